Context: an optimization exercise on an open-source flow, tuned for a short achievable clock period and few clock cycles. The choices shown serve that exercise and are no tape-out recipe. In this exercise RTL edits were held to simulation tests only and were not proved equivalent to the original. Order is by start time. A run may have started before the one above it ended, and the first run may already hold edits. The series may have gaps, and a smaller design here may also do less where the tests do not look.

==> design/flow/config.mk <==
export PLATFORM = sky130hd
export DESIGN_NAME = lc_3b_processor
export DESIGN_NICKNAME = lc_3b_processor
export VERILOG_FILES = /design/flow/design.v
export SDC_FILE = /design/flow/constraint.sdc
export NUM_CORES = 4
export LEC_CHECK = 0
export CAP_MARGIN = 20
export CORE_MARGIN = 2
export CORE_UTILIZATION = 40
export SLEW_MARGIN = 20
==> design/flow/design.v <==
module lc_3b_processor(clk,reset,mem_addr,mem_rdata,mem_wdata,mem_we,halt);
input clk,reset;
output [15:0] mem_addr;
input [15:0] mem_rdata;
output [15:0] mem_wdata;
output [1:0] mem_we;
output halt;
reg [15:0] areg;       
reg [15:0] fpc;        
reg        mcyc;       
reg        mld;        
reg [2:0]  mdr;        
reg        mbyte;      
reg [15:0] ir;         
reg [15:0] irpc;       
reg        irv;        
reg [15:0] rf [0:7];
reg        n, z, p;
reg [1:0]  we_r;
reg [15:0] wd_r;
reg        halt_r;
assign mem_addr  = areg;
assign mem_we    = we_r;
assign mem_wdata = wd_r;
assign halt      = halt_r;
wire [3:0] op = ir[15:12];
wire [2:0] dr = ir[11:9];
wire [2:0] sr1 = ir[8:6];
wire [15:0] a  = rf[sr1];
wire [15:0] b  = ir[5] ? {{11{ir[4]}}, ir[4:0]} : rf[ir[2:0]];
wire [15:0] sd = rf[dr];
wire xv = irv & ~mcyc & ~halt_r;
wire is_br   = (op == 4'b0000);
wire is_jsr  = (op == 4'b0100);
wire is_jmp  = (op == 4'b1100);
wire is_lea  = (op == 4'b1110);
wire is_ld   = (op == 4'b0010) | (op == 4'b0110);
wire is_st   = (op == 4'b0011) | (op == 4'b0111);
wire is_zero = (ir == 16'd0);
wire is_alu  = ~(is_br | is_jsr | is_jmp | is_lea | is_ld | is_st);
wire [15:0] off9  = {{6{ir[8]}}, ir[8:0], 1'b0};
wire [15:0] off11 = {{4{ir[10]}}, ir[10:0], 1'b0};
wire [15:0] off6  = ir[14] ? {{9{ir[5]}}, ir[5:0], 1'b0} : {{10{ir[5]}}, ir[5:0]};
wire [31:0] sra32 = {{16{a[15]}}, a} >> ir[3:0];
wire [15:0] sra = sra32[15:0];
reg [15:0] alu;
always @(*) begin
  case (op[3:2])
    2'b00: alu = a + b;
    2'b01: alu = a & b;
    2'b10: alu = a ^ b;
    default: case (ir[5:4])
      2'b00: alu = a << ir[3:0];
      2'b01: alu = a >> ir[3:0];
      default: alu = sra;
    endcase
  endcase
end
wire [15:0] brt  = irpc + (is_jsr ? off11 : off9);
wire [15:0] ea   = a + off6;
wire br_take = is_br & ~is_zero & ((ir[11] & n) | (ir[10] & z) | (ir[9] & p)) & (ir[8:0] != 9'd0);
wire jsr_rel = is_jsr & ir[11];
wire jsr_reg = is_jsr & ~ir[11] & (sr1 != 3'd7);    
wire redirect = xv & (br_take | is_jmp | jsr_rel | jsr_reg);
wire [15:0] rtarget = (br_take | jsr_rel) ? brt : a;
wire ldst = xv & (is_ld | is_st);
wire [15:0] xres = is_lea ? brt : alu;
wire xwr = xv & (is_alu | is_lea) & ~is_zero;
wire [15:0] ldata = ~mbyte ? mem_rdata :
                    areg[0] ? {{8{mem_rdata[15]}}, mem_rdata[15:8]} : {{8{mem_rdata[7]}}, mem_rdata[7:0]};
wire mwr = mcyc & mld & ~halt_r;
wire [15:0] wval = mwr ? ldata : xres;
wire [2:0]  wadr = mwr ? mdr : dr;
wire fetch_ok = ~mcyc & ~halt_r & ~redirect;
wire halt_f = fetch_ok & (mem_rdata == 16'd0) & ~(xv & is_st);
wire halt_x = irv & is_zero & ~halt_r;
integer i;
always @(posedge clk) begin
  if (!reset) begin
    areg <= 16'd0;
    mcyc <= 1'b0;
    mld <= 1'b0;
    irv <= 1'b0;
    n <= 1'b0; z <= 1'b0; p <= 1'b0;
    we_r <= 2'b00;
    halt_r <= 1'b0;
    for (i = 0; i < 8; i = i + 1) rf[i] <= 16'd0;
  end else begin
    if (mwr | xwr) begin
      rf[wadr] <= wval;
      n <= wval[15];
      z <= (wval == 16'd0);
      p <= ~wval[15] & (wval != 16'd0);
    end
    if (xv & is_jsr) rf[7] <= irpc;
    if (halt_f | halt_x) halt_r <= 1'b1;
    we_r <= 2'b00;
    if (mcyc) begin
      mcyc <= 1'b0;
      areg <= fpc;
    end else if (!halt_r) begin
      if (redirect) begin
        areg <= rtarget;
        irv <= 1'b0;
      end else begin
        ir <= mem_rdata;
        irpc <= areg + 16'd2;
        irv <= 1'b1;
        if (ldst) begin
          areg <= ea;
          fpc <= areg + 16'd2;
          mcyc <= 1'b1;
          mld <= is_ld;
          mdr <= dr;
          mbyte <= ~ir[14];
          if (is_st) begin
            we_r <= ir[14] ? 2'b11 : (ea[0] ? 2'b10 : 2'b01);
            wd_r <= ir[14] ? sd : {sd[7:0], sd[7:0]};
          end
        end else
          areg <= areg + 16'd2;
      end
    end
  end
end
endmodule
==> design/flow/constraint.sdc <==
create_clock -name core_clock -period 8.0 [get_ports {clk}]
set_input_delay 1.6000 -clock core_clock [delete_from_list [all_inputs] [get_ports {clk}]]
set_output_delay 1.6000 -clock core_clock [all_outputs]
set_load 0.01 [all_outputs]
==> design/flow/run.sh <==
#!/bin/bash
# synth_recipe.tcl (not shown) runs the flow's synth.tcl, then flattens the netlist and writes it again
# the make line also repeats each setting of config.mk as NAME=value (left out here)
make -C /OpenROAD-flow-scripts/flow DESIGN_CONFIG=/design/flow/config.mk WORK_HOME=/design/flow/orfs CLKGATE_MAP_FILE= SYNTH_SCRIPT=/design/flow/synth_recipe.tcl finish
==> run_summary.xml, run 1 <==
<?xml version="1.0" encoding="UTF-8"?>
<metrics>
  <group name="sta">
    <metric name="hold_slack" unit="ns">0.4852</metric>
    <metric name="final.setup_skew" unit="ns">0.01764</metric>
    <metric name="count_of_pins_over_their_slew_limit" unit="">0</metric>
    <metric name="report.final.hold_viol_count" unit="">0</metric>
    <metric name="max-slew-margin-rel" unit="%">22.49</metric>
    <metric name="finalCritPeriodShare" unit="%">69.75</metric>
    <metric name="fin_tns_setup" unit="ns">0</metric>
    <metric name="max_slew.worst_pin.slew" unit="ns">1.160</metric>
    <metric name="rsz0062_at_grt" unit="">no</metric>
    <metric name="fmaxAchievable" unit="MHz">179.2</metric>
    <metric name="finalSetupViolCount" unit="">0</metric>
    <metric name="final_critical_period" unit="ns">5.580</metric>
  </group>
  <group name="worst_setup_path">
    <metric name="path_class" unit="">reg2reg</metric>
    <metric name="worst_ep_arrival_time" unit="ns">5.98</metric>
    <metric name="cell_family_with_most_cp_delay" unit="">compound AO/OA/AOI/OAI gates</metric>
    <metric name="critical_path.slowest_cell" unit="">mux4_2</metric>
    <metric name="critPathRequiredTime" unit="ns">8.40</metric>
    <metric name="critical_path.max_fanout" unit="">39</metric>
    <metric name="r2r_setup_slack" unit="ns">2.42</metric>
    <metric name="critical_path.startpoint_type" unit="">register</metric>
    <metric name="critical_path.n_buffers_inverters" unit="">2</metric>
    <metric name="timing.critical_path.slowest_cell_delay" unit="ns">0.58</metric>
    <metric name="critPathCaptureType" unit="">register</metric>
    <metric name="chain_of_cells_forming_the_critical_path" unit="">buf_4 &gt; mux4_2 &gt; or2_2 &gt; nand2_1 &gt; inv_1 &gt; ha_1 &gt; fa_1 &gt; a211oi_1 &gt; o21ai_0 &gt; a21oi_1 &gt; nor2_1 &gt; o41ai_1 &gt; o21ai_0 &gt; o2111a_1 &gt; a21oi_1 &gt; nand3b_1 &gt; o221ai_1</metric>
  </group>
  <group name="die">
    <metric name="floorplan.core_area" unit="um2">46460</metric>
    <metric name="fp.dieH" unit="um">220.8</metric>
    <metric name="initial_utilization" unit="%">40.46</metric>
    <metric name="die-area" unit="um2">48740</metric>
    <metric name="die_w" unit="um">220.8</metric>
    <metric name="design.portCount" unit="">53</metric>
    <metric name="rows" unit="">79</metric>
  </group>
  <group name="synthesis">
    <metric name="postSynthAreaPerCell" unit="um2">10.12</metric>
    <metric name="synth-seq-area-share" unit="%">34.94</metric>
    <metric name="post_synth_arst_share" unit="%">0</metric>
    <metric name="syn_inst" unit="">1858</metric>
    <metric name="yosysTopAreaCell" unit="">edfxtp_1</metric>
    <metric name="syn_area" unit="um2">18800</metric>
    <metric name="yosys-top-cells-count" unit="">251 x nor2_1, 196 x edfxtp_1, 159 x nand2_1, 135 x mux4_2, 106 x o21ai_0</metric>
    <metric name="post_synth_main_area_contributors" unit="">edfxtp_1 31%, mux4_2 16%, nor2_1 5.0%</metric>
    <metric name="synth-seq-cells" unit="">230</metric>
    <metric name="synth_top_area_share" unit="%">31.31</metric>
    <metric name="yosys.cell_count.top_type" unit="">nor2_1</metric>
    <metric name="count_of_distinct_cell_types_in_the_synthesized_netlist" unit="">88</metric>
    <metric name="synth_flop_cell" unit="">edfxtp_1</metric>
    <metric name="synth_fp_nets" unit="">1925</metric>
    <metric name="synth.yosys.warnings" unit="">1</metric>
    <metric name="synth-edff-count" unit="">196</metric>
  </group>
  <group name="detailed_routing">
    <metric name="drc_errors" unit="">0</metric>
    <metric name="viasPerCell" unit="">6.839</metric>
    <metric name="ant_nets" unit="">0</metric>
    <metric name="dr.first_iter.drc_count" unit="">2533</metric>
    <metric name="wire_per_inst" unit="um">31.56</metric>
    <metric name="detail_route.wirelength" unit="mm">77.87</metric>
    <metric name="route.vias.total" unit="">16870</metric>
    <metric name="drtPass1Iterations" unit="">5</metric>
  </group>
  <group name="placed_design">
    <metric name="gp_routability_congestion" unit="">1.024</metric>
    <metric name="port_buffers" unit="">52</metric>
    <metric name="detailed_place_hpwl" unit="mm">57.69</metric>
  </group>
  <group name="clocking">
    <metric name="cts_resized" unit="">0</metric>
    <metric name="post_cts_buffers" unit="">0</metric>
    <metric name="tritoncts" unit="">yes</metric>
    <metric name="htreeDepth" unit="">1</metric>
    <metric name="clk_transition_reported_paths" unit="ns">0.06</metric>
    <metric name="clock_path_buffers" unit="">3</metric>
    <metric name="clock_sink_total" unit="">230</metric>
    <metric name="post_cts_hold_buffer_count" unit="">0</metric>
    <metric name="cts-buffers-inserted" unit="">27</metric>
    <metric name="clkLatencyLatePin" unit="ns">0.57</metric>
    <metric name="clk_root_buffer_cell" unit="">clkbuf_16</metric>
  </group>
  <group name="flow_run">
    <metric name="max_cap_violations" unit="">0</metric>
  </group>
  <group name="final_layout">
    <metric name="synthToLayoutAreaGrowth" unit="%">10.30</metric>
    <metric name="insertedDiodeCount" unit="">0</metric>
    <metric name="layout-drive-gt1-share" unit="%">16.61</metric>
    <metric name="nNetsFinal" unit="">1907</metric>
    <metric name="finalCoreUtilization" unit="%">44.63</metric>
  </group>
  <group name="hold_path">
    <metric name="hold_path.class" unit="">reg2reg</metric>
  </group>
  <group name="outcome">
    <metric name="status" unit="">no timing/DRC/antenna violations</metric>
  </group>
  <group name="global_route">
    <metric name="grt_overflow" unit="">0</metric>
    <metric name="grt_pass1_wl" unit="mm">112.9</metric>
    <metric name="antenna_found_initial" unit="">0</metric>
    <metric name="total_global_route_track_usage" unit="%">31.98</metric>
    <metric name="grt_max_degree" unit="">115</metric>
    <metric name="grt_pass1_vias" unit="">16110</metric>
  </group>
</metrics>
[metal layers]
metal	vias up	wire length [um]	GRT usage (%)
li1	7195	-	-
met1	8485	32270	44.80
met2	1047	33900	47.44
met3	145	9086	9.663
met4	0	2616	9.911
met5	-	0	0
[tightest hold or removal path, delay by kind of cell, from the launching register on]
family / cells / cell delay, ns
flip-flops: 1 / 0.31
AND/OR/NAND/NOR: 1 / 0.07
AO/OA/AOI/OAI: 1 / 0.06
[worst paths after layout]
check / startpoint / to / cells after the start
hold / removal: fpc[8]$_DFFE_PP_ / areg[8]$_SDFFE_PN0P_ / 2
setup reg to reg: register / p$_SDFFE_PN0N_ / 17
hold reg to reg: fpc[8]$_DFFE_PP_ / areg[8]$_SDFFE_PN0P_ / 2
setup / recovery: register / p$_SDFFE_PN0N_ / 17
[final cells by class]
class | instances | area [um2]
inverters | 39 | 146.4
repair buffers | 88 | 803.3
fillers | 4389 | 25720
clock buffers | 36 | 769.5
well taps | 607 | 759.5
clock inverters | 13 | 155.1
flip-flops and latches | 230 | 6574
multi-input cells | 1454 | 11520
[logic make-up after synthesis]
group           Yosys count  share of synthesized area, %
xor+xnor                 39                         1.817
fa+ha+maj                49                         3.382
buf+inv                 174                         3.921
flops                   230                         34.94
compound gates          464                         16.58
simple gates            624                         15.08
mux                     278                         24.29
[layout by cell type (no fill, tap or decap), types with 21 or more instances in the layout]
master / instances
a21oi_1: 94
nor2_1: 250
buf_4: 35
ha_1: 46
mux2_2: 52
edfxtp_1: 196
inv_1: 36
clkdlybuf4s50_1: 52
clkbuf_16: 27
nor3_1: 40
o22ai_1: 21
xnor2_1: 24
mux4_2: 135
nand2_1: 155
nor2b_1: 31
nand3_1: 33
a211oi_1: 43
mux2i_1: 89
dfxtp_1: 30
o21ai_0: 106
[through the flow]
step	instances	instance area [um2]	setup WS, ns
floorplan	1858	18800	3.357
detailed placement	2418	19800	2.584
CTS	2467	20720	2.540
finish	2467	20730	2.420
global placement	2417	19790	2.670
global route	2467	20730	2.151
[flip-flops by register name (all words and copies together), names as in the netlist, 2 cells and up, named ones only]
name  flops
areg     16
fpc      16
ir       16
irpc     16
mdr       3
rf      128
wd_r     16
we_r      2
Testbench counts, summed over its fixed seeds: cycles 89,512.
Power of run 1 is not shown: the default activity estimate is doubtful for this run.
==> inputs of run 2 (changes only) <==
==> design/flow/design.v (replaced) <==
module lc_3b_processor(clk,reset,mem_addr,mem_rdata,mem_wdata,mem_we,halt);
input clk,reset;
output [15:0] mem_addr;
input [15:0] mem_rdata;
output [15:0] mem_wdata;
output [1:0] mem_we;
output halt;
reg [15:0] areg;       
reg [15:0] fpc;        
reg        mcyc;       
reg        mld;        
reg [2:0]  mdr;        
reg        mbyte;      
reg [1:0]  we_r;
reg [15:0] wd_r;
reg        halt_r;
reg [15:0] rfd [0:7];   
reg [7:0]  rfv;         
wire [15:0] rf [0:7];
genvar g;
generate
  for (g = 0; g < 8; g = g + 1) begin : rfr
    assign rf[g] = rfv[g] ? rfd[g] : 16'd0;
  end
endgenerate
reg [15:0] ccv;        
reg        ccs;        
reg        d_v,  sk_v;
reg [15:0] d_ir, sk_ir;
reg [15:0] d_pc, sk_pc;      
reg [15:0] d_pc2, sk_pc2;    
reg        d_pt, sk_pt;      
reg [3:0]  d_hi, sk_hi;      
reg [15:0] d_np, sk_np;      
reg [15:0] d_off, sk_off;    
reg        d_sp, sk_sp;      
function [15:0] f_off;
  input [15:0] w;
  f_off = (w[15:12] == 4'b0100) ? {{4{w[10]}}, w[10:0], 1'b0} : {{6{w[8]}}, w[8:0], 1'b0};
endfunction
function f_sp;
  input [15:0] w;
  f_sp = ((w[15:12] == 4'b0100) & w[11]) |
         ((w[15:12] == 4'b0000) & (w[8:0] != 9'd0) & ((w[11:9] == 3'b111) | (w[8] & (w[11:9] != 3'b000))));
endfunction
reg        x_v;
reg [15:0] x_pc, x_pc2, x_brt, x_off, x_np;
reg        x_pt;             
reg        x_bh;             
reg [3:0]  x_hi;
reg [15:0] x_a, x_b, x_s;
reg [2:0]  x_dr, x_sr1;
reg [3:0]  x_sh;             
reg [1:0]  x_sht;            
reg [2:0]  x_nzp;
reg        x_add, x_and, x_xor, x_shf, x_lea, x_jsr, x_jsrl, x_br, x_jmp, x_ld, x_st, x_word, x_br0;
localparam NB = 16;
reg        bv  [0:NB-1];
localparam TW = 9;          
reg [TW-1:0] btag[0:NB-1];
reg [15:0] btgt[0:NB-1];
reg        br7 [0:NB-1];    
reg [3:0]  bptr;
assign mem_addr  = areg;
assign mem_we    = we_r;
assign mem_wdata = wd_r;
assign halt      = halt_r;
wire xv = x_v & ~mcyc & ~halt_r;
wire [31:0] sra32 = {{16{x_a[15]}}, x_a} >> x_sh;
wire [15:0] shl = x_a << x_sh;
wire [15:0] shr = (x_sht == 2'b01) ? (x_a >> x_sh) : sra32[15:0];
wire [15:0] sum;
add16 u_sum(.a(x_a), .b(x_b), .s(sum));
wire [15:0] xoth = ({16{x_and}} & (x_a & x_b)) | ({16{x_xor}} & (x_a ^ x_b)) |
                   ({16{x_shf & ~x_sht[1] & ~x_sht[0]}} & shl) | ({16{x_shf & (x_sht != 2'b00)}} & shr) |
                   ({16{x_lea}} & x_brt) | ({16{x_jsr}} & x_pc2);
wire [15:0] xres = x_add ? sum : xoth;
wire xw  = xv & (x_add | x_and | x_xor | x_shf | x_lea | x_jsr);    
wire xcc = xv & (x_add | x_and | x_xor | x_shf | x_lea);
wire [2:0] xwa = x_jsr ? 3'd7 : x_dr;
wire cn = ccs & ccv[15];
wire cz = ccs & (ccv == 16'd0);
wire cp = ccs & ~ccv[15] & (ccv != 16'd0);
wire br_take = x_br & ~x_br0 & ((x_nzp[2] & cn) | (x_nzp[1] & cz) | (x_nzp[0] & cp));
wire jsr_reg = x_jsr & ~x_jsrl & (x_sr1 != 3'd7);    
wire rel     = br_take | x_jsrl;
wire indir   = x_jmp | jsr_reg;
wire taken   = rel | indir;
wire [15:0] tgt = (x_br | x_jsrl) ? x_brt : x_a;    
wire tgt_bad = taken & x_bh & (x_np != tgt);
wire mispred = xv & ~x_ld & ~x_st & ((x_pt != taken) | tgt_bad);
wire [15:0] rtarget = taken ? tgt : x_pc2;
wire [15:0] ea;
add16 u_ea(.a(x_a), .b(x_off), .s(ea));
wire xls = xv & (x_ld | x_st);
wire bupd = xv & taken & (~x_bh | tgt_bad);
reg        u_upd, u_inv, u_new, u_r7;
reg [3:0]  u_idx;
reg [15:0] u_tag, u_tgt;
wire binv = xv & x_bh & ~taken;
wire [15:0] ldata = ~mbyte ? mem_rdata :
                    areg[0] ? {{8{mem_rdata[15]}}, mem_rdata[15:8]} : {{8{mem_rdata[7]}}, mem_rdata[7:0]};
wire mwr = mcyc & mld & ~halt_r;
wire [2:0] ra = d_ir[8:6], rb = d_ir[2:0], rs = d_ir[11:9];
wire sxa = ~mcyc & xw & (xwa == ra);
wire sxb = ~mcyc & xw & (xwa == rb) & ~d_ir[5];
wire sxs = ~mcyc & xw & (xwa == rs);
wire sma = mwr & (mdr == ra);
wire smb = mwr & (mdr == rb) & ~d_ir[5];
wire sms = mwr & (mdr == rs);
wire [15:0] oa0 = sxa ? xoth : sma ? ldata : rf[ra];
wire [15:0] ob0 = d_ir[5] ? {{11{d_ir[4]}}, d_ir[4:0]} : sxb ? xoth : smb ? ldata : rf[rb];
wire [15:0] os0 = sxs ? xoth : sms ? ldata : rf[rs];
wire [15:0] opa = (sxa & x_add) ? sum : oa0;
wire [15:0] opb = (sxb & x_add) ? sum : ob0;
wire [15:0] ops = (sxs & x_add) ? sum : os0;
wire [3:0]  dop = d_ir[15:12];
wire        d_jsr = (dop == 4'b0100);
wire [15:0] dbrt;
add16 u_brt(.a(d_pc2), .b(d_off), .s(dbrt));
wire        d_z = (d_ir == 16'd0);
reg        bhit;
reg [3:0]  bidx;
reg [15:0] bt;
integer k;
always @(*) begin
  bhit = 1'b0; bidx = 4'd0; bt = 16'd0;
  for (k = 0; k < NB; k = k + 1)
    if (bv[k] && btag[k] == areg[TW:1]) begin
      bhit = 1'b1; bidx = bidx | k; bt = bt | (br7[k] ? rf[7] : btgt[k]);
    end
end
wire [15:0] apc2 = areg + 16'd2;
wire [15:0] npred = bhit ? bt : apc2;
wire xls_bad = xls & x_pt;
wire squash = mispred | xls_bad;
wire d_stt = d_v & ~d_pt & d_sp;
wire dredir = d_stt & ~squash & (mcyc | ~xls);
wire [15:0] anext = mcyc ? (d_stt ? dbrt : fpc) : xls ? ea : d_stt ? dbrt : npred;
wire halt_set = d_v & d_z & ~squash & ~(xv & x_st) & ~halt_r;
integer i;
always @(posedge clk) begin
  if (!reset) begin
    areg <= 16'd0;
    mcyc <= 1'b0;
    mld <= 1'b0;
    we_r <= 2'b00;
    halt_r <= 1'b0;
    ccs <= 1'b0;
    d_v <= 1'b0;
    sk_v <= 1'b0;
    x_v <= 1'b0;
    bptr <= 4'd0;
    u_upd <= 1'b0;
    u_inv <= 1'b0;
    for (i = 0; i < NB; i = i + 1) bv[i] <= 1'b0;
    rfv <= 8'd0;
  end else begin
    if (mwr) begin
      rfv[mdr] <= 1'b1;
      ccs <= 1'b1;
    end
    if (xw) rfv[xwa] <= 1'b1;
    if (xcc) ccs <= 1'b1;
    if (halt_set) halt_r <= 1'b1;
    u_upd <= bupd;
    u_inv <= binv;
    if (u_upd) begin
      bv[u_idx] <= 1'b1;
      if (u_new) bptr <= bptr + 4'd1;
    end
    if (u_inv) bv[u_idx] <= 1'b0;
    we_r <= 2'b00;
    areg <= mispred ? rtarget : anext;
    if (mcyc) begin
      mcyc <= 1'b0;
    end else if (mispred) begin
    end else if (xls) begin
      mcyc <= 1'b1;
      mld <= x_ld;
      if (x_st) we_r <= x_word ? 2'b11 : (ea[0] ? 2'b10 : 2'b01);
    end
    if (squash) begin
      d_v <= 1'b0;
      sk_v <= 1'b0;
    end
    if (!mcyc && xls) begin
      x_v <= 1'b0;
      sk_v <= ~xls_bad;
    end else if (squash) begin
      x_v <= 1'b0;
    end else begin
      x_v <= d_v & ~d_z;
      d_v <= ~dredir & (mcyc ? sk_v : 1'b1);
    end
  end
end
always @(posedge clk) begin
  if (mwr) rfd[mdr] <= ldata;
  if (xw) rfd[xwa] <= xres;
  if (mwr) ccv <= ldata;
  if (xcc) ccv <= xres;
  u_idx <= x_bh ? x_hi : bptr;
  u_new <= ~x_bh;
  u_tag <= x_pc;
  u_tgt <= tgt;
  u_r7 <= x_jmp & (x_sr1 == 3'd7);
  if (u_upd) begin
    btag[u_idx] <= u_tag[TW:1];
    btgt[u_idx] <= u_tgt;
    br7[u_idx] <= u_r7;
  end
  if (!mcyc && xls) begin
    fpc <= xls_bad ? x_pc2 : npred;
    mdr <= x_dr;
    mbyte <= ~x_word;
    wd_r <= x_word ? x_s : {x_s[7:0], x_s[7:0]};
    sk_ir <= mem_rdata; sk_off <= f_off(mem_rdata); sk_sp <= f_sp(mem_rdata); sk_pc <= areg; sk_pc2 <= apc2; sk_pt <= bhit; sk_hi <= bidx; sk_np <= bt;
  end
  x_pc <= d_pc; x_pc2 <= d_pc2; x_brt <= dbrt; x_np <= d_np;
  x_pt <= d_pt | d_stt; x_bh <= d_pt; x_hi <= d_hi;
  x_a <= opa; x_b <= opb; x_s <= ops;
  x_dr <= d_ir[11:9]; x_sr1 <= d_ir[8:6];
  x_sh <= d_ir[3:0]; x_sht <= d_ir[5:4]; x_nzp <= d_ir[11:9];
  x_off <= d_ir[14] ? {{9{d_ir[5]}}, d_ir[5:0], 1'b0} : {{10{d_ir[5]}}, d_ir[5:0]};
  x_word <= d_ir[14];
  x_br0 <= (d_ir[8:0] == 9'd0);
  x_add <= (dop[3:2] == 2'b00) & ~(dop == 4'b0000) & ~(dop == 4'b0010) & ~(dop == 4'b0011);
  x_and <= (dop[3:2] == 2'b01) & ~(dop == 4'b0100) & ~(dop == 4'b0110) & ~(dop == 4'b0111);
  x_xor <= (dop[3:2] == 2'b10);
  x_shf <= (dop == 4'b1101) | (dop == 4'b1111);
  x_lea <= (dop == 4'b1110);
  x_jsr <= d_jsr;
  x_jsrl <= d_jsr & d_ir[11];
  x_br <= (dop == 4'b0000);
  x_jmp <= (dop == 4'b1100);
  x_ld <= (dop == 4'b0010) | (dop == 4'b0110);
  x_st <= (dop == 4'b0011) | (dop == 4'b0111);
  if (mcyc) begin
    d_ir <= sk_ir; d_off <= sk_off; d_sp <= sk_sp; d_pc <= sk_pc; d_pc2 <= sk_pc2; d_pt <= sk_pt; d_hi <= sk_hi; d_np <= sk_np;
  end else if (!xls) begin
    d_ir <= mem_rdata; d_off <= f_off(mem_rdata); d_sp <= f_sp(mem_rdata); d_pc <= areg; d_pc2 <= apc2; d_pt <= bhit; d_hi <= bidx; d_np <= bt;
  end
end
endmodule
module add16(a, b, s);
input [15:0] a, b;
output [15:0] s;
wire [15:0] g0 = a & b, p0 = a ^ b;
wire [15:0] g1, p1, g2, p2, g3, p3, g4, p4;
genvar i;
generate
  for (i = 0; i < 16; i = i + 1) begin : l1
    if (i >= 1) begin : c
      assign g1[i] = g0[i] | (p0[i] & g0[i-1]);
      assign p1[i] = p0[i] & p0[i-1];
    end else begin : n
      assign g1[i] = g0[i];
      assign p1[i] = p0[i];
    end
  end
  for (i = 0; i < 16; i = i + 1) begin : l2
    if (i >= 2) begin : c
      assign g2[i] = g1[i] | (p1[i] & g1[i-2]);
      assign p2[i] = p1[i] & p1[i-2];
    end else begin : n
      assign g2[i] = g1[i];
      assign p2[i] = p1[i];
    end
  end
  for (i = 0; i < 16; i = i + 1) begin : l3
    if (i >= 4) begin : c
      assign g3[i] = g2[i] | (p2[i] & g2[i-4]);
      assign p3[i] = p2[i] & p2[i-4];
    end else begin : n
      assign g3[i] = g2[i];
      assign p3[i] = p2[i];
    end
  end
  for (i = 0; i < 16; i = i + 1) begin : l4
    if (i >= 8) begin : c
      assign g4[i] = g3[i] | (p3[i] & g3[i-8]);
      assign p4[i] = p3[i] & p3[i-8];
    end else begin : n
      assign g4[i] = g3[i];
      assign p4[i] = p3[i];
    end
  end
endgenerate
assign s = p0 ^ {g4[14:0], 1'b0};
endmodule
--- a/design/flow/config.mk
+++ b/design/flow/config.mk
@@ -8,4 +8,6 @@
 export CAP_MARGIN = 20
 export CORE_MARGIN = 2
 export CORE_UTILIZATION = 40
+export SETUP_SLACK_MARGIN = 5
 export SLEW_MARGIN = 20
+export TNS_END_PERCENT = 10
==> run_summary.xml, run 2 <==
<?xml version="1.0" encoding="UTF-8"?>
<metrics>
  <group name="worst_setup_path">
    <metric name="chain_of_cells_forming_the_critical_path" unit="">buf_4 &gt; buf_4 &gt; nand2b_1 &gt; or2_2 &gt; o2111ai_1 &gt; o211ai_1 &gt; o21ai_0 &gt; mux2_2</metric>
    <metric name="critical_path.startpoint_type" unit="">register</metric>
    <metric name="critPathRequiredTime" unit="ns">8.60</metric>
    <metric name="worst_path_most_repeated_cell" unit="">buf_4</metric>
    <metric name="cell_family_with_most_cp_delay" unit="">compound AO/OA/AOI/OAI gates</metric>
    <metric name="worst_ep_arrival_time" unit="ns">3.94</metric>
    <metric name="critical_path.n_buffers_inverters" unit="">2</metric>
    <metric name="critical_path.max_fanout" unit="">33</metric>
    <metric name="timing.critical_path.slowest_cell_delay" unit="ns">0.46</metric>
    <metric name="r2r_setup_slack" unit="ns">4.65</metric>
    <metric name="path_class" unit="">reg2reg</metric>
    <metric name="critical_path.slowest_cell" unit="">edfxtp_1</metric>
    <metric name="critPathCaptureType" unit="">register</metric>
  </group>
  <group name="final_layout">
    <metric name="top_library_cells_by_usage_in_the_layout_fill_and_taps_aside" unit="">726 x edfxtp_1, 352 x nand2_1, 294 x mux2i_1, 246 x nor2_1, 195 x buf_4</metric>
    <metric name="top_register" unit="">btgt</metric>
    <metric name="top_regs" unit="">btgt (256), btag (144), rfd (128)</metric>
    <metric name="final_common_cell" unit="">edfxtp_1</metric>
    <metric name="largest_register_ff_count" unit="">256</metric>
    <metric name="layout-drive-gt1-share" unit="%">18.14</metric>
    <metric name="synthToLayoutAreaGrowth" unit="%">18.57</metric>
    <metric name="nNetsFinal" unit="">4238</metric>
  </group>
  <group name="detailed_routing">
    <metric name="route.vias.total" unit="">36660</metric>
    <metric name="dr.first_iter.drc_count" unit="">5223</metric>
    <metric name="wire_per_inst" unit="um">30.85</metric>
    <metric name="met2_wirelength" unit="mm">76.51</metric>
    <metric name="drtPass1Iterations" unit="">6</metric>
    <metric name="ant_nets" unit="">0</metric>
    <metric name="met3_length" unit="mm">21.06</metric>
    <metric name="drc_errors" unit="">0</metric>
    <metric name="viasPerCell" unit="">6.353</metric>
    <metric name="route.layer.met1.wl" unit="mm">71.84</metric>
    <metric name="top_signal_layer_used" unit="">met5</metric>
    <metric name="detail_route.wirelength" unit="mm">178.0</metric>
  </group>
  <group name="sta">
    <metric name="fmaxAchievable" unit="MHz">298.6</metric>
    <metric name="rsz0062_at_grt" unit="">yes</metric>
    <metric name="max_slew.worst_pin.slew" unit="ns">1.280</metric>
    <metric name="fin_tns_setup" unit="ns">0</metric>
    <metric name="finalSetupViolCount" unit="">0</metric>
    <metric name="count_of_pins_over_their_slew_limit" unit="">0</metric>
    <metric name="report.final.hold_viol_count" unit="">0</metric>
    <metric name="final_critical_period" unit="ns">3.349</metric>
    <metric name="finalCritPeriodShare" unit="%">41.87</metric>
    <metric name="max-slew-margin-rel" unit="%">13.91</metric>
    <metric name="final.setup_skew" unit="ns">0.05914</metric>
  </group>
  <group name="global_route">
    <metric name="grt_pass1_vias" unit="">34000</metric>
    <metric name="antenna_found_initial" unit="">12</metric>
    <metric name="grt_max_degree" unit="">72</metric>
    <metric name="grt_overflow" unit="">0</metric>
    <metric name="total_global_route_track_usage" unit="%">29.38</metric>
    <metric name="grt_pass1_wl" unit="mm">250.4</metric>
  </group>
  <group name="synthesis">
    <metric name="count_of_distinct_cell_types_in_the_synthesized_netlist" unit="">88</metric>
    <metric name="largest_family_of_logic_cells_by_synthesized_area" unit="">compound AO/OA/AOI/OAI gates</metric>
    <metric name="synth-seq-cells" unit="">953</metric>
    <metric name="synth_compound_area_share" unit="%">12.90</metric>
    <metric name="synth-adder-area-share" unit="%">1.561</metric>
    <metric name="yosysTopAreaCell" unit="">edfxtp_1</metric>
    <metric name="post_synth_and_or_nand_nor_area_fraction" unit="%">11.49</metric>
    <metric name="synth-edff-count" unit="">726</metric>
    <metric name="synth_fp_nets" unit="">4117</metric>
    <metric name="yosys.cell_count.top_type" unit="">edfxtp_1</metric>
    <metric name="syn_inst" unit="">4043</metric>
    <metric name="post_synth_mux_area_share" unit="%">9.734</metric>
    <metric name="yosys-top-cells-count" unit="">726 x edfxtp_1, 361 x nand2_1, 310 x mux2i_1, 261 x nor2_1, 236 x clkbuf_1</metric>
    <metric name="post_synth_arst_share" unit="%">0</metric>
    <metric name="postSynthAreaPerCell" unit="um2">11.46</metric>
    <metric name="syn_area" unit="um2">46340</metric>
    <metric name="post_synth_main_area_contributors" unit="">edfxtp_1 47%, dfxtp_1 9.8%, mux2i_1 6.7%</metric>
    <metric name="synth-seq-area-share" unit="%">56.85</metric>
    <metric name="synth_flop_cell" unit="">edfxtp_1</metric>
    <metric name="synth_top_area_share" unit="%">47.05</metric>
    <metric name="synth-xor-area-share" unit="%">4.366</metric>
    <metric name="synth.yosys.warnings" unit="">1</metric>
  </group>
  <group name="hold_path">
    <metric name="hold_path.class" unit="">reg2reg</metric>
  </group>
  <group name="clocking">
    <metric name="clock_sink_total" unit="">953</metric>
    <metric name="cts-buffers-inserted" unit="">104</metric>
    <metric name="clk_root_buffer_cell" unit="">clkbuf_16</metric>
    <metric name="tritoncts" unit="">yes</metric>
    <metric name="clock_path_buffers" unit="">3</metric>
    <metric name="clk_transition_reported_paths" unit="ns">0.06</metric>
    <metric name="clkLatencyLatePin" unit="ns">0.74</metric>
    <metric name="htreeDepth" unit="">3</metric>
  </group>
  <group name="placed_design">
    <metric name="gp_routability_congestion" unit="">0.9795</metric>
    <metric name="detailed_place_hpwl" unit="mm">112.4</metric>
    <metric name="port_buffers" unit="">52</metric>
  </group>
  <group name="flow_run">
    <metric name="max_cap_violations" unit="">0</metric>
  </group>
  <group name="die">
    <metric name="design.portCount" unit="">53</metric>
    <metric name="floorplan.core_area" unit="um2">114700</metric>
    <metric name="fp.dieH" unit="um">344.4</metric>
    <metric name="rows" unit="">124</metric>
    <metric name="die-area" unit="um2">118600</metric>
    <metric name="die_w" unit="um">344.4</metric>
    <metric name="initial_utilization" unit="%">40.42</metric>
  </group>
  <group name="outcome">
    <metric name="status" unit="">no timing/DRC/antenna violations</metric>
  </group>
</metrics>
## run 2: path summary, 6_finish.rpt
path / startpoint / to / cells after the start
setup / recovery: d_ir[6]$_DFFE_PN_ / x_a[1]$_DFF_P_ / 8
hold / removal: x_pc[5]$_DFF_P_ / u_tag[5]$_DFF_P_ / 0
setup reg to reg: d_ir[6]$_DFFE_PN_ / x_a[1]$_DFF_P_ / 8
hold reg to reg: x_pc[5]$_DFF_P_ / u_tag[5]$_DFF_P_ / 0
## run 2: cell families (layout without fill, tap and decap cells)
group	count (synthesis)	in the layout
other	0	3
and+or+nand+nor	1109	1110
adders and majority gates	56	56
DFF	953	953
muxes	420	420
AOI/OAI and AO/OA	915	915
xor gates and xnor gates	231	231
buffers and inverters	359	570
## run 2: worst register-to-register path: stages (launching register included)
cell and delay (ns):
edfxtp_1 0.46, buf_4 0.45, buf_4 0.41, nand2b_1 0.24
or2_2 0.40, o2111ai_1 0.20, o211ai_1 0.38, o21ai_0 0.33
mux2_2 0.36
## run 2: cell type report
type	count	area, um2
Inverter	63	266.5
Fill cell	10250	59710
Clock inverter	72	762.0
Antenna cell	3	7.507
Multi-Input combinational cell	2732	19540
Sequential cell	953	26430
Tap cell	1512	1892
Timing Repair Buffer	310	3229
Clock buffer	125	2816
## run 2: routing by layer
layer  vias to the layer above  global-route usage [%]
met3                       448                   6.933
met1                     18120                   40.99
met5                         -                       0
li1                      15640                       -
met2                      2439                   43.27
met4                        10                   13.38
## run 2: repair_timing
action	in CTS	in global routing
gates cloned	12	0
hold buffers	0	0
endpoints found under the setup margin	435	418
setup buffers	87	40
resized for setup	242	100
pin swaps	48	43
## run 2: per-stage QoR
step	cells	util, %	hold WS (ns)	worst slack [ns]	instance area (um2)
6_report	5770	47.92	0.3239	4.651	54940
5_1_grt	5769	47.92	0.3281	4.740	54940
3_3_place_gp	5426	42.38	0.3115	3.914	48590
2_1_floorplan	4043	-	0.3096	4.925	46360
3_5_place_dp	5428	42.42	0.3175	3.936	48630
4_1_cts	5724	47.19	0.3249	4.727	54100
Testbench counts for the RTL of run 2, summed over its fixed seeds: cycles 82,386.
Power of run 2 is not shown: the default activity estimate is doubtful for this run.
==> inputs of run 3 (changes only) <==
--- a/design/flow/config.mk
+++ b/design/flow/config.mk
@@ -7,7 +7,8 @@
 export LEC_CHECK = 0
 export CAP_MARGIN = 20
 export CORE_MARGIN = 2
-export CORE_UTILIZATION = 40
-export SETUP_SLACK_MARGIN = 5
+export CORE_UTILIZATION = 55
+export PLACE_DENSITY = 0.7
+export SETUP_SLACK_MARGIN = 4.7
 export SLEW_MARGIN = 20
 export TNS_END_PERCENT = 10
==> run_summary.xml, run 3 <==
<?xml version="1.0" encoding="UTF-8"?>
<metrics>
  <group name="outcome">
    <metric name="status" unit="">no timing/DRC/antenna violations</metric>
  </group>
  <group name="sta">
    <metric name="max_slew.worst_pin.slew" unit="ns">1.205</metric>
    <metric name="final_critical_period" unit="ns">3.586</metric>
    <metric name="count_of_pins_over_their_slew_limit" unit="">0</metric>
    <metric name="report.final.hold_viol_count" unit="">0</metric>
    <metric name="final.setup_skew" unit="ns">0.05604</metric>
    <metric name="finalCritPeriodShare" unit="%">44.83</metric>
    <metric name="rsz0062_at_grt" unit="">yes</metric>
    <metric name="fmaxAchievable" unit="MHz">278.8</metric>
    <metric name="finalSetupViolCount" unit="">0</metric>
    <metric name="max-slew-margin-rel" unit="%">19.58</metric>
    <metric name="fin_tns_setup" unit="ns">0</metric>
  </group>
  <group name="global_route">
    <metric name="grt_overflow" unit="">0</metric>
    <metric name="grt_pass1_wl" unit="mm">235.2</metric>
    <metric name="grt_pass1_vias" unit="">33700</metric>
    <metric name="antenna_found_initial" unit="">11</metric>
    <metric name="total_global_route_track_usage" unit="%">37.50</metric>
    <metric name="grt_max_degree" unit="">76</metric>
  </group>
  <group name="synthesis">
    <metric name="postSynthAreaPerCell" unit="um2">11.46</metric>
    <metric name="syn_inst" unit="">4043</metric>
    <metric name="yosys.cell_count.top_type" unit="">edfxtp_1</metric>
    <metric name="syn_area" unit="um2">46340</metric>
    <metric name="post_synth_arst_share" unit="%">0</metric>
    <metric name="post_synth_main_area_contributors" unit="">edfxtp_1 47%, dfxtp_1 9.8%, mux2i_1 6.7%</metric>
    <metric name="yosysTopAreaCell" unit="">edfxtp_1</metric>
    <metric name="synth-edff-count" unit="">726</metric>
    <metric name="yosys-top-cells-count" unit="">726 x edfxtp_1, 361 x nand2_1, 310 x mux2i_1, 261 x nor2_1, 236 x clkbuf_1</metric>
    <metric name="synth-seq-cells" unit="">953</metric>
    <metric name="synth_flop_cell" unit="">edfxtp_1</metric>
    <metric name="synth_fp_nets" unit="">4117</metric>
    <metric name="synth-seq-area-share" unit="%">56.85</metric>
    <metric name="synth.yosys.warnings" unit="">1</metric>
    <metric name="count_of_distinct_cell_types_in_the_synthesized_netlist" unit="">88</metric>
    <metric name="synth_top_area_share" unit="%">47.05</metric>
  </group>
  <group name="detailed_routing">
    <metric name="viasPerCell" unit="">7.004</metric>
    <metric name="detail_route.wirelength" unit="mm">164.6</metric>
    <metric name="ant_nets" unit="">0</metric>
    <metric name="wire_per_inst" unit="um">31.68</metric>
    <metric name="route.vias.total" unit="">36390</metric>
    <metric name="drtPass1Iterations" unit="">12</metric>
    <metric name="drc_errors" unit="">0</metric>
    <metric name="dr.first_iter.drc_count" unit="">5354</metric>
  </group>
  <group name="clocking">
    <metric name="clk_root_buffer_cell" unit="">clkbuf_16</metric>
    <metric name="clock_path_buffers" unit="">3</metric>
    <metric name="htreeDepth" unit="">3</metric>
    <metric name="clk_transition_reported_paths" unit="ns">0.07</metric>
    <metric name="cts-buffers-inserted" unit="">100</metric>
    <metric name="clkLatencyLatePin" unit="ns">0.72</metric>
    <metric name="clock_sink_total" unit="">953</metric>
    <metric name="tritoncts" unit="">yes</metric>
  </group>
  <group name="worst_setup_path">
    <metric name="critPathCaptureType" unit="">register</metric>
    <metric name="timing.critical_path.slowest_cell_delay" unit="ns">0.55</metric>
    <metric name="critical_path.slowest_cell" unit="">a211oi_1</metric>
    <metric name="critPathRequiredTime" unit="ns">8.62</metric>
    <metric name="worst_ep_arrival_time" unit="ns">4.20</metric>
    <metric name="critical_path.startpoint_type" unit="">register</metric>
    <metric name="crit_path_launch" unit="">d_ir[0]$_DFFE_PN_</metric>
    <metric name="critical_path.n_buffers_inverters" unit="">2</metric>
    <metric name="critical_path.max_fanout" unit="">38</metric>
    <metric name="path_class" unit="">reg2reg</metric>
    <metric name="chain_of_cells_forming_the_critical_path" unit="">buf_4 &gt; buf_6 &gt; and2_1 &gt; nand2_1 &gt; o221ai_1 &gt; a211oi_1 &gt; a211oi_1 &gt; a211oi_1 &gt; o311ai_0 &gt; o21a_1</metric>
    <metric name="r2r_setup_slack" unit="ns">4.41</metric>
    <metric name="rr_startpoint" unit="">d_ir[0]$_DFFE_PN_</metric>
    <metric name="cell_family_with_most_cp_delay" unit="">compound AO/OA/AOI/OAI gates</metric>
    <metric name="worst_path_most_repeated_cell" unit="">a211oi_1</metric>
  </group>
  <group name="final_layout">
    <metric name="final-seq-area" unit="um2">26380</metric>
    <metric name="top_register" unit="">btgt</metric>
    <metric name="synthToLayoutAreaGrowth" unit="%">12.55</metric>
    <metric name="cell_area_after_layout" unit="um2">52160</metric>
    <metric name="layout-drive-gt1-share" unit="%">12.60</metric>
    <metric name="top_library_cells_by_usage_in_the_layout_fill_and_taps_aside" unit="">726 x edfxtp_1, 359 x nand2_1, 303 x mux2i_1, 248 x nor2_1, 211 x dfxtp_1</metric>
    <metric name="multi_input_area" unit="um2">18930</metric>
    <metric name="nNetsFinal" unit="">4097</metric>
    <metric name="fillCellCount" unit="">6488</metric>
    <metric name="top_regs" unit="">btgt (256), btag (144), rfd (128)</metric>
    <metric name="largest_register_ff_count" unit="">256</metric>
    <metric name="final_common_cell" unit="">edfxtp_1</metric>
  </group>
  <group name="placed_design">
    <metric name="placed_area" unit="um2">47940</metric>
    <metric name="detailed_place_hpwl" unit="mm">107.3</metric>
    <metric name="port_buffers" unit="">52</metric>
    <metric name="gp_routability_congestion" unit="">1.007</metric>
  </group>
  <group name="hold_path">
    <metric name="hold_path.class" unit="">reg2reg</metric>
    <metric name="holdCritStartpoint" unit="">d_np[9]$_DFFE_PN_</metric>
  </group>
  <group name="die">
    <metric name="initial_utilization" unit="%">55.46</metric>
    <metric name="die-area" unit="um2">86590</metric>
    <metric name="design.portCount" unit="">53</metric>
    <metric name="floorplan.core_area" unit="um2">83560</metric>
    <metric name="fp.dieH" unit="um">294.3</metric>
    <metric name="die_w" unit="um">294.3</metric>
    <metric name="rows" unit="">106</metric>
  </group>
  <group name="flow_run">
    <metric name="max_cap_violations" unit="">0</metric>
  </group>
</metrics>
==> run 3: path summary, 6_finish.rpt <==
path / end / depth (start not counted)
setup / recovery: x_b[8]$_DFF_P_ / 10
hold / removal: x_np[9]$_DFF_P_ / 0
setup reg to reg: x_b[8]$_DFF_P_ / 10
hold reg to reg: x_np[9]$_DFF_P_ / 0
==> run 3: what timing repair did <==
action	in CTS	in global routing
hold buffers	0	0
gates cloned	2	0
endpoints found under the setup margin	209	203
resized for setup	80	37
pin swaps	9	3
setup buffers	14	1
==> run 3: layout make-up <==
| class | instances | share of cell area [%] |
|---|---|---|
| Antenna cell | 4 | 0.01919 |
| Multi-Input combinational cell | 2731 | 36.29 |
| Clock buffer | 122 | 5.112 |
| Timing Repair Buffer | 174 | 3.061 |
| Tap cell | 1080 | 2.591 |
| Inverter | 63 | 0.4822 |
| Sequential cell | 953 | 50.58 |
| Clock inverter | 68 | 1.862 |
==> run 3: cells by family after synthesis <==
| logic type | synth area share [%] |
|---|---|
| AOI/OAI and AO/OA | 12.90 |
| muxes | 9.734 |
| xor gates and xnor gates | 4.366 |
| DFF | 56.85 |
| buffers and inverters | 3.100 |
| adders and majority gates | 1.561 |
| and+or+nand+nor | 11.49 |
==> run 3: through the flow <==
step / worst slack [ns] / hold slack, ns / util [%] / std cells
global route: 4.406 / 0.3281 / 62.41 / 5191
global placement: 3.774 / 0.3099 / 57.37 / 4984
CTS: 4.366 / 0.3012 / 62.25 / 5190
detailed placement: 3.752 / 0.3121 / 57.37 / 4984
finish: 4.414 / 0.2959 / 62.42 / 5195
floorplan: 4.452 / 0.3096 / - / 4043
==> run 3: worst register-to-register path: cells and delay by family, from the launching register on <==
kind	cells	cell delay, ns
and+or+nand+nor	2	0.84
DFF	1	0.32
buffers and inverters	2	0.72
AOI/OAI and AO/OA	6	1.66
==> run 3: routing by layer <==
metal	vias up	routed length (um)	GRT usage, %
li1	15360	-	-
met1	17450	60090	49.59
met2	2890	71590	56.13
met3	668	21160	9.162
met4	18	11640	22.42
met5	-	121	0
Power of run 3 is not shown: the default activity estimate is doubtful for this run.
==> inputs of run 4 (changes only) <==
==> design/flow/flow/run.sh (new file) <==
#!/bin/bash
# The standard layout (standard.sh: ORFS synthesis through finish), with
# one change: the buffers that ORFS puts on every input and output port are
# sky130_fd_sc_hd__buf_8 instead of the slow delay buffer buffer_ports picks by
# default, which footprint-matched resizing can then not replace.
set -euo pipefail
bash standard.sh BUFFER_PORTS_ARGS="-buffer_cell sky130_fd_sc_hd__buf_8" finish > flow_make.log 2>&1
==> design/flow/standard.sh (new file) <==
#!/bin/bash
# synth_recipe.tcl (not shown) runs the flow's synth.tcl, then flattens the netlist and writes it again
# the make line also repeats each setting of config.mk as NAME=value (left out here)
make -C /OpenROAD-flow-scripts/flow DESIGN_CONFIG=/design/flow/config.mk WORK_HOME=/design/flow/orfs CLKGATE_MAP_FILE= SYNTH_SCRIPT=/design/flow/synth_recipe.tcl "${@:-finish}"
--- a/design/flow/config.mk
+++ b/design/flow/config.mk
@@ -7,8 +7,7 @@
 export LEC_CHECK = 0
 export CAP_MARGIN = 20
 export CORE_MARGIN = 2
-export CORE_UTILIZATION = 55
-export PLACE_DENSITY = 0.7
-export SETUP_SLACK_MARGIN = 4.7
+export CORE_UTILIZATION = 40
+export SETUP_SLACK_MARGIN = 5
 export SLEW_MARGIN = 20
 export TNS_END_PERCENT = 10
removed: design/flow/run.sh
==> run_summary.xml, run 4 <==
<?xml version="1.0" encoding="UTF-8"?>
<metrics>
  <group name="worst_setup_path">
    <metric name="worst_path_most_repeated_cell" unit="">a211oi_1</metric>
    <metric name="critPathRequiredTime" unit="ns">8.68</metric>
    <metric name="timing.reg2reg.worst_path_depth" unit="">8</metric>
    <metric name="rr_startpoint" unit="">d_ir[2]$_DFFE_PN_</metric>
    <metric name="cell_family_with_most_cp_delay" unit="">compound AO/OA/AOI/OAI gates</metric>
    <metric name="critPathCaptureType" unit="">register</metric>
    <metric name="worst_ep_arrival_time" unit="ns">3.91</metric>
    <metric name="r2r_setup_slack" unit="ns">4.76</metric>
    <metric name="path_class" unit="">reg2reg</metric>
    <metric name="critical_path.max_fanout" unit="">32</metric>
    <metric name="worst_r2r_endpoint" unit="">x_b[8]$_DFF_P_</metric>
    <metric name="timing.critical_path.slowest_cell_delay" unit="ns">0.71</metric>
    <metric name="worst_setup_path_endpoint" unit="">x_b[8]$_DFF_P_</metric>
    <metric name="worstSetupPathDepth" unit="">8</metric>
    <metric name="critical_path.n_buffers_inverters" unit="">1</metric>
    <metric name="critical_path.startpoint_type" unit="">register</metric>
    <metric name="critical_path.slowest_cell" unit="">nand3b_1</metric>
    <metric name="chain_of_cells_forming_the_critical_path" unit="">buf_6 &gt; nand3b_1 &gt; o22ai_1 &gt; a211oi_1 &gt; a211oi_1 &gt; a211oi_1 &gt; o311ai_0 &gt; o21a_1</metric>
    <metric name="crit_path_launch" unit="">d_ir[2]$_DFFE_PN_</metric>
  </group>
  <group name="synthesis">
    <metric name="synth-edff-count" unit="">726</metric>
    <metric name="yosys.cell_count.top_type" unit="">edfxtp_1</metric>
    <metric name="syn_inst" unit="">4043</metric>
    <metric name="yosysTopAreaCell" unit="">edfxtp_1</metric>
    <metric name="synth_fp_nets" unit="">4117</metric>
    <metric name="synth-seq-cells" unit="">953</metric>
    <metric name="synth.yosys.warnings" unit="">1</metric>
    <metric name="syn_area" unit="um2">46340</metric>
    <metric name="post_synth_main_area_contributors" unit="">edfxtp_1 47%, dfxtp_1 9.8%, mux2i_1 6.7%</metric>
    <metric name="synth-seq-area-share" unit="%">56.85</metric>
    <metric name="yosys-top-cells-count" unit="">726 x edfxtp_1, 361 x nand2_1, 310 x mux2i_1, 261 x nor2_1, 236 x clkbuf_1</metric>
    <metric name="count_of_distinct_cell_types_in_the_synthesized_netlist" unit="">88</metric>
    <metric name="synth_top_area_share" unit="%">47.05</metric>
    <metric name="synth_flop_cell" unit="">edfxtp_1</metric>
    <metric name="post_synth_arst_share" unit="%">0</metric>
    <metric name="postSynthAreaPerCell" unit="um2">11.46</metric>
  </group>
  <group name="sta">
    <metric name="final_critical_period" unit="ns">3.239</metric>
    <metric name="rsz0062_at_grt" unit="">yes</metric>
    <metric name="finalCritPeriodShare" unit="%">40.48</metric>
    <metric name="count_of_pins_over_their_slew_limit" unit="">0</metric>
    <metric name="fin_tns_setup" unit="ns">0</metric>
    <metric name="finalSetupViolCount" unit="">0</metric>
    <metric name="max_slew.worst_pin.slew" unit="ns">1.136</metric>
    <metric name="fmaxAchievable" unit="MHz">308.8</metric>
    <metric name="final.setup_skew" unit="ns">0.07656</metric>
    <metric name="report.final.hold_viol_count" unit="">0</metric>
    <metric name="max-slew-margin-rel" unit="%">24.06</metric>
  </group>
  <group name="global_route">
    <metric name="grt_overflow" unit="">0</metric>
    <metric name="antenna_found_initial" unit="">7</metric>
    <metric name="grt_pass1_vias" unit="">33570</metric>
    <metric name="grt_max_degree" unit="">80</metric>
    <metric name="grt_pass1_wl" unit="mm">245.9</metric>
    <metric name="total_global_route_track_usage" unit="%">28.60</metric>
  </group>
  <group name="clocking">
    <metric name="clk_root_buffer_cell" unit="">clkbuf_16</metric>
    <metric name="htreeDepth" unit="">3</metric>
    <metric name="post_cts_hold_buffer_count" unit="">0</metric>
    <metric name="clkLatencyLatePin" unit="ns">0.74</metric>
    <metric name="clock_path_buffers" unit="">3</metric>
    <metric name="tritoncts" unit="">yes</metric>
    <metric name="clk_transition_reported_paths" unit="ns">0.06</metric>
    <metric name="cts-buffers-inserted" unit="">103</metric>
    <metric name="clock_sink_total" unit="">953</metric>
  </group>
  <group name="die">
    <metric name="die-area" unit="um2">118600</metric>
    <metric name="fp.dieH" unit="um">344.4</metric>
    <metric name="floorplan.core_area" unit="um2">114700</metric>
    <metric name="rows" unit="">124</metric>
    <metric name="design.portCount" unit="">53</metric>
    <metric name="die_w" unit="um">344.4</metric>
    <metric name="initial_utilization" unit="%">40.42</metric>
  </group>
  <group name="detailed_routing">
    <metric name="drtPass1Iterations" unit="">6</metric>
    <metric name="route.vias.total" unit="">35900</metric>
    <metric name="ant_nets" unit="">0</metric>
    <metric name="top_signal_layer_used" unit="">met5</metric>
    <metric name="dr.first_iter.drc_count" unit="">5129</metric>
    <metric name="met2_wirelength" unit="mm">76.01</metric>
    <metric name="met3_length" unit="mm">17.97</metric>
    <metric name="route.layer.met1.wl" unit="mm">71.41</metric>
    <metric name="wire_per_inst" unit="um">30.46</metric>
    <metric name="drc_errors" unit="">0</metric>
    <metric name="detail_route.wirelength" unit="mm">173.1</metric>
    <metric name="viasPerCell" unit="">6.320</metric>
  </group>
  <group name="final_layout">
    <metric name="top_register" unit="">btgt</metric>
    <metric name="nNetsFinal" unit="">4152</metric>
    <metric name="final_common_cell" unit="">edfxtp_1</metric>
    <metric name="synthToLayoutAreaGrowth" unit="%">16.51</metric>
    <metric name="largest_register_ff_count" unit="">256</metric>
    <metric name="top_library_cells_by_usage_in_the_layout_fill_and_taps_aside" unit="">726 x edfxtp_1, 350 x nand2_1, 291 x mux2i_1, 244 x nor2_1, 199 x dfxtp_1</metric>
    <metric name="layout-drive-gt1-share" unit="%">16.87</metric>
    <metric name="top_regs" unit="">btgt (256), btag (144), rfd (128)</metric>
  </group>
  <group name="flow_run">
    <metric name="max_cap_violations" unit="">0</metric>
  </group>
  <group name="outcome">
    <metric name="status" unit="">no timing/DRC/antenna violations</metric>
  </group>
  <group name="hold_path">
    <metric name="hold_path.class" unit="">reg2reg</metric>
    <metric name="whs_path_depth" unit="">0</metric>
  </group>
  <group name="placed_design">
    <metric name="detailed_place_hpwl" unit="mm">113.6</metric>
    <metric name="gp_routability_congestion" unit="">0.9823</metric>
    <metric name="port_buffers" unit="">52</metric>
  </group>
</metrics>
## run 4: cell counts after synthesis
No cell type changed its count.
## run 4: logic make-up (layout without fill, tap and decap cells)
family | after synthesis | count (layout) | share of synthesized area, %
mux | 420 | 420 | 9.734
simple gates | 1109 | 1112 | 11.49
xor+xnor | 231 | 231 | 4.366
fa+ha+maj | 56 | 56 | 1.561
compound gates | 915 | 915 | 12.90
buf+inv | 359 | 481 | 3.100
flops | 953 | 953 | 56.85
other cells | 0 | 1 | 0
## run 4: cell type report
type | count | area (um2)
Fill cell | 10340 | 60660
Clock buffer | 138 | 2763
Multi-Input combinational cell | 2734 | 19480
Sequential cell | 953 | 26400
Tap cell | 1512 | 1892
Clock inverter | 57 | 763.2
Inverter | 63 | 259.0
Timing Repair Buffer | 223 | 2432
Antenna cell | 1 | 2.502
## run 4: worst register-to-register path, stage by stage (launching register included)
cell	delay, ns
edfxtp_1	0.38
buf_6	0.23
nand3b_1	0.77
o22ai_1	0.43
a211oi_1	0.12
a211oi_1	0.57
a211oi_1	0.18
o311ai_0	0.36
o21a_1	0.17
## run 4: worst min path at each step
stage	from	to	slack [ns]
final	x_pc[8]$_DFF_P_	u_tag[8]$_DFF_P_	0.32
after global routing	x_pc[8]$_DFF_P_	u_tag[8]$_DFF_P_	0.33
after global placement	x_pc[8]$_DFF_P_	u_tag[8]$_DFF_P_	0.31
after detailed placement	x_pc[3]$_DFF_P_	u_tag[3]$_DFF_P_	0.31
after floorplan	x_pc[1]$_DFF_P_	u_tag[1]$_DFF_P_	0.31
after CTS	x_pc[7]$_DFF_P_	u_tag[7]$_DFF_P_	0.33
## run 4: metal layers
| metal | vias up | global-route usage, % |
|---|---|---|
| met5 | - | 0 |
| met4 | 12 | 12.06 |
| met3 | 406 | 5.963 |
| met2 | 2268 | 42.98 |
| met1 | 17750 | 40.10 |
| li1 | 15470 | - |
## run 4: repair_timing
item,in CTS,in global routing
gates cloned,7,0
buffers inserted,57,17
setup endpoints to repair,310,251
pin swaps,38,5
gates resized for setup,236,31
## run 4: stage by stage
| stage | hold WS [ns] | std cells | worst slack [ns] | utilization, % | instance area (um2) |
|---|---|---|---|---|---|
| 3_5_place_dp | 0.3128 | 5403 | 3.833 | 42.46 | 48680 |
| 4_1_cts | 0.3276 | 5662 | 4.883 | 46.82 | 53690 |
| 2_1_floorplan | 0.3096 | 4043 | 4.925 | - | 46360 |
| 5_1_grt | 0.3325 | 5681 | 4.738 | 47.09 | 53990 |
| 6_report | 0.3241 | 5681 | 4.761 | 47.09 | 53990 |
| 3_3_place_gp | 0.3110 | 5403 | 3.784 | 42.46 | 48680 |
Power of run 4 is not shown: the default activity estimate is doubtful for this run.
==> inputs of run 5 (changes only) <==
--- a/design/flow/design.v
+++ b/design/flow/design.v
@@ -9,7 +9,6 @@
 reg [15:0] fpc;        
 reg        mcyc;       
 reg        mld;        
-reg [2:0]  mdr;        
 reg        mbyte;      
 reg [1:0]  we_r;
 reg [15:0] wd_r;
@@ -34,10 +33,17 @@
 reg [15:0] d_np, sk_np;      
 reg [15:0] d_off, sk_off;    
 reg        d_sp, sk_sp;      
+reg [7:0]  d_ra, sk_ra;      
+reg [7:0]  d_rb, sk_rb;      
+reg [7:0]  d_rs, sk_rs;      
 function [15:0] f_off;
   input [15:0] w;
   f_off = (w[15:12] == 4'b0100) ? {{4{w[10]}}, w[10:0], 1'b0} : {{6{w[8]}}, w[8:0], 1'b0};
 endfunction
+function [7:0] f_1h;
+  input [2:0] r;
+  f_1h = 8'd1 << r;
+endfunction
 function f_sp;
   input [15:0] w;
   f_sp = ((w[15:12] == 4'b0100) & w[11]) |
@@ -50,8 +56,9 @@
 reg [3:0]  x_hi;
 reg [15:0] x_a, x_b, x_s;
 reg [2:0]  x_dr, x_sr1;
-reg [3:0]  x_sh;             
-reg [1:0]  x_sht;            
+reg [7:0]  x_wa;             
+reg [7:0]  m_dr;             
+reg [3:0]  x_l_lo, x_l_hi, x_r_lo, x_r_hi, x_s_lo, x_s_hi;   
 reg [2:0]  x_nzp;
 reg        x_add, x_and, x_xor, x_shf, x_lea, x_jsr, x_jsrl, x_br, x_jmp, x_ld, x_st, x_word, x_br0;
 localparam NB = 16;
@@ -66,18 +73,30 @@
 assign mem_wdata = wd_r;
 assign halt      = halt_r;
 wire xv = x_v & ~mcyc & ~halt_r;
-wire [31:0] sra32 = {{16{x_a[15]}}, x_a} >> x_sh;
-wire [15:0] shl = x_a << x_sh;
-wire [15:0] shr = (x_sht == 2'b01) ? (x_a >> x_sh) : sra32[15:0];
+reg [15:0] shl1, shr1, sra1, shl, shr, sra;
+integer j;
+always @(*) begin
+  shl1 = 16'd0; shr1 = 16'd0; sra1 = 16'd0;
+  for (j = 0; j < 4; j = j + 1) begin
+    shl1 = shl1 | ({16{x_l_lo[j]}} & (x_a << j));
+    shr1 = shr1 | ({16{x_r_lo[j]}} & (x_a >> j));
+    sra1 = sra1 | ({16{x_s_lo[j]}} & ((x_a >> j) | ~(16'hffff >> j) & {16{x_a[15]}}));
+  end
+  shl = 16'd0; shr = 16'd0; sra = 16'd0;
+  for (j = 0; j < 4; j = j + 1) begin
+    shl = shl | ({16{x_l_hi[j]}} & (shl1 << (4*j)));
+    shr = shr | ({16{x_r_hi[j]}} & (shr1 >> (4*j)));
+    sra = sra | ({16{x_s_hi[j]}} & ((sra1 >> (4*j)) | ~(16'hffff >> (4*j)) & {16{sra1[15]}}));
+  end
+end
 wire [15:0] sum;
 add16 u_sum(.a(x_a), .b(x_b), .s(sum));
 wire [15:0] xoth = ({16{x_and}} & (x_a & x_b)) | ({16{x_xor}} & (x_a ^ x_b)) |
-                   ({16{x_shf & ~x_sht[1] & ~x_sht[0]}} & shl) | ({16{x_shf & (x_sht != 2'b00)}} & shr) |
+                   shl | shr | sra |
                    ({16{x_lea}} & x_brt) | ({16{x_jsr}} & x_pc2);
 wire [15:0] xres = x_add ? sum : xoth;
 wire xw  = xv & (x_add | x_and | x_xor | x_shf | x_lea | x_jsr);    
 wire xcc = xv & (x_add | x_and | x_xor | x_shf | x_lea);
-wire [2:0] xwa = x_jsr ? 3'd7 : x_dr;
 wire cn = ccs & ccv[15];
 wire cz = ccs & (ccv == 16'd0);
 wire cp = ccs & ~ccv[15] & (ccv != 16'd0);
@@ -101,21 +120,31 @@
 wire [15:0] ldata = ~mbyte ? mem_rdata :
                     areg[0] ? {{8{mem_rdata[15]}}, mem_rdata[15:8]} : {{8{mem_rdata[7]}}, mem_rdata[7:0]};
 wire mwr = mcyc & mld & ~halt_r;
-wire [2:0] ra = d_ir[8:6], rb = d_ir[2:0], rs = d_ir[11:9];
-wire sxa = ~mcyc & xw & (xwa == ra);
-wire sxb = ~mcyc & xw & (xwa == rb) & ~d_ir[5];
-wire sxs = ~mcyc & xw & (xwa == rs);
-wire sma = mwr & (mdr == ra);
-wire smb = mwr & (mdr == rb) & ~d_ir[5];
-wire sms = mwr & (mdr == rs);
-wire [15:0] oa0 = sxa ? xoth : sma ? ldata : rf[ra];
-wire [15:0] ob0 = d_ir[5] ? {{11{d_ir[4]}}, d_ir[4:0]} : sxb ? xoth : smb ? ldata : rf[rb];
-wire [15:0] os0 = sxs ? xoth : sms ? ldata : rf[rs];
+wire sxa = ~mcyc & xw & |(x_wa & d_ra);
+wire sxb = ~mcyc & xw & |(x_wa & d_rb) & ~d_ir[5];
+wire sxs = ~mcyc & xw & |(x_wa & d_rs);
+wire sma = mwr & |(m_dr & d_ra);
+wire smb = mwr & |(m_dr & d_rb) & ~d_ir[5];
+wire sms = mwr & |(m_dr & d_rs);
+reg [15:0] rfa, rfb, rfs;
+integer r;
+always @(*) begin
+  rfa = 16'd0; rfb = 16'd0; rfs = 16'd0;
+  for (r = 0; r < 8; r = r + 1) begin
+    rfa = rfa | ({16{d_ra[r] & rfv[r]}} & rfd[r]);
+    rfb = rfb | ({16{d_rb[r] & rfv[r]}} & rfd[r]);
+    rfs = rfs | ({16{d_rs[r] & rfv[r]}} & rfd[r]);
+  end
+end
+wire [15:0] oa0 = sxa ? xoth : sma ? ldata : rfa;
+wire [15:0] ob0 = d_ir[5] ? {{11{d_ir[4]}}, d_ir[4:0]} : sxb ? xoth : smb ? ldata : rfb;
+wire [15:0] os0 = sxs ? xoth : sms ? ldata : rfs;
 wire [15:0] opa = (sxa & x_add) ? sum : oa0;
 wire [15:0] opb = (sxb & x_add) ? sum : ob0;
 wire [15:0] ops = (sxs & x_add) ? sum : os0;
 wire [3:0]  dop = d_ir[15:12];
 wire        d_jsr = (dop == 4'b0100);
+wire        d_shf = (dop == 4'b1101) | (dop == 4'b1111);
 wire [15:0] dbrt;
 add16 u_brt(.a(d_pc2), .b(d_off), .s(dbrt));
 wire        d_z = (d_ir == 16'd0);
@@ -156,11 +185,8 @@
     for (i = 0; i < NB; i = i + 1) bv[i] <= 1'b0;
     rfv <= 8'd0;
   end else begin
-    if (mwr) begin
-      rfv[mdr] <= 1'b1;
-      ccs <= 1'b1;
-    end
-    if (xw) rfv[xwa] <= 1'b1;
+    if (mwr) ccs <= 1'b1;
+    rfv <= rfv | ({8{mwr}} & m_dr) | ({8{xw}} & x_wa);
     if (xcc) ccs <= 1'b1;
     if (halt_set) halt_r <= 1'b1;
     u_upd <= bupd;
@@ -196,8 +222,10 @@
   end
 end
 always @(posedge clk) begin
-  if (mwr) rfd[mdr] <= ldata;
-  if (xw) rfd[xwa] <= xres;
+  for (i = 0; i < 8; i = i + 1) begin
+    if (mwr & m_dr[i]) rfd[i] <= ldata;
+    if (xw & x_wa[i]) rfd[i] <= xres;
+  end
   if (mwr) ccv <= ldata;
   if (xcc) ccv <= xres;
   u_idx <= x_bh ? x_hi : bptr;
@@ -212,23 +240,29 @@
   end
   if (!mcyc && xls) begin
     fpc <= xls_bad ? x_pc2 : npred;
-    mdr <= x_dr;
+    m_dr <= x_wa;
     mbyte <= ~x_word;
     wd_r <= x_word ? x_s : {x_s[7:0], x_s[7:0]};
-    sk_ir <= mem_rdata; sk_off <= f_off(mem_rdata); sk_sp <= f_sp(mem_rdata); sk_pc <= areg; sk_pc2 <= apc2; sk_pt <= bhit; sk_hi <= bidx; sk_np <= bt;
+    sk_ir <= mem_rdata; sk_off <= f_off(mem_rdata); sk_sp <= f_sp(mem_rdata); sk_ra <= f_1h(mem_rdata[8:6]); sk_rb <= f_1h(mem_rdata[2:0]); sk_rs <= f_1h(mem_rdata[11:9]); sk_pc <= areg; sk_pc2 <= apc2; sk_pt <= bhit; sk_hi <= bidx; sk_np <= bt;
   end
   x_pc <= d_pc; x_pc2 <= d_pc2; x_brt <= dbrt; x_np <= d_np;
   x_pt <= d_pt | d_stt; x_bh <= d_pt; x_hi <= d_hi;
   x_a <= opa; x_b <= opb; x_s <= ops;
-  x_dr <= d_ir[11:9]; x_sr1 <= d_ir[8:6];
-  x_sh <= d_ir[3:0]; x_sht <= d_ir[5:4]; x_nzp <= d_ir[11:9];
+  x_dr <= d_ir[11:9]; x_sr1 <= d_ir[8:6]; x_wa <= d_jsr ? 8'h80 : d_rs;
+  x_nzp <= d_ir[11:9];
+  x_l_lo <= {4{d_shf & (d_ir[5:4] == 2'b00)}} & (4'd1 << d_ir[1:0]);
+  x_l_hi <= {4{d_shf & (d_ir[5:4] == 2'b00)}} & (4'd1 << d_ir[3:2]);
+  x_r_lo <= {4{d_shf & (d_ir[5:4] == 2'b01)}} & (4'd1 << d_ir[1:0]);
+  x_r_hi <= {4{d_shf & (d_ir[5:4] == 2'b01)}} & (4'd1 << d_ir[3:2]);
+  x_s_lo <= {4{d_shf & d_ir[5]}} & (4'd1 << d_ir[1:0]);
+  x_s_hi <= {4{d_shf & d_ir[5]}} & (4'd1 << d_ir[3:2]);
   x_off <= d_ir[14] ? {{9{d_ir[5]}}, d_ir[5:0], 1'b0} : {{10{d_ir[5]}}, d_ir[5:0]};
   x_word <= d_ir[14];
   x_br0 <= (d_ir[8:0] == 9'd0);
   x_add <= (dop[3:2] == 2'b00) & ~(dop == 4'b0000) & ~(dop == 4'b0010) & ~(dop == 4'b0011);
   x_and <= (dop[3:2] == 2'b01) & ~(dop == 4'b0100) & ~(dop == 4'b0110) & ~(dop == 4'b0111);
   x_xor <= (dop[3:2] == 2'b10);
-  x_shf <= (dop == 4'b1101) | (dop == 4'b1111);
+  x_shf <= d_shf;
   x_lea <= (dop == 4'b1110);
   x_jsr <= d_jsr;
   x_jsrl <= d_jsr & d_ir[11];
@@ -237,9 +271,9 @@
   x_ld <= (dop == 4'b0010) | (dop == 4'b0110);
   x_st <= (dop == 4'b0011) | (dop == 4'b0111);
   if (mcyc) begin
-    d_ir <= sk_ir; d_off <= sk_off; d_sp <= sk_sp; d_pc <= sk_pc; d_pc2 <= sk_pc2; d_pt <= sk_pt; d_hi <= sk_hi; d_np <= sk_np;
+    d_ir <= sk_ir; d_off <= sk_off; d_sp <= sk_sp; d_ra <= sk_ra; d_rb <= sk_rb; d_rs <= sk_rs; d_pc <= sk_pc; d_pc2 <= sk_pc2; d_pt <= sk_pt; d_hi <= sk_hi; d_np <= sk_np;
   end else if (!xls) begin
-    d_ir <= mem_rdata; d_off <= f_off(mem_rdata); d_sp <= f_sp(mem_rdata); d_pc <= areg; d_pc2 <= apc2; d_pt <= bhit; d_hi <= bidx; d_np <= bt;
+    d_ir <= mem_rdata; d_off <= f_off(mem_rdata); d_sp <= f_sp(mem_rdata); d_ra <= f_1h(mem_rdata[8:6]); d_rb <= f_1h(mem_rdata[2:0]); d_rs <= f_1h(mem_rdata[11:9]); d_pc <= areg; d_pc2 <= apc2; d_pt <= bhit; d_hi <= bidx; d_np <= bt;
   end
 end
 endmodule
==> run_summary.xml, run 5 <==
<?xml version="1.0" encoding="UTF-8"?>
<metrics>
  <group name="synthesis">
    <metric name="synth_flop_cell" unit="">edfxtp_1</metric>
    <metric name="post_synth_main_area_contributors" unit="">edfxtp_1 47%, dfxtp_1 10%, mux2i_1 6.8%</metric>
    <metric name="synth-seq-area-share" unit="%">57.35</metric>
    <metric name="postSynthAreaPerCell" unit="um2">11.92</metric>
    <metric name="synth_fp_nets" unit="">4233</metric>
    <metric name="count_of_distinct_cell_types_in_the_synthesized_netlist" unit="">87</metric>
    <metric name="synth.yosys.warnings" unit="">2</metric>
    <metric name="yosys-top-cells-count" unit="">779 x edfxtp_1, 337 x mux2i_1, 261 x nor2_1, 254 x dfxtp_1, 253 x clkbuf_1</metric>
    <metric name="synth-seq-cells" unit="">1033</metric>
    <metric name="yosysTopAreaCell" unit="">edfxtp_1</metric>
    <metric name="post_synth_arst_share" unit="%">0</metric>
    <metric name="synth_top_area_share" unit="%">47.11</metric>
    <metric name="synth-edff-count" unit="">779</metric>
    <metric name="syn_inst" unit="">4165</metric>
    <metric name="yosys.cell_count.top_type" unit="">edfxtp_1</metric>
    <metric name="syn_area" unit="um2">49650</metric>
  </group>
  <group name="clocking">
    <metric name="post_cts_hold_buffer_count" unit="">0</metric>
    <metric name="cts-buffers-inserted" unit="">112</metric>
    <metric name="clkLatencyLatePin" unit="ns">0.75</metric>
    <metric name="clock_path_buffers" unit="">3</metric>
    <metric name="tritoncts" unit="">yes</metric>
    <metric name="clk_root_buffer_cell" unit="">clkbuf_16</metric>
    <metric name="clk_transition_reported_paths" unit="ns">0.07</metric>
    <metric name="clock_sink_total" unit="">1033</metric>
    <metric name="htreeDepth" unit="">3</metric>
  </group>
  <group name="global_route">
    <metric name="total_global_route_track_usage" unit="%">29.34</metric>
    <metric name="grt_pass1_wl" unit="mm">269.5</metric>
    <metric name="antenna_found_initial" unit="">5</metric>
    <metric name="grt_pass1_vias" unit="">36320</metric>
    <metric name="grt_overflow" unit="">0</metric>
    <metric name="grt_max_degree" unit="">67</metric>
  </group>
  <group name="placed_design">
    <metric name="detailed_place_hpwl" unit="mm">126.5</metric>
    <metric name="gp_routability_congestion" unit="">0.9774</metric>
    <metric name="port_buffers" unit="">52</metric>
  </group>
  <group name="final_layout">
    <metric name="nNetsFinal" unit="">4245</metric>
    <metric name="layout-drive-gt1-share" unit="%">16.12</metric>
    <metric name="synthToLayoutAreaGrowth" unit="%">14.98</metric>
    <metric name="final_common_cell" unit="">edfxtp_1</metric>
    <metric name="top_library_cells_by_usage_in_the_layout_fill_and_taps_aside" unit="">779 x edfxtp_1, 327 x mux2i_1, 243 x nor2_1, 243 x a22oi_1, 231 x dfxtp_1</metric>
    <metric name="top_register" unit="">btgt</metric>
    <metric name="largest_register_ff_count" unit="">256</metric>
    <metric name="top_regs" unit="">btgt (256), btag (144), rfd (128)</metric>
  </group>
  <group name="detailed_routing">
    <metric name="route.vias.total" unit="">38340</metric>
    <metric name="detail_route.wirelength" unit="mm">190.8</metric>
    <metric name="dr.first_iter.drc_count" unit="">5934</metric>
    <metric name="wire_per_inst" unit="um">32.27</metric>
    <metric name="viasPerCell" unit="">6.482</metric>
    <metric name="drc_errors" unit="">0</metric>
    <metric name="drtPass1Iterations" unit="">7</metric>
    <metric name="ant_nets" unit="">0</metric>
  </group>
  <group name="sta">
    <metric name="max-slew-margin-rel" unit="%">7.952</metric>
    <metric name="fmaxAchievable" unit="MHz">314.2</metric>
    <metric name="count_of_pins_over_their_slew_limit" unit="">0</metric>
    <metric name="report.final.hold_viol_count" unit="">0</metric>
    <metric name="fin_tns_setup" unit="ns">0</metric>
    <metric name="final.setup_skew" unit="ns">0.03362</metric>
    <metric name="finalSetupViolCount" unit="">0</metric>
    <metric name="max_slew.worst_pin.slew" unit="ns">1.381</metric>
    <metric name="finalCritPeriodShare" unit="%">39.78</metric>
    <metric name="final_critical_period" unit="ns">3.182</metric>
    <metric name="rsz0062_at_grt" unit="">yes</metric>
  </group>
  <group name="die">
    <metric name="rows" unit="">129</metric>
    <metric name="fp.dieH" unit="um">356.3</metric>
    <metric name="floorplan.core_area" unit="um2">123500</metric>
    <metric name="die_w" unit="um">356.3</metric>
    <metric name="initial_utilization" unit="%">40.21</metric>
    <metric name="design.portCount" unit="">53</metric>
    <metric name="die-area" unit="um2">127000</metric>
  </group>
  <group name="worst_setup_path">
    <metric name="critical_path.max_fanout" unit="">16</metric>
    <metric name="worst_ep_arrival_time" unit="ns">3.81</metric>
    <metric name="critPathCaptureType" unit="">register</metric>
    <metric name="critical_path.startpoint_type" unit="">register</metric>
    <metric name="critPathRequiredTime" unit="ns">8.63</metric>
    <metric name="path_class" unit="">reg2reg</metric>
  </group>
  <group name="flow_run">
    <metric name="max_cap_violations" unit="">0</metric>
  </group>
  <group name="outcome">
    <metric name="status" unit="">no timing/DRC/antenna violations</metric>
  </group>
  <group name="hold_path">
    <metric name="hold_path.class" unit="">reg2reg</metric>
  </group>
</metrics>
-- run 5: changes by cell type after synthesis, sizes merged, moves of 31 or more --
cell    before  now
a22oi       30  244
nand2      361  234
o22ai      156   95
nand4       70  128
a22o         8   65
edfxtp     726  779
a221oi      18   68
a21oi      200  159
nand3       82   45
a211oi      44    9
o21ai      164  133
-- run 5: critical path, stage by stage, from the launching register on --
cell	delay (ns)
edfxtp_1	0.52
and2_1	0.25
buf_4	0.25
mux2i_1	0.33
nor4_1	0.11
a2111oi_0	0.72
nand4_1	0.18
buf_4	0.24
a21oi_1	0.16
and3_1	0.18
o32ai_1	0.08
-- run 5: worst paths after layout --
check                                          start             endpoint  slack (ns)  cells past startpoint
worst min-delay path                 x_pc[2]$_DFF_P_     u_tag[2]$_DFF_P_        0.33                      0
worst max-delay path            rfd[7][15]$_DFFE_PP_  areg[15]$_SDFF_PN0_        4.82                     10
worst min register to register       x_pc[2]$_DFF_P_     u_tag[2]$_DFF_P_        0.33                      0
worst max register to register  rfd[7][15]$_DFFE_PP_  areg[15]$_SDFF_PN0_        4.82                     10
-- run 5: cell families after synthesis --
family	share of synthesized area, %
adder cells (fa/ha/maj)	1.305
AND/OR/NAND/NOR	10.71
XOR/XNOR	3.800
flip-flops	57.35
AO/OA/AOI/OAI	14.08
multiplexers	9.409
buffers and inverters	3.336
-- run 5: area by class of cell --
type	instances	area, um2
clock buffers	150	3163
flip-flops and latches	1033	28530
diodes	2	5.005
multi-input cells	2738	20070
clock inverters	62	598.1
repair buffers	230	2435
well taps	1637	2048
inverters	62	242.7
fillers	11180	66380
-- run 5: per-layer routing --
layer  global-route usage (%)  up-vias  part of all wire [%]
li1                         -    16190                     -
met1                    41.82    18970                    41
met2                    43.11     2718                    43
met3                    6.772      457                    12
met4                    11.64        0                   4.1
met5                        0        -                     0
-- run 5: per-stage QoR --
stage	std cells	cell area, um2	util (%)	setup slack (ns)	hold WS [ns]
floorplan	4165	49670	-	4.966	0.3096
global placement	5639	52100	42.19	3.959	0.3112
detailed placement	5640	52120	42.21	3.799	0.3121
CTS	5903	56800	46.00	4.769	0.3265
global route	5912	57090	46.23	4.846	0.3317
finish	5914	57090	46.24	4.818	0.3251
-- run 5: timing repair --
| action | 4_1_cts | 5_1_grt |
|---|---|---|
| pin swaps | 18 | 2 |
| setup endpoints to repair | 416 | 287 |
| cloned | 2 | 1 |
| setup buffers | 49 | 3 |
| resized for setup | 107 | 37 |
Testbench counts for the RTL of run 5, summed over its fixed seeds: cycles 82,386.
Power of run 5 is not shown: the default activity estimate is doubtful for this run.
==> inputs of run 6 (changes only) <==
--- a/design/flow/design.v
+++ b/design/flow/design.v
@@ -63,7 +63,7 @@
 reg        x_add, x_and, x_xor, x_shf, x_lea, x_jsr, x_jsrl, x_br, x_jmp, x_ld, x_st, x_word, x_br0;
 localparam NB = 16;
 reg        bv  [0:NB-1];
-localparam TW = 9;          
+localparam TW = 8;          
 reg [TW-1:0] btag[0:NB-1];
 reg [15:0] btgt[0:NB-1];
 reg        br7 [0:NB-1];    
@@ -152,12 +152,15 @@
 reg [3:0]  bidx;
 reg [15:0] bt;
 integer k;
+reg [NB-1:0] bh;
 always @(*) begin
   bhit = 1'b0; bidx = 4'd0; bt = 16'd0;
-  for (k = 0; k < NB; k = k + 1)
-    if (bv[k] && btag[k] == areg[TW:1]) begin
+  for (k = 0; k < NB; k = k + 1) begin
+    bh[k] = bv[k] && btag[k] == areg[TW:1];
+    if (bh[k]) begin
       bhit = 1'b1; bidx = bidx | k; bt = bt | (br7[k] ? rf[7] : btgt[k]);
     end
+  end
 end
 wire [15:0] apc2 = areg + 16'd2;
 wire [15:0] npred = bhit ? bt : apc2;
@@ -165,7 +168,9 @@
 wire squash = mispred | xls_bad;
 wire d_stt = d_v & ~d_pt & d_sp;
 wire dredir = d_stt & ~squash & (mcyc | ~xls);
-wire [15:0] anext = mcyc ? (d_stt ? dbrt : fpc) : xls ? ea : d_stt ? dbrt : npred;
+wire use_bt = ~mcyc & ~xls & ~d_stt;
+wire [15:0] alt = mcyc ? (d_stt ? dbrt : fpc) : xls ? ea : d_stt ? dbrt : apc2;
+wire [15:0] anext = ({16{use_bt}} & bt) | ({16{~(use_bt & bhit)}} & alt);
 wire halt_set = d_v & d_z & ~squash & ~(xv & x_st) & ~halt_r;
 integer i;
 always @(posedge clk) begin
==> run_summary.xml, run 6 <==
<?xml version="1.0" encoding="UTF-8"?>
<metrics>
  <group name="clocking">
    <metric name="cts-buffers-inserted" unit="">110</metric>
    <metric name="clkLatencyLatePin" unit="ns">0.73</metric>
    <metric name="htreeDepth" unit="">3</metric>
    <metric name="clk_root_buffer_cell" unit="">clkbuf_16</metric>
    <metric name="clk_transition_reported_paths" unit="ns">0.06</metric>
    <metric name="clock_sink_total" unit="">1013</metric>
    <metric name="post_cts_hold_buffer_count" unit="">0</metric>
    <metric name="clock_path_buffers" unit="">3</metric>
    <metric name="tritoncts" unit="">yes</metric>
  </group>
  <group name="detailed_routing">
    <metric name="drc_errors" unit="">0</metric>
    <metric name="ant_nets" unit="">0</metric>
    <metric name="wire_per_inst" unit="um">31.15</metric>
    <metric name="viasPerCell" unit="">6.384</metric>
    <metric name="detail_route.wirelength" unit="mm">179.2</metric>
    <metric name="drtPass1Iterations" unit="">7</metric>
    <metric name="dr.first_iter.drc_count" unit="">5499</metric>
    <metric name="route.vias.total" unit="">36730</metric>
  </group>
  <group name="final_layout">
    <metric name="largest_register_ff_count" unit="">256</metric>
    <metric name="final-seq-area" unit="um2">27920</metric>
    <metric name="finalCoreUtilization" unit="%">45.89</metric>
    <metric name="synthToLayoutAreaGrowth" unit="%">13.90</metric>
    <metric name="top_library_cells_by_usage_in_the_layout_fill_and_taps_aside" unit="">761 x edfxtp_1, 265 x mux2i_1, 246 x nand2_1, 242 x dfxtp_1, 235 x a22oi_1</metric>
    <metric name="multi_input_area" unit="um2">19240</metric>
    <metric name="top_regs" unit="">btgt (256), btag (128), rfd (128)</metric>
    <metric name="fillCellCount" unit="">10860</metric>
    <metric name="layout-drive-gt1-share" unit="%">15.66</metric>
    <metric name="final_common_cell" unit="">edfxtp_1</metric>
    <metric name="top_register" unit="">btgt</metric>
    <metric name="nNetsFinal" unit="">4109</metric>
  </group>
  <group name="placed_design">
    <metric name="placement.setup.worst_slack" unit="ns">3.926</metric>
    <metric name="detailed_place_hpwl" unit="mm">117.9</metric>
    <metric name="port_buffers" unit="">52</metric>
    <metric name="gp_routability_congestion" unit="">0.9912</metric>
  </group>
  <group name="synthesis">
    <metric name="syn_area" unit="um2">48270</metric>
    <metric name="synth-edff-count" unit="">761</metric>
    <metric name="synth_fp_nets" unit="">4150</metric>
    <metric name="synth.yosys.warnings" unit="">2</metric>
    <metric name="yosys-top-cells-count" unit="">761 x edfxtp_1, 302 x clkbuf_1, 269 x mux2i_1, 265 x nand2_1, 252 x dfxtp_1</metric>
    <metric name="yosys.cell_count.top_type" unit="">edfxtp_1</metric>
    <metric name="synth-seq-cells" unit="">1013</metric>
    <metric name="postSynthAreaPerCell" unit="um2">11.82</metric>
    <metric name="syn_inst" unit="">4082</metric>
    <metric name="post_synth_main_area_contributors" unit="">edfxtp_1 47%, dfxtp_1 10%, mux2i_1 5.6%</metric>
    <metric name="synth_flop_cell" unit="">edfxtp_1</metric>
    <metric name="post_synth_arst_share" unit="%">0</metric>
    <metric name="yosysTopAreaCell" unit="">edfxtp_1</metric>
    <metric name="synth_top_area_share" unit="%">47.34</metric>
    <metric name="synth-seq-area-share" unit="%">57.79</metric>
    <metric name="count_of_distinct_cell_types_in_the_synthesized_netlist" unit="">86</metric>
  </group>
  <group name="sta">
    <metric name="final_critical_period" unit="ns">3.153</metric>
    <metric name="count_of_pins_over_their_slew_limit" unit="">0</metric>
    <metric name="rsz0062_at_grt" unit="">yes</metric>
    <metric name="fin_tns_setup" unit="ns">0</metric>
    <metric name="max_slew.worst_pin.slew" unit="ns">1.177</metric>
    <metric name="finalCritPeriodShare" unit="%">39.41</metric>
    <metric name="hold_slack" unit="ns">0.3093</metric>
    <metric name="final.setup_skew" unit="ns">0.05466</metric>
    <metric name="report.final.hold_viol_count" unit="">0</metric>
    <metric name="max-slew-margin-rel" unit="%">20.68</metric>
    <metric name="finalSetupViolCount" unit="">0</metric>
    <metric name="fmaxAchievable" unit="MHz">317.2</metric>
    <metric name="post-route-worst-setup-slack" unit="ns">4.847</metric>
  </group>
  <group name="worst_setup_path">
    <metric name="timing.critical_path.slowest_cell_delay" unit="ns">0.47</metric>
    <metric name="critical_path.startpoint_type" unit="">register</metric>
    <metric name="worst_ep_arrival_time" unit="ns">3.62</metric>
    <metric name="chain_of_cells_forming_the_critical_path" unit="">buf_8 &gt; xnor2_1 &gt; nand4_1 &gt; or3_1 &gt; buf_4 &gt; nor2_1 &gt; a2111oi_0 &gt; nand4_1 &gt; mux2_2</metric>
    <metric name="critPathRequiredTime" unit="ns">8.47</metric>
    <metric name="critical_path.n_buffers_inverters" unit="">2</metric>
    <metric name="crit_path_launch" unit="">areg[4]$_SDFF_PN0_</metric>
    <metric name="cell_family_with_most_cp_delay" unit="">simple AND/OR/NAND/NOR gates</metric>
    <metric name="critPathCaptureType" unit="">register</metric>
    <metric name="critical_path.slowest_cell" unit="">nand4_1</metric>
    <metric name="rr_startpoint" unit="">areg[4]$_SDFF_PN0_</metric>
    <metric name="critical_path.max_fanout" unit="">24</metric>
    <metric name="path_class" unit="">reg2reg</metric>
    <metric name="worst_path_most_repeated_cell" unit="">nand4_1</metric>
  </group>
  <group name="die">
    <metric name="die_w" unit="um">351.4</metric>
    <metric name="die-area" unit="um2">123500</metric>
    <metric name="fp.dieH" unit="um">351.4</metric>
    <metric name="initial_utilization" unit="%">40.29</metric>
    <metric name="design.portCount" unit="">53</metric>
    <metric name="floorplan.core_area" unit="um2">119800</metric>
    <metric name="rows" unit="">127</metric>
  </group>
  <group name="hold_path">
    <metric name="hold_path.class" unit="">reg2reg</metric>
    <metric name="holdCritStartpoint" unit="">d_np[3]$_DFFE_PN_</metric>
  </group>
  <group name="global_route">
    <metric name="grt_max_degree" unit="">83</metric>
    <metric name="grt_pass1_vias" unit="">34110</metric>
    <metric name="grt_pass1_wl" unit="mm">253.6</metric>
    <metric name="grt_overflow" unit="">0</metric>
    <metric name="antenna_found_initial" unit="">3</metric>
    <metric name="total_global_route_track_usage" unit="%">28.27</metric>
  </group>
  <group name="outcome">
    <metric name="status" unit="">no timing/DRC/antenna violations</metric>
  </group>
  <group name="flow_run">
    <metric name="max_cap_violations" unit="">0</metric>
  </group>
</metrics>
## run 6: changes by cell type after synthesis, sizes merged, moves of 25 or more
cell | before | now
o21ai | 133 | 166
nor4 | 101 | 37
mux2i | 337 | 269
buf | 81 | 44
clkbuf | 253 | 302
nand2 | 234 | 265
nand4 | 128 | 85
a21oi | 159 | 184
mux2 | 115 | 172
## run 6: worst paths after layout
check | to | slack (ns) | cells past startpoint
hold reg to reg | x_np[3]$_DFF_P_ | 0.31 | 0
setup reg to reg | d_np[1]$_DFFE_PN_ | 4.85 | 9
hold / removal | x_np[3]$_DFF_P_ | 0.31 | 0
setup / recovery | d_np[1]$_DFFE_PN_ | 4.85 | 9
## run 6: cell families (layout without fill, tap and decap cells)
group / Yosys count / count (layout) / share of synthesized area [%]
AOI/OAI and AO/OA: 1072 / 1073 / 15.35
DFF: 1013 / 1013 / 57.79
and+or+nand+nor: 909 / 911 / 9.073
muxes: 441 / 441 / 9.591
buffers and inverters: 407 / 461 / 3.403
xor gates and xnor gates: 190 / 190 / 3.448
adders and majority gates: 50 / 50 / 1.343
other: 0 / 2 / 0
## run 6: what timing repair did
action	CTS	global route
buffers inserted	4	17
gates cloned	1	3
endpoints found under the setup margin	465	400
pin swaps	2	11
resized for setup	77	49
## run 6: worst register-to-register path, cell delays in order (launching register included)
cell       delay [ns]
dfxtp_1          0.34
buf_8            0.27
xnor2_1          0.14
nand4_1          0.19
or3_1            0.18
buf_4            0.32
nor2_1           0.09
a2111oi_0        0.46
nand4_1          0.47
mux2_2           0.43
## run 6: metrics by stage
step | cells | cell area [um2]
after detailed placement | 5515 | 50720
after global placement | 5513 | 50680
after CTS | 5730 | 54580
final | 5753 | 54980
after global routing | 5751 | 54970
after floorplan | 4082 | 48270
## run 6: per-layer routing
metal	track usage [%]	up-vias	share of wire (%)
met4	10.00	4	4.0
met5	0	-	0.014
met1	40.92	18250	42
li1	-	15640	-
met2	41.75	2437	43
met3	5.970	399	11
## run 6: cell type report
| class | count | area share [%] |
|---|---|---|
| sequential | 1013 | 50.79 |
| multi-input combinational | 2665 | 35.00 |
| clock buffer | 145 | 5.467 |
| tap | 1612 | 3.669 |
| timing repair buffer | 190 | 3.591 |
| clock inverter | 65 | 1.026 |
| inverter | 61 | 0.4415 |
| antenna | 2 | 0.009103 |
Testbench counts for the RTL of run 6, summed over its fixed seeds: cycles 82,386.
Power of run 6 is not shown: the default activity estimate is doubtful for this run.
==> inputs of run 7 (changes only) <==
--- a/design/flow/design.v
+++ b/design/flow/design.v
@@ -55,6 +55,8 @@
 reg        x_bh;             
 reg [3:0]  x_hi;
 reg [15:0] x_a, x_b, x_s;
+reg [15:0] x_sa;             
+reg [15:0] x_ia;             
 reg [2:0]  x_dr, x_sr1;
 reg [7:0]  x_wa;             
 reg [7:0]  m_dr;             
@@ -78,9 +80,9 @@
 always @(*) begin
   shl1 = 16'd0; shr1 = 16'd0; sra1 = 16'd0;
   for (j = 0; j < 4; j = j + 1) begin
-    shl1 = shl1 | ({16{x_l_lo[j]}} & (x_a << j));
-    shr1 = shr1 | ({16{x_r_lo[j]}} & (x_a >> j));
-    sra1 = sra1 | ({16{x_s_lo[j]}} & ((x_a >> j) | ~(16'hffff >> j) & {16{x_a[15]}}));
+    shl1 = shl1 | ({16{x_l_lo[j]}} & (x_sa << j));
+    shr1 = shr1 | ({16{x_r_lo[j]}} & (x_sa >> j));
+    sra1 = sra1 | ({16{x_s_lo[j]}} & ((x_sa >> j) | ~(16'hffff >> j) & {16{x_sa[15]}}));
   end
   shl = 16'd0; shr = 16'd0; sra = 16'd0;
   for (j = 0; j < 4; j = j + 1) begin
@@ -105,12 +107,12 @@
 wire rel     = br_take | x_jsrl;
 wire indir   = x_jmp | jsr_reg;
 wire taken   = rel | indir;
-wire [15:0] tgt = (x_br | x_jsrl) ? x_brt : x_a;    
+wire [15:0] tgt = (x_br | x_jsrl) ? x_brt : x_ia;    
 wire tgt_bad = taken & x_bh & (x_np != tgt);
 wire mispred = xv & ~x_ld & ~x_st & ((x_pt != taken) | tgt_bad);
 wire [15:0] rtarget = taken ? tgt : x_pc2;
 wire [15:0] ea;
-add16 u_ea(.a(x_a), .b(x_off), .s(ea));
+add16 u_ea(.a(x_ia), .b(x_off), .s(ea));
 wire xls = xv & (x_ld | x_st);
 wire bupd = xv & taken & (~x_bh | tgt_bad);
 reg        u_upd, u_inv, u_new, u_r7;
@@ -153,14 +155,18 @@
 reg [15:0] bt;
 integer k;
 reg [NB-1:0] bh;
+reg        bhr;             
+reg [15:0] btt;             
 always @(*) begin
-  bhit = 1'b0; bidx = 4'd0; bt = 16'd0;
+  bhit = 1'b0; bidx = 4'd0; btt = 16'd0; bhr = 1'b0;
   for (k = 0; k < NB; k = k + 1) begin
     bh[k] = bv[k] && btag[k] == areg[TW:1];
     if (bh[k]) begin
-      bhit = 1'b1; bidx = bidx | k; bt = bt | (br7[k] ? rf[7] : btgt[k]);
+      bhit = 1'b1; bidx = bidx | k;
+      if (br7[k]) bhr = 1'b1; else btt = btt | btgt[k];
     end
   end
+  bt = btt | ({16{bhr}} & rf[7]);
 end
 wire [15:0] apc2 = areg + 16'd2;
 wire [15:0] npred = bhit ? bt : apc2;
@@ -253,6 +259,8 @@
   x_pc <= d_pc; x_pc2 <= d_pc2; x_brt <= dbrt; x_np <= d_np;
   x_pt <= d_pt | d_stt; x_bh <= d_pt; x_hi <= d_hi;
   x_a <= opa; x_b <= opb; x_s <= ops;
+  x_sa <= d_shf ? opa : 16'd0;
+  x_ia <= ((dop == 4'b0010) | (dop == 4'b0110) | (dop == 4'b0011) | (dop == 4'b0111) | d_jsr | (dop == 4'b1100)) ? opa : 16'd0;
   x_dr <= d_ir[11:9]; x_sr1 <= d_ir[8:6]; x_wa <= d_jsr ? 8'h80 : d_rs;
   x_nzp <= d_ir[11:9];
   x_l_lo <= {4{d_shf & (d_ir[5:4] == 2'b00)}} & (4'd1 << d_ir[1:0]);
==> run_summary.xml, run 7 <==
<?xml version="1.0" encoding="UTF-8"?>
<metrics>
  <group name="flow_run">
    <metric name="max_cap_violations" unit="">0</metric>
  </group>
  <group name="sta">
    <metric name="final.setup_skew" unit="ns">0.04771</metric>
    <metric name="count_of_pins_over_their_slew_limit" unit="">0</metric>
    <metric name="report.final.hold_viol_count" unit="">0</metric>
    <metric name="finalSetupViolCount" unit="">0</metric>
    <metric name="max_slew.worst_pin.slew" unit="ns">1.264</metric>
    <metric name="final_critical_period" unit="ns">3.449</metric>
    <metric name="hold_slack" unit="ns">0.3269</metric>
    <metric name="max-slew-margin-rel" unit="%">15.72</metric>
    <metric name="finalCritPeriodShare" unit="%">43.12</metric>
    <metric name="fin_tns_setup" unit="ns">0</metric>
    <metric name="rsz0062_at_grt" unit="">yes</metric>
    <metric name="fmaxAchievable" unit="MHz">289.9</metric>
    <metric name="post-route-worst-setup-slack" unit="ns">4.551</metric>
  </group>
  <group name="die">
    <metric name="floorplan.core_area" unit="um2">115900</metric>
    <metric name="rows" unit="">125</metric>
    <metric name="design.portCount" unit="">53</metric>
    <metric name="die-area" unit="um2">119400</metric>
    <metric name="initial_utilization" unit="%">40.28</metric>
    <metric name="fp.dieH" unit="um">345.6</metric>
    <metric name="die_w" unit="um">345.6</metric>
  </group>
  <group name="final_layout">
    <metric name="synthToLayoutAreaGrowth" unit="%">17.73</metric>
    <metric name="cell_area_after_layout" unit="um2">54950</metric>
    <metric name="top_register" unit="">btgt</metric>
    <metric name="layout-drive-gt1-share" unit="%">17.57</metric>
    <metric name="top_regs" unit="">btgt (256), btag (128), rfd (128)</metric>
    <metric name="largest_register_ff_count" unit="">256</metric>
    <metric name="top_library_cells_by_usage_in_the_layout_fill_and_taps_aside" unit="">761 x edfxtp_1, 297 x a22oi_1, 273 x dfxtp_1, 246 x nor2_1, 184 x nand2_1</metric>
    <metric name="final_common_cell" unit="">edfxtp_1</metric>
    <metric name="nNetsFinal" unit="">3916</metric>
  </group>
  <group name="placed_design">
    <metric name="port_buffers" unit="">52</metric>
    <metric name="placed_area" unit="um2">49150</metric>
    <metric name="gp_routability_congestion" unit="">0.9671</metric>
    <metric name="detailed_place_hpwl" unit="mm">111.7</metric>
    <metric name="placement.setup.worst_slack" unit="ns">3.338</metric>
  </group>
  <group name="worst_setup_path">
    <metric name="critical_path.startpoint_type" unit="">register</metric>
    <metric name="worst_path_most_repeated_cell" unit="">a221o_1</metric>
    <metric name="worst_ep_arrival_time" unit="ns">4.05</metric>
    <metric name="critical_path.max_fanout" unit="">3</metric>
    <metric name="chain_of_cells_forming_the_critical_path" unit="">ha_4 &gt; fa_2 &gt; a211oi_4 &gt; nor2_2 &gt; or4_4 &gt; a221o_1 &gt; o41a_1 &gt; xor2_2 &gt; o211ai_2 &gt; o21ai_2 &gt; a221o_1</metric>
    <metric name="cell_family_with_most_cp_delay" unit="">compound AO/OA/AOI/OAI gates</metric>
    <metric name="r2r_setup_slack" unit="ns">4.55</metric>
    <metric name="rr_startpoint" unit="">d_pc2[1]$_DFFE_PN_</metric>
    <metric name="critPathCaptureType" unit="">register</metric>
    <metric name="timing.reg2reg.worst_path_depth" unit="">11</metric>
    <metric name="critPathRequiredTime" unit="ns">8.60</metric>
    <metric name="path_class" unit="">reg2reg</metric>
    <metric name="critical_path.n_buffers_inverters" unit="">0</metric>
    <metric name="critical_path.slowest_cell" unit="">edfxtp_1</metric>
    <metric name="worst_r2r_endpoint" unit="">areg[13]$_SDFF_PN0_</metric>
    <metric name="timing.critical_path.slowest_cell_delay" unit="ns">0.47</metric>
  </group>
  <group name="detailed_routing">
    <metric name="dr.first_iter.drc_count" unit="">5698</metric>
    <metric name="route.vias.total" unit="">35100</metric>
    <metric name="drtPass1Iterations" unit="">9</metric>
    <metric name="wire_per_inst" unit="um">31.98</metric>
    <metric name="ant_nets" unit="">0</metric>
    <metric name="drc_errors" unit="">0</metric>
    <metric name="detail_route.wirelength" unit="mm">175.1</metric>
    <metric name="viasPerCell" unit="">6.413</metric>
  </group>
  <group name="outcome">
    <metric name="status" unit="">no timing/DRC/antenna violations</metric>
  </group>
  <group name="synthesis">
    <metric name="post_synth_arst_share" unit="%">0</metric>
    <metric name="syn_inst" unit="">3818</metric>
    <metric name="synth_flop_cell" unit="">edfxtp_1</metric>
    <metric name="yosys.cell_count.top_type" unit="">edfxtp_1</metric>
    <metric name="synth-seq-area-share" unit="%">61.14</metric>
    <metric name="synth_fp_nets" unit="">3886</metric>
    <metric name="synth-seq-cells" unit="">1045</metric>
    <metric name="yosys-top-cells-count" unit="">761 x edfxtp_1, 297 x a22oi_1, 284 x dfxtp_1, 264 x nor2_1, 224 x clkbuf_1</metric>
    <metric name="synth_top_area_share" unit="%">48.96</metric>
    <metric name="synth.yosys.warnings" unit="">2</metric>
    <metric name="syn_area" unit="um2">46680</metric>
    <metric name="synth-edff-count" unit="">761</metric>
    <metric name="post_synth_main_area_contributors" unit="">edfxtp_1 49%, dfxtp_1 12%, a22oi_1 4.8%</metric>
    <metric name="count_of_distinct_cell_types_in_the_synthesized_netlist" unit="">93</metric>
    <metric name="postSynthAreaPerCell" unit="um2">12.23</metric>
    <metric name="yosysTopAreaCell" unit="">edfxtp_1</metric>
  </group>
  <group name="global_route">
    <metric name="grt_overflow" unit="">0</metric>
    <metric name="grt_pass1_vias" unit="">32250</metric>
    <metric name="grt_pass1_wl" unit="mm">241.6</metric>
    <metric name="antenna_found_initial" unit="">7</metric>
    <metric name="total_global_route_track_usage" unit="%">27.74</metric>
    <metric name="grt_max_degree" unit="">105</metric>
  </group>
  <group name="hold_path">
    <metric name="hold_path.class" unit="">reg2reg</metric>
    <metric name="min_to" unit="">u_tag[2]$_DFF_P_</metric>
    <metric name="holdCritStartpoint" unit="">x_pc[2]$_DFF_P_</metric>
    <metric name="whs_path_depth" unit="">0</metric>
  </group>
  <group name="clocking">
    <metric name="clk_root_buffer_cell" unit="">clkbuf_16</metric>
    <metric name="clkLatencyLatePin" unit="ns">0.73</metric>
    <metric name="cts-buffers-inserted" unit="">109</metric>
    <metric name="tritoncts" unit="">yes</metric>
    <metric name="clock_path_buffers" unit="">3</metric>
    <metric name="clk_transition_reported_paths" unit="ns">0.06</metric>
    <metric name="htreeDepth" unit="">3</metric>
    <metric name="post_cts_hold_buffer_count" unit="">0</metric>
    <metric name="clock_sink_total" unit="">1045</metric>
  </group>
</metrics>
==> run 7: cell count changes after synthesis, sizes merged, moves of 16 or more <==
cell	before	now
mux2i	269	115
clkbuf	302	224
o22ai	83	6
mux2	172	106
a22oi	235	297
nand2	265	208
o21ai	166	113
nand3	61	95
dfxtp	252	284
a221oi	81	104
nor2	242	265
a22o	72	92
inv	60	80
o211ai	50	34
==> run 7: worst register-to-register path, cell delays in order (launching register included) <==
cell,delay [ns]
edfxtp_1,0.47
ha_4,0.21
fa_2,0.41
a211oi_4,0.26
nor2_2,0.07
or4_4,0.43
a221o_1,0.34
o41a_1,0.38
xor2_2,0.18
o211ai_2,0.16
o21ai_2,0.09
a221o_1,0.33
==> run 7: cells by family after synthesis <==
| family | after synthesis | synth area share, % |
|---|---|---|
| flops | 1045 | 61.14 |
| buf+inv | 361 | 3.174 |
| simple gates | 933 | 9.996 |
| compound gates | 1017 | 15.67 |
| fa+ha+maj | 50 | 1.389 |
| mux | 221 | 5.050 |
| xor+xnor | 191 | 3.584 |
==> run 7: worst max-delay path by stage <==
stage | from | to | slack (ns) | depth (start not counted)
global placement | x_add$_DFF_P_ | rfv[2]$_SDFF_PN0_ | 3.40 | 8
floorplan | d_ir[0]$_DFFE_PN_ | areg[13]$_SDFF_PN0_ | 4.88 | 11
finish | d_pc2[1]$_DFFE_PN_ | areg[13]$_SDFF_PN0_ | 4.55 | 11
global route | d_pc2[1]$_DFFE_PN_ | areg[13]$_SDFF_PN0_ | 4.48 | 11
CTS | d_pc2[1]$_DFFE_PN_ | areg[13]$_SDFF_PN0_ | 4.54 | 11
detailed placement | x_add$_DFF_P_ | rfd[2][3]$_DFFE_PP_ | 3.34 | 6
==> run 7: cell type report <==
class,count,area (um2)
Fill cell,10120,60940
Sequential cell,1045,28570
Multi-Input combinational cell,2413,17740
Clock buffer,155,3192
Timing Repair Buffer,197,2490
Tap cell,1524,1907
Clock inverter,53,726.9
Inverter,82,315.3
Antenna cell,5,12.51
==> run 7: what timing repair did <==
action / 4_1_cts / 5_1_grt
buffers inserted: 10 / 32
resized for setup: 39 / 201
endpoints found under the setup margin: 499 / 441
pin swaps: 12 / 39
cloned: 1 / 16
==> run 7: per-layer routing <==
layer | vias to the layer above | routed length [um] | global-route usage [%]
li1 | 14830 | - | -
met1 | 17510 | 73450 | 40.72
met2 | 2400 | 73510 | 39.48
met3 | 354 | 21400 | 6.664
met4 | 6 | 6641 | 10.35
met5 | - | 89 | 0.4002
==> run 7: through the flow <==
| stage | util (%) | instances |
|---|---|---|
| after floorplan | - | 3818 |
| after global placement | 42.40 | 5195 |
| after detailed placement | 42.41 | 5196 |
| after CTS | 46.01 | 5415 |
| after global routing | 47.40 | 5469 |
| final | 47.41 | 5474 |
Testbench counts for the RTL of run 7, summed over its fixed seeds: cycles 82,386.
Power of run 7 is not shown: the default activity estimate is doubtful for this run.
==> inputs of run 8 (changes only) <==
--- a/design/flow/config.mk
+++ b/design/flow/config.mk
@@ -7,7 +7,8 @@
 export LEC_CHECK = 0
 export CAP_MARGIN = 20
 export CORE_MARGIN = 2
-export CORE_UTILIZATION = 40
+export CORE_UTILIZATION = 35
+export PLACE_DENSITY = 0.65
 export SETUP_SLACK_MARGIN = 5
 export SLEW_MARGIN = 20
-export TNS_END_PERCENT = 10
+export TNS_END_PERCENT = 30
==> run_summary.xml, run 8 <==
<?xml version="1.0" encoding="UTF-8"?>
<metrics>
  <group name="global_route">
    <metric name="grt_overflow" unit="">0</metric>
    <metric name="grt_pass1_wl" unit="mm">237.6</metric>
    <metric name="antenna_found_initial" unit="">8</metric>
    <metric name="grt_pass1_vias" unit="">32400</metric>
    <metric name="total_global_route_track_usage" unit="%">23.82</metric>
    <metric name="grt_max_degree" unit="">72</metric>
  </group>
  <group name="synthesis">
    <metric name="count_of_distinct_cell_types_in_the_synthesized_netlist" unit="">93</metric>
    <metric name="syn_inst" unit="">3818</metric>
    <metric name="synth-seq-area-share" unit="%">61.14</metric>
    <metric name="synth_top_area_share" unit="%">48.96</metric>
    <metric name="synth-edff-count" unit="">761</metric>
    <metric name="yosysTopAreaCell" unit="">edfxtp_1</metric>
    <metric name="post_synth_main_area_contributors" unit="">edfxtp_1 49%, dfxtp_1 12%, a22oi_1 4.8%</metric>
    <metric name="synth.yosys.warnings" unit="">2</metric>
    <metric name="yosys-top-cells-count" unit="">761 x edfxtp_1, 297 x a22oi_1, 284 x dfxtp_1, 264 x nor2_1, 224 x clkbuf_1</metric>
    <metric name="postSynthAreaPerCell" unit="um2">12.23</metric>
    <metric name="synth_fp_nets" unit="">3886</metric>
    <metric name="synth-seq-cells" unit="">1045</metric>
    <metric name="syn_area" unit="um2">46680</metric>
    <metric name="synth_flop_cell" unit="">edfxtp_1</metric>
    <metric name="post_synth_arst_share" unit="%">0</metric>
    <metric name="yosys.cell_count.top_type" unit="">edfxtp_1</metric>
  </group>
  <group name="placed_design">
    <metric name="gp_routability_congestion" unit="">0.9937</metric>
    <metric name="placement.setup.worst_slack" unit="ns">3.297</metric>
    <metric name="detailed_place_hpwl" unit="mm">110.4</metric>
    <metric name="port_buffers" unit="">52</metric>
  </group>
  <group name="clocking">
    <metric name="clock_path_buffers" unit="">3</metric>
    <metric name="clk_transition_reported_paths" unit="ns">0.06</metric>
    <metric name="post_cts_hold_buffer_count" unit="">0</metric>
    <metric name="clkLatencyLatePin" unit="ns">0.73</metric>
    <metric name="tritoncts" unit="">yes</metric>
    <metric name="clk_root_buffer_cell" unit="">clkbuf_16</metric>
    <metric name="cts-buffers-inserted" unit="">103</metric>
    <metric name="clock_sink_total" unit="">1045</metric>
    <metric name="htreeDepth" unit="">3</metric>
  </group>
  <group name="worst_setup_path">
    <metric name="critical_path.max_fanout" unit="">3</metric>
    <metric name="timing.critical_path.slowest_cell_delay" unit="ns">0.51</metric>
    <metric name="worst_path_most_repeated_cell" unit="">a221o_1</metric>
    <metric name="chain_of_cells_forming_the_critical_path" unit="">ha_2 &gt; fa_2 &gt; a211oi_2 &gt; nor2_1 &gt; or4_4 &gt; a221o_1 &gt; o41a_1 &gt; xor2_2 &gt; o211ai_2 &gt; o21ai_2 &gt; a221o_1</metric>
    <metric name="critPathRequiredTime" unit="ns">8.60</metric>
    <metric name="worst_ep_arrival_time" unit="ns">4.20</metric>
    <metric name="critical_path.slowest_cell" unit="">edfxtp_1</metric>
    <metric name="critical_path.startpoint_type" unit="">register</metric>
    <metric name="critPathCaptureType" unit="">register</metric>
    <metric name="path_class" unit="">reg2reg</metric>
  </group>
  <group name="sta">
    <metric name="finalCritPeriodShare" unit="%">45.08</metric>
    <metric name="count_of_pins_over_their_slew_limit" unit="">0</metric>
    <metric name="report.final.hold_viol_count" unit="">0</metric>
    <metric name="finalSetupViolCount" unit="">0</metric>
    <metric name="max-slew-margin-rel" unit="%">14.52</metric>
    <metric name="fmaxAchievable" unit="MHz">277.3</metric>
    <metric name="max_slew.worst_pin.slew" unit="ns">1.282</metric>
    <metric name="fin_tns_setup" unit="ns">0</metric>
    <metric name="post-route-worst-setup-slack" unit="ns">4.393</metric>
    <metric name="final.setup_skew" unit="ns">0.03410</metric>
    <metric name="rsz0062_at_grt" unit="">yes</metric>
    <metric name="final_critical_period" unit="ns">3.607</metric>
  </group>
  <group name="final_layout">
    <metric name="fillCellCount" unit="">11980</metric>
    <metric name="final_common_cell" unit="">edfxtp_1</metric>
    <metric name="synthToLayoutAreaGrowth" unit="%">18.18</metric>
    <metric name="finalCoreUtilization" unit="%">41.80</metric>
    <metric name="top_regs" unit="">btgt (256), btag (128), rfd (128)</metric>
    <metric name="largest_register_ff_count" unit="">256</metric>
    <metric name="nNetsFinal" unit="">3924</metric>
    <metric name="layout-drive-gt1-share" unit="%">18.04</metric>
    <metric name="top_library_cells_by_usage_in_the_layout_fill_and_taps_aside" unit="">761 x edfxtp_1, 297 x a22oi_1, 275 x dfxtp_1, 247 x nor2_1, 178 x nand2_1</metric>
    <metric name="top_register" unit="">btgt</metric>
  </group>
  <group name="flow_run">
    <metric name="max_cap_violations" unit="">0</metric>
  </group>
  <group name="hold_path">
    <metric name="hold_path.class" unit="">reg2reg</metric>
  </group>
  <group name="die">
    <metric name="floorplan.core_area" unit="um2">132000</metric>
    <metric name="die-area" unit="um2">136300</metric>
    <metric name="rows" unit="">133</metric>
    <metric name="fp.dieH" unit="um">369.2</metric>
    <metric name="die_w" unit="um">369.2</metric>
    <metric name="initial_utilization" unit="%">35.37</metric>
    <metric name="design.portCount" unit="">53</metric>
  </group>
  <group name="detailed_routing">
    <metric name="drc_errors" unit="">0</metric>
    <metric name="ant_nets" unit="">0</metric>
    <metric name="route.vias.total" unit="">35360</metric>
    <metric name="wire_per_inst" unit="um">30.12</metric>
    <metric name="detail_route.wirelength" unit="mm">171.8</metric>
    <metric name="dr.first_iter.drc_count" unit="">5822</metric>
    <metric name="viasPerCell" unit="">6.200</metric>
    <metric name="drtPass1Iterations" unit="">19</metric>
  </group>
  <group name="outcome">
    <metric name="status" unit="">no timing/DRC/antenna violations</metric>
  </group>
</metrics>
==> run 8: cell counts after synthesis <==
Identical to the previous run, type by type.
==> run 8: per-stage QoR <==
stage / hold WS (ns) / instance area (um2) / instances
floorplan: 0.3096 / 46690 / 3818
global placement: 0.3100 / 49410 / 5427
detailed placement: 0.3132 / 49450 / 5429
CTS: 0.3125 / 53170 / 5635
global route: 0.3243 / 55160 / 5702
finish: 0.3124 / 55160 / 5704
==> run 8: routing by layer <==
layer  part of all wire (%)  vias to the layer above  GRT usage, %
met4                    4.6                       12         10.23
met3                     13                      483         6.160
met5                  0.048                        -             0
met1                     40                    17400         33.43
li1                       -                    14840             -
met2                     43                     2630         34.64
==> run 8: cell type report <==
class                      instances  area (um2)  share of cell area, %
tap                             1755        2196                  3.981
sequential                      1045       28560                  51.77
timing repair buffer             211        2562                  4.645
clock buffer                     139        2913                  5.280
inverter                          82       320.3                 0.5807
clock inverter                    57       599.3                  1.086
antenna                            2       5.005               0.009073
multi-input combinational       2413       18010                  32.64
==> run 8: worst max-delay path: cells and delay by family (launching register included) <==
| family | cells | cell delay (ns) |
|---|---|---|
| AO/OA/AOI/OAI | 6 | 1.60 |
| adder cells (fa/ha/maj) | 2 | 0.63 |
| AND/OR/NAND/NOR | 2 | 0.53 |
| flip-flops | 1 | 0.51 |
| XOR/XNOR | 1 | 0.19 |
==> run 8: worst paths after layout <==
path | end | startpoint | slack [ns] | depth (start not counted)
max | areg[13]$_SDFF_PN0_ | d_ir[0]$_DFFE_PN_ | 4.39 | 11
min | u_tag[8]$_DFF_P_ | x_pc[8]$_DFF_P_ | 0.31 | 0
max reg2reg | areg[13]$_SDFF_PN0_ | d_ir[0]$_DFFE_PN_ | 4.39 | 11
min reg2reg | u_tag[8]$_DFF_P_ | x_pc[8]$_DFF_P_ | 0.31 | 0
==> run 8: logic make-up after synthesis <==
| group | count (synthesis) | synth area share [%] |
|---|---|---|
| xor+xnor | 191 | 3.584 |
| flops | 1045 | 61.14 |
| compound gates | 1017 | 15.67 |
| buf+inv | 361 | 3.174 |
| mux | 221 | 5.050 |
| fa+ha+maj | 50 | 1.389 |
| simple gates | 933 | 9.996 |
==> run 8: repair_timing <==
action	CTS	global route
pin swaps	7	48
setup endpoints to repair	451	388
setup buffers	9	52
gates resized for setup	35	254
cloned	1	12
Power of run 8 is not shown: the default activity estimate is doubtful for this run.
==> inputs of run 9 (changes only) <==
--- a/design/flow/design.v
+++ b/design/flow/design.v
@@ -51,12 +51,11 @@
 endfunction
 reg        x_v;
 reg [15:0] x_pc, x_pc2, x_brt, x_off, x_np;
+reg        x_di;             
 reg        x_pt;             
 reg        x_bh;             
 reg [3:0]  x_hi;
 reg [15:0] x_a, x_b, x_s;
-reg [15:0] x_sa;             
-reg [15:0] x_ia;             
 reg [2:0]  x_dr, x_sr1;
 reg [7:0]  x_wa;             
 reg [7:0]  m_dr;             
@@ -80,9 +79,9 @@
 always @(*) begin
   shl1 = 16'd0; shr1 = 16'd0; sra1 = 16'd0;
   for (j = 0; j < 4; j = j + 1) begin
-    shl1 = shl1 | ({16{x_l_lo[j]}} & (x_sa << j));
-    shr1 = shr1 | ({16{x_r_lo[j]}} & (x_sa >> j));
-    sra1 = sra1 | ({16{x_s_lo[j]}} & ((x_sa >> j) | ~(16'hffff >> j) & {16{x_sa[15]}}));
+    shl1 = shl1 | ({16{x_l_lo[j]}} & (x_a << j));
+    shr1 = shr1 | ({16{x_r_lo[j]}} & (x_a >> j));
+    sra1 = sra1 | ({16{x_s_lo[j]}} & ((x_a >> j) | ~(16'hffff >> j) & {16{x_a[15]}}));
   end
   shl = 16'd0; shr = 16'd0; sra = 16'd0;
   for (j = 0; j < 4; j = j + 1) begin
@@ -107,12 +106,12 @@
 wire rel     = br_take | x_jsrl;
 wire indir   = x_jmp | jsr_reg;
 wire taken   = rel | indir;
-wire [15:0] tgt = (x_br | x_jsrl) ? x_brt : x_ia;    
-wire tgt_bad = taken & x_bh & (x_np != tgt);
+wire [15:0] tgt = (x_br | x_jsrl) ? x_brt : x_a;    
+wire tgt_bad = taken & (x_bh | x_di) & (x_np != tgt);
 wire mispred = xv & ~x_ld & ~x_st & ((x_pt != taken) | tgt_bad);
 wire [15:0] rtarget = taken ? tgt : x_pc2;
 wire [15:0] ea;
-add16 u_ea(.a(x_ia), .b(x_off), .s(ea));
+add16 u_ea(.a(x_a), .b(x_off), .s(ea));
 wire xls = xv & (x_ld | x_st);
 wire bupd = xv & taken & (~x_bh | tgt_bad);
 reg        u_upd, u_inv, u_new, u_r7;
@@ -155,27 +154,27 @@
 reg [15:0] bt;
 integer k;
 reg [NB-1:0] bh;
-reg        bhr;             
-reg [15:0] btt;             
 always @(*) begin
-  bhit = 1'b0; bidx = 4'd0; btt = 16'd0; bhr = 1'b0;
+  bhit = 1'b0; bidx = 4'd0; bt = 16'd0;
   for (k = 0; k < NB; k = k + 1) begin
     bh[k] = bv[k] && btag[k] == areg[TW:1];
     if (bh[k]) begin
-      bhit = 1'b1; bidx = bidx | k;
-      if (br7[k]) bhr = 1'b1; else btt = btt | btgt[k];
+      bhit = 1'b1; bidx = bidx | k; bt = bt | (br7[k] ? rf[7] : btgt[k]);
     end
   end
-  bt = btt | ({16{bhr}} & rf[7]);
 end
 wire [15:0] apc2 = areg + 16'd2;
 wire [15:0] npred = bhit ? bt : apc2;
 wire xls_bad = xls & x_pt;
 wire squash = mispred | xls_bad;
 wire d_stt = d_v & ~d_pt & d_sp;
-wire dredir = d_stt & ~squash & (mcyc | ~xls);
-wire use_bt = ~mcyc & ~xls & ~d_stt;
-wire [15:0] alt = mcyc ? (d_stt ? dbrt : fpc) : xls ? ea : d_stt ? dbrt : apc2;
+wire d_ind = d_v & ~d_pt & ((dop == 4'b1100) | (d_jsr & ~d_ir[11] & ~d_ra[7]));
+wire [15:0] d_itgt = (sxa & x_lea) ? x_brt : rfa;
+wire d_pr = d_stt | d_ind;
+wire [15:0] dtgt = d_stt ? dbrt : d_itgt;
+wire dredir = d_pr & ~squash & (mcyc | ~xls);
+wire use_bt = ~mcyc & ~xls & ~d_pr;
+wire [15:0] alt = mcyc ? (d_pr ? dtgt : fpc) : xls ? ea : d_pr ? dtgt : apc2;
 wire [15:0] anext = ({16{use_bt}} & bt) | ({16{~(use_bt & bhit)}} & alt);
 wire halt_set = d_v & d_z & ~squash & ~(xv & x_st) & ~halt_r;
 integer i;
@@ -256,11 +255,9 @@
     wd_r <= x_word ? x_s : {x_s[7:0], x_s[7:0]};
     sk_ir <= mem_rdata; sk_off <= f_off(mem_rdata); sk_sp <= f_sp(mem_rdata); sk_ra <= f_1h(mem_rdata[8:6]); sk_rb <= f_1h(mem_rdata[2:0]); sk_rs <= f_1h(mem_rdata[11:9]); sk_pc <= areg; sk_pc2 <= apc2; sk_pt <= bhit; sk_hi <= bidx; sk_np <= bt;
   end
-  x_pc <= d_pc; x_pc2 <= d_pc2; x_brt <= dbrt; x_np <= d_np;
-  x_pt <= d_pt | d_stt; x_bh <= d_pt; x_hi <= d_hi;
+  x_pc <= d_pc; x_pc2 <= d_pc2; x_brt <= dbrt; x_np <= d_ind ? d_itgt : d_np; x_di <= d_ind;
+  x_pt <= d_pt | d_pr; x_bh <= d_pt; x_hi <= d_hi;
   x_a <= opa; x_b <= opb; x_s <= ops;
-  x_sa <= d_shf ? opa : 16'd0;
-  x_ia <= ((dop == 4'b0010) | (dop == 4'b0110) | (dop == 4'b0011) | (dop == 4'b0111) | d_jsr | (dop == 4'b1100)) ? opa : 16'd0;
   x_dr <= d_ir[11:9]; x_sr1 <= d_ir[8:6]; x_wa <= d_jsr ? 8'h80 : d_rs;
   x_nzp <= d_ir[11:9];
   x_l_lo <= {4{d_shf & (d_ir[5:4] == 2'b00)}} & (4'd1 << d_ir[1:0]);
--- a/design/flow/config.mk
+++ b/design/flow/config.mk
@@ -7,8 +7,7 @@
 export LEC_CHECK = 0
 export CAP_MARGIN = 20
 export CORE_MARGIN = 2
-export CORE_UTILIZATION = 35
-export PLACE_DENSITY = 0.65
+export CORE_UTILIZATION = 40
 export SETUP_SLACK_MARGIN = 5
 export SLEW_MARGIN = 20
-export TNS_END_PERCENT = 30
+export TNS_END_PERCENT = 10
==> run_summary.xml, run 9 <==
<?xml version="1.0" encoding="UTF-8"?>
<metrics>
  <group name="outcome">
    <metric name="status" unit="">no timing/DRC/antenna violations</metric>
  </group>
  <group name="synthesis">
    <metric name="count_of_distinct_cell_types_in_the_synthesized_netlist" unit="">84</metric>
    <metric name="synth-edff-count" unit="">761</metric>
    <metric name="yosys-top-cells-count" unit="">761 x edfxtp_1, 339 x mux2i_1, 303 x clkbuf_1, 295 x nand2_1, 290 x a22oi_1</metric>
    <metric name="synth.yosys.warnings" unit="">2</metric>
    <metric name="synth-seq-cells" unit="">1014</metric>
    <metric name="synth_fp_nets" unit="">4258</metric>
    <metric name="yosys.cell_count.top_type" unit="">edfxtp_1</metric>
    <metric name="synth-seq-area-share" unit="%">56.85</metric>
    <metric name="yosysTopAreaCell" unit="">edfxtp_1</metric>
    <metric name="syn_area" unit="um2">49100</metric>
    <metric name="synth_top_area_share" unit="%">46.54</metric>
    <metric name="synth_flop_cell" unit="">edfxtp_1</metric>
    <metric name="syn_inst" unit="">4190</metric>
    <metric name="postSynthAreaPerCell" unit="um2">11.72</metric>
    <metric name="post_synth_main_area_contributors" unit="">edfxtp_1 47%, dfxtp_1 10%, mux2i_1 6.9%</metric>
    <metric name="post_synth_arst_share" unit="%">0</metric>
  </group>
  <group name="final_layout">
    <metric name="layout-drive-gt1-share" unit="%">15.77</metric>
    <metric name="top_library_cells_by_usage_in_the_layout_fill_and_taps_aside" unit="">761 x edfxtp_1, 338 x mux2i_1, 290 x a22oi_1, 282 x nand2_1, 240 x dfxtp_1</metric>
    <metric name="fillCellCount" unit="">10880</metric>
    <metric name="top_regs" unit="">btgt (256), btag (128), rfd (128)</metric>
    <metric name="synthToLayoutAreaGrowth" unit="%">14.27</metric>
    <metric name="top_register" unit="">btgt</metric>
    <metric name="final_common_cell" unit="">edfxtp_1</metric>
    <metric name="nNetsFinal" unit="">4231</metric>
    <metric name="largest_register_ff_count" unit="">256</metric>
  </group>
  <group name="sta">
    <metric name="max_slew.worst_pin.slew" unit="ns">1.251</metric>
    <metric name="max-slew-margin-rel" unit="%">16.61</metric>
    <metric name="finalSetupViolCount" unit="">0</metric>
    <metric name="fmaxAchievable" unit="MHz">307.1</metric>
    <metric name="report.final.hold_viol_count" unit="">0</metric>
    <metric name="fin_tns_setup" unit="ns">0</metric>
    <metric name="rsz0062_at_grt" unit="">yes</metric>
    <metric name="finalCritPeriodShare" unit="%">40.71</metric>
    <metric name="final.setup_skew" unit="ns">0.03731</metric>
    <metric name="count_of_pins_over_their_slew_limit" unit="">0</metric>
    <metric name="final_critical_period" unit="ns">3.257</metric>
  </group>
  <group name="clocking">
    <metric name="htreeDepth" unit="">3</metric>
    <metric name="clock_path_buffers" unit="">3</metric>
    <metric name="clock_sink_total" unit="">1014</metric>
    <metric name="post_cts_hold_buffer_count" unit="">0</metric>
    <metric name="clkLatencyLatePin" unit="ns">0.72</metric>
    <metric name="clk_root_buffer_cell" unit="">clkbuf_16</metric>
    <metric name="cts-buffers-inserted" unit="">104</metric>
    <metric name="tritoncts" unit="">yes</metric>
    <metric name="clk_transition_reported_paths" unit="ns">0.06</metric>
  </group>
  <group name="worst_setup_path">
    <metric name="worst_r2r_endpoint" unit="">areg[2]$_SDFF_PN0_</metric>
    <metric name="rr_startpoint" unit="">areg[8]$_SDFF_PN0_</metric>
    <metric name="worst_ep_arrival_time" unit="ns">1.66</metric>
    <metric name="critical_path.max_fanout" unit="">7</metric>
    <metric name="worstSetupPathDepth" unit="">1</metric>
    <metric name="timing.critical_path.slowest_cell_delay" unit="ns">0.76</metric>
    <metric name="critical_path.slowest_cell" unit="">dfxtp_1</metric>
    <metric name="cell_family_with_most_cp_delay" unit="">flip-flops</metric>
    <metric name="critical_path.n_buffers_inverters" unit="">1</metric>
    <metric name="r2r_setup_slack" unit="ns">4.79</metric>
    <metric name="timing.reg2reg.worst_path_depth" unit="">10</metric>
    <metric name="crit_path_launch" unit="">areg[0]$_SDFF_PN0_</metric>
    <metric name="critical_path.startpoint_type" unit="">register</metric>
    <metric name="worst_setup_path_endpoint" unit="">mem_addr[0]</metric>
    <metric name="critPathRequiredTime" unit="ns">6.40</metric>
    <metric name="critPathCaptureType" unit="">primary output</metric>
    <metric name="chain_of_cells_forming_the_critical_path" unit="">buf_8</metric>
    <metric name="path_class" unit="">reg2out</metric>
  </group>
  <group name="hold_path">
    <metric name="whs_path_depth" unit="">0</metric>
    <metric name="holdCritStartpoint" unit="">x_pc[6]$_DFF_P_</metric>
    <metric name="hold_path.class" unit="">reg2reg</metric>
  </group>
  <group name="die">
    <metric name="fp.dieH" unit="um">354.4</metric>
    <metric name="initial_utilization" unit="%">40.29</metric>
    <metric name="floorplan.core_area" unit="um2">121900</metric>
    <metric name="design.portCount" unit="">53</metric>
    <metric name="die_w" unit="um">354.4</metric>
    <metric name="die-area" unit="um2">125600</metric>
    <metric name="rows" unit="">128</metric>
  </group>
  <group name="detailed_routing">
    <metric name="wire_per_inst" unit="um">30.90</metric>
    <metric name="route.vias.total" unit="">37880</metric>
    <metric name="detail_route.wirelength" unit="mm">181.7</metric>
    <metric name="drc_errors" unit="">0</metric>
    <metric name="ant_nets" unit="">0</metric>
    <metric name="viasPerCell" unit="">6.441</metric>
    <metric name="dr.first_iter.drc_count" unit="">5759</metric>
    <metric name="drtPass1Iterations" unit="">9</metric>
  </group>
  <group name="global_route">
    <metric name="grt_pass1_wl" unit="mm">259.0</metric>
    <metric name="grt_overflow" unit="">0</metric>
    <metric name="grt_pass1_vias" unit="">35610</metric>
    <metric name="groute.layer.met2.usage" unit="%">40.23</metric>
    <metric name="grt_max_degree" unit="">92</metric>
    <metric name="total_global_route_track_usage" unit="%">28.08</metric>
    <metric name="grt-busiest-layer" unit="">met1</metric>
    <metric name="antenna_found_initial" unit="">6</metric>
    <metric name="gr-usage-met3" unit="%">6.473</metric>
    <metric name="use_met1" unit="%">40.26</metric>
  </group>
  <group name="placed_design">
    <metric name="port_buffers" unit="">52</metric>
    <metric name="detailed_place_hpwl" unit="mm">118.4</metric>
    <metric name="gp_routability_congestion" unit="">0.9834</metric>
  </group>
  <group name="flow_run">
    <metric name="max_cap_violations" unit="">0</metric>
  </group>
</metrics>
[run 9: changes by cell type after synthesis, moves of 29 or more]
cell / previous run / this run
o22ai_1: 6 / 87
clkbuf_1: 224 / 303
mux2i_1: 114 / 339
dfxtp_1: 284 / 253
nor4_1: 32 / 87
nand4_1: 81 / 52
a22o_1: 92 / 37
nand2_1: 207 / 295
mux2_2: 106 / 157
o21ai_0: 110 / 145
nor2_1: 264 / 199
a221oi_1: 104 / 40
[run 9: logic make-up (layout without fill, tap and decap cells)]
family          count (synthesis)  count (layout)  share of synthesized area [%]
mux                           497             497                          10.56
flops                        1014            1014                          56.85
other cells                     0               2                              0
fa+ha+maj                      50              50                          1.320
buf+inv                       417             480                          3.348
xor+xnor                      196             196                          3.496
simple gates                 1012            1013                          10.35
compound gates               1004            1004                          14.08
[run 9: area by class of cell]
| cell class | count | area, um2 | area share (%) |
|---|---|---|---|
| diodes | 2 | 5.005 | 0.008919 |
| clock buffers | 139 | 2938 | 5.236 |
| clock inverters | 58 | 599.3 | 1.068 |
| inverters | 64 | 256.5 | 0.4571 |
| multi-input cells | 2760 | 19970 | 35.59 |
| flip-flops and latches | 1014 | 27960 | 49.82 |
| well taps | 1625 | 2033 | 3.624 |
| repair buffers | 219 | 2354 | 4.194 |
[run 9: per-layer routing]
layer  up-vias  part of all wire [%]
li1      16070                     -
met4         4                   5.1
met5         -                 0.017
met2      2661                    42
met1     18640                    41
met3       513                    12
[run 9: worst min path at each step]
stage                                  end  slack [ns]
final                     u_tag[6]$_DFF_P_        0.33
after global routing      u_tag[8]$_DFF_P_        0.33
after CTS                 u_tag[6]$_DFF_P_        0.33
after detailed placement  u_tag[2]$_DFF_P_        0.31
after global placement    u_tag[4]$_DFF_P_        0.31
after floorplan           u_tag[1]$_DFF_P_        0.31
[run 9: repair_timing]
action	CTS	global route
pin swaps	16	0
hold endpoints to repair	0	0
setup buffers	34	0
gates resized for setup	116	19
gates cloned	2	0
endpoints found under the setup margin	306	268
[run 9: metrics by stage]
stage	std cells	setup WS (ns)	utilization, %	hold slack (ns)	area [um2]
after global routing	5879	4.730	46.04	0.3326	56110
after CTS	5872	4.717	45.82	0.3271	55840
final	5881	4.743	46.04	0.3267	56110
after global placement	5636	3.647	42.32	0.3100	51580
after floorplan	4190	4.759	-	0.3096	49120
after detailed placement	5639	3.544	42.38	0.3135	51650
Testbench counts for the RTL of run 9, summed over its fixed seeds: cycles 81,701.
Power of run 9 is not shown: the default activity estimate is doubtful for this run.
==> inputs of run 10 (changes only) <==
--- a/design/flow/config.mk
+++ b/design/flow/config.mk
@@ -8,6 +8,6 @@
 export CAP_MARGIN = 20
 export CORE_MARGIN = 2
 export CORE_UTILIZATION = 40
-export SETUP_SLACK_MARGIN = 5
+export SETUP_SLACK_MARGIN = 4.85
 export SLEW_MARGIN = 20
-export TNS_END_PERCENT = 10
+export TNS_END_PERCENT = 100
==> run_summary.xml, run 10 <==
<?xml version="1.0" encoding="UTF-8"?>
<metrics>
  <group name="clocking">
    <metric name="post_cts_hold_buffer_count" unit="">0</metric>
    <metric name="clock_sink_total" unit="">1014</metric>
    <metric name="clock_path_buffers" unit="">3</metric>
    <metric name="tritoncts" unit="">yes</metric>
    <metric name="cts-buffers-inserted" unit="">105</metric>
    <metric name="htreeDepth" unit="">3</metric>
    <metric name="clkLatencyLatePin" unit="ns">0.74</metric>
    <metric name="clk_root_buffer_cell" unit="">clkbuf_16</metric>
    <metric name="clk_transition_reported_paths" unit="ns">0.06</metric>
  </group>
  <group name="die">
    <metric name="design.portCount" unit="">53</metric>
    <metric name="floorplan.core_area" unit="um2">121900</metric>
    <metric name="die_w" unit="um">354.4</metric>
    <metric name="initial_utilization" unit="%">40.29</metric>
    <metric name="fp.dieH" unit="um">354.4</metric>
    <metric name="die-area" unit="um2">125600</metric>
    <metric name="rows" unit="">128</metric>
  </group>
  <group name="synthesis">
    <metric name="synth_flop_cell" unit="">edfxtp_1</metric>
    <metric name="largest_family_of_logic_cells_by_synthesized_area" unit="">compound AO/OA/AOI/OAI gates</metric>
    <metric name="synth_fp_nets" unit="">4258</metric>
    <metric name="synth_top_area_share" unit="%">46.54</metric>
    <metric name="synth.yosys.warnings" unit="">2</metric>
    <metric name="synth-seq-cells" unit="">1014</metric>
    <metric name="synth-edff-count" unit="">761</metric>
    <metric name="synth_compound_area_share" unit="%">14.08</metric>
    <metric name="postSynthAreaPerCell" unit="um2">11.72</metric>
    <metric name="post_synth_arst_share" unit="%">0</metric>
    <metric name="synth-adder-area-share" unit="%">1.320</metric>
    <metric name="syn_area" unit="um2">49100</metric>
    <metric name="post_synth_and_or_nand_nor_area_fraction" unit="%">10.35</metric>
    <metric name="post_synth_main_area_contributors" unit="">edfxtp_1 47%, dfxtp_1 10%, mux2i_1 6.9%</metric>
    <metric name="syn_inst" unit="">4190</metric>
    <metric name="synth-xor-area-share" unit="%">3.496</metric>
    <metric name="yosys.cell_count.top_type" unit="">edfxtp_1</metric>
    <metric name="yosys-top-cells-count" unit="">761 x edfxtp_1, 339 x mux2i_1, 303 x clkbuf_1, 295 x nand2_1, 290 x a22oi_1</metric>
    <metric name="yosysTopAreaCell" unit="">edfxtp_1</metric>
    <metric name="post_synth_mux_area_share" unit="%">10.56</metric>
    <metric name="synth-seq-area-share" unit="%">56.85</metric>
    <metric name="count_of_distinct_cell_types_in_the_synthesized_netlist" unit="">84</metric>
  </group>
  <group name="final_layout">
    <metric name="final_common_cell" unit="">edfxtp_1</metric>
    <metric name="fillCellCount" unit="">10960</metric>
    <metric name="layout-drive-gt1-share" unit="%">15.76</metric>
    <metric name="top_regs" unit="">btgt (256), btag (128), rfd (128)</metric>
    <metric name="top_library_cells_by_usage_in_the_layout_fill_and_taps_aside" unit="">761 x edfxtp_1, 335 x mux2i_1, 290 x a22oi_1, 281 x nand2_1, 240 x dfxtp_1</metric>
    <metric name="synthToLayoutAreaGrowth" unit="%">14.54</metric>
    <metric name="largest_register_ff_count" unit="">256</metric>
    <metric name="top_register" unit="">btgt</metric>
    <metric name="nNetsFinal" unit="">4237</metric>
  </group>
  <group name="worst_setup_path">
    <metric name="critical_path.max_fanout" unit="">8</metric>
    <metric name="worst_ep_arrival_time" unit="ns">3.93</metric>
    <metric name="path_class" unit="">reg2reg</metric>
    <metric name="cell_family_with_most_cp_delay" unit="">simple AND/OR/NAND/NOR gates</metric>
    <metric name="critPathCaptureType" unit="">register</metric>
    <metric name="critical_path.slowest_cell" unit="">and2_1</metric>
    <metric name="critPathRequiredTime" unit="ns">8.65</metric>
    <metric name="critical_path.startpoint_type" unit="">register</metric>
    <metric name="chain_of_cells_forming_the_critical_path" unit="">and2_1 &gt; buf_4 &gt; a22oi_1 &gt; and4_1 &gt; and2_1 &gt; o21ai_1 &gt; a22oi_1 &gt; or3_1 &gt; a31oi_1</metric>
    <metric name="critical_path.n_buffers_inverters" unit="">1</metric>
    <metric name="timing.critical_path.slowest_cell_delay" unit="ns">0.57</metric>
  </group>
  <group name="sta">
    <metric name="rsz0062_at_grt" unit="">yes</metric>
    <metric name="count_of_pins_over_their_slew_limit" unit="">0</metric>
    <metric name="fmaxAchievable" unit="MHz">304.4</metric>
    <metric name="max-slew-margin-rel" unit="%">20.51</metric>
    <metric name="fin_tns_setup" unit="ns">0</metric>
    <metric name="max_slew.worst_pin.slew" unit="ns">1.190</metric>
    <metric name="final.setup_skew" unit="ns">0.04219</metric>
    <metric name="report.final.hold_viol_count" unit="">0</metric>
    <metric name="finalSetupViolCount" unit="">0</metric>
    <metric name="final_critical_period" unit="ns">3.286</metric>
    <metric name="finalCritPeriodShare" unit="%">41.07</metric>
  </group>
  <group name="global_route">
    <metric name="grt_pass1_vias" unit="">35430</metric>
    <metric name="grt_overflow" unit="">0</metric>
    <metric name="grt_max_degree" unit="">120</metric>
    <metric name="total_global_route_track_usage" unit="%">28.27</metric>
    <metric name="antenna_found_initial" unit="">8</metric>
    <metric name="grt_pass1_wl" unit="mm">260.1</metric>
  </group>
  <group name="placed_design">
    <metric name="port_buffers" unit="">52</metric>
    <metric name="gp_routability_congestion" unit="">0.9852</metric>
    <metric name="detailed_place_hpwl" unit="mm">120.4</metric>
  </group>
  <group name="outcome">
    <metric name="status" unit="">no timing/DRC/antenna violations</metric>
  </group>
  <group name="detailed_routing">
    <metric name="drc_errors" unit="">0</metric>
    <metric name="detail_route.wirelength" unit="mm">182.9</metric>
    <metric name="wire_per_inst" unit="um">31.07</metric>
    <metric name="route.vias.total" unit="">38080</metric>
    <metric name="drtPass1Iterations" unit="">7</metric>
    <metric name="dr.first_iter.drc_count" unit="">5819</metric>
    <metric name="ant_nets" unit="">0</metric>
    <metric name="viasPerCell" unit="">6.465</metric>
  </group>
  <group name="flow_run">
    <metric name="max_cap_violations" unit="">0</metric>
  </group>
  <group name="hold_path">
    <metric name="hold_path.class" unit="">reg2reg</metric>
  </group>
</metrics>
## run 10: cell counts after synthesis
Identical to the previous run, type by type.
## run 10: final timing paths
check / slack [ns] / endpoint / start / cells past startpoint
max: 4.71 / areg[5]$_SDFF_PN0_ / d_ra[1]$_DFFE_PN_ / 9
min: 0.32 / x_hi[3]$_DFF_P_ / d_hi[3]$_DFFE_PN_ / 0
max reg2reg: 4.71 / areg[5]$_SDFF_PN0_ / d_ra[1]$_DFFE_PN_ / 9
min reg2reg: 0.32 / x_hi[3]$_DFF_P_ / d_hi[3]$_DFFE_PN_ / 0
## run 10: cell type report
| cell class | instances | area, um2 | area share (%) |
|---|---|---|---|
| clock buffer | 137 | 2890 | 5.139 |
| antenna | 6 | 15.01 | 0.02670 |
| timing repair buffer | 223 | 2399 | 4.265 |
| inverter | 64 | 251.5 | 0.4472 |
| sequential | 1014 | 27950 | 49.69 |
| clock inverter | 59 | 625.6 | 1.112 |
| multi-input combinational | 2761 | 20080 | 35.70 |
| tap | 1625 | 2033 | 3.615 |
## run 10: through the flow
step                hold WS [ns]  utilization, %  cells  area, um2  worst slack, ns
floorplan                 0.3096               -   4190      49110            5.002
finish                    0.3240           46.15   5889      56240            4.714
global placement          0.3109           42.34   5636      51600            3.781
CTS                       0.3278           45.73   5856      55730            4.830
detailed placement        0.3121           42.46   5643      51750            3.656
global route              0.3326           46.14   5884      56230            4.710
## run 10: metal layers
layer	track usage (%)	routed length, um
met1	40.36	75190
met4	11.53	7744
met3	6.231	21350
met5	0	43
met2	41.54	78620
## run 10: cells by family (layout without fill, tap and decap cells)
logic type,after synthesis,in the layout
DFF,1014,1014
and+or+nand+nor,1012,1013
AOI/OAI and AO/OA,1004,1005
muxes,497,497
buffers and inverters,417,483
xor gates and xnor gates,196,196
adders and majority gates,50,50
other,0,6
## run 10: timing repair
item / CTS / global route
cloned: 1 / 1
buffers inserted: 16 / 20
endpoints found under the setup margin: 299 / 160
gates resized for setup: 100 / 53
pin swaps: 11 / 12
Power of run 10 is not shown: the default activity estimate is doubtful for this run.
==> inputs of run 11 (changes only) <==
--- a/design/flow/design.v
+++ b/design/flow/design.v
@@ -15,6 +15,8 @@
 reg        halt_r;
 reg [15:0] rfd [0:7];   
 reg [7:0]  rfv;         
+reg [7:0]  wb_r;        
+reg [15:0] wb_val;
 wire [15:0] rf [0:7];
 genvar g;
 generate
@@ -132,10 +134,13 @@
 always @(*) begin
   rfa = 16'd0; rfb = 16'd0; rfs = 16'd0;
   for (r = 0; r < 8; r = r + 1) begin
-    rfa = rfa | ({16{d_ra[r] & rfv[r]}} & rfd[r]);
-    rfb = rfb | ({16{d_rb[r] & rfv[r]}} & rfd[r]);
-    rfs = rfs | ({16{d_rs[r] & rfv[r]}} & rfd[r]);
-  end
+    rfa = rfa | ({16{d_ra[r] & rfv[r] & ~wb_r[r]}} & rfd[r]);
+    rfb = rfb | ({16{d_rb[r] & rfv[r] & ~wb_r[r]}} & rfd[r]);
+    rfs = rfs | ({16{d_rs[r] & rfv[r] & ~wb_r[r]}} & rfd[r]);
+  end
+  rfa = rfa | ({16{|(d_ra & wb_r)}} & wb_val);
+  rfb = rfb | ({16{|(d_rb & wb_r)}} & wb_val);
+  rfs = rfs | ({16{|(d_rs & wb_r)}} & wb_val);
 end
 wire [15:0] oa0 = sxa ? xoth : sma ? ldata : rfa;
 wire [15:0] ob0 = d_ir[5] ? {{11{d_ir[4]}}, d_ir[4:0]} : sxb ? xoth : smb ? ldata : rfb;
@@ -153,13 +158,14 @@
 reg [3:0]  bidx;
 reg [15:0] bt;
 integer k;
+wire [15:0] r7 = wb_r[7] ? wb_val : rf[7];    
 reg [NB-1:0] bh;
 always @(*) begin
   bhit = 1'b0; bidx = 4'd0; bt = 16'd0;
   for (k = 0; k < NB; k = k + 1) begin
     bh[k] = bv[k] && btag[k] == areg[TW:1];
     if (bh[k]) begin
-      bhit = 1'b1; bidx = bidx | k; bt = bt | (br7[k] ? rf[7] : btgt[k]);
+      bhit = 1'b1; bidx = bidx | k; bt = bt | (br7[k] ? r7 : btgt[k]);
     end
   end
 end
@@ -194,9 +200,11 @@
     u_inv <= 1'b0;
     for (i = 0; i < NB; i = i + 1) bv[i] <= 1'b0;
     rfv <= 8'd0;
+    wb_r <= 8'd0;
   end else begin
     if (mwr) ccs <= 1'b1;
-    rfv <= rfv | ({8{mwr}} & m_dr) | ({8{xw}} & x_wa);
+    wb_r <= ({8{mwr}} & m_dr) | ({8{xw}} & x_wa);
+    rfv <= rfv | wb_r;
     if (xcc) ccs <= 1'b1;
     if (halt_set) halt_r <= 1'b1;
     u_upd <= bupd;
@@ -232,9 +240,9 @@
   end
 end
 always @(posedge clk) begin
+  wb_val <= mcyc ? ldata : xres;
   for (i = 0; i < 8; i = i + 1) begin
-    if (mwr & m_dr[i]) rfd[i] <= ldata;
-    if (xw & x_wa[i]) rfd[i] <= xres;
+    if (wb_r[i]) rfd[i] <= wb_val;
   end
   if (mwr) ccv <= ldata;
   if (xcc) ccv <= xres;
--- a/design/flow/config.mk
+++ b/design/flow/config.mk
@@ -8,6 +8,6 @@
 export CAP_MARGIN = 20
 export CORE_MARGIN = 2
 export CORE_UTILIZATION = 40
-export SETUP_SLACK_MARGIN = 4.85
+export SETUP_SLACK_MARGIN = 5
 export SLEW_MARGIN = 20
-export TNS_END_PERCENT = 100
+export TNS_END_PERCENT = 10
==> run_summary.xml, run 11 <==
<?xml version="1.0" encoding="UTF-8"?>
<metrics>
  <group name="outcome">
    <metric name="status" unit="">no timing/DRC/antenna violations</metric>
  </group>
  <group name="die">
    <metric name="floorplan.core_area" unit="um2">121600</metric>
    <metric name="die_w" unit="um">353.9</metric>
    <metric name="fp.dieH" unit="um">353.9</metric>
    <metric name="design.portCount" unit="">53</metric>
    <metric name="rows" unit="">128</metric>
    <metric name="die-area" unit="um2">125200</metric>
    <metric name="initial_utilization" unit="%">40.29</metric>
  </group>
  <group name="sta">
    <metric name="finalCritPeriodShare" unit="%">39.15</metric>
    <metric name="fmaxAchievable" unit="MHz">319.3</metric>
    <metric name="final.setup_skew" unit="ns">0.03635</metric>
    <metric name="rsz0062_at_grt" unit="">yes</metric>
    <metric name="max_slew.worst_pin.slew" unit="ns">1.261</metric>
    <metric name="final_critical_period" unit="ns">3.132</metric>
    <metric name="max-slew-margin-rel" unit="%">15.07</metric>
    <metric name="report.final.hold_viol_count" unit="">0</metric>
    <metric name="count_of_pins_over_their_slew_limit" unit="">0</metric>
    <metric name="fin_tns_setup" unit="ns">0</metric>
    <metric name="finalSetupViolCount" unit="">0</metric>
  </group>
  <group name="detailed_routing">
    <metric name="detail_route.wirelength" unit="mm">184.1</metric>
    <metric name="ant_nets" unit="">0</metric>
    <metric name="viasPerCell" unit="">6.479</metric>
    <metric name="route.vias.total" unit="">38650</metric>
    <metric name="drtPass1Iterations" unit="">10</metric>
    <metric name="dr.first_iter.drc_count" unit="">6723</metric>
    <metric name="wire_per_inst" unit="um">30.86</metric>
    <metric name="drc_errors" unit="">0</metric>
  </group>
  <group name="synthesis">
    <metric name="synth-edff-count" unit="">761</metric>
    <metric name="synth-seq-cells" unit="">1038</metric>
    <metric name="syn_inst" unit="">4210</metric>
    <metric name="synth_fp_nets" unit="">4278</metric>
    <metric name="syn_area" unit="um2">48970</metric>
    <metric name="post_synth_arst_share" unit="%">0</metric>
    <metric name="count_of_distinct_cell_types_in_the_synthesized_netlist" unit="">96</metric>
    <metric name="postSynthAreaPerCell" unit="um2">11.63</metric>
    <metric name="synth_top_area_share" unit="%">46.67</metric>
    <metric name="synth_flop_cell" unit="">edfxtp_1</metric>
    <metric name="post_synth_main_area_contributors" unit="">edfxtp_1 47%, dfxtp_1 11%, a22oi_1 3.8%</metric>
    <metric name="yosysTopAreaCell" unit="">edfxtp_1</metric>
    <metric name="yosys-top-cells-count" unit="">761 x edfxtp_1, 277 x dfxtp_1, 276 x nor2_1, 253 x clkbuf_1, 250 x a22oi_1</metric>
    <metric name="synth-seq-area-share" unit="%">57.99</metric>
    <metric name="yosys.cell_count.top_type" unit="">edfxtp_1</metric>
    <metric name="synth.yosys.warnings" unit="">2</metric>
  </group>
  <group name="worst_setup_path">
    <metric name="worst_path_most_repeated_cell" unit="">a22oi_1</metric>
    <metric name="worstSetupPathDepth" unit="">8</metric>
    <metric name="timing.reg2reg.worst_path_depth" unit="">8</metric>
    <metric name="critical_path.max_fanout" unit="">13</metric>
    <metric name="worst_setup_path_endpoint" unit="">areg[2]$_SDFF_PN0_</metric>
    <metric name="worst_r2r_endpoint" unit="">areg[2]$_SDFF_PN0_</metric>
    <metric name="critical_path.n_buffers_inverters" unit="">0</metric>
    <metric name="worst_ep_arrival_time" unit="ns">3.72</metric>
    <metric name="critPathRequiredTime" unit="ns">8.59</metric>
    <metric name="critPathCaptureType" unit="">register</metric>
    <metric name="cell_family_with_most_cp_delay" unit="">compound AO/OA/AOI/OAI gates</metric>
    <metric name="critical_path.slowest_cell" unit="">a2111oi_4</metric>
    <metric name="r2r_setup_slack" unit="ns">4.87</metric>
    <metric name="rr_startpoint" unit="">d_ra[6]$_DFFE_PN_</metric>
    <metric name="path_class" unit="">reg2reg</metric>
    <metric name="timing.critical_path.slowest_cell_delay" unit="ns">0.66</metric>
    <metric name="critical_path.startpoint_type" unit="">register</metric>
    <metric name="chain_of_cells_forming_the_critical_path" unit="">and3b_2 &gt; a22o_1 &gt; a2111oi_4 &gt; a211oi_2 &gt; o211ai_1 &gt; a22oi_1 &gt; a22oi_1 &gt; a211oi_1</metric>
    <metric name="crit_path_launch" unit="">d_ra[6]$_DFFE_PN_</metric>
  </group>
  <group name="clocking">
    <metric name="cts-buffers-inserted" unit="">105</metric>
    <metric name="clk_transition_reported_paths" unit="ns">0.07</metric>
    <metric name="clock_path_buffers" unit="">3</metric>
    <metric name="clk_root_buffer_cell" unit="">clkbuf_16</metric>
    <metric name="htreeDepth" unit="">3</metric>
    <metric name="clock_sink_total" unit="">1038</metric>
    <metric name="clkLatencyLatePin" unit="ns">0.75</metric>
    <metric name="tritoncts" unit="">yes</metric>
  </group>
  <group name="final_layout">
    <metric name="layout-drive-gt1-share" unit="%">17.23</metric>
    <metric name="fillCellCount" unit="">10870</metric>
    <metric name="top_regs" unit="">btgt (256), btag (128), rfd (128)</metric>
    <metric name="final_common_cell" unit="">edfxtp_1</metric>
    <metric name="largest_register_ff_count" unit="">256</metric>
    <metric name="multi_input_area" unit="um2">19950</metric>
    <metric name="top_register" unit="">btgt</metric>
    <metric name="synthToLayoutAreaGrowth" unit="%">16.33</metric>
    <metric name="cell_area_after_layout" unit="um2">56970</metric>
    <metric name="top_library_cells_by_usage_in_the_layout_fill_and_taps_aside" unit="">761 x edfxtp_1, 260 x nor2_1, 260 x dfxtp_1, 247 x a22oi_1, 223 x nand2_1</metric>
    <metric name="final-seq-area" unit="um2">28430</metric>
    <metric name="nNetsFinal" unit="">4310</metric>
  </group>
  <group name="placed_design">
    <metric name="port_buffers" unit="">52</metric>
    <metric name="gp_routability_congestion" unit="">0.9995</metric>
    <metric name="placed_area" unit="um2">51370</metric>
    <metric name="detailed_place_hpwl" unit="mm">119.1</metric>
  </group>
  <group name="global_route">
    <metric name="total_global_route_track_usage" unit="%">28.42</metric>
    <metric name="grt_max_degree" unit="">82</metric>
    <metric name="antenna_found_initial" unit="">14</metric>
    <metric name="grt_pass1_vias" unit="">35780</metric>
    <metric name="grt_overflow" unit="">0</metric>
    <metric name="grt_pass1_wl" unit="mm">263.1</metric>
  </group>
  <group name="hold_path">
    <metric name="hold_path.class" unit="">reg2reg</metric>
  </group>
  <group name="flow_run">
    <metric name="max_cap_violations" unit="">0</metric>
  </group>
</metrics>
==> run 11: metal layers <==
metal / track usage [%] / vias up / routed length, um
met5: 0 / - / 97
met4: 9.653 / 12 / 7842
met3: 6.567 / 494 / 20690
met2: 43.31 / 2634 / 80830
met1: 39.83 / 19030 / 74600
li1: - / 16480 / -
==> run 11: worst min path at each step <==
stage / end / startpoint / cells past startpoint
after global routing: u_tag[7]$_DFF_P_ / x_pc[7]$_DFF_P_ / 0
after global placement: u_tag[1]$_DFF_P_ / x_pc[1]$_DFF_P_ / 0
final: u_tag[5]$_DFF_P_ / x_pc[5]$_DFF_P_ / 0
after floorplan: u_tag[1]$_DFF_P_ / x_pc[1]$_DFF_P_ / 0
after CTS: u_tag[7]$_DFF_P_ / x_pc[7]$_DFF_P_ / 0
after detailed placement: u_tag[7]$_DFF_P_ / x_pc[7]$_DFF_P_ / 0
==> run 11: layout make-up <==
type / count / share of cell area (%)
repair buffers: 244 / 4.650
flip-flops and latches: 1038 / 49.91
well taps: 1625 / 3.569
multi-input cells: 2794 / 35.03
clock inverters: 65 / 1.186
inverters: 59 / 0.4217
diodes: 5 / 0.02196
clock buffers: 135 / 5.219
==> run 11: logic make-up (layout without fill, tap and decap cells) <==
| logic type | Yosys count | count (layout) | share of synthesized area, % |
|---|---|---|---|
| compound gates | 1182 | 1182 | 16.70 |
| xor+xnor | 189 | 189 | 3.380 |
| fa+ha+maj | 50 | 50 | 1.324 |
| buf+inv | 379 | 503 | 3.258 |
| flops | 1038 | 1038 | 57.99 |
| mux | 258 | 258 | 5.603 |
| other cells | 0 | 5 | 0 |
| simple gates | 1114 | 1115 | 11.75 |
==> run 11: timing repair <==
| action | in CTS | in global routing |
|---|---|---|
| cloned | 1 | 1 |
| setup buffers | 53 | 32 |
| endpoints found under the setup margin | 253 | 153 |
| pin swaps | 23 | 20 |
| gates resized for setup | 116 | 118 |
| hold buffers | 0 | 0 |
==> run 11: through the flow <==
step	hold slack, ns	instances	util, %	setup WS (ns)
2_1_floorplan	0.3096	4210	-	5.029
3_3_place_gp	0.3103	5670	42.24	3.970
3_5_place_dp	0.3138	5671	42.26	3.957
4_1_cts	0.3287	5925	46.19	4.708
5_1_grt	0.3341	5962	46.86	4.885
6_report	0.3273	5965	46.86	4.868
Testbench counts for the RTL of run 11, summed over its fixed seeds: cycles 81,701.
Power of run 11 is not shown: the default activity estimate is doubtful for this run.
==> inputs of run 12 (changes only) <==
--- a/design/flow/config.mk
+++ b/design/flow/config.mk
@@ -10,4 +10,4 @@
 export CORE_UTILIZATION = 40
 export SETUP_SLACK_MARGIN = 5
 export SLEW_MARGIN = 20
-export TNS_END_PERCENT = 10
+export TNS_END_PERCENT = 2
==> run_summary.xml, run 12 <==
<?xml version="1.0" encoding="UTF-8"?>
<metrics>
  <group name="global_route">
    <metric name="total_global_route_track_usage" unit="%">28.34</metric>
    <metric name="grt_pass1_vias" unit="">35660</metric>
    <metric name="antenna_found_initial" unit="">13</metric>
    <metric name="grt_max_degree" unit="">82</metric>
    <metric name="grt_pass1_wl" unit="mm">262.4</metric>
    <metric name="grt_overflow" unit="">0</metric>
  </group>
  <group name="synthesis">
    <metric name="synth-edff-count" unit="">761</metric>
    <metric name="postSynthAreaPerCell" unit="um2">11.63</metric>
    <metric name="post_synth_and_or_nand_nor_area_fraction" unit="%">11.75</metric>
    <metric name="synth-xor-area-share" unit="%">3.380</metric>
    <metric name="synth-seq-cells" unit="">1038</metric>
    <metric name="synth_top_area_share" unit="%">46.67</metric>
    <metric name="yosysTopAreaCell" unit="">edfxtp_1</metric>
    <metric name="synth_compound_area_share" unit="%">16.70</metric>
    <metric name="synth-seq-area-share" unit="%">57.99</metric>
    <metric name="post_synth_mux_area_share" unit="%">5.603</metric>
    <metric name="yosys.cell_count.top_type" unit="">edfxtp_1</metric>
    <metric name="syn_area" unit="um2">48970</metric>
    <metric name="synth_fp_nets" unit="">4278</metric>
    <metric name="synth_flop_cell" unit="">edfxtp_1</metric>
    <metric name="post_synth_arst_share" unit="%">0</metric>
    <metric name="syn_inst" unit="">4210</metric>
    <metric name="yosys-top-cells-count" unit="">761 x edfxtp_1, 277 x dfxtp_1, 276 x nor2_1, 253 x clkbuf_1, 250 x a22oi_1</metric>
    <metric name="synth.yosys.warnings" unit="">2</metric>
    <metric name="synth-adder-area-share" unit="%">1.324</metric>
    <metric name="largest_family_of_logic_cells_by_synthesized_area" unit="">compound AO/OA/AOI/OAI gates</metric>
    <metric name="count_of_distinct_cell_types_in_the_synthesized_netlist" unit="">96</metric>
    <metric name="post_synth_main_area_contributors" unit="">edfxtp_1 47%, dfxtp_1 11%, a22oi_1 3.8%</metric>
  </group>
  <group name="final_layout">
    <metric name="nNetsFinal" unit="">4293</metric>
    <metric name="layout-drive-gt1-share" unit="%">16.21</metric>
    <metric name="instances_no_fill" unit="">5951</metric>
    <metric name="synthToLayoutAreaGrowth" unit="%">15.54</metric>
    <metric name="top_regs" unit="">btgt (256), btag (128), rfd (128)</metric>
    <metric name="final_common_cell" unit="">edfxtp_1</metric>
    <metric name="top_register" unit="">btgt</metric>
    <metric name="largest_register_ff_count" unit="">256</metric>
    <metric name="top_library_cells_by_usage_in_the_layout_fill_and_taps_aside" unit="">761 x edfxtp_1, 263 x dfxtp_1, 260 x nor2_1, 247 x a22oi_1, 225 x nand2_1</metric>
    <metric name="finalCoreUtilization" unit="%">46.55</metric>
  </group>
  <group name="sta">
    <metric name="fin_tns_setup" unit="ns">0</metric>
    <metric name="max-slew-margin-rel" unit="%">21.56</metric>
    <metric name="final_critical_period" unit="ns">3.210</metric>
    <metric name="finalCritPeriodShare" unit="%">40.13</metric>
    <metric name="report.final.hold_viol_count" unit="">0</metric>
    <metric name="max_slew.worst_pin.slew" unit="ns">1.174</metric>
    <metric name="finalSetupViolCount" unit="">0</metric>
    <metric name="fmaxAchievable" unit="MHz">311.5</metric>
    <metric name="rsz0062_at_grt" unit="">yes</metric>
    <metric name="hold_slack" unit="ns">0.3269</metric>
    <metric name="count_of_pins_over_their_slew_limit" unit="">0</metric>
    <metric name="final.setup_skew" unit="ns">0.03429</metric>
  </group>
  <group name="detailed_routing">
    <metric name="viasPerCell" unit="">6.477</metric>
    <metric name="met2_wirelength" unit="mm">80.56</metric>
    <metric name="wire_per_inst" unit="um">30.77</metric>
    <metric name="top_signal_layer_used" unit="">met5</metric>
    <metric name="detail_route.wirelength" unit="mm">183.1</metric>
    <metric name="ant_nets" unit="">0</metric>
    <metric name="route.vias.total" unit="">38550</metric>
    <metric name="drtPass1Iterations" unit="">8</metric>
    <metric name="dr.first_iter.drc_count" unit="">6653</metric>
    <metric name="met3_length" unit="mm">21.39</metric>
    <metric name="drc_errors" unit="">0</metric>
    <metric name="route.layer.met1.wl" unit="mm">73.39</metric>
  </group>
  <group name="clocking">
    <metric name="clock_path_buffers" unit="">3</metric>
    <metric name="cts-buffers-inserted" unit="">105</metric>
    <metric name="post_cts_hold_buffer_count" unit="">0</metric>
    <metric name="clk_transition_reported_paths" unit="ns">0.07</metric>
    <metric name="clock_sink_total" unit="">1038</metric>
    <metric name="tritoncts" unit="">yes</metric>
    <metric name="clk_root_buffer_cell" unit="">clkbuf_16</metric>
    <metric name="htreeDepth" unit="">3</metric>
    <metric name="clkLatencyLatePin" unit="ns">0.75</metric>
  </group>
  <group name="worst_setup_path">
    <metric name="timing.critical_path.slowest_cell_delay" unit="ns">0.81</metric>
    <metric name="path_class" unit="">reg2reg</metric>
    <metric name="critical_path.startpoint_type" unit="">register</metric>
    <metric name="critical_path.max_fanout" unit="">17</metric>
    <metric name="critPathCaptureType" unit="">register</metric>
    <metric name="critical_path.slowest_cell" unit="">dfxtp_1</metric>
    <metric name="worst_ep_arrival_time" unit="ns">3.79</metric>
    <metric name="critPathRequiredTime" unit="ns">8.58</metric>
    <metric name="chain_of_cells_forming_the_critical_path" unit="">nor2_1 &gt; nand2_1 &gt; o21a_1 &gt; nand2_1 &gt; o211ai_1 &gt; o21ai_0 &gt; o22ai_1 &gt; nor2_1</metric>
  </group>
  <group name="die">
    <metric name="die_w" unit="um">353.9</metric>
    <metric name="design.portCount" unit="">53</metric>
    <metric name="die-area" unit="um2">125200</metric>
    <metric name="fp.dieH" unit="um">353.9</metric>
    <metric name="rows" unit="">128</metric>
    <metric name="floorplan.core_area" unit="um2">121600</metric>
    <metric name="initial_utilization" unit="%">40.29</metric>
  </group>
  <group name="hold_path">
    <metric name="hold_path.class" unit="">reg2reg</metric>
  </group>
  <group name="placed_design">
    <metric name="placed_cells" unit="">5671</metric>
    <metric name="port_buffers" unit="">52</metric>
    <metric name="detailed_place_hpwl" unit="mm">119.1</metric>
    <metric name="gp_routability_congestion" unit="">0.9995</metric>
  </group>
  <group name="outcome">
    <metric name="status" unit="">no timing/DRC/antenna violations</metric>
  </group>
  <group name="flow_run">
    <metric name="max_cap_violations" unit="">0</metric>
  </group>
</metrics>
## run 12: cell count changes in the layout (fill, tap and decap cells not counted), moves of 3 or more
cell and delta:
a211oi_2 -4, buf_6 +4, buf_4 -11, ha_1 +3, buf_12 -8, a211oi_1 +5, o21ai_0 +3, diode_2 +3
dfxtp_1 +3, ha_4 -4, dfxtp_2 -4
## run 12: stage by stage
stage	area, um2	worst slack [ns]
floorplan	48980	5.029
global placement	51350	3.970
detailed placement	51370	3.957
CTS	55880	4.707
global route	56560	4.733
finish	56580	4.790
## run 12: routing by layer
metal	GRT usage (%)	up-vias
li1	-	16440
met2	43.19	2598
met1	39.65	19010
met3	6.510	491
met5	0	-
met4	9.856	8
## run 12: path summary, 6_finish.rpt
check	endpoint	from	depth (start not counted)	slack [ns]
worst max-delay path	x_b[12]$_DFF_P_	x_xor$_DFF_P_	8	4.79
worst min-delay path	u_tag[5]$_DFF_P_	x_pc[5]$_DFF_P_	0	0.33
worst max register to register	x_b[12]$_DFF_P_	x_xor$_DFF_P_	8	4.79
worst min register to register	u_tag[5]$_DFF_P_	x_pc[5]$_DFF_P_	0	0.33
## run 12: worst max-delay path: cells and delay by family, from the launching register on
| family | cells | cell delay (ns) |
|---|---|---|
| AOI/OAI and AO/OA | 4 | 1.31 |
| DFF | 1 | 0.81 |
| and+or+nand+nor | 4 | 0.93 |
## run 12: repair_timing
item | 4_1_cts | 5_1_grt
buffers inserted | 35 | 33
gates resized for setup | 89 | 81
cloned | 1 | 1
endpoints found under the setup margin | 253 | 231
pin swaps | 18 | 12
## run 12: cells by family after synthesis
group,after synthesis
mux,258
buf+inv,379
xor+xnor,189
fa+ha+maj,50
simple gates,1114
compound gates,1182
flops,1038
## run 12: final cells by class
class	instances	area (um2)
Antenna cell	8	20.02
Sequential cell	1038	28430
Fill cell	10890	64980
Clock buffer	135	2973
Timing Repair Buffer	226	2396
Inverter	59	240.2
Tap cell	1625	2033
Clock inverter	65	675.6
Multi-Input combinational cell	2795	19810
Power of run 12 is not shown: the default activity estimate is doubtful for this run.
==> inputs of run 13 (changes only) <==
--- a/design/flow/design.v
+++ b/design/flow/design.v
@@ -58,6 +58,7 @@
 reg        x_bh;             
 reg [3:0]  x_hi;
 reg [15:0] x_a, x_b, x_s;
+reg        x_sw;             
 reg [2:0]  x_dr, x_sr1;
 reg [7:0]  x_wa;             
 reg [7:0]  m_dr;             
@@ -115,6 +116,7 @@
 wire [15:0] ea;
 add16 u_ea(.a(x_a), .b(x_off), .s(ea));
 wire xls = xv & (x_ld | x_st);
+wire [15:0] sdat = x_sw ? wb_val : x_s;    
 wire bupd = xv & taken & (~x_bh | tgt_bad);
 reg        u_upd, u_inv, u_new, u_r7;
 reg [3:0]  u_idx;
@@ -144,10 +146,9 @@
 end
 wire [15:0] oa0 = sxa ? xoth : sma ? ldata : rfa;
 wire [15:0] ob0 = d_ir[5] ? {{11{d_ir[4]}}, d_ir[4:0]} : sxb ? xoth : smb ? ldata : rfb;
-wire [15:0] os0 = sxs ? xoth : sms ? ldata : rfs;
+wire [15:0] os0 = sms ? ldata : rfs;    
 wire [15:0] opa = (sxa & x_add) ? sum : oa0;
 wire [15:0] opb = (sxb & x_add) ? sum : ob0;
-wire [15:0] ops = (sxs & x_add) ? sum : os0;
 wire [3:0]  dop = d_ir[15:12];
 wire        d_jsr = (dop == 4'b0100);
 wire        d_shf = (dop == 4'b1101) | (dop == 4'b1111);
@@ -160,14 +161,18 @@
 integer k;
 wire [15:0] r7 = wb_r[7] ? wb_val : rf[7];    
 reg [NB-1:0] bh;
+reg        bhr;             
+reg [15:0] btt;             
 always @(*) begin
-  bhit = 1'b0; bidx = 4'd0; bt = 16'd0;
+  bhit = 1'b0; bidx = 4'd0; btt = 16'd0; bhr = 1'b0;
   for (k = 0; k < NB; k = k + 1) begin
     bh[k] = bv[k] && btag[k] == areg[TW:1];
     if (bh[k]) begin
-      bhit = 1'b1; bidx = bidx | k; bt = bt | (br7[k] ? r7 : btgt[k]);
+      bhit = 1'b1; bidx = bidx | k;
+      if (br7[k]) bhr = 1'b1; else btt = btt | btgt[k];
     end
   end
+  bt = btt | ({16{bhr}} & r7);
 end
 wire [15:0] apc2 = areg + 16'd2;
 wire [15:0] npred = bhit ? bt : apc2;
@@ -260,12 +265,12 @@
     fpc <= xls_bad ? x_pc2 : npred;
     m_dr <= x_wa;
     mbyte <= ~x_word;
-    wd_r <= x_word ? x_s : {x_s[7:0], x_s[7:0]};
+    wd_r <= x_word ? sdat : {sdat[7:0], sdat[7:0]};
     sk_ir <= mem_rdata; sk_off <= f_off(mem_rdata); sk_sp <= f_sp(mem_rdata); sk_ra <= f_1h(mem_rdata[8:6]); sk_rb <= f_1h(mem_rdata[2:0]); sk_rs <= f_1h(mem_rdata[11:9]); sk_pc <= areg; sk_pc2 <= apc2; sk_pt <= bhit; sk_hi <= bidx; sk_np <= bt;
   end
   x_pc <= d_pc; x_pc2 <= d_pc2; x_brt <= dbrt; x_np <= d_ind ? d_itgt : d_np; x_di <= d_ind;
   x_pt <= d_pt | d_pr; x_bh <= d_pt; x_hi <= d_hi;
-  x_a <= opa; x_b <= opb; x_s <= ops;
+  x_a <= opa; x_b <= opb; x_s <= os0; x_sw <= sxs;
   x_dr <= d_ir[11:9]; x_sr1 <= d_ir[8:6]; x_wa <= d_jsr ? 8'h80 : d_rs;
   x_nzp <= d_ir[11:9];
   x_l_lo <= {4{d_shf & (d_ir[5:4] == 2'b00)}} & (4'd1 << d_ir[1:0]);
--- a/design/flow/config.mk
+++ b/design/flow/config.mk
@@ -10,4 +10,4 @@
 export CORE_UTILIZATION = 40
 export SETUP_SLACK_MARGIN = 5
 export SLEW_MARGIN = 20
-export TNS_END_PERCENT = 2
+export TNS_END_PERCENT = 10
==> run_summary.xml, run 13 <==
<?xml version="1.0" encoding="UTF-8"?>
<metrics>
  <group name="final_layout">
    <metric name="insertedDiodeCount" unit="">0</metric>
    <metric name="largest_register_ff_count" unit="">256</metric>
    <metric name="fillCellCount" unit="">10090</metric>
    <metric name="final_common_cell" unit="">edfxtp_1</metric>
    <metric name="cell_area_after_layout" unit="um2">54110</metric>
    <metric name="top_regs" unit="">btgt (256), btag (128), rfd (128)</metric>
    <metric name="layout-drive-gt1-share" unit="%">17.74</metric>
    <metric name="top_library_cells_by_usage_in_the_layout_fill_and_taps_aside" unit="">761 x edfxtp_1, 309 x a22oi_1, 260 x dfxtp_1, 201 x nand2_1, 171 x a21oi_1</metric>
    <metric name="top_register" unit="">btgt</metric>
    <metric name="nNetsFinal" unit="">3779</metric>
    <metric name="synthToLayoutAreaGrowth" unit="%">16.62</metric>
  </group>
  <group name="worst_setup_path">
    <metric name="cell_family_with_most_cp_delay" unit="">flip-flops</metric>
    <metric name="worst_setup_path_endpoint" unit="">mem_addr[7]</metric>
    <metric name="chain_of_cells_forming_the_critical_path" unit="">buf_12 &gt; buf_8</metric>
    <metric name="worst_r2r_endpoint" unit="">areg[7]$_SDFF_PN0_</metric>
    <metric name="critPathRequiredTime" unit="ns">6.40</metric>
    <metric name="worst_ep_arrival_time" unit="ns">1.48</metric>
    <metric name="path_class" unit="">reg2out</metric>
    <metric name="r2r_setup_slack" unit="ns">4.93</metric>
    <metric name="crit_path_launch" unit="">areg[7]$_SDFF_PN0_</metric>
    <metric name="critical_path.slowest_cell" unit="">dfxtp_4</metric>
    <metric name="critical_path.max_fanout" unit="">7</metric>
    <metric name="critical_path.startpoint_type" unit="">register</metric>
    <metric name="timing.critical_path.slowest_cell_delay" unit="ns">0.43</metric>
    <metric name="timing.reg2reg.worst_path_depth" unit="">10</metric>
    <metric name="rr_startpoint" unit="">wb_r[0]$_SDFF_PN0_</metric>
    <metric name="worstSetupPathDepth" unit="">2</metric>
    <metric name="critPathCaptureType" unit="">primary output</metric>
    <metric name="critical_path.n_buffers_inverters" unit="">2</metric>
  </group>
  <group name="synthesis">
    <metric name="synth_flop_cell" unit="">edfxtp_1</metric>
    <metric name="synth_top_area_share" unit="%">49.26</metric>
    <metric name="yosys.cell_count.top_type" unit="">edfxtp_1</metric>
    <metric name="yosysTopAreaCell" unit="">edfxtp_1</metric>
    <metric name="synth-edff-count" unit="">761</metric>
    <metric name="synth.yosys.warnings" unit="">2</metric>
    <metric name="post_synth_main_area_contributors" unit="">edfxtp_1 49%, dfxtp_1 12%, a22oi_1 5.0%</metric>
    <metric name="synth-seq-cells" unit="">1039</metric>
    <metric name="count_of_distinct_cell_types_in_the_synthesized_netlist" unit="">83</metric>
    <metric name="syn_area" unit="um2">46390</metric>
    <metric name="synth_fp_nets" unit="">3716</metric>
    <metric name="synth-seq-area-share" unit="%">61.25</metric>
    <metric name="yosys-top-cells-count" unit="">761 x edfxtp_1, 310 x a22oi_1, 278 x dfxtp_1, 204 x nand2_1, 193 x clkbuf_1</metric>
    <metric name="postSynthAreaPerCell" unit="um2">12.72</metric>
    <metric name="syn_inst" unit="">3648</metric>
    <metric name="post_synth_arst_share" unit="%">0</metric>
  </group>
  <group name="clocking">
    <metric name="clock_sink_total" unit="">1039</metric>
    <metric name="post_cts_hold_buffer_count" unit="">0</metric>
    <metric name="clkLatencyLatePin" unit="ns">0.73</metric>
    <metric name="clk_transition_reported_paths" unit="ns">0.06</metric>
    <metric name="clk_root_buffer_cell" unit="">clkbuf_16</metric>
    <metric name="htreeDepth" unit="">3</metric>
    <metric name="tritoncts" unit="">yes</metric>
    <metric name="clock_path_buffers" unit="">3</metric>
    <metric name="cts-buffers-inserted" unit="">109</metric>
  </group>
  <group name="global_route">
    <metric name="grt_max_degree" unit="">100</metric>
    <metric name="total_global_route_track_usage" unit="%">26.86</metric>
    <metric name="grt_pass1_vias" unit="">31830</metric>
    <metric name="grt_overflow" unit="">0</metric>
    <metric name="antenna_found_initial" unit="">7</metric>
    <metric name="grt_pass1_wl" unit="mm">232.2</metric>
  </group>
  <group name="placed_design">
    <metric name="port_buffers" unit="">52</metric>
    <metric name="detailed_place_hpwl" unit="mm">107.1</metric>
    <metric name="gp_routability_congestion" unit="">0.9614</metric>
    <metric name="placed_area" unit="um2">48860</metric>
  </group>
  <group name="detailed_routing">
    <metric name="drc_errors" unit="">0</metric>
    <metric name="drtPass1Iterations" unit="">7</metric>
    <metric name="dr.first_iter.drc_count" unit="">4815</metric>
    <metric name="detail_route.wirelength" unit="mm">165.3</metric>
    <metric name="ant_nets" unit="">0</metric>
    <metric name="viasPerCell" unit="">6.354</metric>
    <metric name="route.vias.total" unit="">33790</metric>
    <metric name="wire_per_inst" unit="um">31.08</metric>
  </group>
  <group name="sta">
    <metric name="fin_tns_setup" unit="ns">0</metric>
    <metric name="rsz0062_at_grt" unit="">yes</metric>
    <metric name="max-slew-margin-rel" unit="%">24.51</metric>
    <metric name="hold_slack" unit="ns">0.3270</metric>
    <metric name="fmaxAchievable" unit="MHz">325.1</metric>
    <metric name="finalSetupViolCount" unit="">0</metric>
    <metric name="report.final.hold_viol_count" unit="">0</metric>
    <metric name="finalCritPeriodShare" unit="%">38.45</metric>
    <metric name="max_slew.worst_pin.slew" unit="ns">1.120</metric>
    <metric name="count_of_pins_over_their_slew_limit" unit="">0</metric>
    <metric name="final_critical_period" unit="ns">3.076</metric>
    <metric name="final.setup_skew" unit="ns">0.05397</metric>
  </group>
  <group name="die">
    <metric name="initial_utilization" unit="%">40.46</metric>
    <metric name="floorplan.core_area" unit="um2">114700</metric>
    <metric name="design.portCount" unit="">53</metric>
    <metric name="die_w" unit="um">344.6</metric>
    <metric name="rows" unit="">124</metric>
    <metric name="fp.dieH" unit="um">344.6</metric>
    <metric name="die-area" unit="um2">118700</metric>
  </group>
  <group name="hold_path">
    <metric name="whs_path_depth" unit="">0</metric>
    <metric name="hold_path.class" unit="">reg2reg</metric>
  </group>
  <group name="outcome">
    <metric name="status" unit="">no timing/DRC/antenna violations</metric>
  </group>
  <group name="flow_run">
    <metric name="max_cap_violations" unit="">0</metric>
  </group>
</metrics>
-- run 13: changes by cell type after synthesis, moves of 43 or more --
| cell | before | now |
|---|---|---|
| a22o_1 | 71 | 114 |
| xnor2_1 | 54 | 164 |
| a221oi_1 | 68 | 118 |
| clkbuf_1 | 253 | 193 |
| a211oi_1 | 97 | 13 |
| nand3_1 | 200 | 100 |
| a21oi_1 | 133 | 180 |
| xor2_1 | 135 | 28 |
| o21ai_0 | 219 | 108 |
| a22oi_1 | 250 | 310 |
| nor2_1 | 276 | 186 |
| o22ai_1 | 93 | 15 |
| a31oi_1 | 66 | 16 |
-- run 13: cells by family (layout without fill, tap and decap cells) --
| kind of cell | count (synthesis) | count (layout) | share of synthesized area, % |
|---|---|---|---|
| simple gates | 809 | 810 | 9.129 |
| fa+ha+maj | 50 | 50 | 1.397 |
| compound gates | 1038 | 1038 | 16.52 |
| mux | 230 | 230 | 5.307 |
| buf+inv | 290 | 447 | 2.767 |
| flops | 1039 | 1039 | 61.25 |
| xor+xnor | 192 | 192 | 3.625 |
-- run 13: metal layers --
| metal | GRT usage, % | routed length [um] |
|---|---|---|
| met1 | 36.83 | 66210 |
| met2 | 41.42 | 73670 |
| met3 | 5.225 | 16950 |
| met4 | 11.77 | 8333 |
| met5 | 0 | 94 |
-- run 13: per-stage QoR --
step	setup WS (ns)	util, %	std cells
6_report	4.924	47.19	5318
3_3_place_gp	4.222	42.60	5064
3_5_place_dp	4.082	42.61	5065
2_1_floorplan	5.042	-	3648
4_1_cts	4.853	46.59	5294
5_1_grt	4.858	47.19	5318
-- run 13: area by class of cell --
type	count	area (um2)	share of cell area, %
flip-flops and latches	1039	28470	52.62
multi-input cells	2320	17420	32.19
clock buffers	145	3009	5.562
repair buffers	186	2232	4.126
well taps	1512	1892	3.497
clock inverters	61	862.1	1.593
inverters	55	222.7	0.4116
-- run 13: how the worst min path moves through the flow --
stage | startpoint | to | slack [ns]
after floorplan | x_pc[1]$_DFF_P_ | u_tag[1]$_DFF_P_ | 0.31
after global placement | x_pc[4]$_DFF_P_ | u_tag[4]$_DFF_P_ | 0.31
after detailed placement | x_pc[5]$_DFF_P_ | u_tag[5]$_DFF_P_ | 0.31
after CTS | x_pc[3]$_DFF_P_ | u_tag[3]$_DFF_P_ | 0.33
after global routing | x_pc[5]$_DFF_P_ | u_tag[5]$_DFF_P_ | 0.33
final | x_pc[3]$_DFF_P_ | u_tag[3]$_DFF_P_ | 0.33
-- run 13: worst reg2reg max path, stage by stage, from the launching register on --
cell,delay [ns]
dfxtp_1,0.30
buf_4,0.37
and3b_2,0.43
a22o_1,0.26
a221oi_1,0.23
and4_2,0.43
and2_1,0.24
o21ai_0,0.13
a22oi_1,0.30
a2bb2oi_1,0.20
o21ai_1,0.07
-- run 13: repair_timing --
item                                    in CTS  in global routing
endpoints found under the hold margin        0                  0
resized for setup                          117                 83
cloned                                       3                 10
endpoints found under the setup margin     198                161
pin swaps                                   14                 15
setup buffers                               20                 13
Testbench counts for the RTL of run 13, summed over its fixed seeds: cycles 81,701.
Power of run 13 is not shown: the default activity estimate is doubtful for this run.
==> inputs of run 14 (changes only) <==
--- a/design/flow/design.v
+++ b/design/flow/design.v
@@ -161,18 +161,14 @@
 integer k;
 wire [15:0] r7 = wb_r[7] ? wb_val : rf[7];    
 reg [NB-1:0] bh;
-reg        bhr;             
-reg [15:0] btt;             
 always @(*) begin
-  bhit = 1'b0; bidx = 4'd0; btt = 16'd0; bhr = 1'b0;
+  bhit = 1'b0; bidx = 4'd0; bt = 16'd0;
   for (k = 0; k < NB; k = k + 1) begin
     bh[k] = bv[k] && btag[k] == areg[TW:1];
     if (bh[k]) begin
-      bhit = 1'b1; bidx = bidx | k;
-      if (br7[k]) bhr = 1'b1; else btt = btt | btgt[k];
+      bhit = 1'b1; bidx = bidx | k; bt = bt | (br7[k] ? r7 : btgt[k]);
     end
   end
-  bt = btt | ({16{bhr}} & r7);
 end
 wire [15:0] apc2 = areg + 16'd2;
 wire [15:0] npred = bhit ? bt : apc2;
==> run_summary.xml, run 14 <==
<?xml version="1.0" encoding="UTF-8"?>
<metrics>
  <group name="outcome">
    <metric name="status" unit="">no timing/DRC/antenna violations</metric>
  </group>
  <group name="final_layout">
    <metric name="synthToLayoutAreaGrowth" unit="%">15.86</metric>
    <metric name="largest_register_ff_count" unit="">256</metric>
    <metric name="top_library_cells_by_usage_in_the_layout_fill_and_taps_aside" unit="">761 x edfxtp_1, 329 x nor2_1, 291 x a22oi_1, 289 x nand2_1, 275 x a21oi_1</metric>
    <metric name="top_register" unit="">btgt</metric>
    <metric name="nNetsFinal" unit="">4289</metric>
    <metric name="final_common_cell" unit="">edfxtp_1</metric>
    <metric name="multi_input_area" unit="um2">18780</metric>
    <metric name="layout-drive-gt1-share" unit="%">15.37</metric>
    <metric name="fillCellCount" unit="">10780</metric>
    <metric name="final-seq-area" unit="um2">28450</metric>
    <metric name="top_regs" unit="">btgt (256), btag (128), rfd (128)</metric>
  </group>
  <group name="worst_setup_path">
    <metric name="critPathCaptureType" unit="">register</metric>
    <metric name="timing.critical_path.slowest_cell_delay" unit="ns">0.55</metric>
    <metric name="critical_path.max_fanout" unit="">24</metric>
    <metric name="critPathRequiredTime" unit="ns">8.56</metric>
    <metric name="critical_path.startpoint_type" unit="">register</metric>
    <metric name="critical_path.n_buffers_inverters" unit="">2</metric>
    <metric name="r2r_setup_slack" unit="ns">4.83</metric>
    <metric name="path_class" unit="">reg2reg</metric>
    <metric name="cell_family_with_most_cp_delay" unit="">compound AO/OA/AOI/OAI gates</metric>
    <metric name="chain_of_cells_forming_the_critical_path" unit="">buf_4 &gt; and3b_1 &gt; buf_4 &gt; a22o_1 &gt; a221oi_1 &gt; nand3_1 &gt; a21oi_1 &gt; a21oi_2 &gt; o22ai_1 &gt; or3_1 &gt; a221oi_1</metric>
    <metric name="critical_path.slowest_cell" unit="">a21oi_1</metric>
    <metric name="worst_ep_arrival_time" unit="ns">3.73</metric>
  </group>
  <group name="detailed_routing">
    <metric name="met3_length" unit="mm">19.83</metric>
    <metric name="viasPerCell" unit="">6.373</metric>
    <metric name="wire_per_inst" unit="um">30.65</metric>
    <metric name="dr.first_iter.drc_count" unit="">5471</metric>
    <metric name="route.vias.total" unit="">37790</metric>
    <metric name="drtPass1Iterations" unit="">9</metric>
    <metric name="detail_route.wirelength" unit="mm">181.8</metric>
    <metric name="ant_nets" unit="">0</metric>
    <metric name="drc_errors" unit="">0</metric>
    <metric name="top_signal_layer_used" unit="">met5</metric>
    <metric name="route.layer.met1.wl" unit="mm">71.66</metric>
    <metric name="met2_wirelength" unit="mm">80.07</metric>
  </group>
  <group name="global_route">
    <metric name="grt_overflow" unit="">0</metric>
    <metric name="grt_pass1_vias" unit="">34980</metric>
    <metric name="grt_max_degree" unit="">92</metric>
    <metric name="total_global_route_track_usage" unit="%">28.50</metric>
    <metric name="grt_pass1_wl" unit="mm">254.9</metric>
    <metric name="antenna_found_initial" unit="">7</metric>
  </group>
  <group name="sta">
    <metric name="report.final.hold_viol_count" unit="">0</metric>
    <metric name="final_critical_period" unit="ns">3.171</metric>
    <metric name="final.setup_skew" unit="ns">0.02673</metric>
    <metric name="max-slew-margin-rel" unit="%">17.44</metric>
    <metric name="max_slew.worst_pin.slew" unit="ns">1.238</metric>
    <metric name="count_of_pins_over_their_slew_limit" unit="">0</metric>
    <metric name="rsz0062_at_grt" unit="">yes</metric>
    <metric name="finalCritPeriodShare" unit="%">39.63</metric>
    <metric name="finalSetupViolCount" unit="">0</metric>
    <metric name="fin_tns_setup" unit="ns">0</metric>
    <metric name="fmaxAchievable" unit="MHz">315.4</metric>
  </group>
  <group name="clocking">
    <metric name="clk_transition_reported_paths" unit="ns">0.07</metric>
    <metric name="post_cts_hold_buffer_count" unit="">0</metric>
    <metric name="clock_sink_total" unit="">1039</metric>
    <metric name="clk_root_buffer_cell" unit="">clkbuf_16</metric>
    <metric name="htreeDepth" unit="">3</metric>
    <metric name="cts-buffers-inserted" unit="">106</metric>
    <metric name="tritoncts" unit="">yes</metric>
    <metric name="clock_path_buffers" unit="">3</metric>
    <metric name="clkLatencyLatePin" unit="ns">0.72</metric>
  </group>
  <group name="flow_run">
    <metric name="max_cap_violations" unit="">0</metric>
  </group>
  <group name="synthesis">
    <metric name="synth_fp_nets" unit="">4262</metric>
    <metric name="synth-seq-cells" unit="">1039</metric>
    <metric name="syn_area" unit="um2">48150</metric>
    <metric name="postSynthAreaPerCell" unit="um2">11.48</metric>
    <metric name="yosys.cell_count.top_type" unit="">edfxtp_1</metric>
    <metric name="syn_inst" unit="">4194</metric>
    <metric name="count_of_distinct_cell_types_in_the_synthesized_netlist" unit="">83</metric>
    <metric name="post_synth_arst_share" unit="%">0</metric>
    <metric name="synth.yosys.warnings" unit="">2</metric>
    <metric name="yosys-top-cells-count" unit="">761 x edfxtp_1, 346 x nor2_1, 292 x a22oi_1, 291 x nand2_1</metric>
    <metric name="post_synth_main_area_contributors" unit="">edfxtp_1 47%, dfxtp_1 12%, a22oi_1 4.6%</metric>
    <metric name="synth-seq-area-share" unit="%">59.02</metric>
    <metric name="yosysTopAreaCell" unit="">edfxtp_1</metric>
    <metric name="synth_flop_cell" unit="">edfxtp_1</metric>
    <metric name="synth-edff-count" unit="">761</metric>
    <metric name="synth_top_area_share" unit="%">47.46</metric>
  </group>
  <group name="placed_design">
    <metric name="port_buffers" unit="">52</metric>
    <metric name="detailed_place_hpwl" unit="mm">115.1</metric>
    <metric name="gp_routability_congestion" unit="">0.9622</metric>
  </group>
  <group name="hold_path">
    <metric name="hold_path.class" unit="">reg2reg</metric>
  </group>
  <group name="die">
    <metric name="design.portCount" unit="">53</metric>
    <metric name="floorplan.core_area" unit="um2">119700</metric>
    <metric name="die-area" unit="um2">123200</metric>
    <metric name="die_w" unit="um">351.0</metric>
    <metric name="fp.dieH" unit="um">351.0</metric>
    <metric name="rows" unit="">127</metric>
    <metric name="initial_utilization" unit="%">40.24</metric>
  </group>
</metrics>
[run 14: cell types whose count changed after synthesis, moves of 35 or more]
cell and change:
o211ai_1 +54, nand3_1 +35, clkbuf_1 +64, a211oi_1 +42, xnor2_1 -85, o21ai_0 +71
a22o_1 -48, a21oi_1 +98, nand2_1 +87, nor2_1 +160, xor2_1 +87
[run 14: worst paths after layout]
kind                            from            endpoint  cells past startpoint
hold reg to reg      x_pc[8]$_DFF_P_    u_tag[8]$_DFF_P_                      0
hold / removal       x_pc[8]$_DFF_P_    u_tag[8]$_DFF_P_                      0
setup reg to reg  wb_r[6]$_SDFF_PN0_  areg[8]$_SDFF_PN0_                     11
setup / recovery  wb_r[6]$_SDFF_PN0_  areg[8]$_SDFF_PN0_                     11
[run 14: per-stage QoR]
step | hold WS (ns) | worst slack, ns | area (um2) | utilization [%] | std cells
2_1_floorplan | 0.3096 | 4.972 | 48160 | - | 4194
3_3_place_gp | 0.3109 | 3.814 | 50700 | 42.37 | 5669
3_5_place_dp | 0.3121 | 3.693 | 50730 | 42.40 | 5670
4_1_cts | 0.3272 | 4.732 | 55190 | 46.12 | 5901
5_1_grt | 0.3368 | 4.803 | 55780 | 46.62 | 5926
6_report | 0.3230 | 4.829 | 55790 | 46.63 | 5930
[run 14: kinds of logic (layout without fill, tap and decap cells)]
kind of cell / Yosys count / after routing / synth area share (%)
adders and majority gates: 50 / 50 / 1.346
muxes: 206 / 206 / 4.602
other: 0 / 4 / 0
AOI/OAI and AO/OA: 1233 / 1233 / 17.39
xor gates and xnor gates: 194 / 194 / 3.529
DFF: 1039 / 1039 / 59.02
buffers and inverters: 365 / 484 / 3.131
and+or+nand+nor: 1107 / 1108 / 10.98
[run 14: final cells by class]
| cell class | instances | area share [%] |
|---|---|---|
| Antenna cell | 4 | 0.01794 |
| Clock buffer | 147 | 5.459 |
| Clock inverter | 54 | 1.204 |
| Inverter | 56 | 0.4194 |
| Multi-Input combinational cell | 2791 | 33.66 |
| Sequential cell | 1039 | 51.00 |
| Tap cell | 1612 | 3.615 |
| Timing Repair Buffer | 227 | 4.622 |
[run 14: what timing repair did]
item / in CTS / in global routing
pin swaps: 26 / 20
buffers inserted: 28 / 16
setup endpoints to repair: 186 / 117
gates resized for setup: 109 / 71
cloned: 2 / 8
hold endpoints to repair: 0 / 0
[run 14: metal layers]
metal  vias up  global-route usage, %
li1      16200                      -
met1     18550                  37.86
met2      2455                  43.41
met3       579                  6.922
met4         8                  14.25
met5         -                      0
Testbench counts for the RTL of run 14, summed over its fixed seeds: cycles 81,701.
Power of run 14 is not shown: the default activity estimate is doubtful for this run.
==> inputs of run 15 (changes only) <==
--- a/design/flow/design.v
+++ b/design/flow/design.v
@@ -161,14 +161,18 @@
 integer k;
 wire [15:0] r7 = wb_r[7] ? wb_val : rf[7];    
 reg [NB-1:0] bh;
+reg        bhr;             
+reg [15:0] btt;             
 always @(*) begin
-  bhit = 1'b0; bidx = 4'd0; bt = 16'd0;
+  bhit = 1'b0; bidx = 4'd0; btt = 16'd0; bhr = 1'b0;
   for (k = 0; k < NB; k = k + 1) begin
     bh[k] = bv[k] && btag[k] == areg[TW:1];
     if (bh[k]) begin
-      bhit = 1'b1; bidx = bidx | k; bt = bt | (br7[k] ? r7 : btgt[k]);
+      bhit = 1'b1; bidx = bidx | k;
+      if (br7[k]) bhr = 1'b1; else btt = btt | btgt[k];
     end
   end
+  bt = btt | ({16{bhr}} & r7);
 end
 wire [15:0] apc2 = areg + 16'd2;
 wire [15:0] npred = bhit ? bt : apc2;
--- a/design/flow/config.mk
+++ b/design/flow/config.mk
@@ -8,6 +8,7 @@
 export CAP_MARGIN = 20
 export CORE_MARGIN = 2
 export CORE_UTILIZATION = 40
+export GPL_ROUTABILITY_DRIVEN = 0
 export SETUP_SLACK_MARGIN = 5
 export SLEW_MARGIN = 20
 export TNS_END_PERCENT = 10
==> run_summary.xml, run 15 <==
<?xml version="1.0" encoding="UTF-8"?>
<metrics>
  <group name="worst_setup_path">
    <metric name="critPathCaptureType" unit="">register</metric>
    <metric name="critPathRequiredTime" unit="ns">8.57</metric>
    <metric name="critical_path.startpoint_type" unit="">register</metric>
    <metric name="path_class" unit="">reg2reg</metric>
    <metric name="critical_path.max_fanout" unit="">23</metric>
    <metric name="critical_path.slowest_cell" unit="">a21oi_1</metric>
    <metric name="chain_of_cells_forming_the_critical_path" unit="">buf_4 &gt; and3b_2 &gt; a22oi_1 &gt; nand4_1 &gt; a21oi_1 &gt; a21oi_1 &gt; o21ai_0 &gt; a21oi_1 &gt; a21oi_1 &gt; a21oi_1</metric>
    <metric name="worst_path_most_repeated_cell" unit="">a21oi_1</metric>
    <metric name="worst_ep_arrival_time" unit="ns">3.70</metric>
    <metric name="timing.critical_path.slowest_cell_delay" unit="ns">0.70</metric>
    <metric name="critical_path.n_buffers_inverters" unit="">1</metric>
    <metric name="cell_family_with_most_cp_delay" unit="">compound AO/OA/AOI/OAI gates</metric>
  </group>
  <group name="sta">
    <metric name="rsz0062_at_grt" unit="">yes</metric>
    <metric name="max-slew-margin-rel" unit="%">23.43</metric>
    <metric name="count_of_pins_over_their_slew_limit" unit="">0</metric>
    <metric name="report.final.hold_viol_count" unit="">0</metric>
    <metric name="final.setup_skew" unit="ns">0.05046</metric>
    <metric name="max_slew.worst_pin.slew" unit="ns">1.137</metric>
    <metric name="hold_slack" unit="ns">0.3268</metric>
    <metric name="fin_tns_setup" unit="ns">0</metric>
    <metric name="final_critical_period" unit="ns">3.127</metric>
    <metric name="finalSetupViolCount" unit="">0</metric>
    <metric name="finalCritPeriodShare" unit="%">39.09</metric>
    <metric name="fmaxAchievable" unit="MHz">319.8</metric>
  </group>
  <group name="clocking">
    <metric name="cts-buffers-inserted" unit="">110</metric>
    <metric name="htreeDepth" unit="">3</metric>
    <metric name="clk_transition_reported_paths" unit="ns">0.06</metric>
    <metric name="tritoncts" unit="">yes</metric>
    <metric name="clk_root_buffer_cell" unit="">clkbuf_16</metric>
    <metric name="clock_path_buffers" unit="">3</metric>
    <metric name="clock_sink_total" unit="">1039</metric>
    <metric name="clkLatencyLatePin" unit="ns">0.73</metric>
  </group>
  <group name="final_layout">
    <metric name="fillCellCount" unit="">10080</metric>
    <metric name="layout-drive-gt1-share" unit="%">18.22</metric>
    <metric name="top_regs" unit="">btgt (256), btag (128), rfd (128)</metric>
    <metric name="multi_input_area" unit="um2">17480</metric>
    <metric name="top_library_cells_by_usage_in_the_layout_fill_and_taps_aside" unit="">761 x edfxtp_1, 309 x a22oi_1, 256 x dfxtp_1, 200 x nand2_1, 175 x a21oi_1</metric>
    <metric name="synthToLayoutAreaGrowth" unit="%">17.13</metric>
    <metric name="final_common_cell" unit="">edfxtp_1</metric>
    <metric name="insertedDiodeCount" unit="">0</metric>
    <metric name="nNetsFinal" unit="">3796</metric>
    <metric name="top_register" unit="">btgt</metric>
    <metric name="largest_register_ff_count" unit="">256</metric>
    <metric name="final-seq-area" unit="um2">28470</metric>
  </group>
  <group name="global_route">
    <metric name="grt_max_degree" unit="">85</metric>
    <metric name="grt_overflow" unit="">0</metric>
    <metric name="grt_pass1_wl" unit="mm">229.1</metric>
    <metric name="grt_pass1_vias" unit="">31590</metric>
    <metric name="total_global_route_track_usage" unit="%">26.32</metric>
    <metric name="antenna_found_initial" unit="">2</metric>
  </group>
  <group name="synthesis">
    <metric name="postSynthAreaPerCell" unit="um2">12.72</metric>
    <metric name="synth-seq-cells" unit="">1039</metric>
    <metric name="synth-edff-count" unit="">761</metric>
    <metric name="synth.yosys.warnings" unit="">2</metric>
    <metric name="yosys.cell_count.top_type" unit="">edfxtp_1</metric>
    <metric name="count_of_distinct_cell_types_in_the_synthesized_netlist" unit="">83</metric>
    <metric name="yosysTopAreaCell" unit="">edfxtp_1</metric>
    <metric name="post_synth_main_area_contributors" unit="">edfxtp_1 49%, dfxtp_1 12%, a22oi_1 5.0%</metric>
    <metric name="synth_fp_nets" unit="">3716</metric>
    <metric name="yosys-top-cells-count" unit="">761 x edfxtp_1, 310 x a22oi_1, 278 x dfxtp_1, 204 x nand2_1, 193 x clkbuf_1</metric>
    <metric name="synth_top_area_share" unit="%">49.26</metric>
    <metric name="synth_flop_cell" unit="">edfxtp_1</metric>
    <metric name="synth-seq-area-share" unit="%">61.25</metric>
    <metric name="syn_inst" unit="">3648</metric>
    <metric name="post_synth_arst_share" unit="%">0</metric>
    <metric name="syn_area" unit="um2">46390</metric>
  </group>
  <group name="detailed_routing">
    <metric name="wire_per_inst" unit="um">30.19</metric>
    <metric name="detail_route.wirelength" unit="mm">161.1</metric>
    <metric name="route.vias.total" unit="">34090</metric>
    <metric name="viasPerCell" unit="">6.386</metric>
    <metric name="drtPass1Iterations" unit="">7</metric>
    <metric name="dr.first_iter.drc_count" unit="">5427</metric>
    <metric name="ant_nets" unit="">0</metric>
    <metric name="drc_errors" unit="">0</metric>
  </group>
  <group name="placed_design">
    <metric name="port_buffers" unit="">52</metric>
    <metric name="detailed_place_hpwl" unit="mm">103.4</metric>
  </group>
  <group name="flow_run">
    <metric name="max_cap_violations" unit="">0</metric>
  </group>
  <group name="die">
    <metric name="fp.dieH" unit="um">344.6</metric>
    <metric name="die_w" unit="um">344.6</metric>
    <metric name="rows" unit="">124</metric>
    <metric name="design.portCount" unit="">53</metric>
    <metric name="initial_utilization" unit="%">40.46</metric>
    <metric name="floorplan.core_area" unit="um2">114700</metric>
    <metric name="die-area" unit="um2">118700</metric>
  </group>
  <group name="hold_path">
    <metric name="hold_path.class" unit="">reg2reg</metric>
  </group>
  <group name="outcome">
    <metric name="status" unit="">no timing/DRC/antenna violations</metric>
  </group>
</metrics>
[run 15: final timing paths]
kind	start	end	slack [ns]	cells past startpoint
max	wb_r[4]$_SDFF_PN0_	areg[2]$_SDFF_PN0_	4.87	10
min	x_pc[3]$_DFF_P_	u_tag[3]$_DFF_P_	0.33	0
max reg2reg	wb_r[4]$_SDFF_PN0_	areg[2]$_SDFF_PN0_	4.87	10
min reg2reg	x_pc[3]$_DFF_P_	u_tag[3]$_DFF_P_	0.33	0
[run 15: cell type report]
| cell class | count | share of cell area [%] |
|---|---|---|
| Clock buffer | 144 | 5.542 |
| Clock inverter | 66 | 1.637 |
| Inverter | 55 | 0.4098 |
| Multi-Input combinational cell | 2321 | 32.17 |
| Sequential cell | 1039 | 52.39 |
| Tap cell | 1512 | 3.481 |
| Timing Repair Buffer | 201 | 4.368 |
[run 15: stage by stage]
stage                     cells  instance area (um2)  util [%]  setup WS [ns]
final                      5338                54340     47.40          4.873
after global routing       5338                54340     47.40          4.875
after CTS                  5288                53510     46.67          4.817
after detailed placement   5049                48730     42.50          3.944
after global placement     5049                48730     42.50          3.977
after floorplan            3648                46400         -          5.042
[run 15: logic make-up (layout without fill, tap and decap cells)]
logic type | count (synthesis) | in the layout | share of synthesized area (%)
buf+inv | 290 | 466 | 2.767
compound gates | 1038 | 1038 | 16.52
xor+xnor | 192 | 192 | 3.625
simple gates | 809 | 811 | 9.129
flops | 1039 | 1039 | 61.25
fa+ha+maj | 50 | 50 | 1.397
mux | 230 | 230 | 5.307
[run 15: what timing repair did]
action | CTS | global route
pin swaps | 8 | 16
gates cloned | 5 | 5
hold buffers | 0 | 0
endpoints found under the setup margin | 220 | 119
gates resized for setup | 125 | 82
buffers inserted | 24 | 43
[run 15: per-layer routing]
metal	global-route usage (%)	vias to the layer above	wire [um]
met1	36.55	17000	64620
met2	41.19	2221	73220
met4	9.484	2	6456
met5	0	-	13
li1	-	14520	-
met3	4.878	353	16820
Testbench counts for the RTL of run 15, summed over its fixed seeds: cycles 81,701.
Power of run 15 is not shown: the default activity estimate is doubtful for this run.

separate check: timing with driven ports:
How much do the figures lean on ideal ports? The routed layouts below were timed once more, with nothing changed but the port constraints. Step 1 (the two cells are an assumption about what drives the block):
set clk [get_ports {clk}]
set_driving_cell -lib_cell sky130_fd_sc_hd__clkbuf_16 $clk
set_driving_cell -lib_cell sky130_fd_sc_hd__buf_2 [delete_from_list [all_inputs] $clk]
Step 2 moves the port delays by t, midway between the first and last clock arrival at a register: inputs arrive t later, outputs are due t later. That takes back most of the time a late clock gives input paths. Slacks: ideal / step 1 / step 2; pairs: ideal / step 1.
| run | t (ns) | setup WS [ns] | clock arrival spread, ns | slew at the worst register clock pin (ns) | worst data-port slew with drivers (ns) |
|---|---|---|---|---|---|
| run 1 | 0.615 | 2.420 / 2.420 / 2.420 | 0.018 / 0.018 | 0.07 / 0.07 | 0.03 |
| run 2 | 0.776 | 4.651 / 4.651 / 3.954 | 0.062 / 0.063 | 0.07 / 0.07 | 0.18 |
| run 3 | 0.760 | 4.414 / 4.368 / 3.929 | 0.056 / 0.057 | 0.07 / 0.07 | 0.05 |
| run 4 | 0.770 | 4.761 / 4.761 / 4.391 | 0.077 / 0.077 | 0.07 / 0.07 | 0.16 |
| run 5 | 0.812 | 4.818 / 4.781 / 4.254 | 0.039 / 0.039 | 0.07 / 0.07 | 0.07 |
| run 6 | 0.776 | 4.847 / 4.821 / 4.344 | 0.055 / 0.055 | 0.07 / 0.07 | 0.06 |
| run 7 | 0.781 | 4.551 / 4.551 / 4.124 | 0.049 / 0.048 | 0.07 / 0.07 | 0.07 |
| run 8 | 0.790 | 4.393 / 4.393 / 4.349 | 0.035 / 0.035 | 0.07 / 0.07 | 0.07 |
| run 9 | 0.768 | 4.743 / 4.675 / 4.620 | 0.040 / 0.040 | 0.07 / 0.07 | 0.06 |
| run 10 | 0.790 | 4.714 / 4.714 / 4.425 | 0.045 / 0.045 | 0.07 / 0.07 | 0.06 |
| run 11 | 0.811 | 4.868 / 4.867 / 4.294 | 0.037 / 0.038 | 0.07 / 0.07 | 0.24 |
| run 12 | 0.811 | 4.790 / 4.766 / 4.287 | 0.036 / 0.036 | 0.07 / 0.07 | 0.24 |
| run 13 | 0.782 | 4.924 / 4.845 / 4.517 | 0.055 / 0.054 | 0.07 / 0.07 | 0.08 |
| run 14 | 0.773 | 4.829 / 4.829 / 4.292 | 0.029 / 0.030 | 0.07 / 0.07 | 0.08 |
| run 15 | 0.787 | 4.873 / 4.821 / 4.517 | 0.051 / 0.051 | 0.07 / 0.07 | 0.08 |
After both steps every run listed still meets setup and hold. The setup slack of run 2, which loses most, moves by 0.000 ns with the drivers and by -0.697 ns with both steps.
